This design comes from an exercise in tuning for small area on the open sky130 flow, not from production work. At most, simulation tests tie the RTL to the original design; equivalence was not proved. Runs are listed by start time; runs that overlapped did not see each other's results, and the first one shown may already differ from the original design. Not every run is shown, and edits may drop behaviour that the tests do not exercise. No functional check of the RTL was part of run 5. The clock cells of runs 8 to 24 come from the design's own scripts or RTL, not from TritonCTS. The clock input has no modelled driver; a real chip could not lean on it and would need a root buffer or a full tree.

===== flow/design.v =====
`timescale 1ns/1ps
module top(input clk,sys_rst,
            input [15:0] din,
            output reg [15:0] dout,
            output reg dout_valid,      
            output din_ack,             
            output [15:0] imem_addr,    
            input [31:0] imem_data,     
            output halted
);
    reg [15:0] data_mem [15:0];  
    reg [31:0] IR;  
    reg [15:0] GPR [31:0];  
    reg [15:0] SGPR;  
    reg sign, zero, overflow, carry;  
    reg jump_flag;
    reg stop;
    reg [15:0] PC;  
    parameter idle = 0;  
    parameter fetch_inst = 1;  
    parameter dec_exec_inst = 2;  
    parameter next_inst = 3;  
    parameter sense_halt = 4;  
    parameter delay_next_inst = 5;  
    reg [2:0] state, next_state;
    reg [2:0] count;  
    wire [31:0] INST = imem_data;
    wire [4:0]  OP   = INST[31:27];
    wire [4:0]  RDST = INST[26:22];
    wire [4:0]  RS1  = INST[21:17];
    wire        IMM  = INST[16];
    wire [4:0]  RS2  = INST[15:11];
    wire [15:0] ISRC = INST[15:0];
    wire [15:0] A  = GPR[RS1];
    wire [15:0] B  = IMM ? ISRC : GPR[RS2];
    wire [15:0] RD = GPR[RDST];
    wire [15:0] DATA_MEM = data_mem[ISRC[3:0]];
    wire [31:0] mul_res  = A * B;
    wire [16:0] temp_sum = {1'b0, A} + {1'b0, B};
    wire [15:0] temp_dif = A - B;
    reg [15:0] result;
    reg        wr_gpr;
    always @(*) begin
        wr_gpr = 1'b1;
        result = RD;
        case (OP)
            5'b0: result = SGPR;
            5'b1:      result = IMM ? ISRC : A;
            5'b10:      result = temp_sum[15:0];
            5'b11:      result = temp_dif;
            5'b100:      result = mul_res[15:0];
            5'b101:    result = A | B;
            5'b110:   result = A & B;
            5'b111:   result = A ^ B;
            5'b1000:  result = A ~^ B;
            5'b1001:  result = ~(A & B);
            5'b1010:   result = ~(A | B);
            5'b1011:   result = IMM ? ~ISRC : ~A;
            5'b1111:   result = DATA_MEM;
            default:   wr_gpr = 1'b0;
        endcase
    end
    wire [15:0] RNEW = wr_gpr ? result : RD;
    reg jump_now;
    always @(*) begin
        case (OP)
            5'b10000:        jump_now = 1'b1;
            5'b10001:      jump_now = carry;
            5'b10010:    jump_now = ~carry;
            5'b10011:       jump_now = sign;
            5'b10100:     jump_now = ~sign;
            5'b10101:       jump_now = zero;
            5'b10110:     jump_now = ~zero;
            5'b10111:   jump_now = overflow;
            5'b11000: jump_now = ~overflow;
            default:      jump_now = 1'b0;
        endcase
    end
    wire sign_n  = (OP == 5'b100) ? mul_res[31] : RNEW[15];
    wire zero_n  = (OP == 5'b100) ? ~(|mul_res) : ~(|RNEW);
    wire carry_n = (OP == 5'b10) ? temp_sum[16] : 1'b0;
    wire overflow_n =
        (OP == 5'b10) ? ((~A[15] & ~B[15] &  RNEW[15]) | (A[15] &  B[15] & ~RNEW[15])) :
        (OP == 5'b11) ? ((~A[15] &  B[15] &  RNEW[15]) | (A[15] & ~B[15] & ~RNEW[15])) :
        1'b0;
    always @(posedge clk) begin
        if (sys_rst)
            state <= idle;
        else
            state <= next_state;
    end
    always @(*) begin
        case (state)
            idle:            next_state = fetch_inst;
            fetch_inst:      next_state = dec_exec_inst;
            dec_exec_inst:   next_state = delay_next_inst;
            delay_next_inst: next_state = (count < 4) ? delay_next_inst : next_inst;
            next_inst:       next_state = sense_halt;
            sense_halt:      next_state = stop ? sense_halt : fetch_inst;
            default:         next_state = idle;
        endcase
    end
    always @(posedge clk) begin
        case (state)
            delay_next_inst: count <= count + 1;
            default:         count <= 0;
        endcase
    end
    assign din_ack = (state == delay_next_inst) && (count == 0) && (IR[31:27] == 5'b1101);
    assign imem_addr = PC;
    assign halted = (state == sense_halt) && stop;
    always @(posedge clk) begin
        if (sys_rst) begin
            PC <= 16'h0;
            sign <= 1'b0;
            zero <= 1'b0;
            overflow <= 1'b0;
            carry <= 1'b0;
            jump_flag <= 1'b0;
            stop <= 1'b0;
            dout <= 16'h0;
            dout_valid <= 1'b0;
        end else begin
            dout_valid <= 1'b0;
            case (state)
                idle: begin
                    PC <= 16'h0;
                    stop <= 1'b0;
                end
                dec_exec_inst: begin
                    jump_flag <= jump_now;
                    stop <= (OP == 5'b11001);
                    sign <= sign_n;
                    zero <= zero_n;
                    carry <= carry_n;
                    overflow <= overflow_n;
                    if (OP == 5'b1110) begin
                        dout <= DATA_MEM;
                        dout_valid <= 1'b1;
                    end
                end
                next_inst: begin
                    if (jump_flag)
                        PC <= IR[15:0];
                    else
                        PC <= PC + 16'h1;
                end
                default: ;
            endcase
        end
    end
    always @(posedge clk) begin
        if (state == dec_exec_inst) begin
            IR <= INST;
            if (wr_gpr)
                GPR[RDST] <= result;
            if (OP == 5'b100)
                SGPR <= mul_res[31:16];
            if (OP == 5'b1100)
                data_mem[ISRC[3:0]] <= A;
        end
        if (din_ack)
            data_mem[IR[3:0]] <= din;
    end
endmodule

===== flow/run.sh =====
#!/bin/bash
# synth_recipe.tcl (not shown) runs the flow's synth.tcl, then flattens the netlist and writes it again
# the make line also repeats each setting of config.mk as NAME=value (left out here)
make -C /OpenROAD-flow-scripts/flow DESIGN_CONFIG=/design/flow/config.mk WORK_HOME=/design/flow/orfs CLKGATE_MAP_FILE= SYNTH_SCRIPT=/design/flow/synth_recipe.tcl finish

===== flow/config.mk =====
export PLATFORM = sky130hd
export DESIGN_NAME = top
export DESIGN_NICKNAME = top
export VERILOG_FILES = /design/flow/design.v
export SDC_FILE = /design/flow/constraint.sdc
export NUM_CORES = 8
export LEC_CHECK = 0
export CAP_MARGIN = 20
export CORE_MARGIN = 2
export CORE_UTILIZATION = 40
export SLEW_MARGIN = 20

===== flow/constraint.sdc =====
create_clock -name core_clock -period 15.0 [get_ports {clk}]
set_input_delay 3.0000 -clock core_clock [delete_from_list [all_inputs] [get_ports {clk}]]
set_output_delay 3.0000 -clock core_clock [all_outputs]
set_load 0.01 [all_outputs]

==> qor.yml, run 1 <==
run_status:
  outcome: "complete, no violations"
clocking:
  clk_latency_ns: 0.76
  ctsHoldBuffers: 0
  htreeDepth: 3
  numCtsBuffers: 89
  numClockSinks: 850
  path_clk_slew_ns: 0.06
  root_buffer: "clkbuf_16"
  cts_buffer_depth: 3
  cts_resized: 0
  cts_tree: "built"
  cts_setup_buffers: 0
route:
  routedWlPerCell_um: 32.0
  via_per_inst: 6.42
  dr.pass1.iters: 8
  vias: 37400
  antenna_left: 0
  drt_iter0_drc: 5240
  wl_um: 186000
  drcViolationCount: 0
timing:
  finalCritPeriodShare_pct: 85.6
  tightestPinTransition_ns: 1.16
  setup_tns_ns: 0
  finalCriticalPeriod_ns: 12.83
  rsz0062_at_grt: "false"
  clock_skew_ns: 0.0508
  setup_viol: 0
  finalMaxSlewViolations: 0
  slew_headroom_pct: 21.8
  timing.hold.ws_ns: 0.452
  hold_violations: 0
  max_freq_mhz: 77.9
worst_setup_path:
  crit_path_max_incr_delay_ns: 0.59
  r2r_slack_ns: 4.87
  start_kind: "primary input"
  crit_fanout: 66
  cp_common_cell: "fa_1"
  arrival_ns: 13.49
  rr_worst_depth: 27
  r2r_end: "zero$_SDFFE_PP0P_"
  r2r_start: "GPR[8][2]$_DFFE_PP_"
  critPathKind: "primary input to flip-flop"
  endpoint_kind: "flip-flop"
  cp.required_ns: 15.66
  cp_slowest_cell: "buf_8"
cells_and_area:
  nNetsFinal: 4383
  final_cells: 5823
  fillers: 11800
  drive_gt1_share_pct: 22.1
  post-route-util_pct: 45.1
  area_delta_synth_final_pct: 12.2
floorplanning:
  design.core.area_um2: 133000
  chipWidth_um: 369
  dieHeight_um: 369
  io_pins: 85
  dieArea_um2: 136000
  rows: 134
  initial_core_util_pct: 40.1
grt:
  antenna_found_initial: 8
  grt_pass1_wl_um: 266000
  grt_overflow: 0
  track_usage_pct: 27.2
  grt_start_max_net_pins: 87
  grt_pass1_vias: 36600
synth:
  syn_inst: 3901
  synth_nets: 4304
  syn_area_um2: 53400
  synth-edff-count: 805
  async_flop_share_pct: 0
  ys_types: 94
  synth_flop_cell: "edfxtp_1"
  ys_warn_count: 1
  ys_seq_area_share_pct: 47.0
  avgSynthCellArea_um2: 13.7
  synth_seq_cells: 850
place:
  hpwlAfterDp_um: 129000
  port_buffers: 84
  gp_congestion: 0.985
  dp.cells: 5655
hold_path:
  min_path_type: "flip-flop to flip-flop"
  hp-start: "count[0]$_SDFF_PP0_"
  hold_depth: 1
  min_to: "count[0]$_SDFF_PP0_"
run:
  maxCapViolCount: 0
[cells in the final DEF, fill, tap and decap left out, types with 76 or more instances in the layout]
cell type  count
ha_1         158
buf_4        162
inv_1        291
nor2_1       279
a21oi_1      130
mux2i_1      150
o21ai_0       76
o22ai_1       82
clkbuf_16     91
nand2_1      264
mux4_2       444
edfxtp_1     805
fa_1         195
[metrics by stage]
stage / area, um2 / setup slack (ns)
after floorplan: 53400 / 2.48
after global placement: 56800 / 1.59
after detailed placement: 56800 / 1.48
after CTS: 59900 / 2.22
after global routing: 59900 / 1.62
final: 59900 / 2.17
[flip-flops by register name, indices dropped and copies added, names as in the netlist]
name        cells
GPR           512
data_mem      256
IR             21
PC             16
SGPR           16
dout           16
count           3
state           3
carry           1
dout_valid      1
jump_flag       1
overflow        1
sign            1
stop            1
zero            1
[worst max-delay path by stage]
stage               slack (ns)           from                 to
floorplan                 2.48  imem_data[11]  zero$_SDFFE_PP0P_
global placement          1.59  imem_data[11]  zero$_SDFFE_PP0P_
detailed placement        1.48  imem_data[11]  zero$_SDFFE_PP0P_
CTS                       2.22  imem_data[11]  zero$_SDFFE_PP0P_
global route              1.62  imem_data[11]  zero$_SDFFE_PP0P_
finish                    2.17  imem_data[11]  zero$_SDFFE_PP0P_
[cell usage after synthesis, types with 16 or more instances]
master	n	share of area (%)
edfxtp_1	805	45
mux4_2	444	19
nor2_1	327	2.3
inv_1	291	2.0
nand2_1	264	1.9
fa_1	195	7.3
ha_1	158	3.7
mux2i_1	151	2.8
clkbuf_1	150	1.1
a21oi_1	139	1.3
o22ai_1	82	0.96
o21ai_0	80	0.75
buf_1	52	0.37
a22oi_1	48	0.68
buf_2	48	0.45
nor3_1	48	0.45
dfxtp_1	45	1.7
nand3_1	40	0.38
nor2b_1	34	0.40
xnor2_1	33	0.54
nand2b_1	22	0.26
o211ai_1	21	0.30
a21o_1	20	0.28
nor4_1	20	0.23
nand4_1	19	0.22
a31oi_1	18	0.21
clkinv_1	16	0.11
mux2_2	16	0.34
xor2_1	16	0.26
[logic make-up after synthesis]
kind of cell	Yosys count	synth area share (%)
AOI/OAI and AO/OA	580	7.33
xor gates and xnor gates	49	0.804
adders and majority gates	353	11.0
buffers and inverters	566	4.16
DFF	850	47.0
muxes	611	21.9
and+or+nand+nor	892	7.82
[critical path: cells and delay by family]
kind,cells,cell delay [ns]
buf+inv,6,1.67
xor+xnor,1,0.15
simple gates,6,1.93
fa+ha+maj,7,3.28
compound gates,6,1.93
mux,3,1.42
[final cells by class]
| cell class | count | area (um2) | area share [%] |
|---|---|---|---|
| tap | 1768 | 2210 | 3.69 |
| sequential | 850 | 25100 | 41.8 |
| antenna | 2 | 5.00 | 0.00835 |
| multi-input combinational | 2485 | 26300 | 44.0 |
| timing repair buffer | 245 | 2040 | 3.40 |
| inverter | 309 | 1160 | 1.94 |
| clock inverter | 57 | 731 | 1.22 |
| clock buffer | 107 | 2360 | 3.94 |
[metal layers]
layer  vias to the layer above  share of wire, %  GRT usage (%)
met5                         -             0.041              0
met4                        12               5.1           11.4
met3                       461                12           6.75
met2                      2474                45           41.2
met1                     19300                39           37.3
li1                      15200                 -              -
Power of run 1 is not shown: the default activity estimate is doubtful for this run.
==> run 2, diff against run 1 <==
==> flow/design.v (replaced) <==
`timescale 1ns/1ps
module top(input clk,sys_rst,
            input [15:0] din,
            output [15:0] dout,
            output dout_valid,
            output din_ack,
            output [15:0] imem_addr,
            input [31:0] imem_data,
            output halted
);
    localparam [1:0] S_INIT = 2'd0, S_EXEC = 2'd1, S_UPD = 2'd2, S_HALT = 2'd3;
    reg [4:0]  ph;
    reg [1:0]  st;
    reg        cp;         
    reg        jt;         
    reg        pcc;        
    reg        cf, zf, sf, vf;
    reg [15:0] pc;
    reg [15:0] T;          
    reg [15:0] sg;         
    reg [511:0] gq;        
    reg [255:0] dq;        
    wire [3:0] b    = ph[3:0];
    wire       half = ph[4];
    wire       b0   = (b == 4'd0);
    wire       b15  = (b == 4'd15);
    wire [4:0]  op   = imem_data[31:27];
    wire [4:0]  rdst = imem_data[26:22];
    wire [4:0]  rs1  = imem_data[21:17];
    wire        imm  = imem_data[16];
    wire [4:0]  rs2  = imem_data[15:11];
    wire [15:0] isrc = imem_data[15:0];
    wire exec = (st == S_EXEC);
    wire upd  = (st == S_UPD);
    wire init = (st == S_INIT);
    wire op_mul  = (op == 5'd4);
    wire op_add  = (op == 5'd2);
    wire op_sub  = (op == 5'd3);
    wire op_gdm  = (op == 5'd12);
    wire op_din  = (op == 5'd13);
    wire op_dout = (op == 5'd14);
    wire op_dgpr = (op == 5'd15);
    wire op_jmp  = (op[4:3] == 2'b10) | (op == 5'd24);
    wire op_halt = (op == 5'd25);
    wire writes  = (op <= 5'd11) | op_dgpr;
    wire dmw     = op_gdm | op_din;
    wire [15:0] ghead, gmid;
    wire [7:0]  dhead, dmid;
    genvar gi;
    generate
        for (gi = 0; gi < 16; gi = gi + 1) begin : gt
            assign ghead[gi] = gq[32*gi + 31];
            assign gmid[gi]  = gq[32*gi + 15];
        end
        for (gi = 0; gi < 8; gi = gi + 1) begin : dt
            assign dhead[gi] = dq[32*gi + 31];
            assign dmid[gi]  = dq[32*gi + 15];
        end
    endgenerate
    wire [31:0] gtap = {gmid, ghead};
    wire [15:0] dtap = {dmid, dhead};
    wire [4:0] selb  = writes ? rs2 : rdst;
    wire a_bit = gtap[{rs1[4] ^ half, rs1[3:0]}];
    wire r_bit = gtap[{selb[4] ^ half, selb[3:0]}];
    wire m_bit = dtap[{isrc[3] ^ half, isrc[2:0]}];
    wire i_bit = isrc[b];
    wire d_bit = din[b];
    wire bb    = imm ? i_bit : r_bit;
    wire ua    = imm ? i_bit : a_bit;
    wire final_w = op_mul ? (cp & (half == rdst[4])) :
                   writes ? (half == rdst[4]) :
                   dmw    ? (half == isrc[3]) : 1'b1;
    wire mstep = exec & op_mul & cp & final_w;
    wire clr   = exec & op_mul & ~cp;
    wire y     = mstep & a_bit;
    wire [15:0] pp = {16{y}} & T;
    wire [16:0] msum = {1'b0, sg} + {1'b0, pp};
    wire bx   = bb ^ op_sub;
    wire cin  = b0 ? op_sub : cf;
    wire sum  = a_bit ^ bx ^ cin;
    wire cout = (a_bit & bx) | (a_bit & cin) | (bx & cin);
    reg res;
    always @(*) begin
        case (op)
            5'd0:  res = sg[0];
            5'd1:  res = ua;
            5'd2:  res = sum;
            5'd3:  res = sum;
            5'd4:  res = msum[0];
            5'd5:  res = a_bit | bb;
            5'd6:  res = a_bit & bb;
            5'd7:  res = a_bit ^ bb;
            5'd8:  res = ~(a_bit ^ bb);
            5'd9:  res = ~(a_bit & bb);
            5'd10: res = ~(a_bit | bb);
            5'd11: res = ~ua;
            5'd15: res = m_bit;
            default: res = r_bit;
        endcase
    end
    reg jcond;
    always @(*) begin
        case (op)
            5'd16: jcond = 1'b1;
            5'd17: jcond = cf;
            5'd18: jcond = ~cf;
            5'd19: jcond = sf;
            5'd20: jcond = ~sf;
            5'd21: jcond = zf;
            5'd22: jcond = ~zf;
            5'd23: jcond = vf;
            5'd24: jcond = ~vf;
            default: jcond = 1'b0;
        endcase
    end
    wire gwe  = exec & final_w & writes;
    wire dwe  = exec & final_w & dmw;
    wire dbit = op_din ? d_bit : a_bit;
    assign din_ack    = exec & final_w & op_din & b15;
    assign dout_valid = upd & b0 & op_dout;
    assign dout       = T;
    assign imem_addr  = pc;
    assign halted     = (st == S_HALT);
    integer i;
    always @(posedge clk) begin
        for (i = 0; i < 16; i = i + 1)
            gq[32*i +: 32] <= {gq[32*i +: 31],
                               (gwe && rdst[3:0] == i) ? res : gq[32*i + 31]};
        for (i = 0; i < 8; i = i + 1)
            dq[32*i +: 32] <= {dq[32*i +: 31],
                               (dwe && isrc[2:0] == i) ? dbit : dq[32*i + 31]};
    end
    always @(posedge clk)
        sg <= {mstep ? msum[16] : (clr ? 1'b0 : sg[0]), msum[15:1]};
    wire tshift = (exec & op_mul & ~cp) | (exec & final_w & (op_dout | op_jmp)) | (upd & jt);
    wire tin    = op_mul ? bb : (op_dout ? m_bit : i_bit);
    always @(posedge clk)
        if (tshift) T <= {tin, T[15:1]};
    wire pshift = (upd | init) & ~b15;
    wire pcy    = b0 ? pc[0] : pcc;
    wire nb     = init ? 1'b0 : (jt ? T[1] : (pc[1] ^ pcy));
    always @(posedge clk) begin
        pcc <= pcy & pc[1];
        if (pshift) pc[15:1] <= {nb, pc[15:2]};
        if ((upd | init) & b0) pc[0] <= init ? 1'b0 : (jt ? isrc[0] : ~pc[0]);
    end
    always @(posedge clk) begin
        if (sys_rst) begin
            ph <= 5'd0;
            st <= S_INIT;
            cp <= 1'b0;
            cf <= 1'b0;
            zf <= 1'b0;
            sf <= 1'b0;
            vf <= 1'b0;
        end else begin
            ph <= ph + 5'd1;
            case (st)
                S_INIT: if (b15) st <= S_EXEC;
                S_EXEC: begin
                    if (b0) jt <= jcond;
                    if (b0 & op_halt) st <= S_HALT;
                    else if (b15 & final_w) st <= S_UPD;
                    if (b15 & op_mul) cp <= 1'b1;
                    cf <= b15 ? (op_add & cout) : cout;
                    zf <= (b0 ? 1'b1 : zf) & ~res;
                    if (b15) begin
                        sf <= res;
                        vf <= (op_add | op_sub) & (cin ^ cout);
                    end
                end
                S_UPD: begin
                    if (cp) begin
                        zf <= zf & ~sg[0];
                        if (b15) sf <= sg[0];
                    end
                    if (b15) begin
                        st <= S_EXEC;
                        cp <= 1'b0;
                    end
                end
                default: ;
            endcase
        end
    end
endmodule
==> run 2 against run 1 <==
Register-to-register slack gained 5.2 ns. Clock skew shrank 0.028 ns. Still clean. Maximum frequency grew 37%. Die area shrank 61%. Non-clock buffer count shrank 157. Synthesized cell count shrank 66%. Final cell count shrank 62%. Worst setup slack gained 3.5 ns.
==> qor.yml, run 2 <==
synth:
  synthTopCellsByArea: "dfxtp_1 78%, edfxtp_1 4.8%, mux4_2 2.5%"  # was edfxtp_1 45%, mux4_2 19%, fa_1 7.3%
  ys_seq_area_share_pct: 82.5  # was 47.0%
  syn_area_um2: 20500  # was 53400 um2
  syn_inst: 1325  # was 3901
  async_flop_share_pct: 0  # unchanged
  yosysMostFrequentCell: "dfxtp_1"  # was edfxtp_1
  ys_warn_count: 1  # unchanged
  synth_nets: 1398  # was 4304
  synth-edff-count: 33  # was 805
  avgSynthCellArea_um2: 15.5  # was 13.7 um2
  synth_top_area_share_pct: 77.7  # was 45.3%
  synth_flop_cell: "dfxtp_1"  # was edfxtp_1
  synth_common_cells: "797 x dfxtp_1, 61 x nor2_1, 39 x nand2_1, 33 x edfxtp_1, 27 x mux2_2"  # was 805 x edfxtp_1, 444 x mux4_2, 327 x nor2_1, 291 x inv_1, 264 x nand2_1
  synth_seq_cells: 830  # was 850
  ys_types: 62  # was 94
  yosys.area.top_type: "dfxtp_1"  # was edfxtp_1
clocking:
  path_clk_slew_ns: 0.06  # about the same
  clk_latency_ns: 0.61  # was 0.76 ns
  cts_buffer_depth: 3  # unchanged
  numCtsBuffers: 76  # was 89
  numClockSinks: 830  # was 850
  cts_setup_buffers: 0  # unchanged
  cts_tree: "built"  # unchanged
  cts_resized: 0  # unchanged
  htreeDepth: 3  # unchanged
  root_buffer: "clkbuf_16"  # unchanged
  ctsHoldBuffers: 0  # unchanged
cells_and_area:
  layout_commonest_cell: "dfxtp_1"  # was edfxtp_1
  fillers: 4346  # was 11800
  area_delta_synth_final_pct: 20.7  # was 12.2%
  regArea_um2: 16900  # was 25100 um2
  multi_input_area_um2: 3350  # was 26300 um2
  stdcell_area_um2: 24800  # was 59900 um2
  nNetsFinal: 1528  # was 4383
  largest-register: "gq"  # was GPR
  largest_register_ffs: 512  # unchanged
  final_cell_mix: "797 x dfxtp_1, 84 x clkdlybuf4s50_1, 77 x clkbuf_16"  # was 805 x edfxtp_1, 444 x mux4_2, 291 x inv_1
  final_cells: 2198  # was 5823
  drive_gt1_share_pct: 12.7  # was 22.1%
hold_path:
  hp-start: "gq[156]$_DFF_P_"  # was count[0]$_SDFF_PP0_
  min_path_type: "flip-flop to flip-flop"  # unchanged
run:
  maxCapViolCount: 0  # unchanged
place:
  dp.cells: 2057  # was 5655
  gp_congestion: 0.881  # was 0.985
  dpl_cell_area_um2: 22100  # was 56800 um2
  port_buffers: 84  # unchanged
  hpwlAfterDp_um: 21800  # was 129000 um
route:
  drt_iter0_drc: 471  # was 5240
  drcViolationCount: 0  # unchanged
  wl_met3_um: 1810  # was 21600 um
  via_per_inst: 4.38  # was 6.42
  met1_length_um: 16600  # was 71800 um
  dr.pass1.iters: 5  # was 8
  route.met2.wl_um: 13800  # was 83300 um
  antenna_left: 0  # unchanged
  vias: 9627  # was 37400
  wl_um: 33300  # was 186000 um
  routedWlPerCell_um: 15.1  # was 32.0 um
  highest_layer: "met5"  # unchanged
grt:
  grt_start_max_net_pins: 30  # was 87
  grt_pass1_vias: 9551  # was 36600
  grt_pass1_wl_um: 52300  # was 266000 um
  grt_overflow: 0  # unchanged
  antenna_found_initial: 4  # was 8
  track_usage_pct: 12.9  # was 27.2%
run_status:
  outcome: "complete, no violations"  # unchanged
timing:
  max_freq_mhz: 107  # was 77.9 MHz
  hold_violations: 0  # unchanged
  setup_tns_ns: 0  # unchanged
  clock_skew_ns: 0.0231  # was 0.0508 ns
  finalCriticalPeriod_ns: 9.35  # was 12.83 ns
  finalMaxSlewViolations: 0  # unchanged
  rsz0062_at_grt: "false"  # unchanged
  setup_viol: 0  # unchanged
  tightestPinTransition_ns: 0.886  # was 1.16 ns
  slew_headroom_pct: 40.7  # was 21.8%
  finalCritPeriodShare_pct: 62.4  # was 85.6%
worst_setup_path:
  endpoint_kind: "output pin"  # was flip-flop
  cp-startpoint: "imem_data[28]"  # was imem_data[11]
  cp.required_ns: 12.00  # was 15.66 ns
  r2r_start: "ph[4]$_SDFF_PP0_"  # was GPR[8][2]$_DFFE_PP_
  start_kind: "primary input"  # unchanged
  arrival_ns: 6.35  # was 13.49 ns
  critPathKind: "primary input to output pin"  # was primary input to flip-flop
  crit_fanout: 29  # was 66
floorplanning:
  dieHeight_um: 231  # was 369 um
  rows: 83  # was 134
  chipWidth_um: 231  # was 369 um
  io_pins: 85  # unchanged
  initial_core_util_pct: 40.2  # was 40.1%
  dieArea_um2: 53200  # was 136000 um2
  design.core.area_um2: 51100  # was 133000 um2
run 2: cell families (layout without fill, tap and decap cells):
kind of cell / Yosys count / after routing / share of synthesized area [%]
AO/OA/AOI/OAI: 114 / 114 / 4.03
XOR/XNOR: 21 / 21 / 0.895
adder cells (fa/ha/maj): 23 / 23 / 1.47
buffers and inverters: 58 / 250 / 1.21
flip-flops: 830 / 830 / 82.5
multiplexers: 65 / 65 / 4.76
other: 0 / 1 / 0
AND/OR/NAND/NOR: 214 / 214 / 5.15
run 2: worst max-delay path, cell delays in order:
cell and delay [ns]:
clkdlybuf4s50_1 0.76, nand2_2 0.29, a31o_1 0.17, buf_4 0.30, o32ai_1 0.22, or2_1 0.42, nor4_1 0.55, clkdlybuf4s50_1 0.64
run 2: path summary, 6_finish.rpt:
path	slack, ns	cells after the start	end
worst max-delay path	5.65	8	din_ack
worst min-delay path	0.30	0	gq[157]$_DFF_P_
worst max register to register	10.12	18	sg[15]$_DFF_P_
worst min register to register	0.30	0	gq[157]$_DFF_P_
run 2: cell type report:
type	instances	share of cell area (%)
Inverter	22	0.333
Clock inverter	33	2.08
Clock buffer	107	8.79
Multi-Input combinational cell	437	13.5
Timing Repair Buffer	88	3.51
Tap cell	680	3.43
Sequential cell	830	68.3
Antenna cell	1	0.0101
run 2: per-layer routing:
layer	up-vias	global-route usage, %
met4	6	6.09
met5	-	0
li1	4732	-
met3	91	4.05
met2	228	18.1
met1	4570	17.9
run 2: through the flow:
stage	hold WS, ns	util (%)	setup slack, ns
final	0.304	48.5	5.65
after global routing	0.302	48.5	5.49
after CTS	0.303	48.5	5.62
after detailed placement	0.312	43.3	5.64
after global placement	0.310	43.3	5.70
after floorplan	0.310	-	7.61
Power of run 2 is not shown: the default activity estimate is doubtful for this run.
==> run 3, diff against run 2 <==
--- a/flow/config.mk
+++ b/flow/config.mk
@@ -10,2 +10,5 @@
 export CORE_UTILIZATION = 40
+export CTS_BUF_LIST = sky130_fd_sc_hd__clkbuf_16
+export CTS_CLUSTER_DIAMETER = 60
+export CTS_CLUSTER_SIZE = 30
 export SLEW_MARGIN = 20
==> run 3 against run 2 <==
Cell area shrank 5.1%. Worst setup slack is essentially flat. Die area is the same. First-iteration DRC count up 19%. Sequential share of layout area up 3.7 points. Wire length down 2.6%. Hold slack better by 0.0093 ns. Maximum frequency hardly changed. Core utilization decreased by 2.5 points. Critical path type unchanged.
==> qor.yml, run 3 <==
clocking:
  cts_buffer_depth: 3  # unchanged
  numCtsBuffers: 42  # was 76
  clk_latency_ns: 0.59  # was 0.61 ns
  root_buffer: "clkbuf_16"  # unchanged
  path_clk_slew_ns: 0.10  # was 0.06 ns
  htreeDepth: 2  # was 3
  cts_resized: 0  # unchanged
  cts_setup_buffers: 0  # unchanged
  ctsHoldBuffers: 0  # unchanged
  cts_tree: "built"  # unchanged
  numClockSinks: 830  # unchanged
floorplanning:
  rows: 83  # unchanged
  design.core.area_um2: 51100  # unchanged
  dieArea_um2: 53200  # unchanged
  chipWidth_um: 231  # unchanged
  initial_core_util_pct: 40.2  # unchanged
  dieHeight_um: 231  # unchanged
  io_pins: 85  # unchanged
synth:
  synth_seq_cells: 830  # unchanged
  synth-edff-count: 33  # unchanged
  ys_warn_count: 1  # unchanged
  synth_flop_cell: "dfxtp_1"  # unchanged
  synth_adder_area_share_pct: 1.47  # unchanged
  yosysMostFrequentCell: "dfxtp_1"  # unchanged
  avgSynthCellArea_um2: 15.5  # unchanged
  synth_top_area_share_pct: 77.7  # unchanged
  syn_area_um2: 20500  # unchanged
  synth_xor_xnor_area_share_pct: 0.895  # unchanged
  yosys.area.top_type: "dfxtp_1"  # unchanged
  synth_common_cells: "797 x dfxtp_1, 61 x nor2_1, 39 x nand2_1, 33 x edfxtp_1, 27 x mux2_2"  # unchanged
  synth_compound_area_share_pct: 4.03  # unchanged
  synth-simple-area-share_pct: 5.15  # unchanged
  synth.mux.area_fraction_pct: 4.76  # unchanged
  async_flop_share_pct: 0  # unchanged
  ys_types: 62  # unchanged
  synth_top_family_by_area: "simple AND/OR/NAND/NOR gates"  # unchanged
  syn_inst: 1325  # unchanged
  synthTopCellsByArea: "dfxtp_1 78%, edfxtp_1 4.8%, mux4_2 2.5%"  # unchanged
  ys_seq_area_share_pct: 82.5  # unchanged
  synth_nets: 1398  # unchanged
timing:
  rsz0062_at_grt: "false"  # unchanged
  clock_skew_ns: 0.0199  # was 0.0231 ns
  slew_headroom_pct: 39.1  # was 40.7%
  setup_tns_ns: 0  # unchanged
  finalCriticalPeriod_ns: 9.35  # about the same
  max_freq_mhz: 107  # about the same
  tightestPinTransition_ns: 0.911  # was 0.886 ns
  setup_viol: 0  # unchanged
  finalCritPeriodShare_pct: 62.3  # was 62.4%
  hold_violations: 0  # unchanged
  setup_slack_ns: 5.65  # about the same
  finalMaxSlewViolations: 0  # unchanged
worst_setup_path:
  cp-startpoint: "imem_data[28]"  # unchanged
  cp.required_ns: 12.00  # about the same
  endpoint_kind: "output pin"  # unchanged
  start_kind: "primary input"  # unchanged
  r2r_slack_ns: 10.15  # was 10.12 ns
  crit_fanout: 29  # unchanged
  r2r_end: "sg[15]$_DFF_P_"  # unchanged
  r2r_start: "ph[4]$_SDFF_PP0_"  # unchanged
  rr_worst_depth: 18  # unchanged
  arrival_ns: 6.35  # about the same
  critPathKind: "primary input to output pin"  # unchanged
grt:
  grt_pass1_wl_um: 50700  # was 52300 um
  antenna_found_initial: 4  # unchanged
  grt_pass1_vias: 9216  # was 9551
  grt_start_max_net_pins: 31  # was 30
  track_usage_pct: 12.3  # was 12.9%
  grt_overflow: 0  # unchanged
cells_and_area:
  largest_register_ffs: 512  # unchanged
  final_cells: 2128  # was 2198
  final_cell_mix: "797 x dfxtp_1, 84 x clkdlybuf4s50_1, 61 x nor2_1"  # was 797 x dfxtp_1, 84 x clkdlybuf4s50_1, 77 x clkbuf_16
  area_delta_synth_final_pct: 14.5  # was 20.7%
  layout_commonest_cell: "dfxtp_1"  # unchanged
  largest-register: "gq"  # unchanged
  nNetsFinal: 1494  # was 1528
  fillers: 4467  # was 4346
  drive_gt1_share_pct: 9.47  # was 12.7%
place:
  dp.cells: 2057  # unchanged
  gp_congestion: 0.881  # unchanged
  hpwlAfterDp_um: 21800  # unchanged
  dp_slack_ns: 5.64  # unchanged
  port_buffers: 84  # unchanged
route:
  drcViolationCount: 0  # unchanged
  wl_um: 32400  # was 33300 um
  vias: 9342  # was 9627
  antenna_left: 0  # unchanged
  via_per_inst: 4.39  # was 4.38
  dr.pass1.iters: 5  # unchanged
  routedWlPerCell_um: 15.2  # was 15.1 um
  drt_iter0_drc: 560  # was 471
hold_path:
  hold_depth: 0  # unchanged
  min_to: "gq[484]$_DFF_P_"  # was gq[157]$_DFF_P_
  min_path_type: "flip-flop to flip-flop"  # unchanged
  hp-start: "gq[483]$_DFF_P_"  # was gq[156]$_DFF_P_
run_status:
  outcome: "complete, no violations"  # unchanged
run:
  maxCapViolCount: 0  # unchanged
## run 3: cell counts after synthesis
No cell type changed its count.
## run 3: worst max path at each step
stage,endpoint,depth (start not counted)
after floorplan,din_ack,7
after global routing,din_ack,8
final,din_ack,8
after detailed placement,din_ack,7
after CTS,din_ack,7
after global placement,din_ack,7
## run 3: area by class of cell
class,count,area (um2),share of cell area (%)
multi-input cells,437,3350,14.2
diodes,2,5.00,0.0213
repair buffers,88,871,3.70
flip-flops and latches,830,16900,72.0
clock inverters,27,373,1.58
clock buffers,42,1050,4.47
inverters,22,82.6,0.351
well taps,680,851,3.62
## run 3: cells by family (layout without fill, tap and decap cells)
group	count (synthesis)	count (layout)
other cells	0	2
flops	830	830
simple gates	214	214
mux	65	65
buf+inv	58	179
xor+xnor	21	21
compound gates	114	114
fa+ha+maj	23	23
## run 3: critical path, cell delays in order
cell and delay (ns):
clkdlybuf4s50_1 0.76, nand2_2 0.29, a31o_1 0.17, buf_4 0.29
o32ai_1 0.22, or2_1 0.42, nor4_1 0.55, clkdlybuf4s50_1 0.64
## run 3: per-layer routing
metal	track usage (%)	up-vias	part of all wire (%)
li1	-	4640	-
met1	17.7	4441	51
met2	17.7	190	41
met3	2.84	67	4.8
met4	5.67	4	3.1
met5	0	-	0.10
## run 3: stage by stage
stage	hold WS, ns	area [um2]	utilization (%)
floorplan	0.310	20500	-
global placement	0.310	22100	43.3
detailed placement	0.312	22100	43.3
CTS	0.316	23500	46.0
global route	0.312	23500	46.0
finish	0.314	23500	46.1
Power of run 3 is not shown: the default activity estimate is doubtful for this run.
==> run 4, diff against run 3 <==
--- a/flow/config.mk
+++ b/flow/config.mk
@@ -11,4 +11,4 @@
 export CTS_BUF_LIST = sky130_fd_sc_hd__clkbuf_16
-export CTS_CLUSTER_DIAMETER = 60
-export CTS_CLUSTER_SIZE = 30
+export CTS_CLUSTER_DIAMETER = 50
+export CTS_CLUSTER_SIZE = 40
 export SLEW_MARGIN = 20
==> run 4 against run 3 <==
Via count rose by 1.1%. First-iteration DRC count fell by 12%. Area after synthesis did not move. Critical path depth did not move. Sequential share of layout area fell by 1.0 points. Critical endpoint unchanged. Largest cell class unchanged. Highest routed layer unchanged.
==> qor.yml, run 4 <==
timing:
  max_freq_mhz: 107  # about the same
  finalCritPeriodShare_pct: 62.2  # was 62.3%
  tightestPinTransition_ns: 0.882  # was 0.911 ns
  slew_headroom_pct: 41.0  # was 39.1%
  clock_skew_ns: 0.0259  # was 0.0199 ns
  rsz0062_at_grt: "false"  # unchanged
  finalCriticalPeriod_ns: 9.33  # was 9.35 ns
  setup_tns_ns: 0  # unchanged
  finalMaxSlewViolations: 0  # unchanged
  hold_violations: 0  # unchanged
  setup_viol: 0  # unchanged
worst_setup_path:
  start_kind: "primary input"  # unchanged
  cp.required_ns: 12.00  # about the same
  endpoint_kind: "output pin"  # unchanged
  crit_fanout: 29  # unchanged
  critPathKind: "primary input to output pin"  # unchanged
  arrival_ns: 6.33  # was 6.35 ns
synth:
  async_flop_share_pct: 0  # unchanged
  synthTopCellsByArea: "dfxtp_1 78%, edfxtp_1 4.8%, mux4_2 2.5%"  # unchanged
  synth_common_cells: "797 x dfxtp_1, 61 x nor2_1, 39 x nand2_1, 33 x edfxtp_1, 27 x mux2_2"  # unchanged
  syn_inst: 1325  # unchanged
  syn_area_um2: 20500  # unchanged
  ys_seq_area_share_pct: 82.5  # unchanged
  yosys.area.top_type: "dfxtp_1"  # unchanged
  synth_flop_cell: "dfxtp_1"  # unchanged
  synth-edff-count: 33  # unchanged
  synth_nets: 1398  # unchanged
  ys_warn_count: 1  # unchanged
  synth_seq_cells: 830  # unchanged
  avgSynthCellArea_um2: 15.5  # unchanged
  synth_top_area_share_pct: 77.7  # unchanged
  ys_types: 62  # unchanged
  yosysMostFrequentCell: "dfxtp_1"  # unchanged
place:
  hpwlAfterDp_um: 21800  # unchanged
  port_buffers: 84  # unchanged
  gp_congestion: 0.881  # unchanged
cells_and_area:
  area_delta_synth_final_pct: 16.2  # was 14.5%
  largest_register_ffs: 512  # unchanged
  multi_input_area_um2: 3350  # unchanged
  fillers: 4455  # was 4467
  regArea_um2: 16900  # unchanged
  largest-register: "gq"  # unchanged
  final_cell_mix: "797 x dfxtp_1, 84 x clkdlybuf4s50_1, 61 x nor2_1"  # unchanged
  nNetsFinal: 1503  # was 1494
  layout_commonest_cell: "dfxtp_1"  # unchanged
  drive_gt1_share_pct: 10.6  # was 9.47%
floorplanning:
  initial_core_util_pct: 40.2  # unchanged
  chipWidth_um: 231  # unchanged
  rows: 83  # unchanged
  dieArea_um2: 53200  # unchanged
  design.core.area_um2: 51100  # unchanged
  io_pins: 85  # unchanged
  dieHeight_um: 231  # unchanged
grt:
  grt_pass1_wl_um: 51400  # was 50700 um
  groute.layer.met2.usage_pct: 17.9  # was 17.7%
  use_met1_pct: 17.8  # was 17.7%
  track_usage_pct: 12.5  # was 12.3%
  antenna_found_initial: 3  # was 4
  grt_busiest_layer: "met2"  # was met1
  grt_overflow: 0  # unchanged
  met3_usage_pct: 3.67  # was 2.84%
  grt_pass1_vias: 9299  # was 9216
  grt_start_max_net_pins: 30  # was 31
clocking:
  numCtsBuffers: 51  # was 42
  path_clk_slew_ns: 0.09  # was 0.10 ns
  cts_resized: 0  # unchanged
  numClockSinks: 830  # unchanged
  clk_latency_ns: 0.60  # was 0.59 ns
  ctsHoldBuffers: 0  # unchanged
  cts_setup_buffers: 0  # unchanged
  cts_tree: "built"  # unchanged
  htreeDepth: 2  # unchanged
  cts_buffer_depth: 3  # unchanged
  root_buffer: "clkbuf_16"  # unchanged
hold_path:
  min_path_type: "flip-flop to flip-flop"  # unchanged
route:
  antenna_left: 0  # unchanged
  vias: 9442  # was 9342
  wl_um: 32600  # was 32400 um
  dr.pass1.iters: 4  # was 5
  via_per_inst: 4.39  # about the same
  drt_iter0_drc: 495  # was 560
  routedWlPerCell_um: 15.1  # was 15.2 um
  drcViolationCount: 0  # unchanged
run:
  maxCapViolCount: 0  # unchanged
run_status:
  outcome: "complete, no violations"  # unchanged
[run 4: cell counts after synthesis]
No cell type changed its count.
[run 4: cell type report]
class,count,area share [%]
flip-flops and latches,830,71.0
multi-input cells,437,14.0
clock buffers,51,5.35
repair buffers,88,3.65
well taps,680,3.56
clock inverters,43,2.04
inverters,22,0.346
diodes,2,0.0210
[run 4: logic make-up (layout without fill, tap and decap cells)]
group           Yosys count  count (layout)  synth area share [%]
xor+xnor                 21              21                 0.895
other cells               0               2                     0
buf+inv                  58             204                  1.21
flops                   830             830                  82.5
simple gates            214             214                  5.15
mux                      65              65                  4.76
fa+ha+maj                23              23                  1.47
compound gates          114             114                  4.03
[run 4: per-stage QoR]
stage	area [um2]	cells	util (%)	setup WS, ns	hold slack (ns)
global placement	22100	2057	43.3	5.70	0.310
finish	23900	2153	46.7	5.67	0.309
detailed placement	22100	2057	43.3	5.64	0.312
global route	23900	2151	46.7	5.48	0.314
floorplan	20500	1325	-	7.61	0.310
CTS	23900	2151	46.7	5.62	0.317
[run 4: critical path, cell delays in order]
cell and delay, ns:
clkdlybuf4s50_1 0.74, nand2_2 0.30, a31o_1 0.17, buf_4 0.30, o32ai_1 0.23, or2_1 0.42
nor4_1 0.53, clkdlybuf4s50_1 0.63
[run 4: path summary, 6_finish.rpt]
check                    from              end  slack [ns]  depth (start not counted)
max             imem_data[27]          din_ack        5.67                          8
min           gq[156]$_DFF_P_  gq[157]$_DFF_P_        0.31                          0
max reg2reg  ph[4]$_SDFF_PP0_   sg[15]$_DFF_P_       10.14                         18
min reg2reg   gq[156]$_DFF_P_  gq[157]$_DFF_P_        0.31                          0
[run 4: per-layer routing]
| layer | wire [um] | part of all wire [%] |
|---|---|---|
| met5 | 25 | 0.077 |
| met4 | 912 | 2.8 |
| met3 | 1780 | 5.5 |
| met2 | 13500 | 41 |
| met1 | 16400 | 50 |
Power of run 4 is not shown: the default activity estimate is doubtful for this run.
==> run 5, diff against run 4 <==
--- a/flow/design.v
+++ b/flow/design.v
@@ -61,5 +61,7 @@
     wire [15:0] dtap = {dmid, dhead};
-    wire [4:0] selb  = writes ? rs2 : rdst;
-    wire a_bit = gtap[{rs1[4] ^ half, rs1[3:0]}];
-    wire r_bit = gtap[{selb[4] ^ half, selb[3:0]}];
+    wire needcp = op_mul | op_gdm | (~imm & ((op == 5'd2) | (op == 5'd3) | ((op >= 5'd5) & (op <= 5'd10))));
+    wire copyw  = needcp & ~cp;
+    wire [4:0] sa = copyw ? (op_gdm ? rs1 : rs2) : (writes ? rs1 : rdst);
+    wire a_bit = gtap[{sa[4] ^ half, sa[3:0]}];
+    wire r_bit = a_bit;
     wire m_bit = dtap[{isrc[3] ^ half, isrc[2:0]}];
@@ -67,9 +69,8 @@
     wire d_bit = din[b];
-    wire bb    = imm ? i_bit : r_bit;
+    wire bb    = imm ? i_bit : T[0];
     wire ua    = imm ? i_bit : a_bit;
-    wire final_w = op_mul ? (cp & (half == rdst[4])) :
-                   writes ? (half == rdst[4]) :
-                   dmw    ? (half == isrc[3]) : 1'b1;
-    wire mstep = exec & op_mul & cp & final_w;
-    wire clr   = exec & op_mul & ~cp;
+    wire final_w = ~copyw & (writes ? (half == rdst[4]) :
+                             dmw    ? (half == isrc[3]) : 1'b1);
+    wire mstep = exec & op_mul & final_w;
+    wire clr   = exec & op_mul & copyw;
     wire y     = mstep & a_bit;
@@ -117,3 +118,3 @@
     wire dwe  = exec & final_w & dmw;
-    wire dbit = op_din ? d_bit : a_bit;
+    wire dbit = op_din ? d_bit : T[0];
     assign din_ack    = exec & final_w & op_din & b15;
@@ -134,4 +135,4 @@
         sg <= {mstep ? msum[16] : (clr ? 1'b0 : sg[0]), msum[15:1]};
-    wire tshift = (exec & op_mul & ~cp) | (exec & final_w & (op_dout | op_jmp)) | (upd & jt);
-    wire tin    = op_mul ? bb : (op_dout ? m_bit : i_bit);
+    wire tshift = (exec & (copyw | (final_w & ~op_mul))) | (upd & jt);
+    wire tin    = op_dout ? m_bit : ((op_jmp | (op_mul & imm)) ? i_bit : a_bit);
     always @(posedge clk)
@@ -163,3 +164,3 @@
                     else if (b15 & final_w) st <= S_UPD;
-                    if (b15 & op_mul) cp <= 1'b1;
+                    if (b15 & needcp) cp <= 1'b1;
                     cf <= b15 ? (op_add & cout) : cout;
@@ -172,5 +173,5 @@
                 S_UPD: begin
-                    if (cp) begin
-                        zf <= zf & ~sg[0];
-                        if (b15) sf <= sg[0];
+                    if (b0 & op_mul) begin
+                        zf <= zf & ~(|sg);
+                        sf <= sg[15];
                     end
==> flow/flow/run.sh (new file) <==
#!/bin/bash
# Own layout flow: the standard flow (standard synthesis, floorplan, power grid
# and tap cells unchanged) with two settings changed:
#  - every port gets a buf_1 as its port buffer (instead of the default buffer cell)
#  - clock tree synthesis builds larger sink clusters and inserts no dummy loads
# Each tool writes its own log under orfs/logs/; make's output goes to flow_make.log.
set -euo pipefail
cd "$(dirname "$0")/.."
source flow/params.sh
export BUFFER_PORTS_ARGS="-buffer_cell sky130_fd_sc_hd__buf_1"
export CTS_ARGS="-sink_clustering_enable -repair_clock_nets -dont_use_dummy_load -buf_list ${CTS_BUFS} -sink_clustering_size ${CTS_SIZE} -sink_clustering_max_diameter ${CTS_DIAM}"
bash standard.sh finish > flow_make.log 2>&1
==> flow/flow/params.sh (new file) <==
CTS_BUFS=sky130_fd_sc_hd__clkbuf_16
CTS_SIZE=40
CTS_DIAM=60
==> flow/standard.sh (new file) <==
#!/bin/bash
# synth_recipe.tcl (not shown) runs the flow's synth.tcl, then flattens the netlist and writes it again
# the make line also repeats each setting of config.mk as NAME=value (left out here)
make -C /OpenROAD-flow-scripts/flow DESIGN_CONFIG=/design/flow/config.mk WORK_HOME=/design/flow/orfs CLKGATE_MAP_FILE= SYNTH_SCRIPT=/design/flow/synth_recipe.tcl "${@:-finish}"
--- a/flow/config.mk
+++ b/flow/config.mk
@@ -10,5 +10,2 @@
 export CORE_UTILIZATION = 40
-export CTS_BUF_LIST = sky130_fd_sc_hd__clkbuf_16
-export CTS_CLUSTER_DIAMETER = 50
-export CTS_CLUSTER_SIZE = 40
 export SLEW_MARGIN = 20
removed: flow/run.sh
==> run 5 against run 4 <==
Still clean on timing, DRC and antenna. Global-route usage shrank 0.50 points. Wire length decreased by 4.6%. Flip-flop and latch count is the same. Area after synthesis down 2.0%. Critical path depth increased by 18. Clock skew grew 0.078 ns. Via count shrank 6.9%. Die area is 1.9% lower. Synthesized cell count decreased by 5.1%. Sequential share of layout area rose by 5.4 points. Register-to-register slack lost 1.2 ns. Core utilization down 2.3 points. Critical endpoint is now sg[15]$_DFF_P_.
==> qor.yml, run 5 <==
route:
  routedWlPerCell_um: 15.3  # was 15.1 um
  via_per_inst: 4.33  # was 4.39
  vias: 8787  # was 9442
  antenna_left: 0  # unchanged
  wl_um: 31100  # was 32600 um
  dr.pass1.iters: 5  # was 4
  drcViolationCount: 0  # unchanged
  drt_iter0_drc: 551  # was 495
clocking:
  htreeDepth: 2  # unchanged
  cts_setup_buffers: 0  # unchanged
  cts_buffer_depth: 3  # unchanged
  root_buffer: "clkbuf_16"  # unchanged
  clk_latency_ns: 0.60  # about the same
  cts_tree: "built"  # unchanged
  numClockSinks: 830  # unchanged
  numCtsBuffers: 40  # was 51
  cts_resized: 0  # unchanged
  path_clk_slew_ns: 0.12  # was 0.09 ns
  ctsHoldBuffers: 0  # unchanged
timing:
  finalCriticalPeriod_ns: 9.31  # was 9.33 ns
  setup_slack_ns: 5.69  # was 5.67 ns
  rsz0062_at_grt: "false"  # unchanged
  tightestPinTransition_ns: 1.04  # was 0.882 ns
  finalMaxSlewViolations: 0  # unchanged
  max_freq_mhz: 107  # about the same
  hold_violations: 0  # unchanged
  finalCritPeriodShare_pct: 62.0  # was 62.2%
  setup_tns_ns: 0  # unchanged
  slew_headroom_pct: 30.7  # was 41.0%
  setup_viol: 0  # unchanged
  clock_skew_ns: 0.104  # was 0.0259 ns
synth:
  ys_types: 57  # was 62
  async_flop_share_pct: 0  # unchanged
  ys_warn_count: 1  # unchanged
  ys_seq_area_share_pct: 84.1  # was 82.5%
  yosys.area.top_type: "dfxtp_1"  # unchanged
  syn_inst: 1257  # was 1325
  yosysMostFrequentCell: "dfxtp_1"  # unchanged
  syn_area_um2: 20100  # was 20500 um2
  synthTopCellsByArea: "dfxtp_1 79%, edfxtp_1 4.9%, mux4_2 1.8%"  # was dfxtp_1 78%, edfxtp_1 4.8%, mux4_2 2.5%
  synth_nets: 1334  # was 1398
  synth_top_area_share_pct: 79.2  # was 77.7%
  avgSynthCellArea_um2: 16.0  # was 15.5 um2
  synth-edff-count: 33  # unchanged
  synth_seq_cells: 830  # unchanged
  synth_common_cells: "797 x dfxtp_1, 55 x nor2_1, 42 x nand2_1, 33 x edfxtp_1, 26 x a21oi_1"  # was 797 x dfxtp_1, 61 x nor2_1, 39 x nand2_1, 33 x edfxtp_1, 27 x mux2_2
  synth_flop_cell: "dfxtp_1"  # unchanged
cells_and_area:
  multi_input_area_um2: 2990  # was 3350 um2
  regArea_um2: 16900  # unchanged
  largest-register: "gq"  # unchanged
  fillers: 4412  # was 4455
  layout_commonest_cell: "dfxtp_1"  # unchanged
  largest_register_ffs: 512  # unchanged
  area_delta_synth_final_pct: 10.2  # was 16.2%
  drive_gt1_share_pct: 7.08  # was 10.6%
  final_cell_mix: "797 x dfxtp_1, 84 x buf_1, 54 x nor2_1"  # was 797 x dfxtp_1, 84 x clkdlybuf4s50_1, 61 x nor2_1
  final_cells: 2031  # was 2153
  nNetsFinal: 1435  # was 1503
grt:
  grt_pass1_wl_um: 47900  # was 51400 um
  grt_overflow: 0  # unchanged
  antenna_found_initial: 7  # was 3
  grt_pass1_vias: 8332  # was 9299
  track_usage_pct: 12.0  # was 12.5%
  grt_start_max_net_pins: 41  # was 30
worst_setup_path:
  endpoint_kind: "flip-flop"  # was output pin
  start_kind: "primary input"  # unchanged
  critPathKind: "primary input to flip-flop"  # was primary input to output pin
  arrival_ns: 9.76  # was 6.33 ns
  crit_fanout: 19  # was 29
  cp.required_ns: 15.45  # was 12.00 ns
place:
  port_buffers: 84  # unchanged
  hpwlAfterDp_um: 21300  # was 21800 um
  gp_congestion: 0.862  # was 0.881
  dp_slack_ns: 5.19  # was 5.64 ns
  dp.cells: 1988  # was 2057
floorplanning:
  design.core.area_um2: 50000  # was 51100 um2
  initial_core_util_pct: 40.3  # was 40.2%
  dieArea_um2: 52200  # was 53200 um2
  chipWidth_um: 228  # was 231 um
  dieHeight_um: 228  # was 231 um
  io_pins: 85  # unchanged
  rows: 82  # was 83
hold_path:
  min_path_type: "flip-flop to flip-flop"  # unchanged
run:
  maxCapViolCount: 0  # unchanged
run_status:
  outcome: "complete, no violations"  # unchanged
==> run 5: changes by cell type after synthesis, moves of 4 or more <==
cell	delta
nor3_1	-14
a211oi_1	-11
buf_2	-11
nand3_1	-9
mux4_1	+7
mux4_2	-7
mux2_4	+6
nor2_1	-6
and2_1	+5
mux2i_1	-5
and3_1	-4
ha_1	+4
xnor2_1	-4
==> run 5: metal layers <==
layer / wire length, um / vias up / track usage (%)
met5: 33 / - / 0
met4: 810 / 6 / 4.23
met3: 2030 / 63 / 3.27
met2: 12400 / 191 / 16.9
met1: 15800 / 4205 / 17.7
li1: - / 4322 / -
==> run 5: critical path: stages <==
cell      delay (ns)
buf_1           0.66
nor2_1          0.21
a211oi_2        0.30
o21a_1          0.37
mux2_4          0.37
o221ai_4        0.35
mux4_1          0.61
mux2_2          0.27
mux4_2          0.61
inv_1           0.12
nor2_1          0.18
and2_1          0.22
ha_1            0.19
inv_1           0.07
fa_1            0.20
nor2b_1         0.05
o21ai_0         0.18
a21boi_0        0.14
o21ai_0         0.21
a21boi_0        0.15
o21ai_0         0.21
a21boi_0        0.16
o21ai_0         0.32
a21oi_1         0.14
a41o_1          0.27
o21a_1          0.18
==> run 5: final cells by class <==
type	count	share of cell area [%]
timing repair buffer	86	1.49
clock buffer	40	4.51
inverter	21	0.355
antenna	3	0.0338
multi-input combinational	379	13.5
sequential	830	76.4
tap	672	3.79
==> run 5: path summary, 6_finish.rpt <==
check / start / to / slack [ns] / depth (start not counted)
hold reg to reg: gq[23]$_DFF_P_ / gq[24]$_DFF_P_ / 0.25 / 0
hold / removal: gq[23]$_DFF_P_ / gq[24]$_DFF_P_ / 0.25 / 0
setup reg to reg: cp$_SDFFE_PP0P_ / sg[15]$_DFF_P_ / 8.90 / 24
setup / recovery: imem_data[28] / sg[15]$_DFF_P_ / 5.69 / 26
==> run 5: per-stage QoR <==
stage	utilization (%)	cell area, um2	hold WS, ns
after floorplan	-	20100	0.310
after detailed placement	42.4	21200	0.312
final	44.4	22200	0.248
after global placement	42.4	21200	0.310
after global routing	44.4	22200	0.246
after CTS	44.4	22200	0.249
==> run 5: cells by family (layout without fill, tap and decap cells) <==
kind of cell               after synthesis  count (layout)  share of synthesized area (%)
DFF                                    830             830                           84.1
and+or+nand+nor                        186             186                           4.49
AOI/OAI and AO/OA                       87              87                           2.89
muxes                                   63              63                           5.01
buffers and inverters                   48             147                           1.02
adders and majority gates               27              27                           1.75
xor gates and xnor gates                16              16                          0.696
other                                    0               3                              0
Power of run 5 is not shown: the default activity estimate is doubtful for this run.
==> run 6, diff against run 5 <==
--- a/flow/design.v
+++ b/flow/design.v
@@ -77,3 +77,12 @@
     wire [15:0] pp = {16{y}} & T;
-    wire [16:0] msum = {1'b0, sg} + {1'b0, pp};
+    wire [16:0] mc;
+    wire [15:0] ms;
+    assign mc[0] = 1'b0;
+    generate
+        for (gi = 0; gi < 16; gi = gi + 1) begin : mfa
+            assign ms[gi]   = sg[gi] ^ pp[gi] ^ mc[gi];
+            assign mc[gi+1] = (sg[gi] & pp[gi]) | (sg[gi] & mc[gi]) | (pp[gi] & mc[gi]);
+        end
+    endgenerate
+    wire [16:0] msum = {mc[16], ms};
     wire bx   = bb ^ op_sub;
==> flow/flow/params.sh (replaced) <==
CTS_BUFS=sky130_fd_sc_hd__clkbuf_16
CTS_SIZE=35
CTS_DIAM=40
--- a/flow/config.mk
+++ b/flow/config.mk
@@ -9,3 +9,3 @@
 export CORE_MARGIN = 2
-export CORE_UTILIZATION = 40
+export CORE_UTILIZATION = 60
 export SLEW_MARGIN = 20
==> run 6 against run 5 <==
Sequential share of layout area hardly changed. Register-to-register slack worse by 3.4 ns. Clock-buffer cell count is 17 higher. Die area is 33% lower. Non-clock buffer count is 1 higher.
==> qor.yml, run 6 <==
route:
  via_per_inst: 4.78  # was 4.33
  drcViolationCount: 0  # unchanged
  vias: 8475  # was 8787
  routedWlPerCell_um: 16.1  # was 15.3 um
  drt_iter0_drc: 320  # was 551
  antenna_left: 0  # unchanged
  wl_um: 28500  # was 31100 um
  dr.pass1.iters: 4  # was 5
synth:
  synth_seq_cells: 830  # unchanged
  ys_types: 60  # was 57
  ys_seq_area_share_pct: 84.7  # was 84.1%
  synth-edff-count: 33  # unchanged
  ys_warn_count: 1  # unchanged
  syn_area_um2: 20000  # was 20100 um2
  avgSynthCellArea_um2: 16.5  # was 16.0 um2
  synth_flop_cell: "dfxtp_1"  # unchanged
  syn_inst: 1212  # was 1257
  synthTopCellsByArea: "dfxtp_1 80%, edfxtp_1 5.0%, mux4_2 1.7%"  # was dfxtp_1 79%, edfxtp_1 4.9%, mux4_2 1.8%
  synth_nets: 1288  # was 1334
  async_flop_share_pct: 0  # unchanged
  synth_common_cells: "797 x dfxtp_1, 42 x nor2_1, 33 x edfxtp_1, 32 x nand2_1, 29 x mux2i_1"  # was 797 x dfxtp_1, 55 x nor2_1, 42 x nand2_1, 33 x edfxtp_1, 26 x a21oi_1
  yosysMostFrequentCell: "dfxtp_1"  # unchanged
  synth_top_area_share_pct: 79.7  # was 79.2%
  yosys.area.top_type: "dfxtp_1"  # unchanged
cells_and_area:
  area_delta_synth_final_pct: 10.9  # was 10.2%
  final_cell_mix: "797 x dfxtp_1, 84 x buf_1, 57 x clkbuf_16"  # was 797 x dfxtp_1, 84 x buf_1, 54 x nor2_1
  final_cells: 1774  # was 2031
  drive_gt1_share_pct: 8.43  # was 7.08%
  fillers: 2304  # was 4412
  largest_register_ffs: 512  # unchanged
  post-route-util_pct: 67.9  # was 44.4%
  multi_input_area_um2: 2880  # was 2990 um2
  nNetsFinal: 1407  # was 1435
  largest-register: "gq"  # unchanged
  layout_commonest_cell: "dfxtp_1"  # unchanged
  regArea_um2: 16900  # unchanged
run:
  maxCapViolCount: 0  # unchanged
worst_setup_path:
  cp_common_cell: "fa_1"  # was o21ai_0
  endpoint_kind: "flip-flop"  # unchanged
  start_kind: "primary input"  # unchanged
  crit_fanout: 24  # was 19
  arrival_ns: 12.85  # was 9.76 ns
  crit_path_max_incr_delay_ns: 0.66  # about the same
  critPathKind: "primary input to flip-flop"  # unchanged
  cp.required_ns: 15.47  # was 15.45 ns
  cp_slowest_cell: "buf_1"  # unchanged
clocking:
  ctsHoldBuffers: 0  # unchanged
  numClockSinks: 830  # unchanged
  root_buffer: "clkbuf_16"  # unchanged
  htreeDepth: 2  # unchanged
  numCtsBuffers: 57  # was 40
  cts_buffer_depth: 3  # unchanged
  cts_resized: 0  # unchanged
  clk_latency_ns: 0.60  # about the same
  cts_setup_buffers: 0  # unchanged
  cts_tree: "built"  # unchanged
  path_clk_slew_ns: 0.07  # was 0.12 ns
grt:
  grt_pass1_vias: 8391  # was 8332
  antenna_found_initial: 3  # was 7
  track_usage_pct: 16.7  # was 12.0%
  grt_overflow: 0  # unchanged
  grt_start_max_net_pins: 29  # was 41
  grt_pass1_wl_um: 45200  # was 47900 um
timing:
  setup_viol: 0  # unchanged
  rsz0062_at_grt: "false"  # unchanged
  finalCritPeriodShare_pct: 82.5  # was 62.0%
  setup_tns_ns: 0  # unchanged
  tightestPinTransition_ns: 0.932  # was 1.04 ns
  finalCriticalPeriod_ns: 12.38  # was 9.31 ns
  slew_headroom_pct: 37.3  # was 30.7%
  hold_violations: 0  # unchanged
  max_freq_mhz: 80.8  # was 107 MHz
  finalMaxSlewViolations: 0  # unchanged
  clock_skew_ns: 0.0809  # was 0.104 ns
run_status:
  outcome: "complete, no violations"  # unchanged
floorplanning:
  dieArea_um2: 34800  # was 52200 um2
  io_pins: 85  # unchanged
  rows: 66  # was 82
  chipWidth_um: 187  # was 228 um
  dieHeight_um: 187  # was 228 um
  design.core.area_um2: 32700  # was 50000 um2
  initial_core_util_pct: 61.2  # was 40.3%
place:
  dp.cells: 1714  # was 1988
  port_buffers: 84  # unchanged
  hpwlAfterDp_um: 18700  # was 21300 um
  gp_congestion: 0.823  # was 0.862
hold_path:
  min_path_type: "flip-flop to flip-flop"  # unchanged
run 6: critical path, delay by kind of cell:
family / cells / cell delay, ns
AO/OA/AOI/OAI: 2 / 0.55
multiplexers: 4 / 1.32
adder cells (fa/ha/maj): 16 / 5.69
AND/OR/NAND/NOR: 4 / 1.34
buffers and inverters: 5 / 0.92
run 6: logic make-up after synthesis:
kind of cell             count (synthesis)  share of synthesized area, %
AND/OR/NAND/NOR                        162                          4.28
multiplexers                            76                          5.21
flip-flops                             830                          84.7
buffers and inverters                   42                         0.956
adder cells (fa/ha/maj)                 26                          2.23
XOR/XNOR                                 8                         0.350
AO/OA/AOI/OAI                           68                          2.29
run 6: stage by stage:
step                      hold slack, ns  cell area, um2  setup slack (ns)
final                              0.288           22200              2.62
after global routing               0.293           22200              2.00
after CTS                          0.286           22200              2.62
after detailed placement           0.312           20800              2.09
after global placement             0.310           20800              2.30
after floorplan                    0.310           20000              3.62
run 6: layout make-up:
class	count	share of cell area [%]
sequential	830	76.3
tap	442	2.49
timing repair buffer	87	1.52
multi-input combinational	340	13.0
clock buffer	57	6.42
inverter	15	0.254
antenna	3	0.0338
run 6: path summary, 6_finish.rpt:
kind                        start              to  slack, ns  cells past startpoint
setup / recovery    imem_data[28]  sg[14]$_DFF_P_       2.62                     31
setup reg to reg  cp$_SDFFE_PP0P_  sg[14]$_DFF_P_       5.54                     30
hold reg to reg    dq[90]$_DFF_P_  dq[91]$_DFF_P_       0.29                      0
hold / removal     dq[90]$_DFF_P_  dq[91]$_DFF_P_       0.29                      0
run 6: layer usage:
layer | share of wire (%) | wire length, um | vias up | track usage [%]
met1 | 52 | 14800 | 4007 | 25.2
met5 | 0.046 | 13 | - | 0
met4 | 3.5 | 1000 | 2 | 7.02
li1 | - | - | 4213 | -
met3 | 4.1 | 1180 | 72 | 3.39
met2 | 40 | 11500 | 181 | 23.5
Power of run 6 is not shown: the default activity estimate is doubtful for this run.
==> run 7, diff against run 6 <==
--- a/flow/config.mk
+++ b/flow/config.mk
@@ -9,3 +9,3 @@
 export CORE_MARGIN = 2
-export CORE_UTILIZATION = 60
+export CORE_UTILIZATION = 75
 export SLEW_MARGIN = 20
==> run 7 against run 6 <==
Flip-flop and latch count unchanged. Critical path depth unchanged. First-iteration DRC count rose to 2.6 times the previous value. Final cell count down 6.7%. Die area down 20%. Clock-buffer cell count down 9. Area after synthesis unchanged. Clock skew about the same. Global-route usage up 12 points. Maximum frequency down 4.9%.
==> qor.yml, run 7 <==
run_status:
  outcome: "complete, no violations"  # unchanged
cells_and_area:
  fillers: 1127  # was 2304
  regArea_um2: 16900  # unchanged
  drive_gt1_share_pct: 7.73  # was 8.43%
  stdcell_area_um2: 21800  # was 22200 um2
  final_cell_mix: "797 x dfxtp_1, 84 x buf_1, 48 x clkbuf_16"  # was 797 x dfxtp_1, 84 x buf_1, 57 x clkbuf_16
  layout_commonest_cell: "dfxtp_1"  # unchanged
  area_delta_synth_final_pct: 9.10  # was 10.9%
  largest-register: "gq"  # unchanged
  largest_register_ffs: 512  # unchanged
  nNetsFinal: 1397  # was 1407
  multi_input_area_um2: 2880  # unchanged
clocking:
  root_buffer: "clkbuf_16"  # unchanged
  clk_latency_ns: 0.59  # was 0.60 ns
  cts_resized: 0  # unchanged
  numClockSinks: 830  # unchanged
  cts_tree: "built"  # unchanged
  path_clk_slew_ns: 0.11  # was 0.07 ns
  htreeDepth: 2  # unchanged
  cts_setup_buffers: 0  # unchanged
  numCtsBuffers: 48  # was 57
  ctsHoldBuffers: 0  # unchanged
  cts_buffer_depth: 3  # unchanged
worst_setup_path:
  cp_common_cell: "fa_1"  # unchanged
  rr_worst_depth: 30  # unchanged
  arrival_ns: 13.47  # was 12.85 ns
  cp_slowest_cell: "buf_1"  # unchanged
  endpoint_kind: "flip-flop"  # unchanged
  cp.required_ns: 15.45  # was 15.47 ns
  start_kind: "primary input"  # unchanged
  crit_fanout: 24  # unchanged
  crit_path_max_incr_delay_ns: 0.71  # was 0.66 ns
  r2r_slack_ns: 4.89  # was 5.54 ns
  critPathKind: "primary input to flip-flop"  # unchanged
place:
  dp_slack_ns: 1.88  # was 2.09 ns
  dpl_cell_area_um2: 20600  # was 20800 um2
  port_buffers: 84  # unchanged
  hpwlAfterDp_um: 23500  # was 18700 um
  gp_congestion: 0.820  # was 0.823
synth:
  ys_types: 60  # unchanged
  synth_flop_cell: "dfxtp_1"  # unchanged
  synth-simple-area-share_pct: 4.28  # unchanged
  synth.mux.area_fraction_pct: 5.21  # unchanged
  syn_area_um2: 20000  # unchanged
  synth_nets: 1288  # unchanged
  synth_common_cells: "797 x dfxtp_1, 42 x nor2_1, 33 x edfxtp_1, 32 x nand2_1, 29 x mux2i_1"  # unchanged
  yosys.area.top_type: "dfxtp_1"  # unchanged
  synth_compound_area_share_pct: 2.29  # unchanged
  synth_xor_xnor_area_share_pct: 0.350  # unchanged
  avgSynthCellArea_um2: 16.5  # unchanged
  synthTopCellsByArea: "dfxtp_1 80%, edfxtp_1 5.0%, mux4_2 1.7%"  # unchanged
  ys_warn_count: 1  # unchanged
  synth_top_family_by_area: "multiplexers"  # unchanged
  synth-edff-count: 33  # unchanged
  async_flop_share_pct: 0  # unchanged
  synth_seq_cells: 830  # unchanged
  synth_adder_area_share_pct: 2.23  # unchanged
  syn_inst: 1212  # unchanged
  ys_seq_area_share_pct: 84.7  # unchanged
  yosysMostFrequentCell: "dfxtp_1"  # unchanged
  synth_top_area_share_pct: 79.7  # unchanged
timing:
  clock_skew_ns: 0.0809  # about the same
  max_freq_mhz: 76.8  # was 80.8 MHz
  setup_viol: 0  # unchanged
  setup_slack_ns: 1.98  # was 2.62 ns
  finalCriticalPeriod_ns: 13.02  # was 12.38 ns
  finalCritPeriodShare_pct: 86.8  # was 82.5%
  tightestPinTransition_ns: 0.977  # was 0.932 ns
  hold_violations: 0  # unchanged
  setup_tns_ns: 0  # unchanged
  slew_headroom_pct: 34.8  # was 37.3%
  rsz0062_at_grt: "false"  # unchanged
  timing.hold.ws_ns: 0.288  # about the same
  finalMaxSlewViolations: 0  # unchanged
floorplanning:
  initial_core_util_pct: 76.6  # was 61.2%
  io_pins: 85  # unchanged
  rows: 59  # was 66
  chipWidth_um: 167  # was 187 um
  dieHeight_um: 167  # was 187 um
  design.core.area_um2: 26100  # was 32700 um2
  dieArea_um2: 28000  # was 34800 um2
route:
  wl_um: 38900  # was 28500 um
  antenna_left: 0  # unchanged
  dr.pass1.iters: 18  # was 4
  routedWlPerCell_um: 23.5  # was 16.1 um
  drt_iter0_drc: 840  # was 320
  vias: 9176  # was 8475
  drcViolationCount: 0  # unchanged
  via_per_inst: 5.54  # was 4.78
grt:
  grt_pass1_vias: 9821  # was 8391
  antenna_found_initial: 4  # was 3
  grt_overflow: 0  # unchanged
  track_usage_pct: 28.7  # was 16.7%
  grt_start_max_net_pins: 33  # was 29
  grt_pass1_wl_um: 59100  # was 45200 um
hold_path:
  min_path_type: "flip-flop to flip-flop"  # unchanged
  hold_depth: 0  # unchanged
run:
  maxCapViolCount: 0  # unchanged
run 7: cell counts after synthesis:
No cell type changed its count.
run 7: routing by layer:
metal | track usage (%) | share of wire (%) | wire, um
met1 | 37.2 | 40 | 15500
met4 | 11.5 | 4.0 | 1560
met3 | 5.18 | 6.6 | 2550
met5 | 0 | 0.051 | 20
met2 | 48.7 | 49 | 19300
run 7: critical path, delay by kind of cell:
family | cells | cell delay (ns)
buf+inv | 5 | 0.97
simple gates | 4 | 1.40
mux | 4 | 1.62
fa+ha+maj | 16 | 5.82
compound gates | 2 | 0.61
run 7: cell families after synthesis:
logic type               Yosys count
AND/OR/NAND/NOR                  162
adder cells (fa/ha/maj)           26
XOR/XNOR                           8
multiplexers                      76
AO/OA/AOI/OAI                     68
buffers and inverters             42
flip-flops                       830
run 7: final cells by class:
| cell class | instances | share of cell area [%] |
|---|---|---|
| Sequential cell | 830 | 77.6 |
| Multi-Input combinational cell | 340 | 13.2 |
| Clock buffer | 48 | 5.50 |
| Tap cell | 335 | 1.92 |
| Timing Repair Buffer | 86 | 1.51 |
| Inverter | 15 | 0.258 |
| Antenna cell | 2 | 0.0229 |
run 7: path summary, 6_finish.rpt:
| check | start | end |
|---|---|---|
| setup reg to reg | cp$_SDFFE_PP0P_ | sg[14]$_DFF_P_ |
| setup / recovery | imem_data[28] | sg[14]$_DFF_P_ |
| hold reg to reg | gq[226]$_DFF_P_ | gq[227]$_DFF_P_ |
| hold / removal | gq[226]$_DFF_P_ | gq[227]$_DFF_P_ |
run 7: stage by stage:
step           util (%)  std cells
6_report           83.5       1656
5_1_grt            83.5       1654
2_1_floorplan         -       1212
4_1_cts            83.5       1654
3_5_place_dp       78.9       1606
3_3_place_gp       78.9       1606
Power of run 7 is not shown: the default activity estimate is doubtful for this run.
==> run 8, diff against run 7 <==
==> flow/flow/run.sh (replaced) <==
#!/bin/bash
# Own layout flow. It is the standard flow (standard synthesis, floorplan,
# power grid, tap cells, placement, routing, finishing unchanged) except:
#  - every port gets a buf_1 as its port buffer (BUFFER_PORTS_ARGS)
#  - the clock tree is built by flow/cts.tcl instead of TritonCTS: balanced
#    groups of flip-flops, each driven by one leaf buffer, under a two-level
#    buffer tree (see flow/cts.tcl); the ORFS post-CTS timing repair still runs.
# Each tool's output goes to its own log: ORFS writes one log per step under
# orfs/logs/, and make's output for each part goes to flow_*.log here.
set -euo pipefail
cd "$(dirname "$0")/.."
source flow/params.sh
export BUFFER_PORTS_ARGS="-buffer_cell sky130_fd_sc_hd__buf_1"
export CTS_LEAF_SINKS CTS_MID_FANOUT CTS_LEAF_CELL CTS_MID_CELL CTS_ROOT_CELL
bash standard.sh place > flow_place.log 2>&1
bash standard.sh run RUN_SCRIPT="$PWD/flow/cts.tcl" RUN_LOG_NAME_STEM=4_1_cts > flow_cts.log 2>&1
bash standard.sh finish > flow_finish.log 2>&1
==> flow/flow/cts.tcl (new file) <==
# Clock tree built by hand: the flip-flops are split by recursive bisection of
# their placed positions into groups of about CTS_LEAF_SINKS, each driven by one
# leaf clock buffer at the group's centre; the leaf buffers are split the same
# way into groups of about CTS_MID_FANOUT, each driven by a middle buffer, and
# one root buffer next to the clock port drives the middle buffers.
# Then the usual post-CTS steps of ORFS's cts.tcl: legalise, repair timing,
# legalise, write 4_1_cts.odb and 4_cts.sdc.
set leaf_sinks $::env(CTS_LEAF_SINKS)
set mid_fanout $::env(CTS_MID_FANOUT)
set leaf_cell $::env(CTS_LEAF_CELL)
set mid_cell $::env(CTS_MID_CELL)
set root_cell $::env(CTS_ROOT_CELL)
source $::env(SCRIPTS_DIR)/load.tcl
erase_non_stage_variables cts
load_design 3_place.odb 3_place.sdc

set block [ord::get_db_block]
set db [ord::get_db]
proc mkinst { name cell } {
  set m [[ord::get_db] findMaster $cell]
  return [odb::dbInst_create [ord::get_db_block] $m $name]
}
proc mknet { name } {
  set n [odb::dbNet_create [ord::get_db_block] $name]
  $n setSigType CLOCK
  return $n
}
proc conn { inst pin net } {
  [$inst findITerm $pin] connect $net
}
set clk_net [$block findNet clk]

# sinks: {x y iterm}
set sinks {}
foreach it [$clk_net getITerms] {
  set inst [$it getInst]
  set bb [$inst getBBox]
  set x [expr {([$bb xMin] + [$bb xMax]) / 2}]
  set y [expr {([$bb yMin] + [$bb yMax]) / 2}]
  lappend sinks [list $x $y $it]
}
puts "own CTS: [llength $sinks] sinks on net clk"

# split items ({x y ...}) into n groups of nearly equal size by recursive bisection
proc bisect { items n } {
  if { $n <= 1 } { return [list $items] }
  set xs [lmap i $items { lindex $i 0 }]
  set ys [lmap i $items { lindex $i 1 }]
  set dx [expr {[tcl::mathfunc::max {*}$xs] - [tcl::mathfunc::min {*}$xs]}]
  set dy [expr {[tcl::mathfunc::max {*}$ys] - [tcl::mathfunc::min {*}$ys]}]
  set k [expr {$dx >= $dy ? 0 : 1}]
  set sorted [lsort -integer -index $k $items]
  set n1 [expr {$n / 2}]
  set cut [expr {int(round(double([llength $items]) * $n1 / $n))}]
  return [concat [bisect [lrange $sorted 0 [expr {$cut - 1}]] $n1] \
            [bisect [lrange $sorted $cut end] [expr {$n - $n1}]]]
}

proc centre { items } {
  set sx 0.0; set sy 0.0
  foreach i $items { set sx [expr {$sx + [lindex $i 0]}]; set sy [expr {$sy + [lindex $i 1]}] }
  set n [llength $items]
  return [list [expr {int($sx / $n)}] [expr {int($sy / $n)}]]
}

set site_w 460
set row_h 2720
proc put { name x y } {
  set inst [[ord::get_db_block] findInst $name]
  set m [$inst getMaster]
  set x [expr {$x - [$m getWidth] / 2}]
  set y [expr {$y - [$m getHeight] / 2}]
  $inst setLocation [expr {($x / 460) * 460}] [expr {($y / 2720) * 2720}]
  $inst setPlacementStatus PLACED
}

set nleaf [expr {int(ceil(double([llength $sinks]) / $leaf_sinks))}]
set leaf_groups [bisect $sinks $nleaf]
set leaves {}
set li 0
foreach g $leaf_groups {
  set name "ctsleaf_$li"
  set net "clknet_leaf_$li"
  set bi [mkinst $name $leaf_cell]
  set bn [mknet $net]
  conn $bi X $bn
  foreach s $g {
    set it [lindex $s 2]
    $it disconnect
    $it connect $bn
  }
  lassign [centre $g] cx cy
  put $name $cx $cy
  lappend leaves [list $cx $cy $name]
  incr li
}
puts "own CTS: $nleaf leaf buffers ($leaf_cell)"

set nmid [expr {int(ceil(double($nleaf) / $mid_fanout))}]
set mid_groups [bisect $leaves $nmid]
set mids {}
set mi 0
foreach g $mid_groups {
  set name "ctsmid_$mi"
  set net "clknet_mid_$mi"
  set bi [mkinst $name $mid_cell]
  set bn [mknet $net]
  conn $bi X $bn
  foreach l $g { conn [$block findInst [lindex $l 2]] A $bn }
  lassign [centre $g] cx cy
  put $name $cx $cy
  lappend mids [list $cx $cy $name]
  incr mi
}
puts "own CTS: $nmid middle buffers ($mid_cell)"

set bi [mkinst ctsroot $root_cell]
set bn [mknet clknet_root]
conn $bi X $bn
foreach m $mids { conn [$block findInst [lindex $m 2]] A $bn }
conn $bi A $clk_net
lassign [centre $mids] cx cy
put ctsroot $cx $cy
$clk_net setSigType CLOCK

set_placement_padding -global \
  -left $::env(CELL_PAD_IN_SITES_DETAIL_PLACEMENT) \
  -right $::env(CELL_PAD_IN_SITES_DETAIL_PLACEMENT)
detailed_placement
set_propagated_clock [all_clocks]
estimate_parasitics -placement
report_clock_skew
report_clock_min_period

repair_timing_helper
detailed_placement
check_placement -verbose
estimate_parasitics -placement
report_clock_skew
report_worst_slack -min
report_worst_slack -max

orfs_write_db $::env(RESULTS_DIR)/4_1_cts.odb
orfs_write_sdc $::env(RESULTS_DIR)/4_cts.sdc
==> flow/flow/params.sh (replaced) <==
CTS_LEAF_SINKS=35
CTS_MID_FANOUT=6
CTS_LEAF_CELL=sky130_fd_sc_hd__clkbuf_16
CTS_MID_CELL=sky130_fd_sc_hd__clkbuf_16
CTS_ROOT_CELL=sky130_fd_sc_hd__clkbuf_16
--- a/flow/config.mk
+++ b/flow/config.mk
@@ -9,3 +9,3 @@
 export CORE_MARGIN = 2
-export CORE_UTILIZATION = 75
+export CORE_UTILIZATION = 40
 export SLEW_MARGIN = 20
==> run 8 against run 7 <==
Register-to-register slack gained 0.47 ns. Worst setup slack better by 0.49 ns. Area after synthesis did not move. Highest routed layer unchanged.
==> qor.yml, run 8 <==
cells_and_area:
  multi_input_area_um2: 2880  # unchanged
  largest_register_ffs: 512  # unchanged
  largest-register: "gq"  # unchanged
  nNetsFinal: 1378  # was 1397
  drive_gt1_share_pct: 6.38  # was 7.73%
  final_cell_mix: "797 x dfxtp_1, 84 x buf_1, 42 x nor2_1"  # was 797 x dfxtp_1, 84 x buf_1, 48 x clkbuf_16
  regArea_um2: 16900  # unchanged
  stdcell_area_um2: 21800  # about the same
  layout_commonest_cell: "dfxtp_1"  # unchanged
  fillers: 4358  # was 1127
  post-route-util_pct: 44.3  # was 83.5%
  area_delta_synth_final_pct: 8.78  # was 9.10%
synth:
  synthTopCellsByArea: "dfxtp_1 80%, edfxtp_1 5.0%, mux4_2 1.7%"  # unchanged
  ys_warn_count: 1  # unchanged
  avgSynthCellArea_um2: 16.5  # unchanged
  synth_common_cells: "797 x dfxtp_1, 42 x nor2_1, 33 x edfxtp_1, 32 x nand2_1, 29 x mux2i_1"  # unchanged
  ys_seq_area_share_pct: 84.7  # unchanged
  synth-edff-count: 33  # unchanged
  syn_inst: 1212  # unchanged
  yosysMostFrequentCell: "dfxtp_1"  # unchanged
  synth_flop_cell: "dfxtp_1"  # unchanged
  async_flop_share_pct: 0  # unchanged
  synth_nets: 1288  # unchanged
  ys_types: 60  # unchanged
  yosys.area.top_type: "dfxtp_1"  # unchanged
  synth_seq_cells: 830  # unchanged
  syn_area_um2: 20000  # unchanged
  synth_top_area_share_pct: 79.7  # unchanged
worst_setup_path:
  arrival_ns: 13.04  # was 13.47 ns
  r2r_end: "sg[14]$_DFF_P_"  # unchanged
  crit_fanout: 24  # unchanged
  rr_worst_depth: 30  # unchanged
  r2r_slack_ns: 5.36  # was 4.89 ns
  cp.required_ns: 15.52  # was 15.45 ns
  start_kind: "primary input"  # unchanged
  cp_slowest_cell: "buf_1"  # unchanged
  endpoint_kind: "flip-flop"  # unchanged
  crit_cells: 31  # unchanged
  cp-startpoint: "imem_data[28]"  # unchanged
  critPathBufInv: 5  # unchanged
  critPathKind: "primary input to flip-flop"  # unchanged
  cpLargestDelayFamily: "adder cells"  # unchanged
  endpoint: "sg[14]$_DFF_P_"  # unchanged
  crit_path_max_incr_delay_ns: 0.71  # about the same
  cp_common_cell: "fa_1"  # unchanged
  r2r_start: "cp$_SDFFE_PP0P_"  # unchanged
timing:
  tightestPinTransition_ns: 0.989  # was 0.977 ns
  setup_viol: 0  # unchanged
  setup_tns_ns: 0  # unchanged
  hold_violations: 0  # unchanged
  max_freq_mhz: 79.8  # was 76.8 MHz
  finalCritPeriodShare_pct: 83.5  # was 86.8%
  finalMaxSlewViolations: 0  # unchanged
  setup_slack_ns: 2.47  # was 1.98 ns
  rsz0062_at_grt: "false"  # unchanged
  slew_headroom_pct: 34.1  # was 34.8%
  finalCriticalPeriod_ns: 12.53  # was 13.02 ns
  clock_skew_ns: 0.0221  # was 0.0809 ns
floorplanning:
  io_pins: 85  # unchanged
  chipWidth_um: 228  # was 167 um
  dieHeight_um: 228  # was 167 um
  rows: 81  # was 59
  initial_core_util_pct: 40.7  # was 76.6%
  design.core.area_um2: 49200  # was 26100 um2
  dieArea_um2: 51800  # was 28000 um2
route:
  drcViolationCount: 0  # unchanged
  antenna_left: 0  # unchanged
  wl_um: 29200  # was 38900 um
  routedWlPerCell_um: 14.8  # was 23.5 um
  drt_iter0_drc: 476  # was 840
  vias: 8247  # was 9176
  via_per_inst: 4.19  # was 5.54
  dr.pass1.iters: 4  # was 18
run:
  maxCapViolCount: 0  # unchanged
clocking:
  clk_latency_ns: 0.56  # was 0.59 ns
  cts_resized: 0  # unchanged
  ctsHoldBuffers: 0  # unchanged
  path_clk_slew_ns: 0.12  # was 0.11 ns
  cts_setup_buffers: 0  # unchanged
grt:
  grt_overflow: 0  # unchanged
  grt_start_max_net_pins: 36  # was 33
  grt_pass1_wl_um: 44900  # was 59100 um
  antenna_found_initial: 5  # was 4
  grt_pass1_vias: 7840  # was 9821
  track_usage_pct: 11.1  # was 28.7%
place:
  dp_slack_ns: 1.92  # was 1.88 ns
  dpl_cell_area_um2: 21000  # was 20600 um2
  gp_congestion: 0.785  # was 0.820
  port_buffers: 84  # unchanged
  hpwlAfterDp_um: 19900  # was 23500 um
run_status:
  outcome: "complete, no violations"  # unchanged
hold_path:
  hp-start: "gq[475]$_DFF_P_"  # was gq[226]$_DFF_P_
  min_path_type: "flip-flop to flip-flop"  # unchanged
==> run 8: cell types whose count changed in the layout (fill, tap and decap cells not counted) <==
| cell | delta |
|---|---|
| clkbuf_16 | -19 |
==> run 8: how the worst min path moves through the flow <==
stage / cells past startpoint / end
after floorplan: 0 / dq[100]$_DFF_P_
after global placement: 0 / gq[73]$_DFF_P_
after detailed placement: 0 / dq[3]$_DFF_P_
after global routing: 0 / dq[172]$_DFF_P_
final: 0 / gq[476]$_DFF_P_
==> run 8: per-layer routing <==
metal | part of all wire, % | GRT usage (%) | vias to the layer above
met3 | 5.0 | 1.74 | 51
met4 | 2.9 | 2.85 | 4
met5 | 0.079 | 0 | -
met2 | 39 | 15.8 | 136
li1 | - | - | 4141
met1 | 53 | 17.6 | 3915
==> run 8: final cells by class <==
cell class,instances,share of cell area [%]
antenna,2,0.0230
buffer,29,3.33
inverter,15,0.259
multi-input combinational,340,13.2
sequential,830,77.8
tap,664,3.82
timing repair buffer,86,1.52
==> run 8: stage by stage <==
stage | instances | hold slack (ns)
after global routing | 1965 | 0.325
after floorplan | 1212 | 0.310
after global placement | 1935 | 0.310
final | 1966 | 0.322
after detailed placement | 1935 | 0.312
==> run 8: logic make-up after synthesis <==
kind of cell,synth area share (%)
AOI/OAI and AO/OA,2.29
xor gates and xnor gates,0.350
adders and majority gates,2.23
buffers and inverters,0.956
DFF,84.7
muxes,5.21
and+or+nand+nor,4.28
Power of run 8 is not shown: the default activity estimate is doubtful for this run.
==> run 9, diff against run 8 <==
--- a/flow/flow/cts.tcl
+++ b/flow/flow/cts.tcl
@@ -98,17 +98,23 @@
 
-set nmid [expr {int(ceil(double($nleaf) / $mid_fanout))}]
-set mid_groups [bisect $leaves $nmid]
+if { $mid_fanout > 0 } {
+  set nmid [expr {int(ceil(double($nleaf) / $mid_fanout))}]
+} else {
+  set nmid 0
+}
 set mids {}
-set mi 0
-foreach g $mid_groups {
-  set name "ctsmid_$mi"
-  set net "clknet_mid_$mi"
-  set bi [mkinst $name $mid_cell]
-  set bn [mknet $net]
-  conn $bi X $bn
-  foreach l $g { conn [$block findInst [lindex $l 2]] A $bn }
-  lassign [centre $g] cx cy
-  put $name $cx $cy
-  lappend mids [list $cx $cy $name]
-  incr mi
+if { $nmid > 0 } {
+  set mid_groups [bisect $leaves $nmid]
+  set mi 0
+  foreach g $mid_groups {
+    set name "ctsmid_$mi"
+    set net "clknet_mid_$mi"
+    set bi [mkinst $name $mid_cell]
+    set bn [mknet $net]
+    conn $bi X $bn
+    foreach l $g { conn [$block findInst [lindex $l 2]] A $bn }
+    lassign [centre $g] cx cy
+    put $name $cx $cy
+    lappend mids [list $cx $cy $name]
+    incr mi
+  }
 }
@@ -119,2 +125,3 @@
 conn $bi X $bn
+if { $nmid == 0 } { set mids $leaves }
 foreach m $mids { conn [$block findInst [lindex $m 2]] A $bn }
==> flow/flow/params.sh (replaced) <==
CTS_LEAF_SINKS=35
CTS_MID_FANOUT=0
CTS_LEAF_CELL=sky130_fd_sc_hd__clkbuf_16
CTS_MID_CELL=sky130_fd_sc_hd__clkbuf_16
CTS_ROOT_CELL=sky130_fd_sc_hd__clkbuf_16
--- a/flow/config.mk
+++ b/flow/config.mk
@@ -9,3 +9,3 @@
 export CORE_MARGIN = 2
-export CORE_UTILIZATION = 40
+export CORE_UTILIZATION = 55
 export SLEW_MARGIN = 20
==> run 9 against run 8 <==
Still clean on timing, DRC and antenna. Area after synthesis unchanged. Hold slack improved by 0.0050 ns. Sequential share of layout area is 1.3 points higher. Synthesized cell count did not move. Wire length decreased by 4.6%. Clock skew is 0.0067 ns lower. Cell area decreased by 1.6%. Final cell count fell by 10%. Largest cell class unchanged.
==> qor.yml, run 9 <==
synth:
  synth_common_cells: "797 x dfxtp_1, 42 x nor2_1, 33 x edfxtp_1, 32 x nand2_1, 29 x mux2i_1"  # unchanged
  syn_area_um2: 20000  # unchanged
  avgSynthCellArea_um2: 16.5  # unchanged
  syn_inst: 1212  # unchanged
  synth_top_area_share_pct: 79.7  # unchanged
  ys_types: 60  # unchanged
  ys_seq_area_share_pct: 84.7  # unchanged
  ys_warn_count: 1  # unchanged
  synth_nets: 1288  # unchanged
  yosys.area.top_type: "dfxtp_1"  # unchanged
  synth_flop_cell: "dfxtp_1"  # unchanged
  synth-edff-count: 33  # unchanged
  synth_seq_cells: 830  # unchanged
  yosysMostFrequentCell: "dfxtp_1"  # unchanged
  async_flop_share_pct: 0  # unchanged
  synthTopCellsByArea: "dfxtp_1 80%, edfxtp_1 5.0%, mux4_2 1.7%"  # unchanged
cells_and_area:
  stdcell_area_um2: 21400  # was 21800 um2
  area_delta_synth_final_pct: 7.05  # was 8.78%
  post-route-util_pct: 59.9  # was 44.3%
  largest_register_ffs: 512  # unchanged
  layout_commonest_cell: "dfxtp_1"  # unchanged
  drive_gt1_share_pct: 6.17  # was 6.38%
  nNetsFinal: 1375  # was 1378
  final_cell_mix: "797 x dfxtp_1, 84 x buf_1, 42 x nor2_1"  # unchanged
  largest-register: "gq"  # unchanged
worst_setup_path:
  critPathKind: "primary input to flip-flop"  # unchanged
  arrival_ns: 12.98  # was 13.04 ns
  endpoint_kind: "flip-flop"  # unchanged
  cp_common_cell: "fa_1"  # unchanged
  crit_fanout: 24  # unchanged
  cp.required_ns: 15.56  # was 15.52 ns
  start_kind: "primary input"  # unchanged
  crit_path_max_incr_delay_ns: 0.68  # was 0.71 ns
  cp_slowest_cell: "buf_1"  # unchanged
floorplanning:
  chipWidth_um: 195  # was 228 um
  dieHeight_um: 195  # was 228 um
  design.core.area_um2: 35700  # was 49200 um2
  initial_core_util_pct: 56.0  # was 40.7%
  dieArea_um2: 37900  # was 51800 um2
  rows: 69  # was 81
  io_pins: 85  # unchanged
timing:
  clock_skew_ns: 0.0153  # was 0.0221 ns
  finalCriticalPeriod_ns: 12.42  # was 12.53 ns
  finalMaxSlewViolations: 0  # unchanged
  tightestPinTransition_ns: 0.939  # was 0.989 ns
  setup_viol: 0  # unchanged
  hold_violations: 0  # unchanged
  finalCritPeriodShare_pct: 82.8  # was 83.5%
  setup_tns_ns: 0  # unchanged
  rsz0062_at_grt: "false"  # unchanged
  slew_headroom_pct: 37.4  # was 34.1%
  max_freq_mhz: 80.5  # was 79.8 MHz
grt:
  grt_pass1_vias: 7795  # was 7840
  track_usage_pct: 14.6  # was 11.1%
  grt_pass1_wl_um: 43400  # was 44900 um
  grt_overflow: 0  # unchanged
  grt_start_max_net_pins: 36  # unchanged
  antenna_found_initial: 3  # was 5
clocking:
  clk_latency_ns: 0.60  # was 0.56 ns
  cts_resized: 0  # unchanged
  ctsHoldBuffers: 0  # unchanged
  cts_setup_buffers: 0  # unchanged
  path_clk_slew_ns: 0.12  # about the same
place:
  port_buffers: 84  # unchanged
  gp_congestion: 0.798  # was 0.785
  dpl_cell_area_um2: 20800  # was 21000 um2
  hpwlAfterDp_um: 19100  # was 19900 um
route:
  antenna_left: 0  # unchanged
  drcViolationCount: 0  # unchanged
  routedWlPerCell_um: 15.8  # was 14.8 um
  dr.pass1.iters: 4  # unchanged
  vias: 8275  # was 8247
  wl_um: 27900  # was 29200 um
  via_per_inst: 4.70  # was 4.19
  drt_iter0_drc: 479  # was 476
run:
  maxCapViolCount: 0  # unchanged
run_status:
  outcome: "complete, no violations"  # unchanged
hold_path:
  min_path_type: "flip-flop to flip-flop"  # unchanged
==> run 9: area by class of cell <==
class	instances	area (um2)
flip-flops and latches	830	16900
fillers	2784	14300
diodes	2	5.00
inverters	15	56.3
multi-input cells	340	2880
plain buffers	25	626
well taps	461	577
repair buffers	87	338
==> run 9: layer usage <==
| metal | up-vias | wire length [um] | track usage [%] |
|---|---|---|---|
| met3 | 41 | 1100 | 1.79 |
| li1 | 4131 | - | - |
| met5 | - | 13 | 0 |
| met4 | 2 | 806 | 3.51 |
| met2 | 114 | 11300 | 21.5 |
| met1 | 3987 | 14700 | 23.0 |
==> run 9: cell families after synthesis <==
kind of cell / Yosys count / synth area share [%]
mux: 76 / 5.21
compound gates: 68 / 2.29
simple gates: 162 / 4.28
xor+xnor: 8 / 0.350
flops: 830 / 84.7
fa+ha+maj: 26 / 2.23
buf+inv: 42 / 0.956
==> run 9: through the flow <==
step                      setup WS, ns  cells  hold slack [ns]
final                             2.58   1760            0.327
after floorplan                   3.62   1212            0.310
after global routing              1.92   1759            0.327
after detailed placement          1.98   1733            0.312
after global placement            2.30   1733            0.309
==> run 9: path summary, 6_finish.rpt <==
| kind | depth (start not counted) | end | slack [ns] | startpoint |
|---|---|---|---|---|
| setup / recovery | 31 | sg[14]$_DFF_P_ | 2.58 | imem_data[28] |
| hold reg to reg | 0 | dq[130]$_DFF_P_ | 0.33 | dq[129]$_DFF_P_ |
| setup reg to reg | 30 | sg[14]$_DFF_P_ | 5.41 | cp$_SDFFE_PP0P_ |
| hold / removal | 0 | dq[130]$_DFF_P_ | 0.33 | dq[129]$_DFF_P_ |
==> run 9: worst max-delay path, delay by kind of cell <==
| kind | cells | cell delay (ns) |
|---|---|---|
| buffers and inverters | 5 | 0.94 |
| AO/OA/AOI/OAI | 2 | 0.57 |
| AND/OR/NAND/NOR | 4 | 1.39 |
| multiplexers | 4 | 1.34 |
| adder cells (fa/ha/maj) | 16 | 5.74 |
Power of run 9 is not shown: the default activity estimate is doubtful for this run.
==> run 10, diff against run 9 <==
--- a/flow/flow/params.sh
+++ b/flow/flow/params.sh
@@ -1,2 +1,2 @@
-CTS_LEAF_SINKS=35
+CTS_LEAF_SINKS=32
 CTS_MID_FANOUT=0
==> run 10 against run 9 <==
Worst setup slack lost 0.0085 ns. Sequential share of layout area fell by 0.18 points. Cell area is 0.23% higher. Still clean on timing, DRC and antenna. Hold slack lost 0.0065 ns. Critical path type unchanged. Via count decreased by 0.11%. Maximum frequency about the same. Clock skew rose by 0.0053 ns. Wire length rose by 0.30%.
==> qor.yml, run 10 <==
synth:
  syn_area_um2: 20000  # unchanged
  yosysMostFrequentCell: "dfxtp_1"  # unchanged
  synth-simple-area-share_pct: 4.28  # unchanged
  synth-edff-count: 33  # unchanged
  synth_xor_xnor_area_share_pct: 0.350  # unchanged
  synth_common_cells: "797 x dfxtp_1, 42 x nor2_1, 33 x edfxtp_1, 32 x nand2_1, 29 x mux2i_1"  # unchanged
  syn_inst: 1212  # unchanged
  synth_top_family_by_area: "multiplexers"  # unchanged
  synthTopCellsByArea: "dfxtp_1 80%, edfxtp_1 5.0%, mux4_2 1.7%"  # unchanged
  synth_nets: 1288  # unchanged
  synth_compound_area_share_pct: 2.29  # unchanged
  synth_top_area_share_pct: 79.7  # unchanged
  avgSynthCellArea_um2: 16.5  # unchanged
  ys_seq_area_share_pct: 84.7  # unchanged
  yosys.area.top_type: "dfxtp_1"  # unchanged
  synth_seq_cells: 830  # unchanged
  synth_adder_area_share_pct: 2.23  # unchanged
  ys_types: 60  # unchanged
  ys_warn_count: 1  # unchanged
  synth_flop_cell: "dfxtp_1"  # unchanged
  async_flop_share_pct: 0  # unchanged
  synth.mux.area_fraction_pct: 5.21  # unchanged
cells_and_area:
  largest-register: "gq"  # unchanged
  fillers: 2784  # unchanged
  nNetsFinal: 1377  # was 1375
  largest_register_ffs: 512  # unchanged
  final_cell_mix: "797 x dfxtp_1, 84 x buf_1, 42 x nor2_1"  # unchanged
  layout_commonest_cell: "dfxtp_1"  # unchanged
  drive_gt1_share_pct: 6.31  # was 6.17%
  area_delta_synth_final_pct: 7.30  # was 7.05%
hold_path:
  min_to: "gq[251]$_DFF_P_"  # was dq[130]$_DFF_P_
  min_path_type: "flip-flop to flip-flop"  # unchanged
  hold_depth: 0  # unchanged
  hp-start: "gq[250]$_DFF_P_"  # was dq[129]$_DFF_P_
floorplanning:
  io_pins: 85  # unchanged
  initial_core_util_pct: 56.0  # unchanged
  dieArea_um2: 37900  # unchanged
  rows: 69  # unchanged
  chipWidth_um: 195  # unchanged
  dieHeight_um: 195  # unchanged
  design.core.area_um2: 35700  # unchanged
timing:
  hold_violations: 0  # unchanged
  setup_tns_ns: 0  # unchanged
  rsz0062_at_grt: "false"  # unchanged
  finalCritPeriodShare_pct: 82.9  # was 82.8%
  timing.hold.ws_ns: 0.321  # was 0.327 ns
  max_freq_mhz: 80.5  # about the same
  setup_slack_ns: 2.57  # was 2.58 ns
  clock_skew_ns: 0.0206  # was 0.0153 ns
  finalMaxSlewViolations: 0  # unchanged
  slew_headroom_pct: 36.6  # was 37.4%
  finalCriticalPeriod_ns: 12.43  # was 12.42 ns
  tightestPinTransition_ns: 0.951  # was 0.939 ns
  setup_viol: 0  # unchanged
route:
  antenna_left: 0  # unchanged
  drt_iter0_drc: 584  # was 479
  wl_um: 27900  # about the same
  dr.pass1.iters: 4  # unchanged
  vias: 8266  # was 8275
  drcViolationCount: 0  # unchanged
  via_per_inst: 4.69  # was 4.70
  routedWlPerCell_um: 15.9  # was 15.8 um
grt:
  track_usage_pct: 14.7  # was 14.6%
  antenna_found_initial: 3  # unchanged
  grt_start_max_net_pins: 33  # was 36
  grt_overflow: 0  # unchanged
  grt_pass1_wl_um: 43800  # was 43400 um
  grt_pass1_vias: 7806  # was 7795
worst_setup_path:
  r2r_end: "sg[14]$_DFF_P_"  # unchanged
  r2r_slack_ns: 5.38  # was 5.41 ns
  endpoint_kind: "flip-flop"  # unchanged
  cp_slowest_cell: "buf_1"  # unchanged
  critPathKind: "primary input to flip-flop"  # unchanged
  crit_fanout: 24  # unchanged
  rr_worst_depth: 30  # unchanged
  crit_path_max_incr_delay_ns: 0.69  # was 0.68 ns
  r2r_start: "cp$_SDFFE_PP0P_"  # unchanged
  cp.required_ns: 15.57  # was 15.56 ns
  arrival_ns: 13.00  # was 12.98 ns
  cp_common_cell: "fa_1"  # unchanged
  start_kind: "primary input"  # unchanged
run:
  maxCapViolCount: 0  # unchanged
clocking:
  ctsHoldBuffers: 0  # unchanged
  cts_setup_buffers: 0  # unchanged
  path_clk_slew_ns: 0.12  # about the same
  cts_resized: 0  # unchanged
  clk_latency_ns: 0.61  # was 0.60 ns
place:
  port_buffers: 84  # unchanged
  dp_slack_ns: 1.98  # unchanged
  gp_congestion: 0.798  # unchanged
  hpwlAfterDp_um: 19100  # unchanged
run_status:
  outcome: "complete, no violations"  # unchanged
==> run 10: per-stage QoR <==
step           cells  area (um2)  util (%)
2_1_floorplan   1212       20000         -
3_3_place_gp    1733       20800      58.2
3_5_place_dp    1733       20800      58.2
5_1_grt         1761       21500      60.1
6_report        1762       21500      60.1
==> run 10: area by class of cell <==
| type | instances | area [um2] | share of cell area [%] |
|---|---|---|---|
| sequential | 830 | 16900 | 78.9 |
| antenna | 2 | 5.00 | 0.0233 |
| multi-input combinational | 340 | 2880 | 13.4 |
| tap | 461 | 577 | 2.69 |
| timing repair buffer | 87 | 338 | 1.57 |
| buffer | 27 | 676 | 3.15 |
| inverter | 15 | 56.3 | 0.262 |
==> run 10: worst max path at each step <==
stage	startpoint	to	slack, ns	depth (start not counted)
floorplan	imem_data[30]	sg[14]$_DFF_P_	3.62	33
global placement	imem_data[28]	sg[14]$_DFF_P_	2.30	31
detailed placement	imem_data[28]	sg[14]$_DFF_P_	1.98	31
global route	imem_data[28]	sg[14]$_DFF_P_	1.94	31
finish	imem_data[28]	sg[14]$_DFF_P_	2.57	31
==> run 10: layer usage <==
metal | up-vias | GRT usage, % | share of wire [%]
met5 | - | 0 | 0.047
met4 | 2 | 2.94 | 2.4
met3 | 38 | 2.03 | 4.0
met2 | 120 | 21.9 | 41
met1 | 3965 | 23.0 | 53
li1 | 4141 | - | -
==> run 10: cell families after synthesis <==
kind of cell | after synthesis
AO/OA/AOI/OAI | 68
XOR/XNOR | 8
adder cells (fa/ha/maj) | 26
buffers and inverters | 42
flip-flops | 830
multiplexers | 76
AND/OR/NAND/NOR | 162
==> run 10: critical path: cells and delay by family <==
kind	cells	cell delay [ns]
adders and majority gates	16	5.74
and+or+nand+nor	4	1.40
AOI/OAI and AO/OA	2	0.57
buffers and inverters	5	0.95
muxes	4	1.34
Power of run 10 is not shown: the default activity estimate is doubtful for this run.
==> run 11, diff against run 10 <==
--- a/flow/design.v
+++ b/flow/design.v
@@ -61,4 +61,3 @@
     wire [15:0] dtap = {dmid, dhead};
-    wire needcp = op_mul | op_gdm | (~imm & ((op == 5'd2) | (op == 5'd3) | ((op >= 5'd5) & (op <= 5'd10))));
-    wire copyw  = needcp & ~cp;
+    wire copyw  = ~cp;
     wire [4:0] sa = copyw ? (op_gdm ? rs1 : rs2) : (writes ? rs1 : rdst);
@@ -69,4 +68,4 @@
     wire d_bit = din[b];
-    wire bb    = imm ? i_bit : T[0];
-    wire ua    = imm ? i_bit : a_bit;
+    wire bb    = T[0];
+    wire ua    = imm ? T[0] : a_bit;
     wire final_w = ~copyw & (writes ? (half == rdst[4]) :
@@ -144,4 +143,6 @@
         sg <= {mstep ? msum[16] : (clr ? 1'b0 : sg[0]), msum[15:1]};
-    wire tshift = (exec & (copyw | (final_w & ~op_mul))) | (upd & jt);
-    wire tin    = op_dout ? m_bit : ((op_jmp | (op_mul & imm)) ? i_bit : a_bit);
+    wire tshift = (exec & (copyw | (final_w & ~op[4] & ~op_mul & (op[3:1] != 3'b111)))) | (upd & jt);
+    wire tin    = op[4] ? i_bit :
+                  (op[3:2] == 2'b11) ? (op[1] ? m_bit : a_bit) :
+                  (imm ? i_bit : a_bit);
     always @(posedge clk)
@@ -170,6 +171,6 @@
                 S_EXEC: begin
-                    if (b0) jt <= jcond;
+                    if (b0 & ~cp) jt <= jcond;
                     if (b0 & op_halt) st <= S_HALT;
                     else if (b15 & final_w) st <= S_UPD;
-                    if (b15 & needcp) cp <= 1'b1;
+                    if (b15) cp <= 1'b1;
                     cf <= b15 ? (op_add & cout) : cout;
--- a/flow/flow/run.sh
+++ b/flow/flow/run.sh
@@ -13,3 +13,3 @@
 export BUFFER_PORTS_ARGS="-buffer_cell sky130_fd_sc_hd__buf_1"
-export CTS_LEAF_SINKS CTS_MID_FANOUT CTS_LEAF_CELL CTS_MID_CELL CTS_ROOT_CELL
+export CTS_LEAF_SINKS CTS_MID_FANOUT CTS_LEAF_CELL CTS_MID_CELL CTS_ROOT_CELL CTS_REFINE
 bash standard.sh place > flow_place.log 2>&1
--- a/flow/flow/cts.tcl
+++ b/flow/flow/cts.tcl
@@ -12,2 +12,3 @@
 set root_cell $::env(CTS_ROOT_CELL)
+set cts_refine $::env(CTS_REFINE)
 source $::env(SCRIPTS_DIR)/load.tcl
@@ -78,2 +79,38 @@
 set leaf_groups [bisect $sinks $nleaf]
+
+# refine the groups: a few rounds of capacity-limited nearest-centre assignment
+proc refine { groups rounds } {
+  set cap [expr {int(ceil(double([llength [concat {*}$groups]]) / [llength $groups]))}]
+  for {set r 0} {$r < $rounds} {incr r} {
+    set centres [lmap g $groups { centre $g }]
+    set items [concat {*}$groups]
+    set pairs {}
+    set ii 0
+    foreach it $items {
+      set ci 0
+      foreach c $centres {
+        set d [expr {abs([lindex $it 0] - [lindex $c 0]) + abs([lindex $it 1] - [lindex $c 1])}]
+        lappend pairs [list $d $ii $ci]
+        incr ci
+      }
+      incr ii
+    }
+    set pairs [lsort -integer -index 0 $pairs]
+    set done [lrepeat [llength $items] 0]
+    set count [lrepeat [llength $centres] 0]
+    set new [lrepeat [llength $centres] {}]
+    foreach p $pairs {
+      lassign $p d ii ci
+      if {[lindex $done $ii] || [lindex $count $ci] >= $cap} continue
+      lset done $ii 1
+      lset count $ci [expr {[lindex $count $ci] + 1}]
+      lset new $ci [concat [lindex $new $ci] [list [lindex $items $ii]]]
+    }
+    set groups [lmap g $new { if {[llength $g] == 0} continue; set g }]
+  }
+  return $groups
+}
+if { $cts_refine > 0 } {
+  set leaf_groups [refine $leaf_groups $cts_refine]
+}
 set leaves {}
@@ -151 +188,17 @@
 orfs_write_sdc $::env(RESULTS_DIR)/4_cts.sdc
+
+# report the clock-pin slews per leaf net (placement parasitics)
+foreach net [$block getNets] {
+  set n [$net getName]
+  if {![string match clknet_* $n]} continue
+  set worst 0.0
+  set cnt 0
+  foreach it [$net getITerms] {
+    if {[$it isOutputSignal]} continue
+    set pin [get_pins [[$it getInst] getName]/[[$it getMTerm] getName]]
+    set s [expr {max([get_property $pin slew_max_rise], [get_property $pin slew_max_fall])}]
+    set worst [expr {max($worst, $s)}]
+    incr cnt
+  }
+  puts [format "own CTS slew: %s sinks %d worst %.4f" $n $cnt $worst]
+}
==> flow/flow/params.sh (replaced) <==
CTS_LEAF_SINKS=18
CTS_MID_FANOUT=0
CTS_LEAF_CELL=sky130_fd_sc_hd__clkbuf_8
CTS_MID_CELL=sky130_fd_sc_hd__clkbuf_16
CTS_ROOT_CELL=sky130_fd_sc_hd__clkbuf_16
CTS_REFINE=0
==> run 11 against run 10 <==
Core utilization down 0.074 points. Die area is 0.61% lower. Final cell count grew 0.45%. Largest cell class unchanged. Highest routed layer unchanged.
==> qor.yml, run 11 <==
timing:
  rsz0062_at_grt: "false"  # unchanged
  clock_skew_ns: 0.0382  # was 0.0206 ns
  setup_tns_ns: 0  # unchanged
  finalCritPeriodShare_pct: 76.5  # was 82.9%
  max_freq_mhz: 87.1  # was 80.5 MHz
  setup_viol: 0  # unchanged
  finalCriticalPeriod_ns: 11.48  # was 12.43 ns
  slew_headroom_pct: 37.8  # was 36.6%
  finalMaxSlewViolations: 0  # unchanged
  tightestPinTransition_ns: 0.915  # was 0.951 ns
  hold_violations: 0  # unchanged
grt:
  grt_pass1_wl_um: 42700  # was 43800 um
  grt_start_max_net_pins: 48  # was 33
  grt_pass1_vias: 7880  # was 7806
  track_usage_pct: 14.2  # was 14.7%
  antenna_found_initial: 3  # unchanged
  grt_overflow: 0  # unchanged
cells_and_area:
  layout_commonest_cell: "dfxtp_1"  # unchanged
  nNetsFinal: 1380  # was 1377
  drive_gt1_share_pct: 8.12  # was 6.31%
  largest_register_ffs: 512  # unchanged
  largest-register: "gq"  # unchanged
  area_delta_synth_final_pct: 7.31  # was 7.30%
  final_cell_mix: "797 x dfxtp_1, 84 x buf_1, 47 x clkbuf_8"  # was 797 x dfxtp_1, 84 x buf_1, 42 x nor2_1
route:
  via_per_inst: 4.65  # was 4.69
  vias: 8228  # was 8266
  antenna_left: 0  # unchanged
  dr.pass1.iters: 4  # unchanged
  drcViolationCount: 0  # unchanged
  routedWlPerCell_um: 15.3  # was 15.9 um
  drt_iter0_drc: 465  # was 584
  wl_um: 27100  # was 27900 um
synth:
  synth_nets: 1270  # was 1288
  synth_top_area_share_pct: 80.2  # was 79.7%
  yosys.area.top_type: "dfxtp_1"  # unchanged
  ys_warn_count: 1  # unchanged
  synth_common_cells: "797 x dfxtp_1, 39 x nor2_1, 35 x nand2_1, 33 x edfxtp_1"  # was 797 x dfxtp_1, 42 x nor2_1, 33 x edfxtp_1, 32 x nand2_1, 29 x mux2i_1
  synth_flop_cell: "dfxtp_1"  # unchanged
  synth-edff-count: 33  # unchanged
  syn_area_um2: 19900  # was 20000 um2
  synth_seq_cells: 830  # unchanged
  syn_inst: 1198  # was 1212
  ys_seq_area_share_pct: 85.2  # was 84.7%
  ys_types: 60  # unchanged
  async_flop_share_pct: 0  # unchanged
  avgSynthCellArea_um2: 16.6  # was 16.5 um2
  yosysMostFrequentCell: "dfxtp_1"  # unchanged
  synthTopCellsByArea: "dfxtp_1 80%, edfxtp_1 5.0%, mux4_2 1.7%"  # unchanged
worst_setup_path:
  crit_fanout: 24  # unchanged
  cp_common_cell: "fa_1"  # unchanged
  critPathKind: "primary input to flip-flop"  # unchanged
  cp_slowest_cell: "mux2i_2"  # was buf_1
  crit_path_max_incr_delay_ns: 0.75  # was 0.69 ns
  arrival_ns: 12.04  # was 13.00 ns
  cp.required_ns: 15.56  # was 15.57 ns
  endpoint_kind: "flip-flop"  # unchanged
  start_kind: "primary input"  # unchanged
clocking:
  cts_setup_buffers: 0  # unchanged
  path_clk_slew_ns: 0.12  # about the same
  ctsHoldBuffers: 0  # unchanged
  cts_resized: 0  # unchanged
  clk_latency_ns: 0.65  # was 0.61 ns
floorplanning:
  dieHeight_um: 194  # was 195 um
  design.core.area_um2: 35600  # was 35700 um2
  chipWidth_um: 194  # was 195 um
  dieArea_um2: 37700  # was 37900 um2
  io_pins: 85  # unchanged
  rows: 69  # unchanged
  initial_core_util_pct: 55.9  # was 56.0%
place:
  port_buffers: 84  # unchanged
  hpwlAfterDp_um: 18500  # was 19100 um
  gp_congestion: 0.817  # was 0.798
run:
  maxCapViolCount: 0  # unchanged
run_status:
  outcome: "complete, no violations"  # unchanged
hold_path:
  min_path_type: "flip-flop to flip-flop"  # unchanged
-- run 11: changes by cell type in the layout (fill, tap and decap cells not counted), sizes merged, moves of 4 or more --
cell,before,now
clkbuf,27,48
o22ai,13,2
a22oi,1,8
nor3b,8,3
a21o,4,0
ha,10,6
nor2b,9,13
o211ai,5,1
-- run 11: per-stage QoR --
| step | utilization (%) | hold WS, ns | cells | setup WS [ns] | cell area, um2 |
|---|---|---|---|---|---|
| 2_1_floorplan | - | 0.310 | 1198 | 4.09 | 19900 |
| 3_3_place_gp | 58.1 | 0.310 | 1719 | 3.14 | 20700 |
| 3_5_place_dp | 58.1 | 0.312 | 1719 | 2.87 | 20700 |
| 5_1_grt | 60.0 | 0.318 | 1768 | 3.10 | 21300 |
| 6_report | 60.0 | 0.299 | 1770 | 3.52 | 21300 |
-- run 11: logic make-up after synthesis --
logic type / share of synthesized area (%)
xor+xnor: 0.352
buf+inv: 0.931
simple gates: 4.42
fa+ha+maj: 1.99
compound gates: 1.89
flops: 85.2
mux: 5.21
-- run 11: worst paths after layout --
check,cells after the start,startpoint,to,slack [ns]
worst max register to register,27,cp$_SDFFE_PP0P_,sg[15]$_DFF_P_,6.34
worst max-delay path,31,imem_data[28],sg[15]$_DFF_P_,3.52
worst min-delay path,0,dq[45]$_DFF_P_,dq[46]$_DFF_P_,0.30
worst min register to register,0,dq[45]$_DFF_P_,dq[46]$_DFF_P_,0.30
-- run 11: metal layers --
metal  share of wire (%)  track usage (%)  vias up
met4                 3.7             4.29        4
met1                  51             21.9     3902
met2                  41             20.7      145
met5                0.11                0        -
met3                 4.5             2.07       72
li1                    -                -     4105
-- run 11: critical path, delay by kind of cell --
family	cells	cell delay, ns
adders and majority gates	15	5.39
muxes	3	1.21
AOI/OAI and AO/OA	5	1.00
buffers and inverters	4	0.84
and+or+nand+nor	4	0.58
-- run 11: layout make-up --
| cell class | instances | area (um2) |
|---|---|---|
| well taps | 461 | 577 |
| flip-flops and latches | 830 | 16900 |
| plain buffers | 48 | 672 |
| repair buffers | 86 | 330 |
| fillers | 2781 | 14200 |
| multi-input cells | 328 | 2760 |
| diodes | 3 | 7.51 |
| inverters | 14 | 52.6 |
Power of run 11 is not shown: the default activity estimate is doubtful for this run.
==> run 12, diff against run 11 <==
--- a/flow/flow/run.sh
+++ b/flow/flow/run.sh
@@ -5,4 +5,5 @@
 #  - the clock tree is built by flow/cts.tcl instead of TritonCTS: balanced
-#    groups of flip-flops, each driven by one leaf buffer, under a two-level
-#    buffer tree (see flow/cts.tcl); the ORFS post-CTS timing repair still runs.
+#    groups of flip-flops, each driven by one leaf buffer, all leaf buffers
+#    driven by one root buffer (see flow/cts.tcl); ORFS's post-CTS timing
+#    repair still runs.
 # Each tool's output goes to its own log: ORFS writes one log per step under
@@ -13,3 +14,3 @@
 export BUFFER_PORTS_ARGS="-buffer_cell sky130_fd_sc_hd__buf_1"
-export CTS_LEAF_SINKS CTS_MID_FANOUT CTS_LEAF_CELL CTS_MID_CELL CTS_ROOT_CELL CTS_REFINE
+export CTS_LEAF_SINKS CTS_LEAF_CELL CTS_ROOT_CELL CTS_MAX_SLEW
 bash standard.sh place > flow_place.log 2>&1
==> flow/flow/cts.tcl (replaced) <==
# Clock tree built by hand, in place of TritonCTS.
#
# The flip-flops are split by recursive bisection of their placed positions
# into groups of about CTS_LEAF_SINKS; each group is driven by one leaf clock
# buffer (CTS_LEAF_CELL) at the group's centre, and one root buffer
# (CTS_ROOT_CELL), driven by the clock port, drives all leaf buffers. After
# legalisation, every leaf whose worst clock-pin slew (placement parasitics)
# is over CTS_MAX_SLEW ns is split in two, until none is.
# Then the usual post-CTS steps of ORFS's cts.tcl: repair timing, legalise,
# write 4_1_cts.odb and 4_cts.sdc.
set leaf_sinks $::env(CTS_LEAF_SINKS)
set leaf_cell $::env(CTS_LEAF_CELL)
set root_cell $::env(CTS_ROOT_CELL)
set max_slew $::env(CTS_MAX_SLEW)
source $::env(SCRIPTS_DIR)/load.tcl
erase_non_stage_variables cts
load_design 3_place.odb 3_place.sdc

set block [ord::get_db_block]
set clk_net [$block findNet clk]

proc mkinst { name cell } {
  set m [[ord::get_db] findMaster $cell]
  return [odb::dbInst_create [ord::get_db_block] $m $name]
}
proc mknet { name } {
  set n [odb::dbNet_create [ord::get_db_block] $name]
  $n setSigType CLOCK
  return $n
}

# split items ({x y ...}) into n groups of nearly equal size by recursive bisection
proc bisect { items n } {
  if { $n <= 1 } { return [list $items] }
  set xs [lmap i $items { lindex $i 0 }]
  set ys [lmap i $items { lindex $i 1 }]
  set dx [expr {[tcl::mathfunc::max {*}$xs] - [tcl::mathfunc::min {*}$xs]}]
  set dy [expr {[tcl::mathfunc::max {*}$ys] - [tcl::mathfunc::min {*}$ys]}]
  set k [expr {$dx >= $dy ? 0 : 1}]
  set sorted [lsort -integer -index $k $items]
  set n1 [expr {$n / 2}]
  set cut [expr {int(round(double([llength $items]) * $n1 / $n))}]
  return [concat [bisect [lrange $sorted 0 [expr {$cut - 1}]] $n1] \
            [bisect [lrange $sorted $cut end] [expr {$n - $n1}]]]
}

proc centre { items } {
  set sx 0.0; set sy 0.0
  foreach i $items { set sx [expr {$sx + [lindex $i 0]}]; set sy [expr {$sy + [lindex $i 1]}] }
  set n [llength $items]
  return [list [expr {int($sx / $n)}] [expr {int($sy / $n)}]]
}

# place inst's centre near (x, y), on the site grid; detailed placement legalises it
proc put { inst x y } {
  set m [$inst getMaster]
  set x [expr {$x - [$m getWidth] / 2}]
  set y [expr {$y - [$m getHeight] / 2}]
  $inst setLocation [expr {($x / 460) * 460}] [expr {($y / 2720) * 2720}]
  $inst setPlacementStatus PLACED
}

# sinks: {x y iterm}
set sinks {}
foreach it [$clk_net getITerms] {
  set b [[$it getInst] getBBox]
  lappend sinks [list [expr {([$b xMin] + [$b xMax]) / 2}] [expr {([$b yMin] + [$b yMax]) / 2}] $it]
}
puts "own CTS: [llength $sinks] sinks on net clk"

set root [mkinst ctsroot $root_cell]
set root_net [mknet clknet_root]
[$root findITerm X] connect $root_net
[$root findITerm A] connect $clk_net

# leaf name -> group of sinks
set nleaves 0
proc make_leaf { group } {
  global nleaves leaf_cell root_net leaf_of
  set name "ctsleaf_$nleaves"
  set inst [mkinst $name $leaf_cell]
  set net [mknet "clknet_leaf_$nleaves"]
  [$inst findITerm X] connect $net
  [$inst findITerm A] connect $root_net
  foreach s $group {
    set it [lindex $s 2]
    $it disconnect
    $it connect $net
  }
  lassign [centre $group] cx cy
  put $inst $cx $cy
  set leaf_of($name) $group
  incr nleaves
}

# remove every leaf, reconnecting its sinks to the clock net
proc clear_leaves { } {
  global leaf_of nleaves clk_net
  set block [ord::get_db_block]
  foreach name [array names leaf_of] {
    set inst [$block findInst $name]
    set net [[$inst findITerm X] getNet]
    foreach s $leaf_of($name) {
      set it [lindex $s 2]
      $it disconnect
      $it connect $clk_net
    }
    [$inst findITerm A] disconnect
    [$inst findITerm X] disconnect
    odb::dbInst_destroy $inst
    odb::dbNet_destroy $net
  }
  array unset leaf_of
  set nleaves 0
}

proc leaf_slew { name } {
  set net [[ord::get_db_block] findNet [string map {ctsleaf_ clknet_leaf_} $name]]
  set worst 0.0
  foreach it [$net getITerms] {
    if {[$it isOutputSignal]} continue
    set pin [get_pins [[$it getInst] getName]/[[$it getMTerm] getName]]
    set worst [expr {max($worst, [get_property $pin slew_max_rise], [get_property $pin slew_max_fall])}]
  }
  return $worst
}

set_placement_padding -global \
  -left $::env(CELL_PAD_IN_SITES_DETAIL_PLACEMENT) \
  -right $::env(CELL_PAD_IN_SITES_DETAIL_PLACEMENT)
set_propagated_clock [all_clocks]
lassign [centre $sinks] cx cy
put $root $cx $cy

# CTS_LEAF_SINKS sinks per leaf, then split every leaf whose slew is over
# CTS_MAX_SLEW in two, until none is
set n [expr {int(ceil(double([llength $sinks]) / $leaf_sinks))}]
foreach g [bisect $sinks $n] { make_leaf $g }
for {set round 0} {$round < 20} {incr round} {
  detailed_placement
  estimate_parasitics -placement
  set bad {}
  set worst 0.0
  foreach name [lsort -dictionary [array names leaf_of]] {
    set s [leaf_slew $name]
    set worst [expr {max($worst, $s)}]
    if { $s > $max_slew } { lappend bad $name }
  }
  puts [format "own CTS: %d leaves, worst clock-pin slew %.4f, %d over" $nleaves $worst [llength $bad]]
  if { [llength $bad] == 0 } break
  foreach name $bad {
    lassign [bisect $leaf_of($name) 2] g1 g2
    set inst [[ord::get_db_block] findInst $name]
    foreach s $g2 {
      [lindex $s 2] disconnect
      [lindex $s 2] connect $clk_net
    }
    set leaf_of($name) $g1
    lassign [centre $g1] cx cy
    put $inst $cx $cy
    make_leaf $g2
  }
}

foreach name [lsort -dictionary [array names leaf_of]] {
  puts [format "own CTS leaf %s: %d sinks, slew %.4f" $name [llength $leaf_of($name)] [leaf_slew $name]]
}
report_clock_skew

repair_timing_helper
detailed_placement
check_placement -verbose
estimate_parasitics -placement
report_clock_skew
report_worst_slack -min
report_worst_slack -max

orfs_write_db $::env(RESULTS_DIR)/4_1_cts.odb
orfs_write_sdc $::env(RESULTS_DIR)/4_cts.sdc
==> flow/flow/params.sh (replaced) <==
CTS_LEAF_SINKS=32
CTS_LEAF_CELL=sky130_fd_sc_hd__clkbuf_16
CTS_ROOT_CELL=sky130_fd_sc_hd__clkbuf_16
CTS_MAX_SLEW=0.12
==> run 12 against run 11 <==
Via count down 0.62%. Clock skew fell by 0.0026 ns. Hold slack better by 0.0041 ns. Maximum frequency decreased by 0.73%. Critical endpoint unchanged. Wire length increased by 0.48%. Critical path depth stayed put. Area after synthesis stayed put. Synthesized cell count is the same.
==> qor.yml, run 12 <==
synth:
  synth-edff-count: 33  # unchanged
  async_flop_share_pct: 0  # unchanged
  avgSynthCellArea_um2: 16.6  # unchanged
  synth_top_area_share_pct: 80.2  # unchanged
  yosysMostFrequentCell: "dfxtp_1"  # unchanged
  ys_types: 60  # unchanged
  synth_flop_cell: "dfxtp_1"  # unchanged
  syn_area_um2: 19900  # unchanged
  ys_seq_area_share_pct: 85.2  # unchanged
  syn_inst: 1198  # unchanged
  synth_common_cells: "797 x dfxtp_1, 39 x nor2_1, 35 x nand2_1, 33 x edfxtp_1"  # unchanged
  yosys.area.top_type: "dfxtp_1"  # unchanged
  synth_nets: 1270  # unchanged
  synth_seq_cells: 830  # unchanged
  ys_warn_count: 1  # unchanged
  synthTopCellsByArea: "dfxtp_1 80%, edfxtp_1 5.0%, mux4_2 1.7%"  # unchanged
route:
  antenna_left: 0  # unchanged
  wl_um: 27200  # was 27100 um
  via_per_inst: 4.67  # was 4.65
  drt_iter0_drc: 449  # was 465
  dr.pass1.iters: 4  # unchanged
  drcViolationCount: 0  # unchanged
  vias: 8177  # was 8228
  routedWlPerCell_um: 15.6  # was 15.3 um
cells_and_area:
  layout_commonest_cell: "dfxtp_1"  # unchanged
  drive_gt1_share_pct: 6.69  # was 8.12%
  stdcell_area_um2: 21400  # was 21300 um2
  largest-register: "gq"  # unchanged
  multi_input_area_um2: 2760  # unchanged
  area_delta_synth_final_pct: 7.45  # was 7.31%
  largest_register_ffs: 512  # unchanged
  final_cell_mix: "797 x dfxtp_1, 84 x buf_1, 39 x nor2_1"  # was 797 x dfxtp_1, 84 x buf_1, 47 x clkbuf_8
  fillers: 2771  # was 2781
  regArea_um2: 16900  # unchanged
  nNetsFinal: 1360  # was 1380
grt:
  grt_pass1_wl_um: 42500  # was 42700 um
  grt_start_max_net_pins: 33  # was 48
  track_usage_pct: 14.2  # about the same
  grt_pass1_vias: 7726  # was 7880
  antenna_found_initial: 3  # unchanged
  grt_overflow: 0  # unchanged
floorplanning:
  design.core.area_um2: 35600  # unchanged
  initial_core_util_pct: 55.9  # unchanged
  chipWidth_um: 194  # unchanged
  dieArea_um2: 37700  # unchanged
  io_pins: 85  # unchanged
  dieHeight_um: 194  # unchanged
  rows: 69  # unchanged
worst_setup_path:
  cp_common_cell: "fa_1"  # unchanged
  critPathKind: "primary input to flip-flop"  # unchanged
  cp.required_ns: 15.49  # was 15.56 ns
  crit_path_max_incr_delay_ns: 0.75  # about the same
  crit_fanout: 24  # unchanged
  critPathBufInv: 4  # unchanged
  cp_slowest_cell: "mux2i_2"  # unchanged
  start_kind: "primary input"  # unchanged
  cpLargestDelayFamily: "adder cells"  # unchanged
  arrival_ns: 12.05  # was 12.04 ns
  endpoint_kind: "flip-flop"  # unchanged
timing:
  setup_tns_ns: 0  # unchanged
  finalMaxSlewViolations: 0  # unchanged
  setup_viol: 0  # unchanged
  clock_skew_ns: 0.0355  # was 0.0382 ns
  tightestPinTransition_ns: 0.920  # was 0.915 ns
  hold_violations: 0  # unchanged
  finalCriticalPeriod_ns: 11.56  # was 11.48 ns
  slew_headroom_pct: 37.5  # was 37.8%
  finalCritPeriodShare_pct: 77.1  # was 76.5%
  rsz0062_at_grt: "false"  # unchanged
  max_freq_mhz: 86.5  # was 87.1 MHz
place:
  gp_congestion: 0.817  # unchanged
  port_buffers: 84  # unchanged
  dpl_cell_area_um2: 20700  # unchanged
  hpwlAfterDp_um: 18500  # unchanged
clocking:
  path_clk_slew_ns: 0.11  # was 0.12 ns
  clk_latency_ns: 0.62  # was 0.65 ns
  cts_setup_buffers: 0  # unchanged
  ctsHoldBuffers: 0  # unchanged
  cts_resized: 0  # unchanged
run_status:
  outcome: "complete, no violations"  # unchanged
hold_path:
  min_path_type: "flip-flop to flip-flop"  # unchanged
run:
  maxCapViolCount: 0  # unchanged
==> run 12: cell type report <==
class | instances | area share, %
flip-flops and latches | 830 | 79.3
plain buffers | 28 | 3.28
diodes | 3 | 0.0351
repair buffers | 86 | 1.55
well taps | 461 | 2.70
inverters | 14 | 0.246
multi-input cells | 328 | 12.9
==> run 12: logic make-up after synthesis <==
logic type,after synthesis,share of synthesized area (%)
DFF,830,85.2
and+or+nand+nor,165,4.42
muxes,77,5.21
AOI/OAI and AO/OA,56,1.89
buffers and inverters,40,0.931
adders and majority gates,22,1.99
xor gates and xnor gates,8,0.352
==> run 12: metal layers <==
layer	vias up	track usage, %	part of all wire (%)
li1	4081	-	-
met1	3921	22.1	52
met2	114	20.9	41
met3	57	1.74	3.3
met4	4	3.87	3.2
met5	-	0	0.11
==> run 12: worst reg2reg max path, stage by stage (launching register included) <==
cell	delay, ns
dfxtp_1	0.78
mux2i_2	0.87
mux2i_1	0.30
a22oi_1	0.10
nand3_1	0.12
o211a_4	0.24
nor3_4	0.10
and2_1	0.21
fa_1	0.38
inv_1	0.07
fa_1	0.18
inv_1	0.06
fa_1	0.38
fa_1	0.39
fa_1	0.39
fa_1	0.39
fa_1	0.39
fa_1	0.40
fa_1	0.40
fa_1	0.41
fa_1	0.39
fa_1	0.38
fa_1	0.39
fa_1	0.37
inv_1	0.08
fa_1	0.16
o31ai_1	0.08
a22o_1	0.18
==> run 12: path summary, 6_finish.rpt <==
kind | slack, ns | to | start | cells past startpoint
worst max-delay path | 3.44 | sg[15]$_DFF_P_ | imem_data[28] | 31
worst max register to register | 6.30 | sg[15]$_DFF_P_ | cp$_SDFFE_PP0P_ | 27
worst min register to register | 0.30 | dq[2]$_DFF_P_ | dq[1]$_DFF_P_ | 0
worst min-delay path | 0.30 | dq[2]$_DFF_P_ | dq[1]$_DFF_P_ | 0
==> run 12: metrics by stage <==
stage	util, %	worst slack, ns	hold WS, ns	std cells
floorplan	-	4.09	0.310	1198
global placement	58.1	3.14	0.310	1719
detailed placement	58.1	2.87	0.312	1719
global route	60.1	3.01	0.309	1748
finish	60.1	3.44	0.303	1750
Power of run 12 is not shown: the default activity estimate is doubtful for this run.
==> run 13, diff against run 12 <==
--- a/flow/config.mk
+++ b/flow/config.mk
@@ -9,3 +9,3 @@
 export CORE_MARGIN = 2
-export CORE_UTILIZATION = 55
+export CORE_UTILIZATION = 65
 export SLEW_MARGIN = 20
==> run 13 against run 12 <==
Still clean on timing, DRC and antenna. Final cell count is 3.8% lower. Critical endpoint is now sg[14]$_DFF_P_. Die area is 15% lower. Core utilization grew 10 points. Clock skew decreased by 0.020 ns. Synthesized cell count unchanged. Flip-flop and latch count is the same. Critical path depth shrank 1.
==> qor.yml, run 13 <==
run_status:
  outcome: "complete, no violations"  # unchanged
timing:
  finalMaxSlewViolations: 0  # unchanged
  rsz0062_at_grt: "false"  # unchanged
  finalCritPeriodShare_pct: 77.0  # was 77.1%
  setup_viol: 0  # unchanged
  setup_tns_ns: 0  # unchanged
  hold_violations: 0  # unchanged
  slew_headroom_pct: 37.9  # was 37.5%
  clock_skew_ns: 0.0155  # was 0.0355 ns
  tightestPinTransition_ns: 0.914  # was 0.920 ns
  finalCriticalPeriod_ns: 11.55  # was 11.56 ns
  max_freq_mhz: 86.6  # was 86.5 MHz
worst_setup_path:
  cp_common_cell: "fa_1"  # unchanged
  cp_slowest_cell: "mux2i_2"  # unchanged
  crit_fanout: 24  # unchanged
  r2r_slack_ns: 6.34  # was 6.30 ns
  r2r_end: "sg[14]$_DFF_P_"  # was sg[15]$_DFF_P_
  start_kind: "primary input"  # unchanged
  crit_path_max_incr_delay_ns: 0.74  # was 0.75 ns
  rr_worst_depth: 26  # was 27
  critPathKind: "primary input to flip-flop"  # unchanged
  endpoint_kind: "flip-flop"  # unchanged
  arrival_ns: 12.10  # was 12.05 ns
  r2r_start: "cp$_SDFFE_PP0P_"  # unchanged
  cp.required_ns: 15.55  # was 15.49 ns
hold_path:
  hp-start: "dq[148]$_DFF_P_"  # was dq[1]$_DFF_P_
  min_to: "dq[149]$_DFF_P_"  # was dq[2]$_DFF_P_
  hold_depth: 0  # unchanged
  min_path_type: "flip-flop to flip-flop"  # unchanged
cells_and_area:
  final_cell_mix: "797 x dfxtp_1, 84 x buf_1, 38 x nor2_1"  # was 797 x dfxtp_1, 84 x buf_1, 39 x nor2_1
  fillers: 2017  # was 2771
  largest-register: "gq"  # unchanged
  area_delta_synth_final_pct: 6.89  # was 7.45%
  largest_register_ffs: 512  # unchanged
  layout_commonest_cell: "dfxtp_1"  # unchanged
  nNetsFinal: 1358  # was 1360
  drive_gt1_share_pct: 6.62  # was 6.69%
floorplanning:
  initial_core_util_pct: 65.5  # was 55.9%
  io_pins: 85  # unchanged
  dieHeight_um: 179  # was 194 um
  dieArea_um2: 32000  # was 37700 um2
  design.core.area_um2: 30300  # was 35600 um2
  chipWidth_um: 179  # was 194 um
  rows: 64  # was 69
route:
  antenna_left: 0  # unchanged
  via_per_inst: 4.83  # was 4.67
  drt_iter0_drc: 298  # was 449
  routedWlPerCell_um: 15.8  # was 15.6 um
  drcViolationCount: 0  # unchanged
  dr.pass1.iters: 4  # unchanged
  wl_um: 26500  # was 27200 um
  vias: 8126  # was 8177
place:
  gp_congestion: 0.865  # was 0.817
  hpwlAfterDp_um: 18000  # was 18500 um
  port_buffers: 84  # unchanged
grt:
  grt_pass1_vias: 7568  # was 7726
  grt_start_max_net_pins: 33  # unchanged
  track_usage_pct: 16.5  # was 14.2%
  grt_pass1_wl_um: 40800  # was 42500 um
  grt_overflow: 0  # unchanged
  antenna_found_initial: 2  # was 3
clocking:
  cts_resized: 0  # unchanged
  path_clk_slew_ns: 0.11  # about the same
  cts_setup_buffers: 0  # unchanged
  clk_latency_ns: 0.60  # was 0.62 ns
  ctsHoldBuffers: 0  # unchanged
synth:
  synth_top_area_share_pct: 80.2  # unchanged
  ys_types: 60  # unchanged
  syn_area_um2: 19900  # unchanged
  synth_common_cells: "797 x dfxtp_1, 39 x nor2_1, 35 x nand2_1, 33 x edfxtp_1"  # unchanged
  avgSynthCellArea_um2: 16.6  # unchanged
  ys_warn_count: 1  # unchanged
  synth_nets: 1270  # unchanged
  ys_seq_area_share_pct: 85.2  # unchanged
  yosys.area.top_type: "dfxtp_1"  # unchanged
  synthTopCellsByArea: "dfxtp_1 80%, edfxtp_1 5.0%, mux4_2 1.7%"  # unchanged
  synth-edff-count: 33  # unchanged
  synth_flop_cell: "dfxtp_1"  # unchanged
  yosysMostFrequentCell: "dfxtp_1"  # unchanged
  async_flop_share_pct: 0  # unchanged
  syn_inst: 1198  # unchanged
  synth_seq_cells: 830  # unchanged
run:
  maxCapViolCount: 0  # unchanged
==> run 13: cell counts after synthesis <==
Identical to the previous run, type by type.
==> run 13: final cells by class <==
cell class	count	area [um2]	area share, %
Sequential cell	830	16900	79.7
Buffer	27	676	3.18
Inverter	14	52.6	0.247
Antenna cell	3	7.51	0.0353
Multi-Input combinational cell	328	2760	13.0
Timing Repair Buffer	85	323	1.52
Tap cell	396	495	2.33
==> run 13: worst max-delay path: cells and delay by family <==
| family | cells | cell delay (ns) |
|---|---|---|
| buffers and inverters | 5 | 0.93 |
| AO/OA/AOI/OAI | 3 | 0.73 |
| AND/OR/NAND/NOR | 4 | 0.60 |
| multiplexers | 3 | 1.20 |
| adder cells (fa/ha/maj) | 15 | 5.65 |
==> run 13: worst max path at each step <==
stage                        from              to  slack, ns  depth (start not counted)
floorplan           imem_data[29]  sg[14]$_DFF_P_       4.09                         31
global placement    imem_data[28]  sg[14]$_DFF_P_       3.15                         30
detailed placement  imem_data[28]  sg[15]$_DFF_P_       2.87                         31
global route        imem_data[28]  sg[14]$_DFF_P_       2.94                         30
finish              imem_data[28]  sg[14]$_DFF_P_       3.45                         30
==> run 13: layer usage <==
layer  routed length, um  vias to the layer above  part of all wire, %  GRT usage, %
met2               11100                      124                   42          24.6
met3                1130                       42                  4.2          2.06
li1                    -                     4061                    -             -
met4                 744                        0                  2.8          4.78
met5                   0                        -                    0             0
met1               13500                     3899                   51          25.5
==> run 13: cells by family (layout without fill, tap and decap cells) <==
family                     after synthesis  in the layout  synth area share [%]
buffers and inverters                   40            126                 0.931
and+or+nand+nor                        165            165                  4.42
AOI/OAI and AO/OA                       56             56                  1.89
muxes                                   77             77                  5.21
DFF                                    830            830                  85.2
other                                    0              3                     0
xor gates and xnor gates                 8              8                 0.352
adders and majority gates               22             22                  1.99
==> run 13: per-stage QoR <==
| step | cells | utilization, % | instance area, um2 | hold slack (ns) | setup slack [ns] |
|---|---|---|---|---|---|
| 3_5_place_dp | 1653 | 67.8 | 20600 | 0.312 | 2.87 |
| 2_1_floorplan | 1198 | - | 19900 | 0.310 | 4.09 |
| 5_1_grt | 1682 | 70.0 | 21300 | 0.331 | 2.94 |
| 3_3_place_gp | 1653 | 67.8 | 20600 | 0.309 | 3.15 |
| 6_report | 1683 | 70.1 | 21300 | 0.326 | 3.45 |
Power of run 13 is not shown: the default activity estimate is doubtful for this run.
==> run 14, diff against run 13 <==
--- a/flow/config.mk
+++ b/flow/config.mk
@@ -9,3 +9,3 @@
 export CORE_MARGIN = 2
-export CORE_UTILIZATION = 65
+export CORE_UTILIZATION = 72
 export SLEW_MARGIN = 20
==> run 14 against run 13 <==
Core utilization up 8.4 points. Largest cell class unchanged. Register-to-register slack lost 0.30 ns. Flip-flop and latch count is the same. Clock skew up 0.031 ns. Synthesized cell count is the same. Area after synthesis unchanged. Maximum frequency decreased by 2.6%. Worst setup slack got worse by 0.31 ns. Die area decreased by 9.5%.
==> qor.yml, run 14 <==
clocking:
  cts_resized: 0  # unchanged
  cts_setup_buffers: 0  # unchanged
  ctsHoldBuffers: 0  # unchanged
  clk_latency_ns: 0.61  # was 0.60 ns
  path_clk_slew_ns: 0.11  # about the same
floorplanning:
  initial_core_util_pct: 73.6  # was 65.5%
  rows: 60  # was 64
  chipWidth_um: 170  # was 179 um
  io_pins: 85  # unchanged
  design.core.area_um2: 27000  # was 30300 um2
  dieHeight_um: 170  # was 179 um
  dieArea_um2: 29000  # was 32000 um2
timing:
  finalCriticalPeriod_ns: 11.85  # was 11.55 ns
  clock_skew_ns: 0.0460  # was 0.0155 ns
  hold_violations: 0  # unchanged
  setup_viol: 0  # unchanged
  finalCritPeriodShare_pct: 79.0  # was 77.0%
  max_freq_mhz: 84.4  # was 86.6 MHz
  setup_tns_ns: 0  # unchanged
  slew_headroom_pct: 36.0  # was 37.9%
  rsz0062_at_grt: "false"  # unchanged
  finalMaxSlewViolations: 0  # unchanged
  tightestPinTransition_ns: 0.960  # was 0.914 ns
route:
  wl_um: 34100  # was 26500 um
  vias: 8428  # was 8126
  antenna_left: 0  # unchanged
  via_per_inst: 5.18  # was 4.83
  drt_iter0_drc: 645  # was 298
  dr.pass1.iters: 7  # was 4
  routedWlPerCell_um: 20.9  # was 15.8 um
  drcViolationCount: 0  # unchanged
grt:
  antenna_found_initial: 2  # unchanged
  track_usage_pct: 23.8  # was 16.5%
  grt_start_max_net_pins: 33  # unchanged
  grt_overflow: 0  # unchanged
  grt_pass1_wl_um: 51700  # was 40800 um
  grt_pass1_vias: 8802  # was 7568
cells_and_area:
  multi_input_area_um2: 2760  # unchanged
  layout_commonest_cell: "dfxtp_1"  # unchanged
  area_delta_synth_final_pct: 6.66  # was 6.89%
  regArea_um2: 16900  # unchanged
  drive_gt1_share_pct: 6.69  # was 6.62%
  final_cell_mix: "797 x dfxtp_1, 84 x buf_1, 38 x nor2_1"  # unchanged
  largest_register_ffs: 512  # unchanged
  nNetsFinal: 1359  # was 1358
  largest-register: "gq"  # unchanged
  fillers: 1368  # was 2017
synth:
  synth_seq_cells: 830  # unchanged
  synthTopCellsByArea: "dfxtp_1 80%, edfxtp_1 5.0%, mux4_2 1.7%"  # unchanged
  yosysMostFrequentCell: "dfxtp_1"  # unchanged
  avgSynthCellArea_um2: 16.6  # unchanged
  async_flop_share_pct: 0  # unchanged
  synth-edff-count: 33  # unchanged
  syn_inst: 1198  # unchanged
  synth_common_cells: "797 x dfxtp_1, 39 x nor2_1, 35 x nand2_1, 33 x edfxtp_1"  # unchanged
  ys_types: 60  # unchanged
  ys_seq_area_share_pct: 85.2  # unchanged
  yosys.area.top_type: "dfxtp_1"  # unchanged
  synth_flop_cell: "dfxtp_1"  # unchanged
  synth_nets: 1270  # unchanged
  synth_top_area_share_pct: 80.2  # unchanged
  syn_area_um2: 19900  # unchanged
  ys_warn_count: 1  # unchanged
worst_setup_path:
  cp.required_ns: 15.47  # was 15.55 ns
  cp_common_cell: "fa_1"  # unchanged
  start_kind: "primary input"  # unchanged
  critPathKind: "primary input to flip-flop"  # unchanged
  arrival_ns: 12.33  # was 12.10 ns
  crit_fanout: 24  # unchanged
  cp_slowest_cell: "mux2i_2"  # unchanged
  endpoint_kind: "flip-flop"  # unchanged
  crit_path_max_incr_delay_ns: 0.75  # was 0.74 ns
run:
  maxCapViolCount: 0  # unchanged
place:
  gp_congestion: 0.834  # was 0.865
  port_buffers: 84  # unchanged
  hpwlAfterDp_um: 20700  # was 18000 um
hold_path:
  min_path_type: "flip-flop to flip-flop"  # unchanged
run_status:
  outcome: "complete, no violations"  # unchanged
## run 14: changes by cell type in the layout (fill, tap and decap cells not counted), sizes merged
cell    previous run  this run
clkbuf            27        28
diode              3         2
## run 14: final cells by class
class                   instances  share of cell area, %
multi-input cells             328                   13.0
flip-flops and latches        830                   79.9
inverters                      14                  0.248
well taps                     341                   2.01
repair buffers                 85                   1.52
diodes                          2                 0.0236
plain buffers                  28                   3.30
## run 14: worst max-delay path: cells and delay by family
family	cells	cell delay [ns]
adders and majority gates	15	5.44
muxes	3	1.30
AOI/OAI and AO/OA	5	1.06
buffers and inverters	4	0.88
and+or+nand+nor	4	0.61
## run 14: per-stage QoR
| step | util [%] | instance area [um2] | std cells | hold slack [ns] | setup WS [ns] |
|---|---|---|---|---|---|
| after global placement | 75.9 | 20500 | 1598 | 0.310 | 3.09 |
| final | 78.5 | 21200 | 1628 | 0.297 | 3.15 |
| after global routing | 78.5 | 21200 | 1628 | 0.296 | 2.67 |
| after floorplan | - | 19900 | 1198 | 0.310 | 4.09 |
| after detailed placement | 75.9 | 20500 | 1598 | 0.312 | 2.80 |
## run 14: routing by layer
metal / vias to the layer above / GRT usage, % / share of wire [%]
met2: 202 / 41.0 / 48
li1: 4067 / - / -
met3: 63 / 2.33 / 3.9
met5: - / 0 / 0
met4: 0 / 5.95 / 3.1
met1: 4096 / 33.0 / 45
## run 14: cells by family after synthesis
| group | Yosys count | share of synthesized area, % |
|---|---|---|
| flip-flops | 830 | 85.2 |
| AND/OR/NAND/NOR | 165 | 4.42 |
| multiplexers | 77 | 5.21 |
| AO/OA/AOI/OAI | 56 | 1.89 |
| buffers and inverters | 40 | 0.931 |
| adder cells (fa/ha/maj) | 22 | 1.99 |
| XOR/XNOR | 8 | 0.352 |
## run 14: path summary, 6_finish.rpt
kind / end / slack (ns) / from / depth (start not counted)
max reg2reg: sg[15]$_DFF_P_ / 6.04 / cp$_SDFFE_PP0P_ / 27
max: sg[15]$_DFF_P_ / 3.15 / imem_data[28] / 31
min: gq[378]$_DFF_P_ / 0.30 / gq[377]$_DFF_P_ / 0
min reg2reg: gq[378]$_DFF_P_ / 0.30 / gq[377]$_DFF_P_ / 0
Power of run 14 is not shown: the default activity estimate is doubtful for this run.
==> run 15, diff against run 14 <==
--- a/flow/config.mk
+++ b/flow/config.mk
@@ -7,5 +7,5 @@
 export LEC_CHECK = 0
-export CAP_MARGIN = 20
+export CAP_MARGIN = 0
 export CORE_MARGIN = 2
-export CORE_UTILIZATION = 72
-export SLEW_MARGIN = 20
+export CORE_UTILIZATION = 65
+export SLEW_MARGIN = 0
==> run 15 against run 14 <==
Wire length shrank 22%. Area after synthesis did not move. First-iteration DRC count is 47% lower. Hold slack better by 0.025 ns. Still clean on timing, DRC and antenna. Final cell count grew 3.5%. Global-route usage shrank 7.3 points. Core utilization decreased by 8.4 points.
==> qor.yml, run 15 <==
cells_and_area:
  regArea_um2: 16900  # unchanged
  area_delta_synth_final_pct: 6.91  # was 6.66%
  largest-register: "gq"  # unchanged
  largest_register_ffs: 512  # unchanged
  nNetsFinal: 1358  # was 1359
  final_cell_mix: "797 x dfxtp_1, 84 x buf_1, 39 x nor2_1"  # was 797 x dfxtp_1, 84 x buf_1, 38 x nor2_1
  layout_commonest_cell: "dfxtp_1"  # unchanged
  fillers: 2015  # was 1368
  drive_gt1_share_pct: 6.54  # was 6.69%
  multi_input_area_um2: 2760  # about the same
timing:
  max_freq_mhz: 86.5  # was 84.4 MHz
  finalCriticalPeriod_ns: 11.57  # was 11.85 ns
  hold_violations: 0  # unchanged
  tightestPinTransition_ns: 1.20  # was 0.960 ns
  setup_tns_ns: 0  # unchanged
  finalCritPeriodShare_pct: 77.1  # was 79.0%
  rsz0062_at_grt: "false"  # unchanged
  clock_skew_ns: 0.0134  # was 0.0460 ns
  slew_headroom_pct: 19.6  # was 36.0%
  setup_viol: 0  # unchanged
  finalMaxSlewViolations: 0  # unchanged
grt:
  grt_start_max_net_pins: 33  # unchanged
  grt_overflow: 0  # unchanged
  track_usage_pct: 16.5  # was 23.8%
  grt_pass1_vias: 7598  # was 8802
  grt_pass1_wl_um: 41000  # was 51700 um
  antenna_found_initial: 3  # was 2
hold_path:
  min_path_type: "flip-flop to flip-flop"  # unchanged
synth:
  avgSynthCellArea_um2: 16.6  # unchanged
  synth_flop_cell: "dfxtp_1"  # unchanged
  syn_inst: 1198  # unchanged
  synth_seq_cells: 830  # unchanged
  synth_common_cells: "797 x dfxtp_1, 39 x nor2_1, 35 x nand2_1, 33 x edfxtp_1"  # unchanged
  synth_nets: 1270  # unchanged
  ys_types: 60  # unchanged
  synth-edff-count: 33  # unchanged
  async_flop_share_pct: 0  # unchanged
  synth_top_area_share_pct: 80.2  # unchanged
  yosys.area.top_type: "dfxtp_1"  # unchanged
  yosysMostFrequentCell: "dfxtp_1"  # unchanged
  ys_seq_area_share_pct: 85.2  # unchanged
  synthTopCellsByArea: "dfxtp_1 80%, edfxtp_1 5.0%, mux4_2 1.7%"  # unchanged
  syn_area_um2: 19900  # unchanged
  ys_warn_count: 1  # unchanged
worst_setup_path:
  crit_fanout: 24  # unchanged
  critPathKind: "primary input to flip-flop"  # unchanged
  crit_path_max_incr_delay_ns: 0.77  # was 0.75 ns
  cp_common_cell: "fa_1"  # unchanged
  cp_slowest_cell: "mux2i_2"  # unchanged
  cp.required_ns: 15.50  # was 15.47 ns
  arrival_ns: 12.07  # was 12.33 ns
  start_kind: "primary input"  # unchanged
  endpoint_kind: "flip-flop"  # unchanged
  r2r_slack_ns: 6.29  # was 6.04 ns
floorplanning:
  io_pins: 85  # unchanged
  initial_core_util_pct: 65.5  # was 73.6%
  dieHeight_um: 179  # was 170 um
  dieArea_um2: 32000  # was 29000 um2
  chipWidth_um: 179  # was 170 um
  rows: 64  # was 60
  design.core.area_um2: 30300  # was 27000 um2
place:
  gp_congestion: 0.865  # was 0.834
  hpwlAfterDp_um: 18000  # was 20700 um
  port_buffers: 84  # unchanged
route:
  wl_um: 26700  # was 34100 um
  dr.pass1.iters: 5  # was 7
  vias: 8123  # was 8428
  via_per_inst: 4.82  # was 5.18
  antenna_left: 0  # unchanged
  drcViolationCount: 0  # unchanged
  routedWlPerCell_um: 15.8  # was 20.9 um
  drt_iter0_drc: 340  # was 645
run_status:
  outcome: "complete, no violations"  # unchanged
clocking:
  cts_setup_buffers: 0  # unchanged
  path_clk_slew_ns: 0.12  # was 0.11 ns
  ctsHoldBuffers: 0  # unchanged
  cts_resized: 0  # unchanged
  clk_latency_ns: 0.60  # was 0.61 ns
run:
  maxCapViolCount: 0  # unchanged
==> run 15: cell types whose count changed in the layout (fill, tap and decap cells not counted) <==
cell / delta
clkbuf_16: -1
diode_2: +3
nor2_1: +1
nor2_2: -1
==> run 15: kinds of logic after synthesis <==
| logic type | synth area share, % |
|---|---|
| AO/OA/AOI/OAI | 1.89 |
| flip-flops | 85.2 |
| XOR/XNOR | 0.352 |
| AND/OR/NAND/NOR | 4.42 |
| buffers and inverters | 0.931 |
| adder cells (fa/ha/maj) | 1.99 |
| multiplexers | 5.21 |
==> run 15: worst paths after layout <==
path,from,endpoint,depth (start not counted)
worst min register to register,dq[148]$_DFF_P_,dq[149]$_DFF_P_,0
worst max register to register,cp$_SDFFE_PP0P_,sg[15]$_DFF_P_,27
worst min-delay path,dq[148]$_DFF_P_,dq[149]$_DFF_P_,0
worst max-delay path,imem_data[28],sg[15]$_DFF_P_,31
==> run 15: through the flow <==
step	utilization, %	area, um2	setup WS [ns]	instances	hold slack [ns]
floorplan	-	19900	4.09	1198	0.310
global placement	67.8	20600	3.15	1653	0.309
detailed placement	67.8	20600	2.85	1653	0.312
global route	70.0	21300	2.88	1682	0.335
finish	70.1	21300	3.43	1685	0.322
==> run 15: area by class of cell <==
type | count | area share [%]
flip-flops and latches | 830 | 79.7
multi-input cells | 328 | 13.0
plain buffers | 27 | 3.18
well taps | 396 | 2.33
repair buffers | 85 | 1.52
inverters | 14 | 0.247
diodes | 5 | 0.0588
==> run 15: per-layer routing <==
metal  part of all wire, %  global-route usage, %
met2                    42                   24.7
met4                   2.6                   4.57
met3                   4.3                   1.91
met1                    51                   25.7
met5                     0                      0
==> run 15: worst max-delay path: cells and delay by family <==
kind            cells  cell delay [ns]
mux                 3             1.23
fa+ha+maj          15             5.40
simple gates        4             0.59
buf+inv             4             0.84
compound gates      5             1.00
Power of run 15 is not shown: the default activity estimate is doubtful for this run.
==> run 16, diff against run 15 <==
--- a/flow/flow/cts.tcl
+++ b/flow/flow/cts.tcl
@@ -169,2 +169,30 @@
 
+# Downsize logic cells that synthesis sized up: each combinational cell that is
+# not a clock buffer and not a port buffer goes to the smallest drive strength
+# of its kind; repair_design and repair_timing below size up again where needed.
+set ndown 0
+set lib_cells {}
+foreach inst [$block getInsts] {
+  set m [$inst getMaster]
+  set mname [$m getName]
+  if { ![regexp {^(sky130_fd_sc_hd__[a-z0-9]+)_([0-9]+)$} $mname -> base drive] } continue
+  if { [string match *df* $base] || [string match *clk* $base] || [string match *dly* $base] } continue
+  if { [string match *tap* $base] || [string match *fill* $base] || [string match *decap* $base] } continue
+  if { [regexp {^(input|output)[0-9]+$} [$inst getName]] } continue
+  set best ""
+  foreach d {0 1} {
+    set cand [[ord::get_db] findMaster ${base}_$d]
+    if { $cand != "NULL" && [$cand getWidth] < [$m getWidth] } { set best $cand; break }
+  }
+  if { $best == "" } continue
+  if { [lsearch -exact $::env(DONT_USE_CELLS) [$best getName]] >= 0 } continue
+  replace_cell [$inst getName] [$best getName]
+  incr ndown
+}
+puts "own CTS: downsized $ndown cells"
+estimate_parasitics -placement
+repair_design_helper
+detailed_placement
+estimate_parasitics -placement
+
 repair_timing_helper
--- a/flow/config.mk
+++ b/flow/config.mk
@@ -7,5 +7,5 @@
 export LEC_CHECK = 0
-export CAP_MARGIN = 0
+export CAP_MARGIN = 20
 export CORE_MARGIN = 2
 export CORE_UTILIZATION = 65
-export SLEW_MARGIN = 0
+export SLEW_MARGIN = 20
==> run 16 against run 15 <==
Maximum frequency decreased by 1.0%. Wire length decreased by 0.84%. Final cell count unchanged. Flip-flop and latch count unchanged. Synthesized cell count unchanged. Hold slack improved by 0.0054 ns. Via count increased by 0.32%. Cell area decreased by 0.28%. Highest routed layer unchanged.
==> qor.yml, run 16 <==
run_status:
  outcome: "complete, no violations"  # unchanged
worst_setup_path:
  arrival_ns: 12.24  # was 12.07 ns
  cp_slowest_cell: "mux2i_2"  # unchanged
  cp.required_ns: 15.55  # was 15.50 ns
  endpoint_kind: "flip-flop"  # unchanged
  crit_path_max_incr_delay_ns: 0.71  # was 0.77 ns
  start_kind: "primary input"  # unchanged
  critPathKind: "primary input to flip-flop"  # unchanged
  cp_common_cell: "fa_1"  # unchanged
  r2r_slack_ns: 6.26  # was 6.29 ns
  crit_fanout: 18  # was 24
cells_and_area:
  stdcell_area_um2: 21200  # was 21300 um2
  largest_register_ffs: 512  # unchanged
  regArea_um2: 16900  # unchanged
  multi_input_area_um2: 2700  # was 2760 um2
  fillers: 2025  # was 2015
  layout_commonest_cell: "dfxtp_1"  # unchanged
  final_cell_mix: "797 x dfxtp_1, 85 x buf_1, 38 x nor2_1"  # was 797 x dfxtp_1, 84 x buf_1, 39 x nor2_1
  drive_gt1_share_pct: 6.15  # was 6.54%
  nNetsFinal: 1359  # was 1358
  largest-register: "gq"  # unchanged
  post-route-util_pct: 69.9  # was 70.1%
  area_delta_synth_final_pct: 6.61  # was 6.91%
synth:
  synth-edff-count: 33  # unchanged
  synth_seq_cells: 830  # unchanged
  synth_nets: 1270  # unchanged
  syn_area_um2: 19900  # unchanged
  yosysMostFrequentCell: "dfxtp_1"  # unchanged
  syn_inst: 1198  # unchanged
  synth_common_cells: "797 x dfxtp_1, 39 x nor2_1, 35 x nand2_1, 33 x edfxtp_1"  # unchanged
  yosys.area.top_type: "dfxtp_1"  # unchanged
  ys_warn_count: 1  # unchanged
  synthTopCellsByArea: "dfxtp_1 80%, edfxtp_1 5.0%, mux4_2 1.7%"  # unchanged
  ys_seq_area_share_pct: 85.2  # unchanged
  synth_flop_cell: "dfxtp_1"  # unchanged
  async_flop_share_pct: 0  # unchanged
  avgSynthCellArea_um2: 16.6  # unchanged
  synth_top_area_share_pct: 80.2  # unchanged
  ys_types: 60  # unchanged
grt:
  track_usage_pct: 16.5  # about the same
  grt_start_max_net_pins: 33  # unchanged
  grt_pass1_wl_um: 40900  # was 41000 um
  grt_overflow: 0  # unchanged
  antenna_found_initial: 2  # was 3
  grt_pass1_vias: 7568  # was 7598
floorplanning:
  chipWidth_um: 179  # unchanged
  dieHeight_um: 179  # unchanged
  design.core.area_um2: 30300  # unchanged
  dieArea_um2: 32000  # unchanged
  io_pins: 85  # unchanged
  initial_core_util_pct: 65.5  # unchanged
  rows: 64  # unchanged
place:
  hpwlAfterDp_um: 18000  # about the same
  dpl_cell_area_um2: 20600  # about the same
  gp_congestion: 0.865  # unchanged
  port_buffers: 84  # unchanged
clocking:
  path_clk_slew_ns: 0.11  # was 0.12 ns
  ctsHoldBuffers: 0  # unchanged
  cts_setup_buffers: 0  # unchanged
  cts_resized: 0  # unchanged
  clk_latency_ns: 0.60  # about the same
timing:
  slew_headroom_pct: 37.0  # was 19.6%
  tightestPinTransition_ns: 0.926  # was 1.20 ns
  finalCritPeriodShare_pct: 77.9  # was 77.1%
  clock_skew_ns: 0.0152  # was 0.0134 ns
  rsz0062_at_grt: "false"  # unchanged
  setup_tns_ns: 0  # unchanged
  finalCriticalPeriod_ns: 11.68  # was 11.57 ns
  timing.hold.ws_ns: 0.328  # was 0.322 ns
  finalMaxSlewViolations: 0  # unchanged
  max_freq_mhz: 85.6  # was 86.5 MHz
  setup_viol: 0  # unchanged
  hold_violations: 0  # unchanged
route:
  drcViolationCount: 0  # unchanged
  drt_iter0_drc: 335  # was 340
  antenna_left: 0  # unchanged
  vias: 8149  # was 8123
  via_per_inst: 4.84  # was 4.82
  routedWlPerCell_um: 15.7  # was 15.8 um
  wl_um: 26500  # was 26700 um
  dr.pass1.iters: 5  # unchanged
run:
  maxCapViolCount: 0  # unchanged
hold_path:
  min_path_type: "flip-flop to flip-flop"  # unchanged
[run 16: cell counts after synthesis]
Identical to the previous run, type by type.
[run 16: metal layers]
layer	track usage, %	vias to the layer above	part of all wire, %
li1	-	4065	-
met1	25.5	3896	51
met2	24.5	146	42
met3	2.06	42	4.5
met4	4.91	0	2.9
met5	0	-	0
[run 16: worst max-delay path: cells and delay by family]
family	cells	cell delay, ns
compound gates	2	0.40
fa+ha+maj	15	5.65
buf+inv	5	0.77
mux	3	1.20
simple gates	5	1.22
[run 16: path summary, 6_finish.rpt]
check                       start              end  cells past startpoint
setup / recovery    imem_data[29]   sg[14]$_DFF_P_                     30
hold / removal    dq[148]$_DFF_P_  dq[149]$_DFF_P_                      0
setup reg to reg  cp$_SDFFE_PP0P_   sg[14]$_DFF_P_                     27
hold reg to reg   dq[148]$_DFF_P_  dq[149]$_DFF_P_                      0
[run 16: final cells by class]
type / count / area share, %
antenna: 4 / 0.0472
buffer: 27 / 3.19
inverter: 14 / 0.248
multi-input combinational: 328 / 12.7
sequential: 830 / 79.9
tap: 396 / 2.34
timing repair buffer: 86 / 1.53
[run 16: per-stage QoR]
step | std cells | worst slack, ns
2_1_floorplan | 1198 | 4.09
5_1_grt | 1683 | 2.80
6_report | 1685 | 3.32
3_3_place_gp | 1653 | 3.15
3_5_place_dp | 1653 | 2.87
[run 16: logic make-up (layout without fill, tap and decap cells)]
group,after synthesis,in the layout,share of synthesized area (%)
muxes,77,77,5.21
DFF,830,830,85.2
AOI/OAI and AO/OA,56,56,1.89
other,0,4,0
xor gates and xnor gates,8,8,0.352
adders and majority gates,22,22,1.99
and+or+nand+nor,165,165,4.42
buffers and inverters,40,127,0.931
Power of run 16 is not shown: the default activity estimate is doubtful for this run.
==> run 17, diff against run 16 <==
--- a/flow/flow/run.sh
+++ b/flow/flow/run.sh
@@ -1,4 +1,5 @@
 #!/bin/bash
-# Own layout flow. It is the standard flow (standard synthesis, floorplan,
-# power grid, tap cells, placement, routing, finishing unchanged) except:
+# Own layout flow. It is the standard flow (floorplan, power grid, tap
+# cells, placement, routing, finishing unchanged) except:
+#  - synthesis maps the logic with an area-oriented abc script (flow/own_synth.tcl)
 #  - every port gets a buf_1 as its port buffer (BUFFER_PORTS_ARGS)
@@ -15,2 +16,3 @@
 export CTS_LEAF_SINKS CTS_LEAF_CELL CTS_ROOT_CELL CTS_MAX_SLEW
+bash standard.sh synth SYNTH_SCRIPT="$PWD/flow/own_synth.tcl" > flow_synth.log 2>&1
 bash standard.sh place > flow_place.log 2>&1
==> flow/flow/abc_own.script (new file) <==
strash
dch -f
amap -m -C 2000 -F 2 -A 8
==> flow/flow/own_synth.tcl (new file) <==
# Synthesis: the standard synthesis script (synth_recipe.tcl) with one
# change: abc maps the logic with flow/abc_own.script, an area-oriented
# mapping (amap), instead of ORFS's speed script. Everything before and after
# abc (including the flip-flop mapping, flattening and renaming) is unchanged,
# so the flip-flops keep their names and cells.
proc synth {args} { yosys synth -nofsm -noshare {*}$args }
set ::own_abc_script [file join [file dirname [file normalize [info script]]] abc_own.script]
proc abc {args} {
  set i [lsearch -exact $args -script]
  if {$i >= 0} { set args [lreplace $args $i [expr {$i + 1}] -script $::own_abc_script] }
  yosys abc {*}$args
}
source $::env(SCRIPTS_DIR)/synth.tcl
# left out here: clear keep_hierarchy, flatten, clean up, hide names made inside functions, write 1_2_yosys.v
==> run 17 against run 16 <==
Clock skew rose by 0.028 ns. Largest cell class unchanged. Highest routed layer unchanged. Core utilization is 0.92 points higher. Still clean. Maximum frequency decreased by 12%.
==> qor.yml, run 17 <==
timing:
  slew_headroom_pct: 33.9  # was 37.0%
  clock_skew_ns: 0.0431  # was 0.0152 ns
  rsz0062_at_grt: "false"  # unchanged
  setup_viol: 0  # unchanged
  max_freq_mhz: 75.1  # was 85.6 MHz
  hold_violations: 0  # unchanged
  setup_slack_ns: 1.69  # was 3.32 ns
  setup_tns_ns: 0  # unchanged
  finalMaxSlewViolations: 0  # unchanged
  finalCriticalPeriod_ns: 13.31  # was 11.68 ns
  tightestPinTransition_ns: 0.981  # was 0.926 ns
  finalCritPeriodShare_pct: 88.7  # was 77.9%
cells_and_area:
  final_cell_mix: "797 x dfxtp_1, 89 x buf_1, 81 x nor2_1"  # was 797 x dfxtp_1, 85 x buf_1, 38 x nor2_1
  multi_input_area_um2: 2170  # was 2700 um2
  post-route-util_pct: 70.8  # was 69.9%
  drive_gt1_share_pct: 2.08  # was 6.15%
  largest_register_ffs: 512  # unchanged
  nNetsFinal: 1421  # was 1359
  largest-register: "gq"  # unchanged
  fillers: 1863  # was 2025
  layout_commonest_cell: "dfxtp_1"  # unchanged
  area_delta_synth_final_pct: 7.87  # was 6.61%
  regArea_um2: 16900  # unchanged
route:
  dr.pass1.iters: 4  # was 5
  vias: 8772  # was 8149
  via_per_inst: 5.04  # was 4.84
  wl_um: 33000  # was 26500 um
  routedWlPerCell_um: 19.0  # was 15.7 um
  drt_iter0_drc: 432  # was 335
  antenna_left: 0  # unchanged
  drcViolationCount: 0  # unchanged
clocking:
  cts_resized: 0  # unchanged
  cts_setup_buffers: 0  # unchanged
  ctsHoldBuffers: 0  # unchanged
  clk_latency_ns: 0.62  # was 0.60 ns
  path_clk_slew_ns: 0.11  # about the same
worst_setup_path:
  r2r_slack_ns: 4.57  # was 6.26 ns
  cp-startpoint: "imem_data[28]"  # was imem_data[29]
  cp_common_cell: "fa_1"  # unchanged
  r2r_start: "cp$_SDFFE_PP0P_"  # unchanged
  start_kind: "primary input"  # unchanged
  crit_fanout: 17  # was 18
  critPathKind: "primary input to flip-flop"  # unchanged
  cp.required_ns: 15.56  # was 15.55 ns
  endpoint: "sg[14]$_DFF_P_"  # unchanged
  rr_worst_depth: 32  # was 27
  endpoint_kind: "flip-flop"  # unchanged
  arrival_ns: 13.87  # was 12.24 ns
  crit_path_max_incr_delay_ns: 0.59  # was 0.71 ns
  r2r_end: "sg[14]$_DFF_P_"  # unchanged
  cp_slowest_cell: "buf_1"  # was mux2i_2
place:
  gp_congestion: 0.842  # was 0.865
  dp_slack_ns: 1.64  # was 2.87 ns
  port_buffers: 84  # unchanged
  hpwlAfterDp_um: 21300  # was 18000 um
floorplanning:
  rows: 63  # was 64
  initial_core_util_pct: 65.6  # was 65.5%
  design.core.area_um2: 29500  # was 30300 um2
  chipWidth_um: 177  # was 179 um
  dieArea_um2: 31200  # was 32000 um2
  dieHeight_um: 177  # was 179 um
  io_pins: 85  # unchanged
synth:
  yosysMostFrequentCell: "dfxtp_1"  # unchanged
  async_flop_share_pct: 0  # unchanged
  ys_types: 35  # was 60
  synth_nets: 1303  # was 1270
  ys_seq_area_share_pct: 87.6  # was 85.2%
  syn_area_um2: 19300  # was 19900 um2
  syn_inst: 1231  # was 1198
  synth_top_area_share_pct: 82.5  # was 80.2%
  synth_seq_cells: 830  # unchanged
  synth_flop_cell: "dfxtp_1"  # unchanged
  yosys.area.top_type: "dfxtp_1"  # unchanged
  ys_warn_count: 1  # unchanged
  avgSynthCellArea_um2: 15.7  # was 16.6 um2
  synth-edff-count: 33  # unchanged
  synth_common_cells: "797 x dfxtp_1, 81 x nor2_1, 60 x clkinv_1, 44 x o22ai_1, 43 x a21oi_1"  # was 797 x dfxtp_1, 39 x nor2_1, 35 x nand2_1, 33 x edfxtp_1
  synthTopCellsByArea: "dfxtp_1 82%, edfxtp_1 5.1%, fa_1 1.7%"  # was dfxtp_1 80%, edfxtp_1 5.0%, mux4_2 1.7%
grt:
  track_usage_pct: 21.3  # was 16.5%
  grt_pass1_vias: 8790  # was 7568
  grt_overflow: 0  # unchanged
  grt_start_max_net_pins: 33  # unchanged
  grt_pass1_wl_um: 50700  # was 40900 um
  antenna_found_initial: 3  # was 2
run_status:
  outcome: "complete, no violations"  # unchanged
run:
  maxCapViolCount: 0  # unchanged
hold_path:
  min_path_type: "flip-flop to flip-flop"  # unchanged
-- run 17: cell types whose count changed after synthesis, moves of 26 or more --
cell	previous run	this run
o22ai_1	2	44
mux2_2	29	0
nor2_1	39	81
clkinv_1	0	60
mux2i_1	29	0
a21oi_1	17	43
-- run 17: how the worst min path moves through the flow --
stage,cells past startpoint,endpoint,from
global placement,0,dq[163]$_DFF_P_,dq[162]$_DFF_P_
floorplan,0,dq[100]$_DFF_P_,dq[99]$_DFF_P_
finish,0,dq[60]$_DFF_P_,dq[59]$_DFF_P_
global route,0,dq[175]$_DFF_P_,dq[174]$_DFF_P_
detailed placement,0,dq[166]$_DFF_P_,dq[165]$_DFF_P_
-- run 17: worst max-delay path, delay by kind of cell --
| family | cells | cell delay [ns] |
|---|---|---|
| buffers and inverters | 9 | 2.17 |
| and+or+nand+nor | 5 | 1.13 |
| adders and majority gates | 16 | 5.84 |
| AOI/OAI and AO/OA | 7 | 1.72 |
-- run 17: layout make-up --
cell class	count	area share [%]
inverter	60	1.08
timing repair buffer	89	1.60
sequential	830	81.2
multi-input combinational	340	10.4
tap	390	2.34
antenna	3	0.0360
buffer	28	3.36
-- run 17: per-layer routing --
metal / wire length [um] / global-route usage, %
met1: 15700 / 31.2
met2: 15200 / 34.8
met3: 1230 / 1.79
met4: 890 / 5.06
met5: 0 / 0
-- run 17: stage by stage --
stage / hold slack, ns / std cells / cell area, um2
3_5_place_dp: 0.312 / 1709 / 20200
6_report: 0.299 / 1740 / 20900
3_3_place_gp: 0.310 / 1709 / 20200
5_1_grt: 0.303 / 1739 / 20900
2_1_floorplan: 0.310 / 1231 / 19300
-- run 17: cell families after synthesis --
logic type / after synthesis / synth area share [%]
AO/OA/AOI/OAI: 155 / 5.32
adder cells (fa/ha/maj): 22 / 2.04
buffers and inverters: 61 / 1.20
flip-flops: 830 / 87.6
AND/OR/NAND/NOR: 163 / 3.84
Power of run 17 is not shown: the default activity estimate is doubtful for this run.
==> run 18, diff against run 17 <==
--- a/flow/flow/cts.tcl
+++ b/flow/flow/cts.tcl
@@ -3,7 +3,9 @@
 # The flip-flops are split by recursive bisection of their placed positions
-# into groups of about CTS_LEAF_SINKS; each group is driven by one leaf clock
-# buffer (CTS_LEAF_CELL) at the group's centre, and one root buffer
-# (CTS_ROOT_CELL), driven by the clock port, drives all leaf buffers. After
-# legalisation, every leaf whose worst clock-pin slew (placement parasitics)
-# is over CTS_MAX_SLEW ns is split in two, until none is.
+# into groups; each group is driven by one leaf clock buffer (CTS_LEAF_CELL)
+# at the group's centre, and one root buffer (CTS_ROOT_CELL), driven by the
+# clock port, drives all leaf buffers. After legalisation, every leaf whose
+# worst clock-pin slew (placement parasitics) is over CTS_MAX_SLEW ns is split
+# in two, until none is. A few trials (group counts from about CTS_LEAF_SINKS
+# sinks per group up, and bisection directions) are made from the same
+# placement, and the one with the fewest leaves is kept.
 # Then the usual post-CTS steps of ORFS's cts.tcl: repair timing, legalise,
@@ -32,3 +34,3 @@
 # split items ({x y ...}) into n groups of nearly equal size by recursive bisection
-proc bisect { items n } {
+proc bisect { items n {w 1.0} } {
   if { $n <= 1 } { return [list $items] }
@@ -38,3 +40,3 @@
   set dy [expr {[tcl::mathfunc::max {*}$ys] - [tcl::mathfunc::min {*}$ys]}]
-  set k [expr {$dx >= $dy ? 0 : 1}]
+  set k [expr {$dx * $w >= $dy ? 0 : 1}]
   set sorted [lsort -integer -index $k $items]
@@ -42,4 +44,4 @@
   set cut [expr {int(round(double([llength $items]) * $n1 / $n))}]
-  return [concat [bisect [lrange $sorted 0 [expr {$cut - 1}]] $n1] \
-            [bisect [lrange $sorted $cut end] [expr {$n - $n1}]]]
+  return [concat [bisect [lrange $sorted 0 [expr {$cut - 1}]] $n1 $w] \
+            [bisect [lrange $sorted $cut end] [expr {$n - $n1}] $w]]
 }
@@ -134,31 +136,63 @@
 
-# CTS_LEAF_SINKS sinks per leaf, then split every leaf whose slew is over
-# CTS_MAX_SLEW in two, until none is
-set n [expr {int(ceil(double([llength $sinks]) / $leaf_sinks))}]
-foreach g [bisect $sinks $n] { make_leaf $g }
-for {set round 0} {$round < 20} {incr round} {
-  detailed_placement
-  estimate_parasitics -placement
-  set bad {}
-  set worst 0.0
-  foreach name [lsort -dictionary [array names leaf_of]] {
-    set s [leaf_slew $name]
-    set worst [expr {max($worst, $s)}]
-    if { $s > $max_slew } { lappend bad $name }
-  }
-  puts [format "own CTS: %d leaves, worst clock-pin slew %.4f, %d over" $nleaves $worst [llength $bad]]
-  if { [llength $bad] == 0 } break
-  foreach name $bad {
-    lassign [bisect $leaf_of($name) 2] g1 g2
-    set inst [[ord::get_db_block] findInst $name]
-    foreach s $g2 {
-      [lindex $s 2] disconnect
-      [lindex $s 2] connect $clk_net
+# the placement before any clock buffer, restored before each trial
+set saved {}
+foreach inst [$block getInsts] {
+  if { [$inst isFixed] } continue
+  lappend saved [list $inst {*}[$inst getLocation] [$inst getOrient]]
+}
+proc restore_placement { } {
+  foreach s $::saved {
+    lassign $s inst x y o
+    $inst setOrient $o
+    $inst setLocation $x $y
+    $inst setPlacementStatus PLACED
+  }
+}
+
+# one trial: n groups by bisection (split direction weighted by w), then every
+# leaf whose slew is over max_slew is split in two until none is; returns the
+# number of leaves
+proc trial { n w } {
+  global sinks leaf_of nleaves max_slew clk_net
+  foreach g [bisect $sinks $n $w] { make_leaf $g }
+  for {set round 0} {$round < 20} {incr round} {
+    detailed_placement
+    estimate_parasitics -placement
+    set bad {}
+    foreach name [lsort -dictionary [array names leaf_of]] {
+      if { [leaf_slew $name] > $max_slew } { lappend bad $name }
     }
-    set leaf_of($name) $g1
-    lassign [centre $g1] cx cy
-    put $inst $cx $cy
-    make_leaf $g2
-  }
-}
+    if { [llength $bad] == 0 } break
+    foreach name $bad {
+      lassign [bisect $leaf_of($name) 2 $w] g1 g2
+      set inst [[ord::get_db_block] findInst $name]
+      foreach s $g2 {
+        [lindex $s 2] disconnect
+        [lindex $s 2] connect $clk_net
+      }
+      set leaf_of($name) $g1
+      lassign [centre $g1] cx cy
+      put $inst $cx $cy
+      make_leaf $g2
+    }
+  }
+  return [array size leaf_of]
+}
+
+# search: from about CTS_LEAF_SINKS sinks per leaf upwards in leaf count,
+# a few split-direction weights; keep the trial with the fewest leaves
+set n0 [expr {int(ceil(double([llength $sinks]) / $leaf_sinks))}]
+set best {}
+foreach n [list $n0 [expr {$n0 + 1}] [expr {$n0 + 2}] [expr {$n0 + 3}]] {
+  foreach w {1.0 0.5 0.7 0.85 1.2 1.4 2.0} {
+    set got [trial $n $w]
+    puts "own CTS trial: $n groups, weight $w -> $got leaves"
+    if { $best == {} || $got < [lindex $best 0] } { set best [list $got $n $w] }
+    clear_leaves
+    restore_placement
+  }
+}
+lassign $best got n w
+puts "own CTS: best trial $n groups, weight $w, $got leaves"
+trial $n $w
 
==> flow/flow/params.sh (replaced) <==
CTS_LEAF_SINKS=36
CTS_LEAF_CELL=sky130_fd_sc_hd__clkbuf_16
CTS_ROOT_CELL=sky130_fd_sc_hd__clkbuf_16
CTS_MAX_SLEW=0.12
==> run 18 against run 17 <==
Still clean. Wire length down 1.4%. Critical path depth unchanged. Flip-flop and latch count unchanged. Area after synthesis unchanged. Final cell count down 0.17%. First-iteration DRC count up 19%. Worst setup slack better by 0.016 ns. Core utilization down 0.18 points. Critical path type unchanged. Highest routed layer unchanged.
==> qor.yml, run 18 <==
run_status:
  outcome: "complete, no violations"  # unchanged
cells_and_area:
  final_cell_mix: "797 x dfxtp_1, 89 x buf_1, 81 x nor2_1"  # unchanged
  nNetsFinal: 1419  # was 1421
  drive_gt1_share_pct: 1.93  # was 2.08%
  layout_commonest_cell: "dfxtp_1"  # unchanged
  area_delta_synth_final_pct: 7.60  # was 7.87%
  multi_input_area_um2: 2170  # unchanged
  regArea_um2: 16900  # unchanged
  fillers: 1875  # was 1863
  largest_register_ffs: 512  # unchanged
  largest-register: "gq"  # unchanged
worst_setup_path:
  cp_common_cell: "fa_1"  # unchanged
  crit_path_max_incr_delay_ns: 0.59  # about the same
  cpLargestDelayFamily: "adder cells"  # unchanged
  arrival_ns: 13.86  # was 13.87 ns
  cp-startpoint: "imem_data[28]"  # unchanged
  endpoint_kind: "flip-flop"  # unchanged
  cp.required_ns: 15.57  # was 15.56 ns
  r2r_start: "cp$_SDFFE_PP0P_"  # unchanged
  critPathKind: "primary input to flip-flop"  # unchanged
  start_kind: "primary input"  # unchanged
  crit_fanout: 17  # unchanged
  critPathBufInv: 9  # unchanged
  cp_slowest_cell: "buf_1"  # unchanged
grt:
  track_usage_pct: 20.9  # was 21.3%
  grt_pass1_vias: 8764  # was 8790
  grt_pass1_wl_um: 50000  # was 50700 um
  grt_start_max_net_pins: 35  # was 33
  grt_overflow: 0  # unchanged
  antenna_found_initial: 2  # was 3
place:
  hpwlAfterDp_um: 21300  # unchanged
  gp_congestion: 0.842  # unchanged
  port_buffers: 84  # unchanged
timing:
  slew_headroom_pct: 34.0  # was 33.9%
  timing.hold.ws_ns: 0.331  # was 0.299 ns
  hold_violations: 0  # unchanged
  tightestPinTransition_ns: 0.980  # was 0.981 ns
  finalCritPeriodShare_pct: 88.6  # was 88.7%
  setup_viol: 0  # unchanged
  finalMaxSlewViolations: 0  # unchanged
  finalCriticalPeriod_ns: 13.29  # was 13.31 ns
  clock_skew_ns: 0.0140  # was 0.0431 ns
  rsz0062_at_grt: "false"  # unchanged
  setup_tns_ns: 0  # unchanged
  max_freq_mhz: 75.2  # was 75.1 MHz
synth:
  synth_common_cells: "797 x dfxtp_1, 81 x nor2_1, 60 x clkinv_1, 44 x o22ai_1, 43 x a21oi_1"  # unchanged
  ys_types: 35  # unchanged
  syn_area_um2: 19300  # unchanged
  ys_seq_area_share_pct: 87.6  # unchanged
  synthTopCellsByArea: "dfxtp_1 82%, edfxtp_1 5.1%, fa_1 1.7%"  # unchanged
  synth_flop_cell: "dfxtp_1"  # unchanged
  yosysMostFrequentCell: "dfxtp_1"  # unchanged
  ys_warn_count: 1  # unchanged
  syn_inst: 1231  # unchanged
  synth_top_area_share_pct: 82.5  # unchanged
  yosys.area.top_type: "dfxtp_1"  # unchanged
  synth_nets: 1303  # unchanged
  avgSynthCellArea_um2: 15.7  # unchanged
  async_flop_share_pct: 0  # unchanged
  synth_seq_cells: 830  # unchanged
  synth-edff-count: 33  # unchanged
floorplanning:
  initial_core_util_pct: 65.6  # unchanged
  dieHeight_um: 177  # unchanged
  io_pins: 85  # unchanged
  design.core.area_um2: 29500  # unchanged
  chipWidth_um: 177  # unchanged
  rows: 63  # unchanged
  dieArea_um2: 31200  # unchanged
route:
  vias: 8720  # was 8772
  dr.pass1.iters: 4  # unchanged
  via_per_inst: 5.02  # was 5.04
  drcViolationCount: 0  # unchanged
  drt_iter0_drc: 513  # was 432
  routedWlPerCell_um: 18.7  # was 19.0 um
  antenna_left: 0  # unchanged
  wl_um: 32600  # was 33000 um
run:
  maxCapViolCount: 0  # unchanged
clocking:
  ctsHoldBuffers: 0  # unchanged
  clk_latency_ns: 0.61  # was 0.62 ns
  path_clk_slew_ns: 0.12  # was 0.11 ns
  cts_setup_buffers: 0  # unchanged
  cts_resized: 0  # unchanged
hold_path:
  hp-start: "gq[341]$_DFF_P_"  # was dq[59]$_DFF_P_
  min_path_type: "flip-flop to flip-flop"  # unchanged
run 18: kinds of logic (layout without fill, tap and decap cells):
kind of cell               count (synthesis)  in the layout  synth area share, %
AOI/OAI and AO/OA                        155            155                 5.32
adders and majority gates                 22             22                 2.04
buffers and inverters                     61            175                 1.20
DFF                                      830            830                 87.6
other                                      0              2                    0
and+or+nand+nor                          163            163                 3.84
run 18: worst paths after layout:
check        slack, ns         endpoint  depth (start not counted)
max               1.71   sg[14]$_DFF_P_                         37
min               0.33  gq[342]$_DFF_P_                          0
max reg2reg       4.54   sg[14]$_DFF_P_                         32
min reg2reg       0.33  gq[342]$_DFF_P_                          0
run 18: layer usage:
layer  GRT usage (%)  part of all wire, %  up-vias
met2            33.9                   45      158
met1            30.9                   49     4203
met4            5.65                  3.2        0
li1                -                    -     4303
met5               0                    0        -
met3            1.27                  2.6       56
run 18: area by class of cell:
class                      count  share of cell area, %
antenna                        2                 0.0240
buffer                        26                   3.13
inverter                      60                   1.08
multi-input combinational    340                   10.4
sequential                   830                   81.4
tap                          390                   2.34
timing repair buffer          89                   1.60
run 18: metrics by stage:
stage	utilization [%]	std cells	setup WS [ns]	cell area [um2]
5_1_grt	70.6	1737	0.884	20800
6_report	70.6	1737	1.71	20800
2_1_floorplan	-	1231	2.41	19300
3_5_place_dp	68.4	1709	1.64	20200
3_3_place_gp	68.4	1709	1.73	20200
Power of run 18 is not shown: the default activity estimate is doubtful for this run.
==> run 19, diff against run 18 <==
==> flow/flow/abc_own.script (replaced) <==
strash
&get -n
&deepsyn -T 120
&put
dch -f
amap -m -C 2000 -F 2 -A 8
==> run 19 against run 18 <==
Wire length is 6.9% higher. Critical path depth shrank 1. Hold slack lost 0.0044 ns. Critical path type unchanged. Still clean. Worst setup slack gained 0.043 ns. Cell area decreased by 0.66%. Core utilization increased by 0.86 points. Via count decreased by 1.4%. Flip-flop and latch count did not move. Maximum frequency rose by 0.32%. Final cell count shrank 1.8%. Area after synthesis decreased by 0.62%.
==> qor.yml, run 19 <==
place:
  hpwlAfterDp_um: 22500  # was 21300 um
  gp_congestion: 0.888  # was 0.842
  port_buffers: 84  # unchanged
synth:
  ys_types: 35  # unchanged
  yosysMostFrequentCell: "dfxtp_1"  # unchanged
  ys_warn_count: 1  # unchanged
  synth-edff-count: 33  # unchanged
  async_flop_share_pct: 0  # unchanged
  avgSynthCellArea_um2: 15.9  # was 15.7 um2
  synth_seq_cells: 830  # unchanged
  syn_inst: 1209  # was 1231
  syn_area_um2: 19200  # was 19300 um2
  synth_common_cells: "797 x dfxtp_1, 100 x nor2_1, 58 x clkinv_1, 33 x a21oi_1, 33 x edfxtp_1"  # was 797 x dfxtp_1, 81 x nor2_1, 60 x clkinv_1, 44 x o22ai_1, 43 x a21oi_1
  synth_top_family_by_area: "compound AO/OA/AOI/OAI gates"  # unchanged
  synth_flop_cell: "dfxtp_1"  # unchanged
  synth-simple-area-share_pct: 4.17  # was 3.84%
  synth_top_area_share_pct: 83.0  # was 82.5%
  ys_seq_area_share_pct: 88.1  # was 87.6%
  synthTopCellsByArea: "dfxtp_1 83%, edfxtp_1 5.2%, nor2_1 2.0%"  # was dfxtp_1 82%, edfxtp_1 5.1%, fa_1 1.7%
  yosys.area.top_type: "dfxtp_1"  # unchanged
  synth.mux.area_fraction_pct: 0  # unchanged
  synth_adder_area_share_pct: 2.06  # was 2.04%
  synth_nets: 1281  # was 1303
  synth_xor_xnor_area_share_pct: 0  # unchanged
  synth_compound_area_share_pct: 4.46  # was 5.32%
worst_setup_path:
  start_kind: "primary input"  # unchanged
  crit_path_max_incr_delay_ns: 0.56  # was 0.59 ns
  endpoint_kind: "flip-flop"  # unchanged
  crit_fanout: 14  # was 17
  cp.required_ns: 15.55  # was 15.57 ns
  cp_common_cell: "fa_1"  # unchanged
  critPathKind: "primary input to flip-flop"  # unchanged
  cp_slowest_cell: "o32ai_1"  # was buf_1
  arrival_ns: 13.80  # was 13.86 ns
timing:
  setup_viol: 0  # unchanged
  hold_violations: 0  # unchanged
  finalCritPeriodShare_pct: 88.3  # was 88.6%
  rsz0062_at_grt: "false"  # unchanged
  finalMaxSlewViolations: 0  # unchanged
  finalCriticalPeriod_ns: 13.25  # was 13.29 ns
  setup_tns_ns: 0  # unchanged
  tightestPinTransition_ns: 1.03  # was 0.980 ns
  clock_skew_ns: 0.0174  # was 0.0140 ns
  max_freq_mhz: 75.5  # was 75.2 MHz
  slew_headroom_pct: 31.2  # was 34.0%
grt:
  grt_pass1_vias: 8948  # was 8764
  grt_pass1_wl_um: 53100  # was 50000 um
  grt_start_max_net_pins: 35  # unchanged
  track_usage_pct: 22.8  # was 20.9%
  antenna_found_initial: 2  # unchanged
  grt_overflow: 0  # unchanged
cells_and_area:
  fillers: 1693  # was 1875
  drive_gt1_share_pct: 2.05  # was 1.93%
  area_delta_synth_final_pct: 7.56  # was 7.60%
  largest-register: "gq"  # unchanged
  largest_register_ffs: 512  # unchanged
  nNetsFinal: 1394  # was 1419
  layout_commonest_cell: "dfxtp_1"  # unchanged
  final_cell_mix: "797 x dfxtp_1, 99 x nor2_1, 86 x buf_1"  # was 797 x dfxtp_1, 89 x buf_1, 81 x nor2_1
floorplanning:
  initial_core_util_pct: 66.4  # was 65.6%
  design.core.area_um2: 28900  # was 29500 um2
  dieArea_um2: 31000  # was 31200 um2
  rows: 62  # was 63
  dieHeight_um: 176  # was 177 um
  chipWidth_um: 176  # was 177 um
  io_pins: 85  # unchanged
route:
  dr.pass1.iters: 5  # was 4
  vias: 8601  # was 8720
  drt_iter0_drc: 842  # was 513
  wl_um: 34800  # was 32600 um
  antenna_left: 0  # unchanged
  routedWlPerCell_um: 20.4  # was 18.7 um
  drcViolationCount: 0  # unchanged
  via_per_inst: 5.04  # was 5.02
run_status:
  outcome: "complete, no violations"  # unchanged
clocking:
  ctsHoldBuffers: 0  # unchanged
  cts_setup_buffers: 0  # unchanged
  clk_latency_ns: 0.59  # was 0.61 ns
  path_clk_slew_ns: 0.12  # about the same
  cts_resized: 0  # unchanged
hold_path:
  min_path_type: "flip-flop to flip-flop"  # unchanged
run:
  maxCapViolCount: 0  # unchanged
-- run 19: changes by cell type after synthesis, moves of 5 or more --
cell	change
a222oi_1	+16
nor2_1	+19
or2_0	+5
a21oi_1	-10
o32a_1	+8
nand4_1	-5
a22oi_1	-12
o221a_1	+5
nand2_1	+9
a221oi_1	-6
nor3_1	-11
o22ai_1	-34
-- run 19: area by class of cell --
cell class              count  area [um2]  share of cell area [%]
inverters                  58         218                    1.05
multi-input cells         320        2060                    9.95
repair buffers             86         323                    1.56
flip-flops and latches    830       16900                    82.0
plain buffers              26         651                    3.15
well taps                 384         480                    2.32
diodes                      1        2.50                  0.0121
-- run 19: per-layer routing --
metal,wire length (um),track usage [%],vias up,part of all wire [%]
met2,16900,39.5,244,48
met5,23,0,-,0.066
met4,651,3.31,4,1.9
met1,15500,31.7,4138,45
li1,-,-,4170,-
met3,1720,3.14,45,4.9
-- run 19: critical path: cells and delay by family --
family,cells,cell delay (ns)
buf+inv,9,1.32
fa+ha+maj,16,5.91
simple gates,6,1.51
compound gates,5,2.03
-- run 19: final timing paths --
path	from	endpoint	slack, ns	depth (start not counted)
worst max-delay path	imem_data[28]	sg[14]$_DFF_P_	1.75	36
worst min-delay path	gq[245]$_DFF_P_	gq[246]$_DFF_P_	0.33	0
worst max register to register	cp$_SDFFE_PP0P_	sg[14]$_DFF_P_	4.59	33
worst min register to register	gq[245]$_DFF_P_	gq[246]$_DFF_P_	0.33	0
-- run 19: logic make-up after synthesis --
group                    after synthesis
AND/OR/NAND/NOR                      182
adder cells (fa/ha/maj)               22
buffers and inverters                 59
flip-flops                           830
AO/OA/AOI/OAI                        116
-- run 19: metrics by stage --
step	setup WS [ns]	util [%]	instances	area, um2	hold WS [ns]
2_1_floorplan	2.81	-	1209	19200	0.310
3_5_place_dp	1.14	69.3	1678	20000	0.312
3_3_place_gp	1.44	69.3	1678	20000	0.310
6_report	1.75	71.5	1705	20700	0.326
5_1_grt	0.832	71.5	1704	20700	0.336
Power of run 19 is not shown: the default activity estimate is doubtful for this run.
==> run 20, diff against run 19 <==
--- a/flow/flow/run.sh
+++ b/flow/flow/run.sh
@@ -3,5 +3,6 @@
 # cells, placement, routing, finishing unchanged) except:
-#  - synthesis maps the logic with an area-oriented abc script (flow/own_synth.tcl)
+#  - synthesis maps the logic with an area-oriented abc script (flow/own_synth.tcl,
+#    flow/abc_own.script)
 #  - every port gets a buf_1 as its port buffer (BUFFER_PORTS_ARGS)
-#  - the clock tree is built by flow/cts.tcl instead of TritonCTS: balanced
+#  - the clock tree is built by flow/cts.tcl instead of TritonCTS: compact
 #    groups of flip-flops, each driven by one leaf buffer, all leaf buffers
--- a/flow/flow/own_synth.tcl
+++ b/flow/flow/own_synth.tcl
@@ -1,4 +1,5 @@
 # Synthesis: the standard synthesis script (synth_recipe.tcl) with one
-# change: abc maps the logic with flow/abc_own.script, an area-oriented
-# mapping (amap), instead of ORFS's speed script. Everything before and after
+# change: abc maps the logic with flow/abc_own.script (a time-limited deep
+# logic optimisation, &deepsyn, then area-oriented mapping, amap)
+# instead of ORFS's speed script. Everything before and after
 # abc (including the flip-flop mapping, flattening and renaming) is unchanged,
==> run 20 against run 19 <==
Register-to-register slack barely moved. Maximum frequency stayed put. Critical path depth unchanged. Hold slack unchanged. Cell area stayed put. Wire length unchanged. Flip-flop and latch count did not move. Largest cell class unchanged.
==> qor.yml, run 20 <==
run_status:
  outcome: "complete, no violations"  # unchanged
synth:
  async_flop_share_pct: 0  # unchanged
  avgSynthCellArea_um2: 15.9  # unchanged
  ys_warn_count: 1  # unchanged
  ys_seq_area_share_pct: 88.1  # unchanged
  synth_flop_cell: "dfxtp_1"  # unchanged
  synth_top_area_share_pct: 83.0  # unchanged
  ys_types: 35  # unchanged
  synth-edff-count: 33  # unchanged
  synth_nets: 1281  # unchanged
  syn_inst: 1209  # unchanged
  synth_xor_xnor_area_share_pct: 0  # unchanged
  synth_top_family_by_area: "compound AO/OA/AOI/OAI gates"  # unchanged
  yosysMostFrequentCell: "dfxtp_1"  # unchanged
  synth.mux.area_fraction_pct: 0  # unchanged
  yosys.area.top_type: "dfxtp_1"  # unchanged
  synthTopCellsByArea: "dfxtp_1 83%, edfxtp_1 5.2%, nor2_1 2.0%"  # unchanged
  synth_seq_cells: 830  # unchanged
  syn_area_um2: 19200  # unchanged
  synth-simple-area-share_pct: 4.17  # unchanged
  synth_compound_area_share_pct: 4.46  # unchanged
  synth_adder_area_share_pct: 2.06  # unchanged
  synth_common_cells: "797 x dfxtp_1, 100 x nor2_1, 58 x clkinv_1, 33 x a21oi_1, 33 x edfxtp_1"  # unchanged
timing:
  timing.hold.ws_ns: 0.326  # unchanged
  slew_headroom_pct: 31.2  # unchanged
  finalCritPeriodShare_pct: 88.3  # unchanged
  setup_tns_ns: 0  # unchanged
  finalMaxSlewViolations: 0  # unchanged
  hold_violations: 0  # unchanged
  clock_skew_ns: 0.0174  # unchanged
  setup_viol: 0  # unchanged
  rsz0062_at_grt: "false"  # unchanged
  finalCriticalPeriod_ns: 13.25  # unchanged
  tightestPinTransition_ns: 1.03  # unchanged
  max_freq_mhz: 75.5  # unchanged
grt:
  met3_usage_pct: 3.14  # unchanged
  grt_busiest_layer: "met2"  # unchanged
  grt_pass1_vias: 8948  # unchanged
  groute.layer.met2.usage_pct: 39.5  # unchanged
  track_usage_pct: 22.8  # unchanged
  use_met1_pct: 31.7  # unchanged
  antenna_found_initial: 2  # unchanged
  grt_start_max_net_pins: 35  # unchanged
  grt_overflow: 0  # unchanged
  grt_pass1_wl_um: 53100  # unchanged
floorplanning:
  rows: 62  # unchanged
  design.core.area_um2: 28900  # unchanged
  initial_core_util_pct: 66.4  # unchanged
  dieArea_um2: 31000  # unchanged
  dieHeight_um: 176  # unchanged
  chipWidth_um: 176  # unchanged
  io_pins: 85  # unchanged
hold_path:
  min_path_type: "flip-flop to flip-flop"  # unchanged
route:
  drcViolationCount: 0  # unchanged
  via_per_inst: 5.04  # unchanged
  antenna_left: 0  # unchanged
  vias: 8601  # unchanged
  dr.pass1.iters: 5  # unchanged
  routedWlPerCell_um: 20.4  # unchanged
  wl_um: 34800  # unchanged
  drt_iter0_drc: 842  # unchanged
run:
  maxCapViolCount: 0  # unchanged
worst_setup_path:
  cp.required_ns: 15.55  # about the same
  start_kind: "primary input"  # unchanged
  arrival_ns: 13.80  # about the same
  crit_fanout: 14  # unchanged
  crit_path_max_incr_delay_ns: 0.56  # about the same
  cp_common_cell: "fa_1"  # unchanged
  cp_slowest_cell: "o32ai_1"  # unchanged
  critPathKind: "primary input to flip-flop"  # unchanged
  endpoint_kind: "flip-flop"  # unchanged
cells_and_area:
  largest-register: "gq"  # unchanged
  nNetsFinal: 1394  # unchanged
  final_cell_mix: "797 x dfxtp_1, 99 x nor2_1, 86 x buf_1"  # unchanged
  area_delta_synth_final_pct: 7.56  # unchanged
  drive_gt1_share_pct: 2.05  # unchanged
  largest_register_ffs: 512  # unchanged
  layout_commonest_cell: "dfxtp_1"  # unchanged
place:
  port_buffers: 84  # unchanged
  hpwlAfterDp_um: 22500  # unchanged
  gp_congestion: 0.888  # unchanged
clocking:
  clk_latency_ns: 0.59  # about the same
  cts_resized: 0  # unchanged
  ctsHoldBuffers: 0  # unchanged
  path_clk_slew_ns: 0.12  # about the same
  cts_setup_buffers: 0  # unchanged
## run 20: cell counts after synthesis
Identical to the previous run, type by type.
## run 20: metrics by stage
step           setup WS, ns  util [%]  area [um2]  cells
5_1_grt               0.832      71.5       20700   1704
3_3_place_gp           1.44      69.3       20000   1678
2_1_floorplan          2.81         -       19200   1209
3_5_place_dp           1.14      69.3       20000   1678
6_report               1.75      71.5       20700   1705
## run 20: kinds of logic (layout without fill, tap and decap cells)
family | count (synthesis) | in the layout
other cells | 0 | 1
simple gates | 182 | 182
flops | 830 | 830
fa+ha+maj | 22 | 22
compound gates | 116 | 116
buf+inv | 59 | 170
## run 20: cell type report
class                   instances  area (um2)
flip-flops and latches        830       16900
fillers                      1693        8260
multi-input cells             320        2060
plain buffers                  26         651
well taps                     384         480
repair buffers                 86         323
inverters                      58         218
diodes                          1        2.50
## run 20: path summary, 6_finish.rpt
path	endpoint	slack, ns	start	cells past startpoint
max reg2reg	sg[14]$_DFF_P_	4.59	cp$_SDFFE_PP0P_	33
min	gq[246]$_DFF_P_	0.33	gq[245]$_DFF_P_	0
min reg2reg	gq[246]$_DFF_P_	0.33	gq[245]$_DFF_P_	0
max	sg[14]$_DFF_P_	1.75	imem_data[28]	36
## run 20: per-layer routing
layer	wire length, um	vias up	share of wire [%]
li1	-	4170	-
met1	15500	4138	45
met2	16900	244	48
met3	1720	45	4.9
met4	651	4	1.9
met5	23	-	0.066
## run 20: critical path: cells and delay by family
family                   cells  cell delay [ns]
AND/OR/NAND/NOR              6             1.51
buffers and inverters        9             1.32
adder cells (fa/ha/maj)     16             5.91
AO/OA/AOI/OAI                5             2.03
Power of run 20 is not shown: the default activity estimate is doubtful for this run.
==> run 21, diff against run 20 <==
--- a/flow/config.mk
+++ b/flow/config.mk
@@ -9,3 +9,3 @@
 export CORE_MARGIN = 2
-export CORE_UTILIZATION = 65
+export CORE_UTILIZATION = 70
 export SLEW_MARGIN = 20
==> run 21 against run 20 <==
Area after synthesis did not move. Die area fell by 7.0%. Global-route usage grew 2.5 points. Wire length increased by 4.3%. Worst setup slack gained 0.071 ns. Still clean. Synthesized cell count unchanged. Cell area fell by 0.25%. Maximum frequency grew 0.54%. First-iteration DRC count up 10%. Flip-flop and latch count is the same.
==> qor.yml, run 21 <==
cells_and_area:
  drive_gt1_share_pct: 2.04  # was 2.05%
  multi_input_area_um2: 2060  # unchanged
  final_cell_mix: "797 x dfxtp_1, 99 x nor2_1, 87 x buf_1"  # was 797 x dfxtp_1, 99 x nor2_1, 86 x buf_1
  layout_commonest_cell: "dfxtp_1"  # unchanged
  largest_register_ffs: 512  # unchanged
  fillers: 1402  # was 1693
  area_delta_synth_final_pct: 7.28  # was 7.56%
  regArea_um2: 16900  # unchanged
  largest-register: "gq"  # unchanged
  nNetsFinal: 1395  # was 1394
  diodes: 0  # was 1
synth:
  synth-simple-area-share_pct: 4.17  # unchanged
  synth_top_area_share_pct: 83.0  # unchanged
  async_flop_share_pct: 0  # unchanged
  yosys.area.top_type: "dfxtp_1"  # unchanged
  synth_adder_area_share_pct: 2.06  # unchanged
  syn_inst: 1209  # unchanged
  yosysMostFrequentCell: "dfxtp_1"  # unchanged
  synth_nets: 1281  # unchanged
  synth.mux.area_fraction_pct: 0  # unchanged
  synth-edff-count: 33  # unchanged
  ys_types: 35  # unchanged
  synthTopCellsByArea: "dfxtp_1 83%, edfxtp_1 5.2%, nor2_1 2.0%"  # unchanged
  syn_area_um2: 19200  # unchanged
  ys_warn_count: 1  # unchanged
  avgSynthCellArea_um2: 15.9  # unchanged
  synth_seq_cells: 830  # unchanged
  synth_top_family_by_area: "compound AO/OA/AOI/OAI gates"  # unchanged
  synth_compound_area_share_pct: 4.46  # unchanged
  synth_flop_cell: "dfxtp_1"  # unchanged
  ys_seq_area_share_pct: 88.1  # unchanged
  synth_xor_xnor_area_share_pct: 0  # unchanged
  synth_common_cells: "797 x dfxtp_1, 100 x nor2_1, 58 x clkinv_1, 33 x a21oi_1, 33 x edfxtp_1"  # unchanged
timing:
  slew_headroom_pct: 36.5  # was 31.2%
  rsz0062_at_grt: "false"  # unchanged
  setup_tns_ns: 0  # unchanged
  finalCriticalPeriod_ns: 13.18  # was 13.25 ns
  finalCritPeriodShare_pct: 87.9  # was 88.3%
  tightestPinTransition_ns: 0.951  # was 1.03 ns
  finalMaxSlewViolations: 0  # unchanged
  max_freq_mhz: 75.9  # was 75.5 MHz
  clock_skew_ns: 0.0172  # was 0.0174 ns
  setup_viol: 0  # unchanged
  hold_violations: 0  # unchanged
worst_setup_path:
  start_kind: "primary input"  # unchanged
  cp_common_cell: "fa_1"  # unchanged
  cp.required_ns: 15.55  # about the same
  endpoint_kind: "flip-flop"  # unchanged
  arrival_ns: 13.73  # was 13.80 ns
  crit_path_max_incr_delay_ns: 0.65  # was 0.56 ns
  critPathKind: "primary input to flip-flop"  # unchanged
  crit_fanout: 14  # unchanged
  cp_slowest_cell: "o32ai_1"  # unchanged
route:
  dr.pass1.iters: 5  # unchanged
  antenna_left: 0  # unchanged
  drcViolationCount: 0  # unchanged
  via_per_inst: 5.32  # was 5.04
  wl_um: 36300  # was 34800 um
  drt_iter0_drc: 929  # was 842
  routedWlPerCell_um: 21.8  # was 20.4 um
  vias: 8843  # was 8601
grt:
  grt_busiest_layer: "met2"  # unchanged
  use_met1_pct: 34.7  # was 31.7%
  grt_pass1_wl_um: 54500  # was 53100 um
  grt_pass1_vias: 9136  # was 8948
  grt_overflow: 0  # unchanged
  antenna_found_initial: 3  # was 2
  groute.layer.met2.usage_pct: 44.3  # was 39.5%
  met3_usage_pct: 2.08  # was 3.14%
  track_usage_pct: 25.3  # was 22.8%
  grt_start_max_net_pins: 35  # unchanged
floorplanning:
  io_pins: 85  # unchanged
  chipWidth_um: 170  # was 176 um
  rows: 60  # was 62
  initial_core_util_pct: 71.3  # was 66.4%
  dieArea_um2: 28800  # was 31000 um2
  design.core.area_um2: 27000  # was 28900 um2
  dieHeight_um: 170  # was 176 um
clocking:
  ctsHoldBuffers: 0  # unchanged
  cts_setup_buffers: 0  # unchanged
  cts_resized: 0  # unchanged
  clk_latency_ns: 0.60  # was 0.59 ns
  path_clk_slew_ns: 0.12  # about the same
place:
  hpwlAfterDp_um: 23300  # was 22500 um
  gp_congestion: 0.844  # was 0.888
  port_buffers: 84  # unchanged
hold_path:
  min_path_type: "flip-flop to flip-flop"  # unchanged
run_status:
  outcome: "complete, no violations"  # unchanged
run:
  maxCapViolCount: 0  # unchanged
[run 21: cell counts after synthesis]
No cell type changed its count.
[run 21: worst paths after layout]
| path | cells past startpoint | endpoint | startpoint | slack (ns) |
|---|---|---|---|---|
| setup reg to reg | 33 | sg[14]$_DFF_P_ | cp$_SDFFE_PP0P_ | 4.55 |
| setup / recovery | 37 | sg[14]$_DFF_P_ | imem_data[28] | 1.82 |
| hold reg to reg | 0 | gq[294]$_DFF_P_ | gq[293]$_DFF_P_ | 0.33 |
| hold / removal | 0 | gq[294]$_DFF_P_ | gq[293]$_DFF_P_ | 0.33 |
[run 21: worst max-delay path: cells and delay by family]
| family | cells | cell delay [ns] |
|---|---|---|
| compound gates | 5 | 1.83 |
| fa+ha+maj | 16 | 5.87 |
| buf+inv | 10 | 1.54 |
| simple gates | 6 | 1.47 |
[run 21: cells by family (layout without fill, tap and decap cells)]
family / count (synthesis) / count (layout)
AOI/OAI and AO/OA: 116 / 116
adders and majority gates: 22 / 22
buffers and inverters: 59 / 171
and+or+nand+nor: 182 / 182
DFF: 830 / 830
[run 21: layout make-up]
cell class                      count  share of cell area (%)
Sequential cell                   830                    82.2
Inverter                           58                    1.06
Tap cell                          341                    2.07
Multi-Input combinational cell    320                    9.97
Buffer                             26                    3.15
Timing Repair Buffer               87                    1.58
[run 21: metrics by stage]
| stage | setup slack (ns) | cells | hold slack (ns) | util (%) | instance area [um2] |
|---|---|---|---|---|---|
| detailed placement | 1.34 | 1636 | 0.312 | 74.2 | 20000 |
| floorplan | 2.81 | 1209 | 0.310 | - | 19200 |
| global route | 1.20 | 1662 | 0.335 | 76.5 | 20600 |
| finish | 1.82 | 1662 | 0.329 | 76.5 | 20600 |
| global placement | 1.49 | 1636 | 0.309 | 74.2 | 20000 |
[run 21: layer usage]
layer / share of wire, % / vias up
li1: - / 4172
met1: 44 / 4275
met2: 49 / 324
met3: 4.9 / 70
met4: 2.8 / 2
met5: 0.030 / -
Power of run 21 is not shown: the default activity estimate is doubtful for this run.
==> run 22, diff against run 21 <==
--- a/flow/flow/run.sh
+++ b/flow/flow/run.sh
@@ -16,3 +16,3 @@
 export BUFFER_PORTS_ARGS="-buffer_cell sky130_fd_sc_hd__buf_1"
-export CTS_LEAF_SINKS CTS_LEAF_CELL CTS_ROOT_CELL CTS_MAX_SLEW
+export CTS_LEAF_SINKS CTS_LEAF_CELL CTS_UPSIZE_CELL CTS_ROOT_CELL CTS_MAX_SLEW
 bash standard.sh synth SYNTH_SCRIPT="$PWD/flow/own_synth.tcl" > flow_synth.log 2>&1
==> flow/flow/abc_own.script (replaced) <==
strash
&get -n
&deepsyn -T 120
&put
dch -f
amap -m -C 4000 -F 4 -A 16
--- a/flow/flow/cts.tcl
+++ b/flow/flow/cts.tcl
@@ -6,8 +6,10 @@
 # clock port, drives all leaf buffers. After legalisation, every leaf whose
-# worst clock-pin slew (placement parasitics) is over CTS_MAX_SLEW ns is split
-# in two, until none is. A few trials (group counts from about CTS_LEAF_SINKS
-# sinks per group up, and bisection directions) are made from the same
-# placement, and the one with the fewest leaves is kept.
-# Then the usual post-CTS steps of ORFS's cts.tcl: repair timing, legalise,
-# write 4_1_cts.odb and 4_cts.sdc.
+# worst clock-pin slew (placement parasitics) is over CTS_MAX_SLEW ns is sized
+# up to CTS_UPSIZE_CELL, or split in two if it already is that cell, until
+# none is. Several trials (group counts around one group per CTS_LEAF_SINKS
+# flip-flops, and bisection directions) are made from the same placement, and
+# the one with the least leaf-buffer area is kept. Then logic cells that
+# synthesis sized up are sized down, and the usual post-CTS steps of ORFS's
+# cts.tcl follow: repair design and timing, legalise, write 4_1_cts.odb and
+# 4_cts.sdc.
 set leaf_sinks $::env(CTS_LEAF_SINKS)
@@ -16,2 +18,3 @@
 set max_slew $::env(CTS_MAX_SLEW)
+set ::upsize_cell $::env(CTS_UPSIZE_CELL)
 source $::env(SCRIPTS_DIR)/load.tcl
@@ -166,4 +169,9 @@
     foreach name $bad {
+      set inst [[ord::get_db_block] findInst $name]
+      # a leaf smaller than the upsize cell is first sized up instead of split
+      if { [[$inst getMaster] getName] != $::upsize_cell } {
+        $inst swapMaster [[ord::get_db] findMaster $::upsize_cell]
+        continue
+      }
       lassign [bisect $leaf_of($name) 2 $w] g1 g2
-      set inst [[ord::get_db_block] findInst $name]
       foreach s $g2 {
@@ -178,3 +186,8 @@
   }
-  return [array size leaf_of]
+  # the leaves' cell area, in site units
+  set area 0
+  foreach name [array names leaf_of] {
+    set area [expr {$area + [[[[ord::get_db_block] findInst $name] getMaster] getWidth]}]
+  }
+  return $area
 }
@@ -182,9 +195,9 @@
 # search: from about CTS_LEAF_SINKS sinks per leaf upwards in leaf count,
-# a few split-direction weights; keep the trial with the fewest leaves
+# a few split-direction weights; keep the trial with the least leaf area
 set n0 [expr {int(ceil(double([llength $sinks]) / $leaf_sinks))}]
 set best {}
-foreach n [list $n0 [expr {$n0 + 1}] [expr {$n0 + 2}] [expr {$n0 + 3}]] {
+foreach n [list [expr {$n0 - 2}] [expr {$n0 - 1}] $n0 [expr {$n0 + 1}] [expr {$n0 + 2}] [expr {$n0 + 3}] [expr {$n0 + 4}]] {
   foreach w {1.0 0.5 0.7 0.85 1.2 1.4 2.0} {
     set got [trial $n $w]
-    puts "own CTS trial: $n groups, weight $w -> $got leaves"
+    puts "own CTS trial: $n groups, weight $w -> [array size leaf_of] leaves, width $got"
     if { $best == {} || $got < [lindex $best 0] } { set best [list $got $n $w] }
@@ -195,3 +208,3 @@
 lassign $best got n w
-puts "own CTS: best trial $n groups, weight $w, $got leaves"
+puts "own CTS: best trial $n groups, weight $w, leaf width $got"
 trial $n $w
==> flow/flow/params.sh (replaced) <==
CTS_LEAF_SINKS=22
CTS_LEAF_CELL=sky130_fd_sc_hd__clkbuf_8
CTS_UPSIZE_CELL=sky130_fd_sc_hd__clkbuf_16
CTS_ROOT_CELL=sky130_fd_sc_hd__clkbuf_16
CTS_MAX_SLEW=0.12
--- a/flow/config.mk
+++ b/flow/config.mk
@@ -9,3 +9,3 @@
 export CORE_MARGIN = 2
-export CORE_UTILIZATION = 70
+export CORE_UTILIZATION = 65
 export SLEW_MARGIN = 20
==> run 22 against run 21 <==
Area after synthesis about the same. Register-to-register slack better by 0.61 ns. Wire length shrank 18%. First-iteration DRC count shrank 33%. Synthesized cell count down 0.17%. Cell area about the same. Worst setup slack gained 0.47 ns. Critical endpoint unchanged. Core utilization is 5.2 points lower. Clock skew grew 0.020 ns. Flip-flop and latch count unchanged. Critical path depth rose by 2.
==> qor.yml, run 22 <==
worst_setup_path:
  endpoint_kind: "flip-flop"  # unchanged
  arrival_ns: 13.23  # was 13.73 ns
  r2r_start: "cp$_SDFFE_PP0P_"  # unchanged
  crit_path_max_incr_delay_ns: 0.48  # was 0.65 ns
  cp.required_ns: 15.52  # was 15.55 ns
  r2r_slack_ns: 5.16  # was 4.55 ns
  rr_worst_depth: 36  # was 33
  cp_slowest_cell: "o21ai_0"  # was o32ai_1
  critPathKind: "primary input to flip-flop"  # unchanged
  crit_fanout: 14  # unchanged
  cp_common_cell: "fa_1"  # unchanged
  r2r_end: "sg[14]$_DFF_P_"  # unchanged
  start_kind: "primary input"  # unchanged
grt:
  grt_pass1_vias: 8357  # was 9136
  grt_pass1_wl_um: 45900  # was 54500 um
  grt_start_max_net_pins: 42  # was 35
  grt_overflow: 0  # unchanged
  track_usage_pct: 19.1  # was 25.3%
  antenna_found_initial: 0  # was 3
synth:
  ys_seq_area_share_pct: 88.2  # was 88.1%
  synth_nets: 1279  # was 1281
  yosys.area.top_type: "dfxtp_1"  # unchanged
  synth_top_area_share_pct: 83.0  # about the same
  ys_warn_count: 1  # unchanged
  synth-edff-count: 33  # unchanged
  synth_flop_cell: "dfxtp_1"  # unchanged
  synth_common_cells: "797 x dfxtp_1, 98 x nor2_1, 61 x clkinv_1, 33 x a21oi_1, 33 x edfxtp_1"  # was 797 x dfxtp_1, 100 x nor2_1, 58 x clkinv_1, 33 x a21oi_1, 33 x edfxtp_1
  synth_xor_xnor_area_share_pct: 0  # unchanged
  synth-simple-area-share_pct: 3.85  # was 4.17%
  ys_types: 38  # was 35
  yosysMostFrequentCell: "dfxtp_1"  # unchanged
  synth_compound_area_share_pct: 4.71  # was 4.46%
  synth_adder_area_share_pct: 2.06  # about the same
  synthTopCellsByArea: "dfxtp_1 83%, edfxtp_1 5.2%, nor2_1 1.9%"  # was dfxtp_1 83%, edfxtp_1 5.2%, nor2_1 2.0%
  async_flop_share_pct: 0  # unchanged
  syn_inst: 1207  # was 1209
  avgSynthCellArea_um2: 15.9  # about the same
  synth_seq_cells: 830  # unchanged
  synth_top_family_by_area: "compound AO/OA/AOI/OAI gates"  # unchanged
  syn_area_um2: 19200  # about the same
  synth.mux.area_fraction_pct: 0  # unchanged
place:
  dpl_cell_area_um2: 20000  # about the same
  port_buffers: 84  # unchanged
  hpwlAfterDp_um: 20700  # was 23300 um
  gp_congestion: 0.887  # was 0.844
hold_path:
  hold_depth: 0  # unchanged
  min_path_type: "flip-flop to flip-flop"  # unchanged
  min_to: "gq[508]$_DFF_P_"  # was gq[294]$_DFF_P_
  hp-start: "gq[507]$_DFF_P_"  # was gq[293]$_DFF_P_
route:
  antenna_left: 0  # unchanged
  vias: 8485  # was 8843
  drcViolationCount: 0  # unchanged
  wl_um: 29800  # was 36300 um
  dr.pass1.iters: 6  # was 5
  via_per_inst: 4.93  # was 5.32
  drt_iter0_drc: 621  # was 929
  routedWlPerCell_um: 17.3  # was 21.8 um
cells_and_area:
  stdcell_area_um2: 20600  # about the same
  area_delta_synth_final_pct: 7.30  # was 7.28%
  fillers: 1753  # was 1402
  drive_gt1_share_pct: 3.22  # was 2.04%
  largest-register: "gq"  # unchanged
  nNetsFinal: 1408  # was 1395
  layout_commonest_cell: "dfxtp_1"  # unchanged
  final_cell_mix: "797 x dfxtp_1, 97 x nor2_1, 86 x buf_1"  # was 797 x dfxtp_1, 99 x nor2_1, 87 x buf_1
  largest_register_ffs: 512  # unchanged
floorplanning:
  design.core.area_um2: 28900  # was 27000 um2
  dieHeight_um: 176  # was 170 um
  io_pins: 85  # unchanged
  chipWidth_um: 176  # was 170 um
  dieArea_um2: 31000  # was 28800 um2
  rows: 62  # was 60
  initial_core_util_pct: 66.4  # was 71.3%
timing:
  hold_violations: 0  # unchanged
  setup_tns_ns: 0  # unchanged
  slew_headroom_pct: 36.3  # was 36.5%
  finalCriticalPeriod_ns: 12.71  # was 13.18 ns
  finalMaxSlewViolations: 0  # unchanged
  clock_skew_ns: 0.0376  # was 0.0172 ns
  max_freq_mhz: 78.7  # was 75.9 MHz
  tightestPinTransition_ns: 0.955  # was 0.951 ns
  timing.hold.ws_ns: 0.326  # was 0.329 ns
  rsz0062_at_grt: "false"  # unchanged
  finalCritPeriodShare_pct: 84.8  # was 87.9%
  setup_viol: 0  # unchanged
clocking:
  path_clk_slew_ns: 0.12  # about the same
  cts_setup_buffers: 0  # unchanged
  clk_latency_ns: 0.60  # about the same
  cts_resized: 0  # unchanged
  ctsHoldBuffers: 0  # unchanged
run:
  maxCapViolCount: 0  # unchanged
run_status:
  outcome: "complete, no violations"  # unchanged
[run 22: cell count changes after synthesis, moves of 2 or more]
cell / delta
o221a_1: -4
clkinv_1: +3
o21ai_0: +2
a222oi_1: +2
nor2_1: -2
nor4_1: -2
a21boi_0: +2
o211ai_1: +3
nand2_1: -5
nand3_1: -2
[run 22: logic make-up after synthesis]
logic type,Yosys count
compound gates,124
fa+ha+maj,22
buf+inv,62
flops,830
simple gates,169
[run 22: how the worst max path moves through the flow]
stage / end / startpoint
after floorplan: sg[14]$_DFF_P_ / imem_data[28]
after global placement: sg[14]$_DFF_P_ / imem_data[28]
after detailed placement: sg[14]$_DFF_P_ / imem_data[28]
after global routing: sg[14]$_DFF_P_ / imem_data[28]
final: sg[14]$_DFF_P_ / imem_data[28]
[run 22: final cells by class]
type | count | area [um2] | area share [%]
flip-flops and latches | 830 | 16900 | 82.2
multi-input cells | 315 | 2040 | 9.90
plain buffers | 42 | 601 | 2.91
well taps | 384 | 480 | 2.33
repair buffers | 86 | 323 | 1.57
inverters | 61 | 229 | 1.11
diodes | 2 | 5.00 | 0.0243
[run 22: through the flow]
step,setup slack (ns),std cells,util [%]
2_1_floorplan,3.17,1207,-
3_5_place_dp,1.96,1676,69.2
5_1_grt,1.61,1718,71.3
6_report,2.29,1720,71.3
3_3_place_gp,2.19,1676,69.2
[run 22: critical path: cells and delay by family]
| family | cells | cell delay, ns |
|---|---|---|
| simple gates | 7 | 1.68 |
| buf+inv | 9 | 1.21 |
| fa+ha+maj | 16 | 5.80 |
| compound gates | 7 | 1.54 |
[run 22: per-layer routing]
layer  share of wire (%)  vias up  wire, um  GRT usage, %
li1                    -     4183         -             -
met1                  49     4014     14500          28.7
met2                  44      232     13200          30.2
met3                 4.5       56      1350          2.09
met4                 2.3        0       699          5.03
met5                   0        -         0             0
Power of run 22 is not shown: the default activity estimate is doubtful for this run.
==> run 23, diff against run 22 <==
--- a/flow/config.mk
+++ b/flow/config.mk
@@ -9,3 +9,3 @@
 export CORE_MARGIN = 2
-export CORE_UTILIZATION = 65
+export CORE_UTILIZATION = 60
 export SLEW_MARGIN = 20
==> run 23 against run 22 <==
Wire length shrank 4.5%. Worst setup slack lost 0.019 ns. Core utilization shrank 5.9 points. Sequential share of layout area shrank 0.065 points. Largest cell class unchanged. Hold slack lost 0.023 ns. Die area grew 8.1%. Critical endpoint unchanged. Area after synthesis is the same. First-iteration DRC count shrank 33%. Register-to-register slack lost 0.05 ns. Global-route usage shrank 2.2 points. Final cell count grew 0.93%.
==> qor.yml, run 23 <==
run_status:
  outcome: "complete, no violations"  # unchanged
synth:
  synth_xor_xnor_area_share_pct: 0  # unchanged
  synth_top_area_share_pct: 83.0  # unchanged
  synth-edff-count: 33  # unchanged
  synth_nets: 1279  # unchanged
  yosys.area.top_type: "dfxtp_1"  # unchanged
  yosysMostFrequentCell: "dfxtp_1"  # unchanged
  avgSynthCellArea_um2: 15.9  # unchanged
  async_flop_share_pct: 0  # unchanged
  synth-simple-area-share_pct: 3.85  # unchanged
  synth_adder_area_share_pct: 2.06  # unchanged
  synth.mux.area_fraction_pct: 0  # unchanged
  synth_common_cells: "797 x dfxtp_1, 98 x nor2_1, 61 x clkinv_1, 33 x a21oi_1, 33 x edfxtp_1"  # unchanged
  synth_top_family_by_area: "compound AO/OA/AOI/OAI gates"  # unchanged
  ys_types: 38  # unchanged
  synth_compound_area_share_pct: 4.71  # unchanged
  syn_inst: 1207  # unchanged
  synth_flop_cell: "dfxtp_1"  # unchanged
  synthTopCellsByArea: "dfxtp_1 83%, edfxtp_1 5.2%, nor2_1 1.9%"  # unchanged
  ys_seq_area_share_pct: 88.2  # unchanged
  syn_area_um2: 19200  # unchanged
  synth_seq_cells: 830  # unchanged
  ys_warn_count: 1  # unchanged
clocking:
  path_clk_slew_ns: 0.11  # was 0.12 ns
  clk_latency_ns: 0.59  # was 0.60 ns
  cts_resized: 0  # unchanged
  cts_setup_buffers: 0  # unchanged
  ctsHoldBuffers: 0  # unchanged
cells_and_area:
  area_delta_synth_final_pct: 7.39  # was 7.30%
  multi_input_area_um2: 2040  # about the same
  regArea_um2: 16900  # unchanged
  final_cells: 1736  # was 1720
  drive_gt1_share_pct: 3.00  # was 3.22%
  largest-register: "gq"  # unchanged
  nNetsFinal: 1407  # was 1408
  final_cell_mix: "797 x dfxtp_1, 98 x nor2_1, 87 x buf_1"  # was 797 x dfxtp_1, 97 x nor2_1, 86 x buf_1
  layout_commonest_cell: "dfxtp_1"  # unchanged
  fillers: 2239  # was 1753
  largest_register_ffs: 512  # unchanged
  post-route-util_pct: 65.4  # was 71.3%
grt:
  antenna_found_initial: 0  # unchanged
  grt_pass1_vias: 8265  # was 8357
  grt_overflow: 0  # unchanged
  grt_start_max_net_pins: 40  # was 42
  track_usage_pct: 16.9  # was 19.1%
  grt_pass1_wl_um: 44200  # was 45900 um
worst_setup_path:
  crit_fanout: 14  # unchanged
  cp_slowest_cell: "o21ai_0"  # unchanged
  r2r_slack_ns: 5.11  # was 5.16 ns
  cp_common_cell: "fa_1"  # unchanged
  cp.required_ns: 15.52  # about the same
  start_kind: "primary input"  # unchanged
  arrival_ns: 13.25  # was 13.23 ns
  critPathKind: "primary input to flip-flop"  # unchanged
  endpoint_kind: "flip-flop"  # unchanged
  crit_path_max_incr_delay_ns: 0.50  # was 0.48 ns
timing:
  finalCritPeriodShare_pct: 84.9  # was 84.8%
  setup_tns_ns: 0  # unchanged
  hold_violations: 0  # unchanged
  slew_headroom_pct: 37.4  # was 36.3%
  clock_skew_ns: 0.0263  # was 0.0376 ns
  setup_viol: 0  # unchanged
  finalCriticalPeriod_ns: 12.73  # was 12.71 ns
  timing.hold.ws_ns: 0.303  # was 0.326 ns
  tightestPinTransition_ns: 0.938  # was 0.955 ns
  rsz0062_at_grt: "false"  # unchanged
  max_freq_mhz: 78.5  # was 78.7 MHz
  finalMaxSlewViolations: 0  # unchanged
place:
  dp.cells: 1695  # was 1676
  port_buffers: 84  # unchanged
  gp_congestion: 0.875  # was 0.887
  hpwlAfterDp_um: 20100  # was 20700 um
floorplanning:
  rows: 65  # was 62
  chipWidth_um: 183  # was 176 um
  dieHeight_um: 183  # was 176 um
  initial_core_util_pct: 60.9  # was 66.4%
  dieArea_um2: 33500  # was 31000 um2
  io_pins: 85  # unchanged
  design.core.area_um2: 31600  # was 28900 um2
route:
  antenna_left: 0  # unchanged
  routedWlPerCell_um: 16.4  # was 17.3 um
  wl_um: 28500  # was 29800 um
  drt_iter0_drc: 419  # was 621
  drcViolationCount: 0  # unchanged
  via_per_inst: 4.83  # was 4.93
  dr.pass1.iters: 7  # was 6
  vias: 8382  # was 8485
hold_path:
  min_path_type: "flip-flop to flip-flop"  # unchanged
run:
  maxCapViolCount: 0  # unchanged
[run 23: worst max-delay path, delay by kind of cell]
kind	cells	cell delay (ns)
AOI/OAI and AO/OA	6	1.42
adders and majority gates	16	5.83
buffers and inverters	9	1.24
and+or+nand+nor	8	1.76
[run 23: logic make-up (layout without fill, tap and decap cells)]
logic type	count (synthesis)	in the layout
flip-flops	830	830
AND/OR/NAND/NOR	169	169
AO/OA/AOI/OAI	124	124
buffers and inverters	62	188
adder cells (fa/ha/maj)	22	22
other	0	1
[run 23: routing by layer]
| metal | up-vias | global-route usage, % | share of wire [%] |
|---|---|---|---|
| met2 | 181 | 26.4 | 43 |
| met3 | 48 | 1.35 | 3.8 |
| li1 | 4191 | - | - |
| met4 | 0 | 4.00 | 2.3 |
| met5 | - | 0 | 0 |
| met1 | 3962 | 26.1 | 51 |
[run 23: worst paths after layout]
path              cells after the start             from               to
setup / recovery                     39    imem_data[28]   sg[14]$_DFF_P_
hold / removal                        0  gq[217]$_DFF_P_  gq[218]$_DFF_P_
setup reg to reg                     36  cp$_SDFFE_PP0P_   sg[14]$_DFF_P_
hold reg to reg                       0  gq[217]$_DFF_P_  gq[218]$_DFF_P_
[run 23: per-stage QoR]
step	cell area [um2]	setup WS, ns
after floorplan	19200	3.17
after global placement	20100	2.16
after detailed placement	20100	1.83
after global routing	20600	1.61
final	20600	2.27
[run 23: cell type report]
cell class / count / share of cell area (%)
Antenna cell: 1 / 0.0121
Buffer: 40 / 2.89
Inverter: 61 / 1.11
Multi-Input combinational cell: 315 / 9.88
Sequential cell: 830 / 82.1
Tap cell: 402 / 2.44
Timing Repair Buffer: 87 / 1.58
Power of run 23 is not shown: the default activity estimate is doubtful for this run.
==> run 24, diff against run 23 <==
--- a/flow/config.mk
+++ b/flow/config.mk
@@ -9,3 +9,3 @@
 export CORE_MARGIN = 2
-export CORE_UTILIZATION = 60
+export CORE_UTILIZATION = 68
 export SLEW_MARGIN = 20
==> run 24 against run 23 <==
Hold slack better by 0.0099 ns. Final cell count decreased by 1.4%. Core utilization up 8.7 points. Flip-flop and latch count did not move. Global-route usage grew 3.8 points. Still clean. Critical path depth stayed put. Register-to-register slack lost 0.17 ns. Sequential share of layout area increased by 0.16 points. First-iteration DRC count is 31% higher. Clock skew is 0.0020 ns higher. Critical path type unchanged.
==> qor.yml, run 24 <==
timing:
  finalCritPeriodShare_pct: 85.7  # was 84.9%
  slew_headroom_pct: 41.8  # was 37.4%
  max_freq_mhz: 77.8  # was 78.5 MHz
  clock_skew_ns: 0.0283  # was 0.0263 ns
  hold_violations: 0  # unchanged
  setup_tns_ns: 0  # unchanged
  finalMaxSlewViolations: 0  # unchanged
  rsz0062_at_grt: "false"  # unchanged
  setup_viol: 0  # unchanged
  tightestPinTransition_ns: 0.873  # was 0.938 ns
  finalCriticalPeriod_ns: 12.86  # was 12.73 ns
place:
  hpwlAfterDp_um: 21400  # was 20100 um
  port_buffers: 84  # unchanged
  gp_congestion: 0.931  # was 0.875
clocking:
  ctsHoldBuffers: 0  # unchanged
  cts_setup_buffers: 0  # unchanged
  clk_latency_ns: 0.60  # was 0.59 ns
  path_clk_slew_ns: 0.11  # about the same
  cts_resized: 0  # unchanged
worst_setup_path:
  cp.required_ns: 15.53  # was 15.52 ns
  arrival_ns: 13.39  # was 13.25 ns
  cp_common_cell: "fa_1"  # unchanged
  cp_slowest_cell: "o21ai_0"  # unchanged
  r2r_start: "cp$_SDFFE_PP0P_"  # unchanged
  start_kind: "primary input"  # unchanged
  r2r_slack_ns: 4.94  # was 5.11 ns
  crit_fanout: 14  # unchanged
  crit_path_max_incr_delay_ns: 0.51  # was 0.50 ns
  endpoint_kind: "flip-flop"  # unchanged
  critPathKind: "primary input to flip-flop"  # unchanged
  r2r_end: "sg[14]$_DFF_P_"  # unchanged
  rr_worst_depth: 36  # unchanged
synth:
  synth_common_cells: "797 x dfxtp_1, 98 x nor2_1, 61 x clkinv_1, 33 x a21oi_1, 33 x edfxtp_1"  # unchanged
  synth_flop_cell: "dfxtp_1"  # unchanged
  ys_types: 38  # unchanged
  async_flop_share_pct: 0  # unchanged
  avgSynthCellArea_um2: 15.9  # unchanged
  syn_inst: 1207  # unchanged
  synth-edff-count: 33  # unchanged
  synthTopCellsByArea: "dfxtp_1 83%, edfxtp_1 5.2%, nor2_1 1.9%"  # unchanged
  yosys.area.top_type: "dfxtp_1"  # unchanged
  synth_nets: 1279  # unchanged
  ys_seq_area_share_pct: 88.2  # unchanged
  synth_seq_cells: 830  # unchanged
  ys_warn_count: 1  # unchanged
  syn_area_um2: 19200  # unchanged
  synth_top_area_share_pct: 83.0  # unchanged
  yosysMostFrequentCell: "dfxtp_1"  # unchanged
route:
  drt_iter0_drc: 548  # was 419
  dr.pass1.iters: 6  # was 7
  met1_length_um: 14000  # was 14600 um
  routedWlPerCell_um: 17.8  # was 16.4 um
  highest_layer: "met4"  # unchanged
  via_per_inst: 4.98  # was 4.83
  wl_met3_um: 1290  # was 1080 um
  route.met2.wl_um: 14200  # was 12200 um
  antenna_left: 0  # unchanged
  vias: 8526  # was 8382
  drcViolationCount: 0  # unchanged
  wl_um: 30500  # was 28500 um
floorplanning:
  dieArea_um2: 29600  # was 33500 um2
  io_pins: 85  # unchanged
  design.core.area_um2: 27800  # was 31600 um2
  initial_core_util_pct: 69.2  # was 60.9%
  rows: 61  # was 65
  dieHeight_um: 172  # was 183 um
  chipWidth_um: 172  # was 183 um
grt:
  grt_pass1_vias: 8533  # was 8265
  grt_pass1_wl_um: 46400  # was 44200 um
  grt_overflow: 0  # unchanged
  grt_start_max_net_pins: 40  # unchanged
  antenna_found_initial: 0  # unchanged
  track_usage_pct: 20.7  # was 16.9%
cells_and_area:
  largest_register_ffs: 512  # unchanged
  nNetsFinal: 1407  # unchanged
  drive_gt1_share_pct: 3.08  # was 3.00%
  area_delta_synth_final_pct: 7.17  # was 7.39%
  layout_commonest_cell: "dfxtp_1"  # unchanged
  final_cell_mix: "797 x dfxtp_1, 97 x nor2_1, 87 x buf_1"  # was 797 x dfxtp_1, 98 x nor2_1, 87 x buf_1
  diodes: 0  # was 1
  largest-register: "gq"  # unchanged
hold_path:
  hold_depth: 0  # unchanged
  min_path_type: "flip-flop to flip-flop"  # unchanged
  min_to: "gq[207]$_DFF_P_"  # was gq[218]$_DFF_P_
  hp-start: "gq[206]$_DFF_P_"  # was gq[217]$_DFF_P_
run:
  maxCapViolCount: 0  # unchanged
run_status:
  outcome: "complete, no violations"  # unchanged
## run 24: worst max path at each step
stage	startpoint	cells after the start	slack, ns	end
after floorplan	imem_data[28]	37	3.17	sg[14]$_DFF_P_
after global placement	imem_data[28]	39	2.12	sg[14]$_DFF_P_
after detailed placement	imem_data[28]	39	1.82	sg[14]$_DFF_P_
after global routing	imem_data[27]	39	1.50	sg[14]$_DFF_P_
final	imem_data[28]	39	2.14	sg[14]$_DFF_P_
## run 24: cells by family (layout without fill, tap and decap cells)
logic type / after synthesis / count (layout) / synth area share, %
adders and majority gates: 22 / 22 / 2.06
DFF: 830 / 830 / 88.2
and+or+nand+nor: 169 / 169 / 3.85
buffers and inverters: 62 / 188 / 1.23
AOI/OAI and AO/OA: 124 / 124 / 4.71
## run 24: worst max-delay path: cells and delay by family
kind,cells,cell delay [ns]
simple gates,7,1.64
buf+inv,9,1.22
compound gates,7,1.70
fa+ha+maj,16,5.86
## run 24: metal layers
metal	global-route usage, %	vias to the layer above
li1	-	4187
met1	28.8	4046
met2	34.5	224
met3	2.31	69
met4	6.83	0
met5	0	-
## run 24: layout make-up
class	count	area, um2
Sequential cell	830	16900
Fill cell	1629	7180
Multi-Input combinational cell	315	2040
Buffer	40	584
Tap cell	378	473
Timing Repair Buffer	87	327
Inverter	61	229
## run 24: stage by stage
| step | utilization (%) | setup slack (ns) | hold slack [ns] | cells | area, um2 |
|---|---|---|---|---|---|
| 5_1_grt | 74.2 | 1.50 | 0.305 | 1711 | 20600 |
| 6_report | 74.2 | 2.14 | 0.313 | 1711 | 20600 |
| 3_5_place_dp | 72.1 | 1.82 | 0.312 | 1671 | 20000 |
| 2_1_floorplan | - | 3.17 | 0.310 | 1207 | 19200 |
| 3_3_place_gp | 72.1 | 2.12 | 0.310 | 1671 | 20000 |
Power of run 24 is not shown: the default activity estimate is doubtful for this run.

-- port drivers added, routing unchanged --
In the flow no input, the clock included, has a driving cell. The finished layouts below were timed again as built, in two steps. Step 1 (the two cells are an assumption about what drives the block):
set clk [get_ports {clk}]
set_driving_cell -lib_cell sky130_fd_sc_hd__clkbuf_16 $clk
set_driving_cell -lib_cell sky130_fd_sc_hd__buf_2 [delete_from_list [all_inputs] $clk]
Step 2 also shifts input and output timing later by t, the mid clock arrival at the registers, as if the neighbouring blocks saw the same clock. Slacks: ideal / step 1 / step 2; pairs: ideal / step 1.
run	t, ns	setup WS [ns]	worst hold slack (ns)	worst setup path at the end	worst data-port slew with drivers (ns)
run 1	0.802	2.167 / 2.190 / 1.387	0.452 / 0.452 / 0.452	input to register	0.08
run 2	0.663	5.647 / 5.581 / 5.581	0.304 / 0.304 / 0.304	input to output	0.09
run 3	0.641	5.648 / 5.580 / 5.580	0.314 / 0.314 / 0.314	input to output	0.09
run 4	0.645	5.666 / 5.602 / 5.602	0.309 / 0.309 / 0.309	input to output	0.09
run 5	0.602	5.694 / 5.718 / 5.116	0.248 / 0.248 / 0.248	input to register	0.14
run 6	0.612	2.622 / 2.632 / 2.020	0.288 / 0.288 / 0.288	input to register	0.10
run 7	0.600	1.983 / 2.005 / 1.405	0.288 / 0.288 / 0.288	input to register	0.10
run 8	0.593	2.472 / 2.492 / 1.899	0.322 / 0.322 / 0.322	input to register	0.11
run 9	0.639	2.579 / 2.571 / 1.931	0.327 / 0.327 / 0.327	input to register	0.10
run 10	0.647	2.570 / 2.562 / 1.914	0.321 / 0.321 / 0.321	input to register	0.10
run 11	0.683	3.520 / 3.524 / 2.841	0.299 / 0.299 / 0.299	input to register	0.09
run 12	0.645	3.436 / 3.433 / 2.788	0.303 / 0.303 / 0.303	input to register	0.09
run 13	0.639	3.455 / 3.441 / 2.802	0.326 / 0.326 / 0.326	input to register	0.09
run 14	0.635	3.145 / 3.153 / 2.518	0.297 / 0.297 / 0.297	input to register	0.09
run 15	0.638	3.433 / 3.424 / 2.786	0.322 / 0.322 / 0.322	input to register	0.09
run 16	0.637	3.316 / 3.312 / 2.674	0.328 / 0.328 / 0.328	input to register	0.09
run 17	0.644	1.692 / 1.692 / 1.048	0.299 / 0.299 / 0.299	input to register	0.11
run 18	0.645	1.708 / 1.708 / 1.064	0.331 / 0.331 / 0.331	input to register	0.11
run 19	0.631	1.751 / 1.775 / 1.145	0.326 / 0.326 / 0.326	input to register	0.07
run 20	0.631	1.751 / 1.775 / 1.145	0.326 / 0.326 / 0.326	input to register	0.07
run 21	0.635	1.822 / 1.846 / 1.212	0.329 / 0.329 / 0.329	input to register	0.07
run 22	0.627	2.287 / 2.296 / 1.669	0.326 / 0.326 / 0.326	input to register	0.09
run 23	0.615	2.268 / 2.280 / 1.664	0.303 / 0.303 / 0.303	input to register	0.07
run 24	0.631	2.139 / 2.152 / 1.521	0.313 / 0.313 / 0.313	input to register	0.08
After both steps every run listed still meets setup and hold. For run 1, which loses most, drivers alone change the setup slack by +0.023 ns; drivers and shift together by -0.780 ns.
